This is an optimization exercise on Yosys and OpenROAD, whose aim is small area, not a production implementation.
Where RTL was checked, it was by simulation tests only, not by an equivalence proof against the original.
Order is by start time. A run may have started before the one above it ended, and the first run may already hold edits.
Some runs may be left out. An edit can pass the tests and still lose a function that they never use.
For runs 3 to 7, only the layout was checked, not whether the RTL still works.
The flow treats the clock pin as an ideal source, which a real chip does not have.

===== design/flow/run.sh =====
#!/bin/bash
# synth_recipe.tcl (not shown) runs the flow's synth.tcl, then flattens the netlist and writes it again
# the make line also repeats each setting of config.mk as NAME=value (left out here)
make -C /OpenROAD-flow-scripts/flow DESIGN_CONFIG=/design/flow/config.mk WORK_HOME=/design/flow/orfs CLKGATE_MAP_FILE= SYNTH_SCRIPT=/design/flow/synth_recipe.tcl finish

===== design/flow/config.mk =====
export PLATFORM = sky130hd
export DESIGN_NAME = top
export DESIGN_NICKNAME = top
export VERILOG_FILES = /design/flow/design.v
export SDC_FILE = /design/flow/constraint.sdc
export NUM_CORES = 4
export LEC_CHECK = 0
export CAP_MARGIN = 20
export CORE_MARGIN = 2
export CORE_UTILIZATION = 40
export SLEW_MARGIN = 20

===== design/flow/constraint.sdc =====
create_clock -name core_clock -period 10.0 [get_ports {ck}]
set_input_delay 2.0000 -clock core_clock [delete_from_list [all_inputs] [get_ports {ck}]]
set_output_delay 2.0000 -clock core_clock [all_outputs]
set_load 0.01 [all_outputs]

===== design/flow/design.v =====
`timescale 1ns/1ps
module compare(
    input [3:0] cnt0, cnt1, cnt2, cnt3, rec0, rec1, rec2, rec3,
    output reg is_new
);
    always @(cnt0, cnt1, cnt2, cnt3, rec0, rec1, rec2, rec3) begin
        if ({cnt3, cnt2, cnt1, cnt0} < {rec3, rec2, rec1, rec0}) is_new = 1;
        else is_new = 0;
    end
endmodule
`timescale 1ns/1ps
module control(
    input ck, reset,
    input start, pul,
    input one_ms, end_wait, is_new, zero, hit_5s,
    output enable, clear_ms_enable, clear_count_ms, write_enable, load_wait, dec_wait, inc_errors, load_rand, clear_5s,
    output led, block
);
    parameter [3:0] 
        IDLE = 0,
        WAIT_RAND = 1,
        ONE_MS = 2,
        ENABLE_MS = 3,
        COMPARE = 4,
        LOAD_MEMORY = 5,
        ERROR = 6,
        LOAD_ERROR = 7,
        WAIT_ERROR = 8,
        DEC_WAIT = 9;
    reg [3:0] state, state_next;
    always @(posedge ck, posedge reset) begin
        if (reset) state <= IDLE;
        else state <= state_next;
    end
    always @(state, start, pul, end_wait, one_ms, is_new, zero, hit_5s) begin
        case (state)
            IDLE: begin
                if (start) state_next = WAIT_RAND;
                else state_next = IDLE;
            end
            WAIT_RAND: begin
                if (zero) state_next = ONE_MS;
                else if (pul) state_next = ERROR;
                else state_next = WAIT_RAND;
            end
            ONE_MS: begin
                if (pul) state_next = COMPARE;
                else if (one_ms) state_next = ENABLE_MS;
                else state_next = ONE_MS;
            end
            ENABLE_MS: begin
                if (pul) state_next = COMPARE;
                else state_next = ONE_MS;
            end
            COMPARE: begin
                if (start && is_new) state_next = LOAD_MEMORY;
                else if (start && !is_new) state_next = WAIT_RAND;
                else state_next = COMPARE;
            end
            LOAD_MEMORY: begin
                state_next = WAIT_RAND;
            end
            ERROR: begin
                state_next = LOAD_ERROR;
            end
            LOAD_ERROR: begin
                state_next = WAIT_ERROR;
            end
            WAIT_ERROR: begin
                if (end_wait) state_next = IDLE;
                else if (hit_5s) state_next = DEC_WAIT;
                else state_next = WAIT_ERROR;
            end
            DEC_WAIT: begin
                state_next = WAIT_ERROR;
            end
            default: state_next = IDLE;
        endcase
    end
    reg [10:0] outputs;
    always @(state) begin
        case (state)
            IDLE:           outputs = 11'b0x10xx01x00;
            WAIT_RAND:      outputs = 11'b0110xx00x00;
            ONE_MS:         outputs = 11'b0000xx0xx10;
            ENABLE_MS:      outputs = 11'b1000xx0xx10;
            COMPARE:        outputs = 11'b0x00xx01x00;
            LOAD_MEMORY:    outputs = 11'b0x11xx01x00;
            ERROR:          outputs = 11'b0x10xx1xx01;
            LOAD_ERROR:     outputs = 11'b0x10100x101;
            WAIT_ERROR:     outputs = 11'b0x10000x001;
            DEC_WAIT:       outputs = 11'b0x10010x001;
            default:        outputs = 11'b0;
        endcase
    end
    assign {enable, clear_ms_enable, clear_count_ms, write_enable, load_wait, dec_wait, inc_errors, load_rand, clear_5s, led, block} = outputs;
endmodule
`timescale 1ns/1ps
module count6bit(
    input ck, reset,
    output reg [5:0] count
);
    reg [5:0] count_next;
    always @(posedge ck, posedge reset) begin
        if (reset) count <= 0;
        else count <= count_next;
    end
    always @(count) begin
        count_next = count + 1;
    end
endmodule
`timescale 1ns/1ps
module count_5s(
    input ck, reset, clear,
    output reg hit
);
    reg [28:0] count, count_next;
    always @(posedge ck) begin
        if (reset) count <= 0;
        else count <= count_next;
    end
    always @(count, clear) begin
        hit = 0;
        if (clear) begin
            count_next = 0;
        end
        else if (count == 50_000) begin
            count_next = 0;
            hit = 1;
        end
        else begin
            count_next = count + 1;
        end
    end
endmodule
`timescale 1ns/1ps
module count_errors(
    input ck, reset, inc_errors,
    output reg [1:0] error_count
);
    reg [1:0] error_count_next;
    always @(posedge ck, posedge reset) begin
        if (reset) error_count <= 0;
        else error_count <= error_count_next;
    end
    always @(error_count, inc_errors) begin
        if (inc_errors) begin
            if (error_count == 3) error_count_next = error_count;
            else error_count_next = error_count + 1;
        end
        else begin
            error_count_next = error_count;
        end
    end
endmodule
`timescale 1ns/1ps
module counter(
    input ck, reset, clear, enable,
    output carry,
    output reg [3:0] count
);
    reg [3:0] count_next;
    always @(posedge ck, posedge reset) begin
        if (reset) count <= 9;
        else count <= count_next;
    end
    always @(count, enable, clear) begin
        if (clear) begin
            count_next = 0;
        end
        else if (enable) begin
            if (count == 9) begin
                count_next = 0;
            end
            else count_next = count + 1;
        end
        else begin
            count_next = count;
        end
    end
    assign carry = (count == 9 && enable) ? 1 : 0;
endmodule
module count_ms(
    input ck, reset, clear, enable,
    output [3:0] cnt0, cnt1, cnt2, cnt3
);
    wire carry0, carry1, carry2, carry3;
    counter c0(ck, reset, clear, enable, carry0, cnt0);
    counter c1(ck, reset, clear, carry0, carry1, cnt1);
    counter c2(ck, reset, clear, carry1, carry2, cnt2);
    counter c3(ck, reset, clear, carry2, carry3, cnt3);
endmodule
`timescale 1ns/1ps
module count_ds(
    input ck, reset, 
    output reg enable_ds
);
    parameter [23:0] MAX_COUNT = 1_000;
    reg [23:0] count, count_next;
    always @(posedge ck, posedge reset) begin
        if (reset) count <= 0;
        else count <= count_next;
    end
    always @(count) begin
        if (count == MAX_COUNT) begin
            count_next = 0;
            enable_ds = 1;
        end
        else begin
            count_next = count + 1;
            enable_ds = 0;
        end
    end
endmodule
module dec_count(
    input ck, reset, load,
    input [5:0] new_value,
    output zero
);
    reg [5:0] value, value_next;
    wire enable;
    count_ds u0(ck, reset, enable);
    always @(posedge ck, posedge reset) begin
        if (reset) value <= 0;
        else value <= value_next;
    end
    always @(new_value, value, load, enable) begin
        if (load) value_next = new_value;
        else if (enable && value) value_next = value - 1;
        else value_next = value;
    end
    assign zero = ~|value;
endmodule
`timescale 1ns/1ps
module cnt_8(
    input ck, reset,
    input refresh,
    output reg [2:0] sel
);
    reg [2:0] sel_next;
    always @(posedge ck, posedge reset) begin
        if (reset) sel <= 0;
        else sel <= sel_next;
    end
    always @(sel, refresh) begin
        if (refresh) sel_next = sel + 1;
        else sel_next = sel;
    end
endmodule
module dec3_8(
    input [2:0] sel,
    output reg [7:0] an
);
    always @(sel) begin
        case (sel)
            3'h0: an = 8'b1111_1110;
            3'h1: an = 8'b1111_1101;
            3'h2: an = 8'b1111_1011;
            3'h3: an = 8'b1111_0111;
            3'h4: an = 8'b1110_1111;
            3'h5: an = 8'b1101_1111;
            3'h6: an = 8'b1011_1111;
            3'h7: an = 8'b0111_1111;
            default: an = 8'b1111_1111;
        endcase
    end
endmodule
module gen_refresh(
    input ck, reset,
    output refresh
);
    reg [26:0] cnt, cnt_next;
    parameter [26:0] MAX_CNT = 27'd9;
    always @(posedge ck, posedge reset) begin
        if (reset) cnt <= 0;
        else cnt <= cnt_next;
    end
    always @(cnt) begin
        if (cnt == MAX_CNT) cnt_next = 0;
        else cnt_next = cnt + 1;
    end
    assign refresh = (cnt == MAX_CNT) ? 1 : 0;
endmodule
module mux_4(
    input [3:0] seg0, seg1, seg2, seg3, seg4, seg5, seg6, seg7,
    input [2:0] sel,
    output reg [3:0] in_seg
);
    always @(seg0, seg1, seg2, seg3, seg4, seg5, seg6, seg7, sel) begin
        case (sel)
            4'h0: in_seg = seg0;
            4'h1: in_seg = seg1;
            4'h2: in_seg = seg2;
            4'h3: in_seg = seg3;
            4'h4: in_seg = seg4;
            4'h5: in_seg = seg5;
            4'h6: in_seg = seg6;
            4'h7: in_seg = seg7;
            default: in_seg = 4'h0;
        endcase
    end
endmodule
module seven_segments(
	input [3:0] in_seg,
	output reg [6:0] c  
);
	always @(in_seg) begin
		case (in_seg)
			4'h0: c = 7'b0000001;
			4'h1: c = 7'b1001111;
			4'h2: c = 7'b0010010;
			4'h3: c = 7'b0000110;
			4'h4: c = 7'b1001100;
			4'h5: c = 7'b0100100;
			4'h6: c = 7'b0100000;
			4'h7: c = 7'b0001111;
			4'h8: c = 7'b0000000;
			4'h9: c = 7'b0000100;
			4'hA: c = 7'b0001000;
			4'hB: c = 7'b1100000;
			4'hC: c = 7'b0110001;
			4'hD: c = 7'b1000010;
			4'hE: c = 7'b0110000;
			4'hF: c = 7'b0111000;
			default: c = 7'b1111111;
		endcase
	end
endmodule
module eight_display(
    input ck, reset,
    input [3:0] seg0, seg1, seg2, seg3, seg4, seg5, seg6, seg7,
    output [7:0] an,
    output [6:0] c
);
    wire refresh;
    wire [2:0] sel;
    wire [3:0] in_seg;
    gen_refresh u0(ck, reset, refresh);
    cnt_8 u1(ck, reset, refresh, sel);
    mux_4 u2(seg0, seg1, seg2, seg3, seg4, seg5, seg6, seg7, sel, in_seg);
    dec3_8 u3(sel, an);
    seven_segments u4(in_seg, c);
endmodule
`timescale 1ns/1ps
module memory(
    input ck, reset, write_enable,
    input [3:0] cnt0, cnt1, cnt2, cnt3,
    output reg [3:0] rec0, rec1, rec2, rec3
);
    reg [3:0] new_rec0, new_rec1, new_rec2, new_rec3;
    always @(posedge ck, posedge reset) begin
        if (reset) begin
            rec0 <= 9;
            rec1 <= 9;
            rec2 <= 9;
            rec3 <= 9;
        end
        else begin
            rec0 <= new_rec0;
            rec1 <= new_rec1;
            rec2 <= new_rec2;
            rec3 <= new_rec3;
        end
    end
    always @(write_enable, cnt0, cnt1, cnt2, cnt3, rec0, rec1, rec2, rec3) begin
        if (write_enable) begin
            new_rec0 = cnt0;
            new_rec1 = cnt1;
            new_rec2 = cnt2;
            new_rec3 = cnt3;
        end
        else begin
            new_rec0 = rec0;
            new_rec1 = rec1;
            new_rec2 = rec2;
            new_rec3 = rec3;
        end
    end
endmodule
`timescale 1ns/1ps
module ms_enable(
    input ck, reset, clear,
    output reg one_ms
);
    reg [16:0] count, count_next;
    always @(posedge ck, posedge reset) begin
        if (reset) count <= 0;
        else count <= count_next;
    end
    always @(count, clear) begin
        one_ms = 0;
        if (clear) begin
            count_next = 0;
        end
        else if (count == 10) begin
            count_next = 0;
            one_ms = 1;
        end
        else begin
            count_next = count + 1;
        end
    end
endmodule
`timescale 1ns/1ps
module wait_count(
    input ck, load_wait, dec_wait,
    input [1:0] new_error_count,
    output end_wait
);
    reg [1:0] error_count, error_count_next;
    always @(posedge ck) begin
        error_count <= error_count_next;
    end
    always @(error_count, load_wait, dec_wait, new_error_count) begin
        if (load_wait) begin
            error_count_next = new_error_count;
        end
        else if (dec_wait) begin
            error_count_next = error_count - 1;
        end
        else begin
            error_count_next = error_count;
        end
    end
    assign end_wait = ~|error_count;
endmodule
`timescale 1ns / 1ps
module datapath(
    input ck, reset,
    input enable, clear_ms_enable, clear_count_ms, write_enable, load_wait, dec_wait, inc_errors, load_rand, clear_5s,
    output zero, hit_5s, end_wait, one_ms, is_new,
    output [3:0] cnt0, cnt1, cnt2, cnt3, rec0, rec1, rec2, rec3
);
    wire [5:0] new_value;
    count6bit u0(ck, reset, new_value);
    dec_count u1(ck, reset, load_rand, new_value, zero);
    ms_enable u2(ck, reset, clear_ms_enable, one_ms);
    count_ms u3(ck, reset, clear_count_ms, enable, cnt0, cnt1, cnt2, cnt3);
    memory u4(ck, reset, write_enable, cnt0, cnt1, cnt2, cnt3, rec0, rec1, rec2, rec3);
    compare u5(cnt0, cnt1, cnt2, cnt3, rec0, rec1, rec2, rec3, is_new);
    count_5s u6(ck, reset, clear_5s, hit_5s);
    wire [1:0] error_count;
    count_errors u7(ck, reset, inc_errors, error_count);
    wait_count u8(ck, load_wait, dec_wait, error_count, end_wait);
endmodule
`timescale 1ns/1ps
module top(
    input ck, reset,
    input start_button, reflex_button,
    output CA, CB, CC, CD, CE, CF, CG, DP,
    output led, block,
    output [7:0] AN
);
    wire refresh;
    wire enable, clear_ms_enable, clear_count_ms, write_enable, load_wait, dec_wait, inc_errors, load_rand, clear_5s, zero, hit_5s, end_wait, one_ms, is_new;
    wire [3:0] cnt0, cnt1, cnt2, cnt3, rec0, rec1, rec2, rec3;
    assign DP = AN[7] & AN[3];
    datapath u0(ck, reset, enable, clear_ms_enable, clear_count_ms, write_enable, load_wait, dec_wait, inc_errors, load_rand, clear_5s, zero, hit_5s, end_wait, one_ms, is_new, cnt0, cnt1, cnt2, cnt3, rec0, rec1, rec2, rec3);
    control u1(ck, reset, start_button, reflex_button, one_ms, end_wait, is_new, zero, hit_5s, enable, clear_ms_enable, clear_count_ms, write_enable, load_wait, dec_wait, inc_errors, load_rand, clear_5s, led, block);
    eight_display u2(ck, reset, cnt0, cnt1, cnt2, cnt3, rec0, rec1, rec2, rec3, AN, {CA, CB, CC, CD, CE, CF, CG});
endmodule

==> summary.txt, run 1 <==
- The run finished with no timing, DRC or antenna violations.
- Syn Area/Cell: 9.459 um2
- Unrepaired setup endpoints after global routing: false
- In the synthesized netlist the dominant register cell turns out to be dfrtp_1.
* Clock tree from TritonCTS: built
- Number of unique standard cell types used by synthesis: 65
- Reg clk slew, reported paths: 0.07 ns
* Shortest period the worst path allows: 6.017 ns
- Synthesis-to-finish area growth: 13.33%
- Element type at the critical path start: register
* Port buffer count: 21
* Critical Path AT: 4.02 ns
- Post-Place Setup Slack: 4.454 ns
* Final setup fails: 0
* CP Class: reg2out
- In this run the worst path has a maximum fanout of 16.
- Nets: 938
- The synthesized netlist devotes 7.484% of its cell area to adder and majority cells.
- The path class of the tightest hold or removal check is reg2reg.
- The number of hold buffers added after CTS was 0.
- Counting instances, the worst hold path has a depth of 1.
- The tool flagged a number of max-cap violations equal to 0.
- The clock tree synthesis step divided the H-tree into 4 levels.
- Dividing the detail-routed wire length by the instance count gives 13.76 um.
- After synthesis, the largest family of logic cells by area is simple AND/OR/NAND/NOR gates.
- Number of gates given a new drive strength after cts: 0
- XOR/XNOR share of the synthesized area: 10.48%
- In this run the deepest clock path goes through 2 buffers.
- The number of cells on the worst reg-to-reg path is 6.
* HPWL after DPL: 11100 um
* Floorplan die area: 0.02164 mm2
- After global routing the overflow that remains totals 0.
- Fraction of synthesis flops using an asynchronous set or reset pin: 79.61%
- The die is 147.1 um wide.
- Entering global routing, the biggest net connects 63 pins.
- Hold violation total from the final report: 0
- The number of antenna violations at the first check in global routing came to 0.
- Worst Tran Pin Value: 0.9890 ns
- Ports placed on the boundary: 22
- The count of nets left with antenna violations once routing finished came out at 0.
* Global-route wire length before repair: 28080 um
- The cell sitting at the root of the clock tree is a clkbuf_16.
- Highest attainable clock frequency: 166.2 MHz
- The post-route netlist has 8.241% of its cells at a drive strength greater than 1.
- Multiplexer cells account for 2.444% of the synthesized area.
- The Yosys step of the flow raised 16 warnings.
- Setup skew after layout: 0.008951 ns
* Type of destination of the critical path: output pin
- In this run the tightest slew margin relative to its limit is 34.07%.
- Number of placement rows: 52
- Via count of the first global-routing pass: 5742
- Post-DR vias/cell: 5.081
- Setup slack on the critical path of the routed design comes to 3.983 ns.
* DR vias: 5935
- Post-synthesis sequential area ratio: 45.03%
- The first TritonRoute pass finished after 4 iterations.
* Post CTS Setup Buffer Count: 0
- Share of the cycle needed by the critical path after routing: 60.17%
* Number of synthesized flops with an enable pin: 2
- Simple-gate share of the synthesized area: 22.76%
- Cts bufs inserted: 17
- The number of antenna diodes in the final layout is 0.
- Total detailed-routing wirelength: 16080 um
- Vert. Die Dim: 147.1 um
- The congestion estimate from routability-driven global placement came to 0.7701.
* Number of pins with negative max-slew slack in the final report: 0
- The synthesized netlist devotes 7.912% of its cell area to compound gates.
- The number of nets in the synthesized netlist is 919.
- Counting every instance in the synthesized netlist gives 866.
- In this run the cell area of the synthesized design comes to 0.008192 mm2.
- For this run, the total global-route usage over all layers was measured as 15.80%.
- DR iter-0 viols: 364
* Setup TNS Final: 0 ns
* Number of register bits inferred by synthesis: 152
- After detailed routing, the number of remaining DRC violations is 0.
- The clock drives 152 sinks.
- For the worst-skew pair, the clock arrives at the later sink with an insertion delay of 0.43 ns.
- Req. time, crit path: 8.00 ns
- Core Region: 0.02017 mm2
- For this configuration, the core starts out at a cell density of 40.61%.
-- placed cells by master, fill, tap and decap left out, drive strengths merged, types with 6 or more instances in the layout --
cell type / Yosys / final
a21o: 6 / 6
a21oi: 23 / 23
and2: 6 / 6
and3: 23 / 23
clkbuf: 16 / 19
clkdlybuf4s50: 0 / 21
clkinv: 0 / 6
dfrtp: 105 / 105
dfstp: 16 / 16
dfxtp: 29 / 29
ha: 49 / 49
inv: 56 / 58
mux2: 8 / 8
mux2i: 11 / 11
nand2: 70 / 70
nand2b: 8 / 8
nand3: 45 / 45
nand4: 27 / 27
nor2: 112 / 112
nor2b: 10 / 10
nor3: 19 / 19
nor4: 19 / 19
o21ai: 30 / 30
or3: 6 / 6
xnor2: 42 / 42
xor2: 56 / 56
-- layer usage --
layer  vias to the layer above  routed length, um  GRT usage (%)
met4                         0                184          4.615
met1                      2822               8228          22.50
li1                       3034                  -              -
met2                        64               7245          24.02
met3                        15                418          3.789
met5                         -                  0              0
-- registers in the layout (all words and copies together), names as in the netlist, 6 cells and up --
| register | cells |
|---|---|
| u0.u2.count | 17 |
| u2.u0.cnt | 27 |
| u0.u0.count | 6 |
| u0.u1.u0.count | 24 |
| u0.u6.count | 29 |
| u0.u1.value | 6 |
-- worst max-delay path, cell delays in order (launching register included) --
cell and delay, ns:
dfrtp_1 0.64, inv_1 0.19, ha_1 0.30, or4_4 0.45
nand2b_4 0.19, a31oi_1 0.44, inv_1 0.19, ha_1 0.36
mux2i_1 0.14, a32o_1 0.15, clkdlybuf4s50_1 0.54
-- worst paths after layout --
path	startpoint	endpoint	slack, ns
worst max-delay path	u2.u1.sel[2]	CB	3.98
worst min-delay path	u0.u1.u0.count[23]	u0.u1.u0.count[23]	0.47
max in group asynchronous	reset	u0.u4.rec1[1]	6.57
worst max register to register	u0.u3.c0.count[0]	u0.u3.c3.count[2]	7.74
worst min register to register	u0.u1.u0.count[23]	u0.u1.u0.count[23]	0.47
min in group asynchronous	reset	u0.u1.u0.count[7]	2.16
-- metrics by stage --
stage	hold slack (ns)	area, um2	cells	utilization (%)
4_1_cts	0.4698	9284	1168	46.03
3_5_place_dp	0.4581	8661	1136	42.94
6_report	0.4668	9284	1168	46.03
3_3_place_gp	0.4561	8661	1136	42.94
2_1_floorplan	0.4371	8192	866	-
5_1_grt	0.5046	9284	1168	46.03
-- cells in the mapped netlist (all sizes together) (16+ instances only) --
master  number  share of area [%]
dfxtp       29                7.1
inv         56                2.6
nor2       112                5.1
nor3        19                1.3
xor2        56                6.0
nor4        19                1.5
xnor2       42                4.5
nand4       27                2.1
nand2       70                3.2
and3        23                1.8
clkbuf      16               0.73
o21ai       30                1.8
dfrtp      105                 32
a21oi       23                1.4
ha          49                7.5
dfstp       16                5.1
nand3       45                2.7
-- layout make-up --
cell class	instances	area, um2
clock buffers	19	452.9
well taps	270	337.8
inverters	56	212.7
flip-flops and latches	152	3689
fillers	1973	10890
clock inverters	13	170.2
repair buffers	24	232.7
multi-input cells	634	4189
-- logic make-up after synthesis --
family	Yosys count
and+or+nand+nor	370
DFF	152
AOI/OAI and AO/OA	98
xor gates and xnor gates	98
buffers and inverters	80
adders and majority gates	49
muxes	19
Power of run 1 is not shown: the default activity estimate is doubtful for this run.
==> run 2, diff against run 1 <==
==> design/flow/design.v (replaced) <==
`timescale 1ns/1ps
module top(
    input ck, reset,
    input start_button, reflex_button,
    output CA, CB, CC, CD, CE, CF, CG, DP,
    output led, block,
    output [7:0] AN
);
    localparam [2:0] S_IDLE = 3'd0, S_WR = 3'd1, S_T = 3'd2, S_CMP = 3'd3, S_LM = 3'd4, S_LOCK = 3'd5;
    reg [2:0] st;
    reg [5:0] r6;        
    reg [9:0] ds;        
    reg [5:0] val;       
    reg [15:0] k;        
    reg [1:0] err;       
    reg [1:0] w;         
    reg [3:0] cnt0, cnt1, cnt2, cnt3;
    reg [3:0] rec0, rec1, rec2, rec3;
    reg [3:0] rf;        
    reg [2:0] sel;
    wire in_wr = (st == S_WR);
    wire in_t = (st == S_T);
    wire in_lock = (st == S_LOCK);
    wire en_ds = (ds == 10'd1000);
    wire zero = ~|val;
    wire wrap = in_t ? (k[3] & k[1]) : (k == 16'd50000);
    wire ms_tick = in_t & k[3] & k[1] & ~k[0];
    wire lock_end = ~|w & k[3] & k[2] & k[1];
    wire [1:0] err_inc = (err == 2'd3) ? 2'd3 : err + 2'd1;
    wire is_new = {cnt3, cnt2, cnt1, cnt0} < {rec3, rec2, rec1, rec0};
    wire clr_cnt = ~(in_t | (st == S_CMP));
    reg [2:0] st_n;
    always @(*) begin
        case (st)
            S_IDLE: st_n = start_button ? S_WR : S_IDLE;
            S_WR:   st_n = zero ? S_T : (reflex_button ? S_LOCK : S_WR);
            S_T:    st_n = reflex_button ? S_CMP : S_T;
            S_CMP:  st_n = start_button ? (is_new ? S_LM : S_WR) : S_CMP;
            S_LM:   st_n = S_WR;
            S_LOCK: st_n = lock_end ? S_IDLE : S_LOCK;
            default: st_n = S_IDLE;
        endcase
    end
    always @(posedge ck or posedge reset)
        if (reset) st <= S_IDLE;
        else st <= st_n;
    always @(posedge ck or posedge reset)
        if (reset) begin
            r6 <= 6'd0;
            ds <= 10'd0;
            err <= 2'd0;
            rf <= 4'd0;
            sel <= 3'd0;
        end else begin
            r6 <= r6 + 6'd1;
            ds <= en_ds ? 10'd0 : ds + 10'd1;
            if (in_wr & ~zero & reflex_button) err <= err_inc;
            rf <= (rf == 4'd9) ? 4'd0 : rf + 4'd1;
            if (rf == 4'd9) sel <= sel + 3'd1;
        end
    always @(posedge ck) begin
        if (in_wr) begin
            if (en_ds & ~zero) val <= val - 6'd1;
        end else
            val <= r6;
        k <= in_wr ? 16'd11 : (wrap ? 16'd0 : k + 16'd1);
        if (~in_lock) w <= err_inc;
        else if (wrap) w <= w - 2'd1;
    end
    wire c0 = ms_tick & (cnt0 == 4'd9);
    wire c1 = c0 & (cnt1 == 4'd9);
    wire c2 = c1 & (cnt2 == 4'd9);
    always @(posedge ck or posedge reset)
        if (reset) cnt0 <= 4'd9;
        else if (clr_cnt) cnt0 <= 4'd0;
        else if (ms_tick) cnt0 <= (cnt0 == 4'd9) ? 4'd0 : cnt0 + 4'd1;
    always @(posedge ck) begin
        if (clr_cnt) begin
            cnt1 <= 4'd0; cnt2 <= 4'd0; cnt3 <= 4'd0;
        end else begin
            if (c0) cnt1 <= (cnt1 == 4'd9) ? 4'd0 : cnt1 + 4'd1;
            if (c1) cnt2 <= (cnt2 == 4'd9) ? 4'd0 : cnt2 + 4'd1;
            if (c2) cnt3 <= (cnt3 == 4'd9) ? 4'd0 : cnt3 + 4'd1;
        end
    end
    always @(posedge ck or posedge reset)
        if (reset) begin
            rec0 <= 4'd9; rec1 <= 4'd9; rec2 <= 4'd9; rec3 <= 4'd9;
        end else if (st == S_LM) begin
            rec0 <= cnt0; rec1 <= cnt1; rec2 <= cnt2; rec3 <= cnt3;
        end
    reg [3:0] dig;
    always @(*) begin
        case (sel)
            3'd0: dig = cnt0;
            3'd1: dig = cnt1;
            3'd2: dig = cnt2;
            3'd3: dig = cnt3;
            3'd4: dig = rec0;
            3'd5: dig = rec1;
            3'd6: dig = rec2;
            default: dig = rec3;
        endcase
    end
    reg [6:0] seg;
    always @(*) begin
        case (dig)
            4'd0: seg = 7'b0000001;
            4'd1: seg = 7'b1001111;
            4'd2: seg = 7'b0010010;
            4'd3: seg = 7'b0000110;
            4'd4: seg = 7'b1001100;
            4'd5: seg = 7'b0100100;
            4'd6: seg = 7'b0100000;
            4'd7: seg = 7'b0001111;
            4'd8: seg = 7'b0000000;
            4'd9: seg = 7'b0000100;
            default: seg = 7'bxxxxxxx;
        endcase
    end
    assign {CA, CB, CC, CD, CE, CF, CG} = seg;
    assign AN = ~(8'd1 << sel);
    assign DP = ~(sel[1] & sel[0]);
    assign led = in_t;
    assign block = in_lock;
endmodule
==> summary.txt, run 2 <==
- The arrival time at the worst endpoint came to 3.73 ns (-0.29 ns).
- Shortest period the worst path allows: 5.725 ns (-0.2910 ns)
* Setup skew after layout: 0.009090 ns (+0.0001388 ns)
* Total detailed-routing wirelength: 9487 um (-41%)
* Final-layout fill cell count: 1089 (-45%)
* Largest net degree at the start of global routing: 49 (-22%)
* CTS hold repair buffers: 0 (unchanged)
- Max FO, Critical Path: 17 (+1)
* Number of synthesized flops with an enable pin: 8 (+6)
* Share of final-layout standard cells stronger than drive strength 1: 7.807% (-0.43 points)
- Post-DR vias/cell: 5.220 (+2.7%)
- Number of placement rows: 39 (-25%)
* Net Count, Synth: 558 (-39%)
- Number of gates given a new drive strength after cts: 0 (unchanged)
- Cell taking the most area after synthesis: dfrtp_1
* Final GP Congestion: 0.7941 (+3.1%)
- The fraction of synthesis flops using an asynchronous set or reset pin was 57.14% (-22 points).
* Critical-path cell with the highest stage delay: or4_1
- Commonest non-fill, non-tap cells in the layout: nand2_1, nor2_1, inv_1, dfrtp_1, ha_1
- Most area-consuming cells after synthesis: dfrtp_1, dfxtp_1, ha_1, dfstp_2, edfxtp_1
* Width of the chip: 112.6 um (-23%)
- Share of the synthesized area in the top cell type: 20.16% (-12 points)
* Number of unique standard cell types used by synthesis: 63 (-3.1%)
- Netlist area before placement: 0.004716 mm2 (-42%)
* Global-route wire length before repair: 16530 um (-41%)
- The number of top-level pins came to 22 (unchanged).
- The maximum level of the CTS H-tree was 3 (-1).
- The clock edge transition at the registers on the reported setup and hold paths came to 0.06 ns (about the same).
- The post-synthesis average cell area came to 9.086 um2 (-3.9%).
- The total number of yosys warnings was 1 (-15).
- The buffer depth of the longest clock path is 2 (unchanged).
- The final standard cell utilization of the core was 46.31% (+0.28 points).
* Vert. Die Dim: 112.6 um (-23%)
- The sequential element share of the synthesized area is 42.72% (-2.3 points).
* Post-placement cell count: 665 (-41%)
- Total overflow reported by the global router: 0 (unchanged)
- Stage delay of the slowest cell on the critical path: 0.69 ns (+0.05 ns)
- The via count of the first global-routing pass came to 3523 (-39%).
- Cts bufs inserted: 9 (-8)
- The setup-violating endpoint count in the final report is 0 (unchanged).
- Req. time, crit path: 8.00 ns (about the same)
- The setup fix buffers added after clock tree synthesis came to 0 (unchanged).
* DR iter-0 viols: 123 (-66%)
* Finished Layout Cells: 681 (-42%)
- The total count of max-transition violations in the final report came to 0 (unchanged).
- The share of the clock period used by the worst path was 57.25% (-2.9 points).
- The setup path with the least slack is of type reg2out.
- The relative max-transition margin is 43.83% (+9.8 points).
- The flow ran to the end and the layout has no timing, DRC or antenna violations.
* Cell chosen for the clock root: clkbuf_16
* Largest Register: k
* Worst Hold Slack: 0.4675 ns (+0.0007090 ns)
* Hold violation total from the final report: 0 (unchanged)
* Antenna violation net count after detailed routing: 0 (unchanged)
* Starting density of the core: 41.12% (+0.51 points)
- Drt wl/cell: 13.93 um (+1.2%)
* Chain of cells forming the critical path: inv_1, ha_1, or4_1, o22ai_1, inv_1, ha_1, a21oi_1, clkdlybuf4s50_1
* Storage cell area: 0.002014 mm2 (-45%)
- The count of max-cap constraint violations was 0 (unchanged).
- For this run, the leading register cell type out of synthesis is dfrtp_1.
- The number of clock sinks came to 84 (-45%).
- The number of synthesized register bits was 84 (-45%).
- Core Region: 0.01147 mm2 (-43%)
* GRT Util Overall: 16.14% (+0.34 points)
- The total via count after detailed routing is 3555 (-40%).
- The die area came to 0.01267 mm2 (-41%).
* Class of the most critical hold timing path: reg2reg
* Count of mapped cells out of synthesis: 519 (-40%)
- The number of port buffers was 21 (unchanged).
- In the final layout, the registers with the most flip-flops are k x16, ds x10.
* Nets: 572 (-39%)
- The number of flip-flops in the largest register is 16 (-45%).
- Most frequent standard cell in the layout excluding fill and tap cells: nand2_1
- The area of the multi-input gates is 0.002429 mm2 (-42%).
- Broken down by cell family, the worst path's largest delay share belongs to buffers and inverters.
- Setup repair after global routing left no endpoint under its margin.
- The worst setup path is captured at an output pin.
* HPWL after DPL: 6855 um (-38%)
- By count the netlist is led by nand2_1, inv_1, nor2_1.
* Initial antenna violation count: 0 (unchanged)
- Clock tree from TritonCTS: built
- Relative to the synthesized area, the layout overhead comes to 12.60%.
* Insertion delay of the later-clocked pin in the worst-skew pair: 0.34 ns (-0.09 ns)
* Number of search-and-repair iterations in the first detailed-routing pass: 4 (unchanged)
- Total buffers and inverters traversed by the critical path: 3 (unchanged)
- The DRC violation count after routing is 0 (unchanged).
* Element type at the critical path start: register
* Antenna Cells: 0 (unchanged)
* Highest attainable clock frequency: 174.7 MHz (+5.1%)
* Worst Tran Pin Value: 0.8416 ns (-0.1474 ns)
* Setup TNS Final: 0 ns (unchanged)
- Count leader, synth: nand2_1
## run 2: area by class of cell
class,instances,share of cell area [%]
clock buffers,15,5.419
clock inverters,1,0.09425
inverters,47,3.346
multi-input cells,369,45.74
flip-flops and latches,84,37.94
well taps,143,3.369
repair buffers,22,4.100
## run 2: cells by family (layout without fill, tap and decap cells)
kind of cell               Yosys count  count (layout)  share of synthesized area [%]
adders and majority gates           35              35                          9.286
AOI/OAI and AO/OA                   90              90                          12.31
DFF                                 84              84                          42.72
xor gates and xnor gates            37              37                          6.872
buffers and inverters               66              85                          5.890
muxes                                6               6                          1.353
and+or+nand+nor                    201             201                          21.57
## run 2: layer usage
metal  vias to the layer above  part of all wire [%]  GRT usage (%)  wire [um]
met2                        43                    46          26.03       4356
li1                       1815                     -              -          -
met5                         -                     0              0          0
met1                      1683                    50          21.58       4701
met3                        14                   2.5          3.294        237
met4                         0                   2.0          5.772        191
## run 2: worst register-to-register path: stages, from the launching register on
cell and delay (ns):
dfxtp_1 0.47, ha_1 0.31, a21oi_1 0.15, nand2_1 0.07, a211o_1 0.31, or4_1 0.57, a31o_2 0.27
## run 2: worst paths after layout
check / startpoint / end / slack (ns) / depth (start not counted)
max: sel[2] / CD / 4.27 / 8
min: r6[5] / r6[5] / 0.47 / 1
max reg2reg: cnt3[2] / st[0] / 7.73 / 6
min reg2reg: r6[5] / r6[5] / 0.47 / 1
max in group asynchronous: reset / cnt0[2] / 7.37 / 2
min in group asynchronous: reset / rf[1] / 2.13 / 2
## run 2: stage by stage
step | setup slack, ns | cell area, um2
floorplan | 5.358 | 4716
global placement | 4.783 | 5016
detailed placement | 4.659 | 5016
CTS | 4.290 | 5309
global route | 4.036 | 5310
finish | 4.275 | 5310
Power of run 2 is not shown: the default activity estimate is doubtful for this run.
==> run 3, diff against run 2 <==
--- a/design/flow/design.v
+++ b/design/flow/design.v
@@ -21,13 +21,26 @@
     wire in_wr = (st == S_WR);
     wire in_t = (st == S_T);
     wire in_lock = (st == S_LOCK);
-    wire en_ds = (ds == 10'd1000);
+    wire rf9 = rf[3] & rf[0];
+    wire en_ds = (ds[8:0] == 9'd278);
     wire zero = ~|val;
-    wire wrap = in_t ? (k[3] & k[1]) : (k == 16'd50000);
-    wire ms_tick = in_t & k[3] & k[1] & ~k[0];
-    wire lock_end = ~|w & k[3] & k[2] & k[1];
-    wire [1:0] err_inc = (err == 2'd3) ? 2'd3 : err + 2'd1;
-    wire is_new = {cnt3, cnt2, cnt1, cnt0} < {rec3, rec2, rec1, rec0};
+    wire lock_hit = (k[15:2] == 14'b11010011000000);
+    wire ms_tick = in_t & k[10];
+    wire wrap = ms_tick | lock_hit;
+    wire lock_end = ~|w & k[2];
+    wire k_fb = ~(k[15] ^ k[9] ^ k[3] ^ k[0]);
+    wire r6_fb = r6[5] ^ (r6[4] | ~|r6[3:0]);
+    wire val_top = val[0] ^ (val[5] | ~|val[4:1]);
+    wire [1:0] err_inc = {err[1] | err[0], err[1] | ~err[0]};
+    wire [15:0] ca = {cnt3, cnt2, cnt1, cnt0};
+    wire [15:0] cb = {rec3, rec2, rec1, rec0};
+    wire [16:0] bw;
+    assign bw[0] = 1'b0;
+    genvar gi;
+    generate for (gi = 0; gi < 16; gi = gi + 1) begin : g_cmp
+        assign bw[gi+1] = (~ca[gi] & cb[gi]) | (~ca[gi] & bw[gi]) | (cb[gi] & bw[gi]);
+    end endgenerate
+    wire is_new = bw[16];
     wire clr_cnt = ~(in_t | (st == S_CMP));
     reg [2:0] st_n;
     always @(*) begin
@@ -47,40 +60,43 @@
     always @(posedge ck or posedge reset)
         if (reset) begin
             r6 <= 6'd0;
-            ds <= 10'd0;
+            ds <= 10'd556;
             err <= 2'd0;
             rf <= 4'd0;
             sel <= 3'd0;
         end else begin
-            r6 <= r6 + 6'd1;
-            ds <= en_ds ? 10'd0 : ds + 10'd1;
+            r6 <= {r6[4:0], r6_fb};
+            ds <= {ds[8:0], ds[9] ^ ds[2] ^ en_ds};
             if (in_wr & ~zero & reflex_button) err <= err_inc;
-            rf <= (rf == 4'd9) ? 4'd0 : rf + 4'd1;
-            if (rf == 4'd9) sel <= sel + 3'd1;
+            rf <= rf9 ? 4'd0 : {rf[3] ^ (rf[2] & rf[1] & rf[0]), rf[2] ^ (rf[1] & rf[0]), rf[1] ^ rf[0], ~rf[0]};
+            if (rf9) sel <= {sel[2] ^ (sel[1] & sel[0]), sel[1] ^ sel[0], ~sel[0]};
         end
     always @(posedge ck) begin
         if (in_wr) begin
-            if (en_ds & ~zero) val <= val - 6'd1;
+            if (en_ds & ~zero) val <= {val_top, val[5:1]};
         end else
             val <= r6;
-        k <= in_wr ? 16'd11 : (wrap ? 16'd0 : k + 16'd1);
+        k <= in_wr ? 16'd0 : (wrap ? 16'd1 : {k[14:0], k_fb});
         if (~in_lock) w <= err_inc;
-        else if (wrap) w <= w - 2'd1;
+        else if (lock_hit) w <= {w[1] ~^ w[0], ~w[0]};
     end
-    wire c0 = ms_tick & (cnt0 == 4'd9);
-    wire c1 = c0 & (cnt1 == 4'd9);
-    wire c2 = c1 & (cnt2 == 4'd9);
+    function [3:0] inc10(input [3:0] d);
+        inc10 = {(d[3] & ~d[0]) | (d[2] & d[1] & d[0]), d[2] ^ (d[1] & d[0]), (d[1] ^ d[0]) & ~d[3], ~d[0]};
+    endfunction
+    wire c0 = ms_tick & cnt0[3] & cnt0[0];
+    wire c1 = c0 & cnt1[3] & cnt1[0];
+    wire c2 = c1 & cnt2[3] & cnt2[0];
     always @(posedge ck or posedge reset)
         if (reset) cnt0 <= 4'd9;
         else if (clr_cnt) cnt0 <= 4'd0;
-        else if (ms_tick) cnt0 <= (cnt0 == 4'd9) ? 4'd0 : cnt0 + 4'd1;
+        else if (ms_tick) cnt0 <= inc10(cnt0);
     always @(posedge ck) begin
         if (clr_cnt) begin
             cnt1 <= 4'd0; cnt2 <= 4'd0; cnt3 <= 4'd0;
         end else begin
-            if (c0) cnt1 <= (cnt1 == 4'd9) ? 4'd0 : cnt1 + 4'd1;
-            if (c1) cnt2 <= (cnt2 == 4'd9) ? 4'd0 : cnt2 + 4'd1;
-            if (c2) cnt3 <= (cnt3 == 4'd9) ? 4'd0 : cnt3 + 4'd1;
+            if (c0) cnt1 <= inc10(cnt1);
+            if (c1) cnt2 <= inc10(cnt2);
+            if (c2) cnt3 <= inc10(cnt3);
         end
     end
     always @(posedge ck or posedge reset)
--- a/design/flow/config.mk
+++ b/design/flow/config.mk
@@ -5,7 +5,9 @@
 export SDC_FILE = /design/flow/constraint.sdc
 export NUM_CORES = 4
 export LEC_CHECK = 0
+export ABC_AREA = 1
 export CAP_MARGIN = 20
 export CORE_MARGIN = 2
 export CORE_UTILIZATION = 40
+export CTS_BUF_LIST = sky130_fd_sc_hd__clkbuf_8
 export SLEW_MARGIN = 20
==> summary.txt, run 3 <==
* Type of destination of the critical path: output pin
- Max FFs per register: 16 (unchanged)
* Insertion delay of the later-clocked pin in the worst-skew pair: 0.37 ns (+0.03 ns)
- Share of the cycle needed by the critical path after routing: 52.83% (-4.4 points)
- Uppermost layer routed: met4
- The count of unique library cells instantiated by Yosys is 37 (-41%).
- Amount of wire on met3 after detailed routing: 366 um (+54%)
- The first-pass GRT wire length was 13740 um (-17%).
* GRT Util Overall: 16.06% (-0.083 points)
- The detailed-route vias per instance came to 4.714 (-9.7%).
* Clock tree from TritonCTS: built
* Worst Tran Pin Value: 0.9234 ns (+0.08186 ns)
* Stage delay of the slowest cell on the critical path: 0.48 ns (-0.21 ns)
* Cell chosen for the clock root: clkbuf_8
- The length of the first detailed-routing pass in iterations came to 4 (unchanged).
- Highest attainable clock frequency: 189.3 MHz (+8.4%)
- Biggest registers after layout: k x16, ds x10
* CP Class: reg2out
- The count of max-cap constraint violations was 0 (unchanged).
- The number of port buffers was 21 (unchanged).
* Met1 Routed Length: 3843 um (-18%)
- CTS max path bufs: 2 (unchanged)
* DR vias: 2984 (-16%)
- Netlist area before placement: 0.003971 mm2 (-16%)
- The routability-driven placement congestion ratio is 0.8509 (+7.2%).
* Number of DRC violations after detailed routing: 0 (unchanged)
- The fraction of synthesis flops using an asynchronous set or reset pin is 57.14% (unchanged).
* Top Family by Delay on Critical Path: adder cells
- The number of clock buffers inserted by TritonCTS came to 9 (unchanged).
* Post-Place Setup Slack: 5.090 ns (+0.4304 ns)
- Req. time, crit path: 8.00 ns (about the same)
- The largest fanout on the critical path was 8 (-9).
- The share of post-route cells with drive strength above 1 was 9.000% (+1.2 points).
* Post CTS Setup Buffer Count: 0 (unchanged)
* Headroom to the max-slew limit: 38.29% (-5.5 points)
* Antenna Cells: 0 (unchanged)
- The aggregate global routing overflow was 0 (unchanged).
* Total buffers and inverters traversed by the critical path: 2 (-1)
- Drt wl/cell: 12.74 um (-8.5%)
- Via count of the first global-routing pass: 2832 (-20%)
- The number of top-level pins was 22 (unchanged).
- Number of register bits inferred by synthesis: 84 (unchanged)
* Number of synthesized flops with an enable pin: 8 (unchanged)
- Post-synth top flop: dfrtp_1
- The total negative slack is 0 ns (unchanged).
- Setup skew after layout: 0.01748 ns (+0.008394 ns)
* Chain of cells forming the critical path: ha_1, ha_1, nor4_4, a211oi_1, a22oi_1, inv_1, ha_1, o21ai_0, a21oi_1, clkdlybuf4s50_1
- Met2 WL: 3743 um (-14%)
* Starting density of the core: 41.01% (-0.12 points)
- H-tree level count: 3 (unchanged)
- The number of clock sinks came to 84 (unchanged).
- The setup-violating endpoint count in the final report is 0 (unchanged).
* Reg clk slew, reported paths: 0.09 ns (+0.03 ns)
* Core Region: 0.009684 mm2 (-16%)
- Vert. Die Dim: 103.6 um (-7.9%)
- The worst setup path is launched from a register.
* Share of the synthesized area in the top cell type: 21.42% (+1.3 points)
- Post-placement cell area: 0.004333 mm2 (-14%)
* Complex-gate fraction of the synthesized area: 14.46% (+2.2 points)
- In this run the worst hold path is classified as reg2reg.
* Cell types with the highest counts after synthesis: inv_1, nand2_1, o21ai_0
- The register with the most flip-flops in the final layout is k.
* Adder-cell area share of the yosys netlist: 5.356% (-3.9 points)
* Antenna violation net count after detailed routing: 0 (unchanged)
- Total detailed-routing wirelength: 8067 um (-15%)
- Nets: 516 (-9.8%)
- Largest net degree at the start of global routing: 49 (unchanged)
- The post-CTS resize count is 0 (unchanged).
* Shortest period the worst path allows: 5.283 ns (-0.4429 ns)
- Run status: timing/DRC/antenna clean
* CTS hold repair buffers: 0 (unchanged)
- Share of synthesized area spent on multiplexers: 0% (-1.4 points)
- Floorplan die area: 0.01074 mm2 (-15%)
- Combinational family with the most area after synthesis: simple AND/OR/NAND/NOR gates
- The count of mapped cells out of synthesis was 468 (-9.8%).
- Critical Path AT: 3.28 ns (-0.45 ns)
* Net Count, Synth: 489 (-12%)
- The post-synthesis average cell area came to 8.486 um2 (-6.6%).
* DR iter-0 viols: 162 (+32%)
* Count leader, synth: inv_1
- Unrepaired setup endpoints after global routing: false
* Initial antenna violation count: 0 (unchanged)
- Number of placement rows: 36 (-7.7%)
- Finished Layout Cells: 633 (-7.0%)
- The total count of max-transition violations in the final report was 0 (unchanged).
- The fraction of the mapped netlist area in simple logic gates came to 17.17% (-4.4 points).
- Synthesis-to-finish area growth: 13.80%
* Most frequent standard cell in the layout excluding fill and tap cells: inv_1
- Post-synthesis sequential area ratio: 50.85% (+8.1 points)
* Most repeated library cell on the critical path: ha_1
- The number of cells in the design after placement was 617 (-7.2%).
- The slowest stage of the critical path is the nor4_4 cell.
- The synthesized design spends more area on one cell type than any other, namely dfrtp_1.
- Post-route design area: 0.004519 mm2 (-15%)
- Most area-consuming cells after synthesis: dfrtp_1, dfxtp_1, inv_1, dfstp_2, nand2_1
- The post-synthesis xor/xnor area fraction is 1.764% (-5.1 points).
- Crit path setup slack, layout: 4.717 ns (+0.4429 ns)
- Commonest non-fill, non-tap cells in the layout: inv_1, nand2_1, o21ai_0, nor2_1, dfrtp_1
- The number of hold violations in the final report came to 0 (unchanged).
* Width of the chip: 103.6 um (-7.9%)
- The post-detailed-placement half-perimeter wirelength is 5953 um (-13%).
- The total number of yosys warnings was 1 (unchanged).
[run 3: cell types whose count changed in the layout (fill, tap and decap cells not counted), moves of 9 or more]
cell	delta
clkbuf_16	-9
nand2_1	+22
ha_1	-18
nor2b_1	-9
nand3_1	-17
inv_1	+55
nor2_1	-9
o21ai_0	+12
and3_1	-9
xnor2_1	-15
xor2_1	-14
o22ai_1	+16
[run 3: metal layers]
| layer | track usage [%] | vias to the layer above |
|---|---|---|
| li1 | - | 1549 |
| met1 | 21.77 | 1378 |
| met2 | 25.31 | 46 |
| met3 | 3.776 | 11 |
| met4 | 5.598 | 0 |
| met5 | 0 | - |
[run 3: area by class of cell]
type / count / area (um2)
timing repair buffer: 22 / 217.7
clock buffer: 9 / 123.9
tap: 133 / 166.4
multi-input combinational: 274 / 1539
sequential: 84 / 2019
fill: 950 / 5165
clock inverter: 7 / 61.31
inverter: 104 / 391.6
[run 3: path summary, 6_finish.rpt]
check,endpoint,slack (ns),cells past startpoint,startpoint
hold reg to reg,r6[4],0.38,0,r6[3]
max in group asynchronous,rec2[2],7.39,2,reset
setup / recovery,CD,4.72,10,sel[0]
setup reg to reg,cnt3[2],7.85,14,st[2]
min in group asynchronous,rf[3],2.09,2,reset
hold / removal,r6[4],0.38,0,r6[3]
[run 3: cells by family after synthesis]
| group | after synthesis |
|---|---|
| buffers and inverters | 110 |
| AO/OA/AOI/OAI | 101 |
| XOR/XNOR | 8 |
| flip-flops | 84 |
| adder cells (fa/ha/maj) | 17 |
| AND/OR/NAND/NOR | 148 |
[run 3: worst reg2reg max path, cell delays in order, from the launching register on]
cell,delay [ns]
dfrtp_1,0.44
nor2_4,0.25
inv_2,0.17
nor2_4,0.13
inv_2,0.08
nor2_8,0.12
nand3_4,0.11
nor2_4,0.14
nand2_4,0.09
nor2_4,0.12
nand2_2,0.09
inv_2,0.08
nand2_1,0.06
o21ai_1,0.11
a21oi_1,0.05
[run 3: through the flow]
| step | hold WS (ns) | utilization, % |
|---|---|---|
| after floorplan | 0.3537 | - |
| after CTS | 0.3795 | 46.65 |
| after global placement | 0.3590 | 44.74 |
| final | 0.3788 | 46.67 |
| after global routing | 0.3887 | 46.67 |
| after detailed placement | 0.3608 | 44.74 |
Power of run 3 is not shown: the default activity estimate is doubtful for this run.
==> run 4, diff against run 3 <==
--- a/design/flow/config.mk
+++ b/design/flow/config.mk
@@ -9,5 +9,5 @@
 export CAP_MARGIN = 20
 export CORE_MARGIN = 2
 export CORE_UTILIZATION = 40
-export CTS_BUF_LIST = sky130_fd_sc_hd__clkbuf_8
+export CTS_BUF_LIST = sky130_fd_sc_hd__clkbuf_4 sky130_fd_sc_hd__clkbuf_8
 export SLEW_MARGIN = 20
==> summary.txt, run 4 <==
- The number of routed nets with antenna violations came to 0 (unchanged).
* Number of gates given a new drive strength after cts: 0 (unchanged)
- Register-to-Register Path Depth: 14 (unchanged)
* CP Class: reg2out
- Worst Tran Pin Value: 0.9160 ns (-0.007440 ns)
- Most utilized layer in the global route result: met2
- The largest net degree at the start of global routing is 49 (unchanged).
- The post-synthesis average cell area is 8.486 um2 (unchanged).
* Class of the most critical hold timing path: reg2reg
- Share of the cycle needed by the critical path after routing: 52.81% (about the same)
- CTS placed an instance of clkbuf_8 at the clock tree root.
- The library cell used most frequently in the layout, excluding fill and tap cells, is inv_1.
* Share of final-layout standard cells stronger than drive strength 1: 9.400% (+0.40 points)
* Number of search-and-repair iterations in the first detailed-routing pass: 4 (unchanged)
* Final setup fails: 0 (unchanged)
* Largest Register: k
- Total detailed-routing wirelength: 8064 um (about the same)
* Port buffer count: 21 (unchanged)
- The DRC violation count after routing is 0 (unchanged).
- Cts bufs inserted: 9 (unchanged)
- Counting instances in the post-synthesis netlist gives the leading cell types as inv_1, nand2_1, o21ai_0.
- The area of the mapped netlist was 0.003971 mm2 (unchanged).
- GRT Util Overall: 16.10% (+0.040 points)
* Met1 track utilization from global routing: 21.56% (-0.20 points)
- Unrepaired setup endpoints after global routing: false
- The arrival time at the worst endpoint came to 3.28 ns (about the same).
* DR iter-0 viols: 179 (+10%)
* Floorplan die area: 0.01074 mm2 (unchanged)
- Core Region: 0.009684 mm2 (unchanged)
- Number of cells on the worst hold path: 0 (unchanged)
* Req. time, crit path: 8.00 ns (about the same)
- The worst hold path terminates at r6[4].
- STA classifies the critical path endpoint as an output pin.
- The number of clock sinks is 84 (unchanged).
- Critical hold path startpoint: r6[3]
* Count leader, synth: inv_1
- In the synthesized netlist the dominant register cell turns out to be dfrtp_1.
* Number of synthesized flops with an enable pin: 8 (unchanged)
- Via count of the first global-routing pass: 2831 (-0.035%)
* RR Startpoint: st[2]
* Final GP Congestion: 0.8509 (unchanged)
- Ports placed on the boundary: 22 (unchanged)
* Count of yosys warnings during synthesis: 1 (unchanged)
* Fraction of synthesis flops using an asynchronous set or reset pin: 57.14% (unchanged)
* Reg clk slew, reported paths: 0.09 ns (about the same)
* Net Count, Synth: 489 (unchanged)
- Post-Place Setup Slack: 5.090 ns (unchanged)
* Run status: timing/DRC/antenna clean
- Summed over all instances, the cell type with the most area after synthesis is dfrtp_1.
- The count of max-cap constraint violations came to 0 (unchanged).
* HPWL after DPL: 5953 um (unchanged)
- By area the synthesized netlist is led by dfrtp_1, dfxtp_1, inv_1, dfstp_2, nand2_1.
- The largest fanout on the critical path came to 8 (unchanged).
- The sequential element share of the synthesized area is 50.85% (unchanged).
- The met2 usage came to 25.40% (+0.095 points).
* Share of the synthesized area in the top cell type: 21.42% (unchanged)
- Vert. Die Dim: 103.6 um (unchanged)
* Starting density of the core: 41.01% (unchanged)
- The layout net count was 516 (unchanged).
- Worst Hold Slack: 0.3788 ns (+0.00001300 ns)
- Antenna Cells: 0 (unchanged)
* Setup skew after layout: 0.01707 ns (-0.0004145 ns)
- Insertion delay of the later-clocked pin in the worst-skew pair: 0.36 ns (about the same)
- Number of register bits inferred by synthesis: 84 (unchanged)
* Commonest non-fill, non-tap cells in the layout: inv_1, nand2_1, o21ai_0, nor2_1, dfrtp_1
- Shortest period the worst path allows: 5.281 ns (-0.001140 ns)
- Number of placement rows: 36 (unchanged)
- Highest attainable clock frequency: 189.3 MHz (about the same)
- The total negative slack is 0 ns (unchanged).
* H-tree level count: 3 (unchanged)
- The total count of max-transition violations in the final report came to 0 (unchanged).
* CTS max path bufs: 2 (unchanged)
- The worst setup path is launched from a register.
* Post CTS Setup Buffer Count: 0 (unchanged)
- Headroom to the max-slew limit: 38.79% (+0.50 points)
* Initial antenna violation count: 0 (unchanged)
* Max FFs per register: 16 (unchanged)
- Clock tree from TritonCTS: built
- The wire length per cell is 12.74 um (about the same).
* Number of unique standard cell types used by synthesis: 37 (unchanged)
* Count of mapped cells out of synthesis: 468 (unchanged)
- The hold buffer count at cts is 0 (unchanged).
- The total via count after detailed routing was 2971 (-0.44%).
- Crit path setup slack, layout: 4.719 ns (+0.001140 ns)
- Post-placement cell area: 0.004333 mm2 (unchanged)
- The largest registers in the layout are k x16, ds x10.
- The aggregate global routing overflow came to 0 (unchanged).
- Width of the chip: 103.6 um (unchanged)
- The filler cell count in the final layout was 950 (unchanged).
* Post-route design area: 0.004527 mm2 (+0.17%)
- The slack of the worst reg-to-reg path came to 7.83 ns (-0.02 ns).
* Post-DR vias/cell: 4.694 (-0.44%)
- The met3 demand-to-capacity share in global routing is 4.531% (+0.76 points).
- From synthesis to final layout, the design area changed by 13.99%.
- Hold violation total from the final report: 0 (unchanged)
* Endpoint of the worst-slack reg-to-reg timing path: cnt3[2]
- The first-pass GRT wire length came to 13740 um (unchanged).
-- run 4: cell counts after synthesis --
Identical to the previous run, type by type.
-- run 4: kinds of logic (layout without fill, tap and decap cells) --
group / count (synthesis) / in the layout / share of synthesized area [%]
flip-flops: 84 / 84 / 50.85
adder cells (fa/ha/maj): 17 / 17 / 5.356
AND/OR/NAND/NOR: 148 / 148 / 17.17
XOR/XNOR: 8 / 8 / 1.764
buffers and inverters: 110 / 142 / 10.40
AO/OA/AOI/OAI: 101 / 101 / 14.46
-- run 4: layer usage --
metal  up-vias  routed length, um
met4         0                 54
met1      1377               3859
met5         -                  0
met3         5                338
li1       1550                  -
met2        39               3811
-- run 4: layout make-up --
type	instances	area, um2	share of cell area, %
clock buffers	11	138.9	3.068
clock inverters	5	53.80	1.189
inverters	104	391.6	8.651
multi-input cells	274	1539	34.00
flip-flops and latches	84	2019	44.61
well taps	133	166.4	3.676
repair buffers	22	217.7	4.809
-- run 4: through the flow --
stage               util [%]  instances
detailed placement     44.74        617
global placement       44.74        617
CTS                    46.73        633
finish                 46.74        633
floorplan                  -        468
global route           46.74        633
-- run 4: how the worst max path moves through the flow --
stage | startpoint | end | slack (ns) | cells after the start
6_report | sel[0] | CD | 4.72 | 10
5_1_grt | sel[0] | CD | 4.43 | 10
4_1_cts | sel[0] | CD | 4.67 | 10
3_5_place_dp | sel[0] | CD | 5.09 | 10
3_3_place_gp | sel[0] | CD | 5.22 | 10
2_1_floorplan | sel[0] | CD | 5.80 | 9
-- run 4: critical path, cell delays in order (launching register included) --
cell,delay [ns]
dfrtp_1,0.41
ha_1,0.25
ha_1,0.28
nor4_4,0.48
a211oi_1,0.08
a22oi_1,0.31
inv_1,0.14
ha_1,0.20
o21ai_0,0.22
a21oi_1,0.07
clkdlybuf4s50_1,0.48
Power of run 4 is not shown: the default activity estimate is doubtful for this run.
==> run 5, diff against run 4 <==
--- a/design/flow/design.v
+++ b/design/flow/design.v
@@ -32,15 +32,9 @@
     wire r6_fb = r6[5] ^ (r6[4] | ~|r6[3:0]);
     wire val_top = val[0] ^ (val[5] | ~|val[4:1]);
     wire [1:0] err_inc = {err[1] | err[0], err[1] | ~err[0]};
-    wire [15:0] ca = {cnt3, cnt2, cnt1, cnt0};
-    wire [15:0] cb = {rec3, rec2, rec1, rec0};
-    wire [16:0] bw;
-    assign bw[0] = 1'b0;
-    genvar gi;
-    generate for (gi = 0; gi < 16; gi = gi + 1) begin : g_cmp
-        assign bw[gi+1] = (~ca[gi] & cb[gi]) | (~ca[gi] & bw[gi]) | (cb[gi] & bw[gi]);
-    end endgenerate
-    wire is_new = bw[16];
+    wire eq = ({cnt3, cnt2, cnt1, cnt0} == {rec3, rec2, rec1, rec0});
+    reg ge;
+    wire is_new = ~(ge | eq);
     wire clr_cnt = ~(in_t | (st == S_CMP));
     reg [2:0] st_n;
     always @(*) begin
@@ -99,6 +93,8 @@
             if (c2) cnt3 <= inc10(cnt3);
         end
     end
+    always @(posedge ck)
+        ge <= ~clr_cnt & ~(c2 & cnt3[3] & cnt3[0]) & (ge | eq);
     always @(posedge ck or posedge reset)
         if (reset) begin
             rec0 <= 4'd9; rec1 <= 4'd9; rec2 <= 4'd9; rec3 <= 4'd9;
==> design/flow/flow/run.sh (new file) <==
#!/bin/bash
# Standard ORFS layout, with two changes:
#  - synthesis maps logic with an area-oriented ABC script (flow/abc_area.script);
#    everything else in synthesis, including register mapping, is the standard one
#  - port buffers use the smallest buffer cell
# Each step's full output goes to a log file in the work folder.
set -euo pipefail
W=$PWD
rm -rf "$W/myscripts"
cp -r "$FLOW_HOME/scripts" "$W/myscripts"
cp "$W/flow/abc_area.script" "$W/myscripts/abc_area.script"
SCRIPTS_DIR="$W/myscripts" bash "$W/standard.sh" synth > "$W/synth.log" 2>&1
BUFFER_PORTS_ARGS="-buffer_cell sky130_fd_sc_hd__buf_1" bash "$W/standard.sh" > "$W/layout.log" 2>&1
==> design/flow/flow/abc_area.script (new file) <==
strash
dc2
balance -l
resub -K 6 -l
rewrite -l
resub -K 6 -N 2 -l
refactor -l
resub -K 8 -l
balance -l
resub -K 8 -N 2 -l
rewrite -l
resub -K 10 -l
rewrite -z -l
resub -K 10 -N 2 -l
balance -l
resub -K 12 -l
refactor -z -l
resub -K 12 -N 2 -l
rewrite -z -l
balance -l
dch -f
amap
topo
==> design/flow/standard.sh (new file) <==
#!/bin/bash
# synth_recipe.tcl (not shown) runs the flow's synth.tcl, then flattens the netlist and writes it again
# the make line also repeats each setting of config.mk as NAME=value (left out here)
make -C /OpenROAD-flow-scripts/flow DESIGN_CONFIG=/design/flow/config.mk WORK_HOME=/design/flow/orfs CLKGATE_MAP_FILE= SYNTH_SCRIPT=/design/flow/synth_recipe.tcl "${@:-finish}"
--- a/design/flow/config.mk
+++ b/design/flow/config.mk
@@ -9,5 +9,5 @@
 export CAP_MARGIN = 20
 export CORE_MARGIN = 2
 export CORE_UTILIZATION = 40
-export CTS_BUF_LIST = sky130_fd_sc_hd__clkbuf_4 sky130_fd_sc_hd__clkbuf_8
+export CTS_BUF_LIST = sky130_fd_sc_hd__clkbuf_8
 export SLEW_MARGIN = 20
removed: design/flow/run.sh
==> summary.txt, run 5 <==
- Setup repair after global routing left no endpoint under its margin.
- Width of the chip: 99.96 um (-3.6%)
* Setup skew after layout: 0.01366 ns (-0.003404 ns)
* Adder-cell area share of the yosys netlist: 5.774% (+0.42 points)
- TritonCTS built the clock tree.
- Biggest registers after layout: k x16, ds x10
- In the layout the commonest cells are clkinv_1, nor2_1, o22ai_1, dfrtp_1, dfxtp_1.
- Port buffer count: 21 (unchanged)
* Number of unique standard cell types used by synthesis: 32 (-14%)
- Simple-gate share of the synthesized area: 12.87% (-4.3 points)
* DR iter-0 viols: 103 (-42%)
- Critical Path AT: 3.11 ns (-0.17 ns)
- Sink Count: 85 (+1.2%)
- Reg clk slew, reported paths: 0.08 ns (about the same)
- The setup-violating endpoint count in the final report was 0 (unchanged).
* Via count of the first global-routing pass: 2792 (-1.4%)
* Element type at the critical path start: register
* Run status: timing/DRC/antenna clean
* Crit path setup slack, layout: 4.887 ns (+0.1681 ns)
- The post-synthesis xor/xnor area fraction is 0% (-1.8 points).
- The initial core utilization is 40.63% (-0.37 points).
- The total count of max-transition violations in the final report was 0 (unchanged).
* Highest attainable clock frequency: 195.6 MHz (+3.3%)
- Total overflow reported by the global router: 0 (unchanged)
* DR vias: 2834 (-4.6%)
- Most frequent standard cell in the layout excluding fill and tap cells: clkinv_1
- HPWL after DPL: 5700 um (-4.3%)
- The die height came to 99.96 um (-3.6%).
- Complex-gate fraction of the synthesized area: 18.55% (+4.1 points)
- The first-pass GRT wire length came to 12930 um (-5.9%).
- Core Region: 0.009065 mm2 (-6.4%)
* Combinational family with the most area after synthesis: compound AO/OA/AOI/OAI gates
- The number of synthesized register bits was 85 (+1.2%).
- The largest fanout on the critical path came to 4 (-4).
- The share of the clock period used by the worst path is 51.13% (-1.7 points).
- Post-synthesis sequential area ratio: 55.37% (+4.5 points)
- Cell types with the highest counts after synthesis: clkinv_1, nor2_1, o22ai_1
- GRT Util Overall: 16.57% (+0.48 points)
- The clock period minus worst slack is 5.113 ns (-0.1681 ns).
- The count of max-cap constraint violations was 0 (unchanged).
* Final GP Congestion: 0.8670 (+1.9%)
- The buffer depth of the longest clock path is 2 (unchanged).
- CTS placed an instance of clkbuf_8 at the clock tree root.
- The cell area after layout was 0.004135 mm2 (-8.7%).
- The most common cell in the synthesized netlist is clkinv_1.
- Count of yosys warnings during synthesis: 1 (unchanged)
* Hold violation total from the final report: 0 (unchanged)
- Synthesis-to-finish area growth: 12.26%
* Netlist area before placement: 0.003684 mm2 (-7.2%)
- CP Class: reg2out
* Headroom to the max-slew limit: 33.16% (-5.6 points)
- The total negative slack came to 0 ns (unchanged).
- Post-placement cell area: 0.003914 mm2 (-9.7%)
- The largest net degree at the start of global routing was 49 (unchanged).
- The number of antenna violations at the first check in global routing came to 0 (unchanged).
- The data required time of the critical path is 8.00 ns (about the same).
- Ranked by flip-flop count, first place goes to k.
- The number of routed nets with antenna violations was 0 (unchanged).
- Count of mapped cells out of synthesis: 384 (-18%)
- Cts bufs inserted: 9 (unchanged)
- Insertion delay of the later-clocked pin in the worst-skew pair: 0.35 ns (about the same)
* Number of search-and-repair iterations in the first detailed-routing pass: 4 (unchanged)
- The count of flip-flops with a built-in enable after synthesis was 8 (unchanged).
- The share of post-route cells with drive strength above 1 is 7.820% (-1.6 points).
- Share of synthesized area spent on multiplexers: 0% (unchanged)
- The die area was 0.009992 mm2 (-7.0%).
- Type of destination of the critical path: output pin
- The detailed-route vias per instance is 5.317 (+13%).
- Drt wl/cell: 14.34 um (+13%)
* Ports placed on the boundary: 22 (unchanged)
- Number of gates given a new drive strength after cts: 0 (unchanged)
- H-tree level count: 3 (unchanged)
- The DRC violation count after routing is 0 (unchanged).
- CTS hold repair buffers: 0 (unchanged)
- Class of the most critical hold timing path: reg2reg
- After synthesis, the cell types taking the most area are dfrtp_1, dfxtp_1, dfstp_2, o22ai_1, clkinv_1.
- The fraction of synthesis flops using an asynchronous set or reset pin came to 56.47% (-0.67 points).
- Nets: 438 (-15%)
- The count of antenna diodes in the layout came to 0 (unchanged).
- Post CTS Setup Buffer Count: 0 (unchanged)
* Net Count, Synth: 405 (-17%)
- Of all cell types, the one taking the most synthesized area is dfrtp_1.
- Share of the synthesized area in the top cell type: 23.10% (+1.7 points)
- Worst Tran Pin Value: 0.9950 ns (+0.07902 ns)
* Total detailed-routing wirelength: 7642 um (-5.2%)
* Post-synth top flop: dfrtp_1
- The post-synthesis average cell area was 9.593 um2 (+13%).
- The worst slack at placement came to 5.213 ns (+0.1233 ns).
- Number of placement rows: 35 (-2.8%)
- The number of flip-flops in the largest register was 16 (unchanged).
[run 5: cell count changes in the layout (fill, tap and decap cells not counted), sizes merged, moves of 26 or more]
cell | previous run | this run
o21ai | 48 | 9
inv | 104 | 3
nand2 | 81 | 16
clkinv | 4 | 74
o22ai | 18 | 44
[run 5: per-layer routing]
layer	GRT usage, %	vias to the layer above	share of wire [%]
li1	-	1440	-
met1	20.42	1299	46
met2	26.77	78	47
met3	5.223	17	4.6
met4	7.482	0	2.3
met5	0	-	0
[run 5: cells by family (layout without fill, tap and decap cells)]
logic type                 count (synthesis)  after routing
DFF                                       85             85
adders and majority gates                 17             17
buffers and inverters                     73            111
AOI/OAI and AO/OA                        105            105
and+or+nand+nor                          104            104
[run 5: metrics by stage]
| stage | instances | hold slack [ns] | utilization (%) |
|---|---|---|---|
| 6_report | 533 | 0.3681 | 45.62 |
| 5_1_grt | 533 | 0.3813 | 45.62 |
| 4_1_cts | 533 | 0.3751 | 45.62 |
| 3_5_place_dp | 517 | 0.3563 | 43.17 |
| 3_3_place_gp | 517 | 0.3504 | 43.17 |
| 2_1_floorplan | 384 | 0.3454 | - |
[run 5: final cells by class]
type                       count  area (um2)
inverter                      73       274.0
sequential                    85        2039
clock buffer                   9       123.9
multi-input combinational    226        1375
fill                         889        4930
clock inverter                 7       97.59
tap                          111       138.9
timing repair buffer          22       86.33
[run 5: critical path, stage by stage (launching register included)]
cell and delay [ns]:
dfrtp_1 0.42, ha_1 0.25, ha_1 0.23, nor4_1 0.37
clkinv_1 0.20, o21ai_0 0.42, clkinv_1 0.22, ha_1 0.22
o21ai_0 0.22, nor2_1 0.08, buf_1 0.13
[run 5: path summary, 6_finish.rpt]
kind | start | endpoint | slack (ns) | depth (start not counted)
max | sel[0] | CA | 4.89 | 10
min | ds[0] | ds[1] | 0.37 | 0
max reg2reg | st[2] | register | 5.88 | 19
min reg2reg | ds[0] | ds[1] | 0.37 | 0
max in group asynchronous | reset | rec3[2] | 7.55 | 2
min in group asynchronous | reset | st[1] | 1.85 | 2
Power of run 5 is not shown: the default activity estimate is doubtful for this run.
==> run 6, diff against run 5 <==
==> design/flow/design.v (replaced) <==
`timescale 1ns/1ps
module top(
    input ck, reset,
    input start_button, reflex_button,
    output CA, CB, CC, CD, CE, CF, CG, DP,
    output led, block,
    output [7:0] AN
);
    localparam [3:0] S_IDLE = 4'd0, S_WR = 4'd1, S_T = 4'd2, S_CMP = 4'd3, S_LM = 4'd4;
    reg [3:0] st;
    reg [5:0] r6;        
    reg [9:0] ds;        
    reg [5:0] val;       
    reg [9:0] kl;        
    reg [1:0] err;       
    reg [3:0] cnt0, cnt1, cnt2, cnt3;
    reg [3:0] rec0, rec1, rec2, rec3;
    reg [3:0] rf;        
    reg [2:0] sel;
    reg ge;              
    wire in_idle = (st == S_IDLE);
    wire in_wr = (st == S_WR);
    wire in_t = (st == S_T);
    wire in_cmp = (st == S_CMP);
    wire in_lm = (st == S_LM);
    wire in_lock = st[3];
    wire [1:0] w = st[1:0];
    wire [15:0] k = {val, kl};
    wire k_fb = ~(k[15] ^ k[9] ^ k[3] ^ k[0]);
    wire lock_hit = (k[15:2] == 14'b11010011000000);
    wire ms_tick = in_t & k[10];
    wire wrap = ms_tick | lock_hit;
    wire lock_end = k[2];
    wire en_ds = (ds[8:0] == 9'd278);
    wire zero = ~|val;
    wire r6_top = r6[0] ^ (r6[5] | ~|r6[4:1]);
    wire val_fb = val[5] ^ (val[4] | ~|val[3:0]);
    wire [1:0] err_inc = {err[1] | err[0], err[1] | ~err[0]};
    wire eq = ({cnt3, cnt2, cnt1, cnt0} == {rec3, rec2, rec1, rec0});
    wire is_new = ~(ge | eq);
    wire clr_cnt = ~(in_t | in_cmp);
    reg [3:0] st_n;
    always @(*) begin
        if (in_lock) begin
            if (w == 2'd0) st_n = lock_end ? S_IDLE : st;
            else st_n = lock_hit ? {2'b10, w[1] & w[0], ~w[0]} : st;
        end else begin
            case (st)
                S_IDLE: st_n = start_button ? S_WR : S_IDLE;
                S_WR:   st_n = zero ? S_T : (reflex_button ? {2'b10, err_inc} : S_WR);
                S_T:    st_n = reflex_button ? S_CMP : S_T;
                S_CMP:  st_n = start_button ? (is_new ? S_LM : S_WR) : S_CMP;
                default: st_n = S_WR;
            endcase
        end
    end
    always @(posedge ck or posedge reset)
        if (reset) st <= S_IDLE;
        else st <= st_n;
    reg rf_fb;
    always @(*) begin
        case (rf)
            4'd0, 4'd2, 4'd5, 4'd11, 4'd7: rf_fb = 1'b1;
            4'd1, 4'd15, 4'd14, 4'd12, 4'd8: rf_fb = 1'b0;
            default: rf_fb = 1'bx;
        endcase
    end
    wire rf9 = rf[3] & ~rf[2] & ~rf[1];
    always @(posedge ck or posedge reset)
        if (reset) begin
            r6 <= 6'd0;
            ds <= 10'd556;
            err <= 2'd0;
            rf <= 4'd0;
            sel <= 3'd0;
        end else begin
            r6 <= {r6_top, r6[5:1]};
            ds <= {ds[8:0], ds[9] ^ ds[2] ^ en_ds};
            if (in_wr & ~zero & reflex_button) err <= err_inc;
            rf <= {rf[2:0], rf_fb};
            if (rf9) sel <= {sel[2] ^ (sel[1] & sel[0]), sel[1] ^ sel[0], ~sel[0]};
        end
    always @(posedge ck) begin
        if (in_wr) begin
            kl <= 10'd0;
            if (reflex_button) val <= 6'd0;
            else if (en_ds & ~zero) val <= {val[4:0], val_fb};
        end else if (in_t | in_lock) begin
            if (wrap) {val, kl} <= 16'd1;
            else {val, kl} <= {k[14:0], k_fb};
        end else begin
            val <= r6;
            kl <= 10'd0;
        end
    end
    function [3:0] inc10(input [3:0] d);
        inc10 = {(d[3] & ~d[0]) | (d[2] & d[1] & d[0]), d[2] ^ (d[1] & d[0]), (d[1] ^ d[0]) & ~d[3], ~d[0]};
    endfunction
    wire c0 = ms_tick & cnt0[3] & cnt0[0];
    wire c1 = c0 & cnt1[3] & cnt1[0];
    wire c2 = c1 & cnt2[3] & cnt2[0];
    wire c3 = c2 & cnt3[3] & cnt3[0];
    always @(posedge ck or posedge reset)
        if (reset) begin
            cnt0 <= 4'd9; cnt1 <= 4'd9; cnt2 <= 4'd9; cnt3 <= 4'd9;
        end else if (clr_cnt) begin
            cnt0 <= 4'd0; cnt1 <= 4'd0; cnt2 <= 4'd0; cnt3 <= 4'd0;
        end else begin
            if (ms_tick) cnt0 <= inc10(cnt0);
            if (c0) cnt1 <= inc10(cnt1);
            if (c1) cnt2 <= inc10(cnt2);
            if (c2) cnt3 <= inc10(cnt3);
        end
    always @(posedge ck)
        ge <= ~clr_cnt & ~c3 & (ge | eq);
    always @(posedge ck)
        if (in_lm | reset) begin
            rec0 <= cnt0; rec1 <= cnt1; rec2 <= cnt2; rec3 <= cnt3;
        end
    reg [3:0] dig;
    always @(*) begin
        case (sel)
            3'd0: dig = cnt0;
            3'd1: dig = cnt1;
            3'd2: dig = cnt2;
            3'd3: dig = cnt3;
            3'd4: dig = rec0;
            3'd5: dig = rec1;
            3'd6: dig = rec2;
            default: dig = rec3;
        endcase
    end
    reg [6:0] seg;
    always @(*) begin
        case (dig)
            4'd0: seg = 7'b0000001;
            4'd1: seg = 7'b1001111;
            4'd2: seg = 7'b0010010;
            4'd3: seg = 7'b0000110;
            4'd4: seg = 7'b1001100;
            4'd5: seg = 7'b0100100;
            4'd6: seg = 7'b0100000;
            4'd7: seg = 7'b0001111;
            4'd8: seg = 7'b0000000;
            4'd9: seg = 7'b0000100;
            default: seg = 7'bxxxxxxx;
        endcase
    end
    assign {CA, CB, CC, CD, CE, CF, CG} = seg;
    assign AN = ~(8'd1 << sel);
    assign DP = ~(sel[1] & sel[0]);
    assign led = in_t;
    assign block = in_lock;
endmodule
==> design/flow/flow/run.sh (replaced) <==
#!/bin/bash
# Standard ORFS layout (standard.sh), with these changes:
#  - synthesis maps logic with an area-oriented ABC script (flow/abc_area.script);
#    everything else in synthesis, including register mapping, is the standard one
#  - port buffers use the smallest buffer cell
#  - clock tree synthesis arguments from flow/cts_args.txt (no dummy loads)
# Each step's full output goes to a log file in the work folder.
set -euo pipefail
W=$PWD
rm -rf "$W/myscripts"
cp -r "$FLOW_HOME/scripts" "$W/myscripts"
cp "$W/flow/abc_area.script" "$W/myscripts/abc_area.script"
SCRIPTS_DIR="$W/myscripts" bash "$W/standard.sh" synth > "$W/synth.log" 2>&1
export BUFFER_PORTS_ARGS="-buffer_cell sky130_fd_sc_hd__buf_1"
export CTS_ARGS="$(cat "$W/flow/cts_args.txt")"
bash "$W/standard.sh" > "$W/layout.log" 2>&1
==> design/flow/flow/cts_args.txt (new file) <==
-sink_clustering_enable -repair_clock_nets -buf_list sky130_fd_sc_hd__clkbuf_8 -dont_use_dummy_load
--- a/design/flow/config.mk
+++ b/design/flow/config.mk
@@ -9,5 +9,4 @@
 export CAP_MARGIN = 20
 export CORE_MARGIN = 2
 export CORE_UTILIZATION = 40
-export CTS_BUF_LIST = sky130_fd_sc_hd__clkbuf_8
 export SLEW_MARGIN = 20
==> summary.txt, run 6 <==
- Run status: timing/DRC/antenna clean
- The total number of yosys warnings was 1 (unchanged).
* Hold violation total from the final report: 0 (unchanged)
* Netlist area before placement: 0.003537 mm2 (-4.0%)
- The top cell types in the final layout, fill and taps aside, are clkinv_1, nor2_1, dfrtp_1, nand2_1, o22ai_1.
- Req. time, crit path: 8.00 ns (about the same)
- Highest attainable clock frequency: 193.2 MHz (-1.2%)
- Max FO, Critical Path: 4 (unchanged)
- Minimum setup slack among reg-to-reg paths: 5.71 ns (-0.17 ns)
- Global-route wire length before repair: 12720 um (-1.6%)
* Insertion delay of the later-clocked pin in the worst-skew pair: 0.35 ns (about the same)
- Final GP Congestion: 0.9288 (+7.1%)
* Count of mapped cells out of synthesis: 352 (-8.3%)
* Number of placement rows: 34 (-2.9%)
- The arrival time at the worst endpoint was 3.18 ns (+0.07 ns).
- The wire length per cell was 15.16 um (+5.8%).
- Post-Place Setup Slack: 5.189 ns (-0.02361 ns)
* Antenna violation net count after detailed routing: 0 (unchanged)
- The layout net count is 405 (-7.5%).
- Number of register bits inferred by synthesis: 78 (-8.2%)
- Cell taking the most area after synthesis: dfrtp_1
- Setup repair after global routing left no endpoint under its margin.
- The hold buffer count at cts is 0 (unchanged).
- The largest registers in the layout are ds x10, kl x10.
- The total via count after detailed routing was 2696 (-4.9%).
- HPWL after DPL: 5663 um (-0.65%)
- By instance count, the leading cell after synthesis is clkinv_1.
- Post-route design area: 0.003890 mm2 (-5.9%)
- The placed instance area was 0.003766 mm2 (-3.8%).
- Following the worst setup path forward leads to its endpoint at CA.
* Core Region: 0.008636 mm2 (-4.7%)
- The relative max-transition margin came to 54.41% (+21 points).
- The worst register-to-register path begins at st[3].
- STA classifies the critical path endpoint as an output pin.
* Most frequent standard cell in the layout excluding fill and tap cells: clkinv_1
- Via count of the first global-routing pass: 2566 (-8.1%)
- The number of clock buffers inserted by TritonCTS was 9 (unchanged).
- Total overflow reported by the global router: 0 (unchanged)
- For this run, the leading register cell type out of synthesis is dfrtp_1.
- The setup fix buffers added after clock tree synthesis came to 0 (unchanged).
- The violation count after the first detailed-routing iteration was 127 (+23%).
* Element type at the critical path start: register
- Number of DRC violations after detailed routing: 0 (unchanged)
- The share of post-route cells with drive strength above 1 was 6.250% (-1.6 points).
- CTS max path bufs: 2 (unchanged)
- Share of the cycle needed by the critical path after routing: 51.75% (+0.62 points)
- Post-DR vias/cell: 5.480 (+3.1%)
- The count of antenna diodes in the layout came to 0 (unchanged).
- The die height came to 98.04 um (-1.9%).
* Setup skew after layout: 0.01831 ns (+0.004641 ns)
* Origin of the worst setup path: sel[0]
- GRT Util Overall: 16.79% (+0.22 points)
- Number of gates given a new drive strength after cts: 0 (unchanged)
* Number of pins with negative max-slew slack in the final report: 0 (unchanged)
- In this run the clock root is driven by a clkbuf_8.
- The initial core utilization came to 40.96% (+0.32 points).
* Net Count, Synth: 371 (-8.4%)
- Ports placed on the boundary: 22 (unchanged)
- The largest net degree at the start of global routing came to 47 (-4.1%).
- CP Class: reg2out
- The routed wire length was 7460 um (-2.4%).
- The count of flip-flops with a built-in enable after synthesis is 22 (+14).
* Initial antenna violation count: 0 (unchanged)
- The setup slack of the critical path after layout is 4.825 ns (-0.06214 ns).
* Setup TNS Final: 0 ns (unchanged)
- Final setup fails: 0 (unchanged)
- The fraction of synthesis flops using an asynchronous set or reset pin came to 57.69% (+1.2 points).
- The worst-margin pin slew came to 0.6822 ns (-0.3128 ns).
- The floorplan die width is 98.04 um (-1.9%).
* Endpoint of the worst-slack reg-to-reg timing path: cnt3[3]
- The clock edge transition at the registers on the reported setup and hold paths came to 0.07 ns (about the same).
* Cell types with the highest counts after synthesis: clkinv_1, nor2_1, dfrtp_1
- Floorplan die area: 0.009611 mm2 (-3.8%)
* Syn Area/Cell: 10.05 um2 (+4.8%)
- H-tree level count: 3 (unchanged)
- The length of the first detailed-routing pass in iterations came to 4 (unchanged).
- TritonCTS built the clock tree.
* Class of the most critical hold timing path: reg2reg
* Number of unique standard cell types used by synthesis: 38 (+19%)
* Most area-consuming cells after synthesis: dfrtp_1, edfxtp_1, dfstp_2, clkinv_1, dfxtp_1
- Maximum capacitance violations: 0 (unchanged)
* Sink Count: 78 (-8.2%)
- Share of the synthesized area in the top cell type: 23.35% (+0.25 points)
- Post-synthesis sequential area ratio: 57.16% (+1.8 points)
* Register-to-Register Path Depth: 17 (-2)
- Port buffer count: 21 (unchanged)
* Shortest period the worst path allows: 5.175 ns (+0.06214 ns)
* Synthesis-to-finish area growth: 9.975%
==> run 6: cell types whose count changed after synthesis, sizes merged, moves of 6 or more <==
cell    delta
edfxtp    +14
nor2       -7
a32o       +7
clkinv    -11
o22ai     -21
dfxtp     -18
a211oi     -6
nand2      +8
==> run 6: kinds of logic (layout without fill, tap and decap cells) <==
family,Yosys count,count (layout),synth area share (%)
and+or+nand+nor,107,107,13.72
buffers and inverters,62,94,6.579
AOI/OAI and AO/OA,90,90,17.23
DFF,78,78,57.16
adders and majority gates,15,15,5.306
==> run 6: layer usage <==
metal  part of all wire, %  track usage (%)  vias up
li1                      -                -     1333
met4                   2.0            5.769        0
met1                    48            23.07     1292
met2                    45            25.03       57
met3                   4.7            5.655       14
met5                     0                0        -
==> run 6: how the worst min path moves through the flow <==
stage | startpoint | slack, ns | endpoint | depth (start not counted)
global placement | ds[0] | 0.35 | ds[1] | 0
global route | ds[0] | 0.38 | ds[1] | 0
detailed placement | ds[0] | 0.36 | ds[1] | 0
floorplan | ds[0] | 0.35 | ds[1] | 0
finish | ds[0] | 0.37 | ds[1] | 0
CTS | ds[0] | 0.37 | ds[1] | 0
==> run 6: worst max-delay path, cell delays in order, from the launching register on <==
cell and delay [ns]:
dfrtp_1 0.42, ha_1 0.26, ha_1 0.23, nor4_1 0.48, clkinv_1 0.17, o21ai_0 0.41, clkinv_1 0.22, ha_1 0.23
o21ai_0 0.21, nor2_1 0.08, buf_1 0.13
==> run 6: layout make-up <==
cell class,count,area [um2]
Timing Repair Buffer,23,93.84
Inverter,62,232.7
Multi-Input combinational cell,212,1282
Tap cell,108,135.1
Sequential cell,78,2022
Fill cell,829,4746
Clock buffer,9,123.9
==> run 6: through the flow <==
step,cells,hold WS (ns),util (%)
after global routing,492,0.3789,45.04
final,492,0.3688,45.04
after detailed placement,483,0.3577,43.61
after CTS,492,0.3707,45.04
after global placement,483,0.3542,43.61
after floorplan,352,0.3454,-
Power of run 6 is not shown: the default activity estimate is doubtful for this run.
==> run 7, diff against run 6 <==
==> design/flow/flow/cts_args.txt (replaced) <==
-sink_clustering_enable -repair_clock_nets -buf_list sky130_fd_sc_hd__clkbuf_4 -sink_clustering_size 8 -dont_use_dummy_load
==> summary.txt, run 7 <==
* Run status: timing/DRC/antenna clean
- Port buffer count: 21 (unchanged)
- Drt wl/cell: 15.06 um (-0.67%)
* Via count of the first global-routing pass: 2560 (-0.23%)
- The data required time of the critical path is 8.00 ns (about the same).
- The share of post-route cells with drive strength above 1 was 6.250% (unchanged).
* Count leader, synth: clkinv_1
- Netlist area before placement: 0.003537 mm2 (unchanged)
- The violation count after the first detailed-routing iteration came to 134 (+5.5%).
- Class of the most critical hold timing path: reg2reg
- Antenna violation net count after detailed routing: 0 (unchanged)
- GRT Util Overall: 16.53% (-0.26 points)
- The number of hold violations in the final report came to 0 (unchanged).
* DR vias: 2683 (-0.48%)
* Clock tree from TritonCTS: built
* Stage delay of the slowest cell on the critical path: 0.47 ns (about the same)
- Total overflow reported by the global router: 0 (unchanged)
- CTS max path bufs: 2 (unchanged)
- Setup repair after global routing left no endpoint under its margin.
* Vert. Die Dim: 98.04 um (unchanged)
* Cts bufs inserted: 9 (unchanged)
* Number of register bits inferred by synthesis: 78 (unchanged)
- Headroom to the max-slew limit: 54.10% (-0.31 points)
* Floorplan die area: 0.009611 mm2 (unchanged)
- Synthesis-to-finish area growth: 8.384%
- The length of the first detailed-routing pass in iterations was 4 (unchanged).
- Post-synth top flop: dfrtp_1
* HPWL after DPL: 5663 um (unchanged)
- Post-DR vias/cell: 5.453 (-0.48%)
- The routed wire length is 7410 um (-0.67%).
* Cell taking the most area after synthesis: dfrtp_1
- The initial core utilization came to 40.96% (unchanged).
- The maximum frequency from static timing analysis came to 191.3 MHz (-1.0%).
- Number of unique standard cell types used by synthesis: 38 (unchanged)
- The clock edge transition at the registers on the reported setup and hold paths is 0.11 ns (+0.04 ns).
- Maximum capacitance violations: 0 (unchanged)
- Post CTS Setup Buffer Count: 0 (unchanged)
- The slowest stage of the critical path belongs to the cell nor4_1.
- The worst setup path is captured at an output pin.
* Ports placed on the boundary: 22 (unchanged)
- Final setup fails: 0 (unchanged)
* Worst Tran Pin Value: 0.6869 ns (+0.004675 ns)
- Commonest non-fill, non-tap cells in the layout: clkinv_1, nor2_1, dfrtp_1, nand2_1, o22ai_1
* Element type at the critical path start: register
* Shortest period the worst path allows: 5.228 ns (+0.05284 ns)
- Setup TNS Final: 0 ns (unchanged)
* CP Class: reg2out
- Cell chosen for the clock root: clkbuf_4
- The post-CTS resize count was 0 (unchanged).
- Global-route wire length before repair: 12650 um (-0.60%)
- Critical Path AT: 3.23 ns (+0.05 ns)
- The number of antenna violations at the first check in global routing came to 0 (unchanged).
- The share of the clock period used by the worst path is 52.28% (+0.53 points).
- Cell types with the highest counts after synthesis: clkinv_1, nor2_1, dfrtp_1
* Syn Area/Cell: 10.05 um2 (unchanged)
* Insertion delay of the later-clocked pin in the worst-skew pair: 0.41 ns (+0.06 ns)
* Nets: 405 (unchanged)
- The placeable core region was 0.008636 mm2 (unchanged).
- Final GP Congestion: 0.9288 (unchanged)
- The count of mapped cells out of synthesis came to 352 (unchanged).
* Post-synthesis sequential area ratio: 57.16% (unchanged)
- Yosys attributes the largest share of cell area to dfrtp_1, edfxtp_1, dfstp_2, clkinv_1, dfxtp_1.
- The largest fanout on the critical path came to 4 (unchanged).
- The floorplan die width came to 98.04 um (unchanged).
* Number of DRC violations after detailed routing: 0 (unchanged)
- The total number of yosys warnings was 1 (unchanged).
- Largest net degree at the start of global routing: 47 (unchanged)
* Most repeated library cell on the critical path: ha_1
- The number of clock sinks came to 78 (unchanged).
* H-tree level count: 3 (unchanged)
* Number of placement rows: 34 (unchanged)
- Most frequent standard cell in the layout excluding fill and tap cells: clkinv_1
- Net Count, Synth: 371 (unchanged)
- Fraction of synthesis flops using an asynchronous set or reset pin: 57.69% (unchanged)
- The area share of the leading cell type in the synthesized netlist was 23.35% (unchanged).
- The worst setup skew after layout is 0.02892 ns (+0.01062 ns).
* Biggest registers after layout: ds x10, kl x10
- CTS hold repair buffers: 0 (unchanged)
* Number of pins with negative max-slew slack in the final report: 0 (unchanged)
- The signal on the critical path passes through ha_1, ha_1, nor4_1, clkinv_1, o21ai_0, clkinv_1, ha_1, o21ai_0, nor2_1, buf_1.
- Antenna Cells: 0 (unchanged)
- The count of flip-flops with a built-in enable after synthesis came to 22 (unchanged).
[run 7: cell type report]
| class | count | area [um2] |
|---|---|---|
| fill | 834 | 4802 |
| sequential | 78 | 2022 |
| multi-input combinational | 212 | 1282 |
| inverter | 62 | 232.7 |
| tap | 108 | 135.1 |
| timing repair buffer | 23 | 93.84 |
| clock buffer | 9 | 67.56 |
[run 7: routing by layer]
| metal | part of all wire, % | global-route usage [%] | vias to the layer above |
|---|---|---|---|
| li1 | - | - | 1330 |
| met1 | 49 | 23.07 | 1290 |
| met2 | 45 | 24.92 | 55 |
| met3 | 4.7 | 4.581 | 8 |
| met4 | 1.6 | 5.769 | 0 |
| met5 | 0 | 0 | - |
[run 7: cell families (layout without fill, tap and decap cells)]
kind of cell / count (synthesis) / after routing / synth area share [%]
flops: 78 / 78 / 57.16
simple gates: 107 / 107 / 13.72
buf+inv: 62 / 94 / 6.579
fa+ha+maj: 15 / 15 / 5.306
compound gates: 90 / 90 / 17.23
[run 7: path summary, 6_finish.rpt]
kind                        start       to  slack [ns]  cells after the start
hold / removal              ds[0]    ds[1]        0.38                      0
setup / recovery           sel[0]       CA        4.77                     10
min in group asynchronous   reset    st[2]        1.71                      3
max in group asynchronous   reset  cnt3[3]        7.88                      3
setup reg to reg            st[3]  cnt3[3]        5.71                     17
hold reg to reg             ds[0]    ds[1]        0.38                      0
[run 7: through the flow]
step	hold WS, ns	utilization, %	setup WS [ns]	cell area (um2)	std cells
floorplan	0.3454	-	5.504	3537	352
global placement	0.3542	43.61	5.274	3766	483
detailed placement	0.3577	43.61	5.189	3766	483
CTS	0.3775	44.39	4.700	3834	492
global route	0.3862	44.39	4.300	3834	492
finish	0.3751	44.39	4.772	3834	492
[run 7: worst max-delay path: cells and delay by family (launching register included)]
family          cells  cell delay (ns)
compound gates      2             0.62
buf+inv             3             0.51
fa+ha+maj           3             0.72
simple gates        2             0.55
flops               1             0.43
Power of run 7 is not shown: the default activity estimate is doubtful for this run.
==> run 8, diff against run 7 <==
--- a/design/flow/design.v
+++ b/design/flow/design.v
@@ -13,8 +13,10 @@
     reg [5:0] val;       
     reg [9:0] kl;        
     reg [1:0] err;       
-    reg [3:0] cnt0, cnt1, cnt2, cnt3;
-    reg [3:0] rec0, rec1, rec2, rec3;
+    reg [3:0] ncnt0, ncnt1, ncnt2, ncnt3;
+    reg [3:0] nrec0, nrec1, nrec2, nrec3;
+    wire [3:0] cnt0 = ~ncnt0, cnt1 = ~ncnt1, cnt2 = ~ncnt2, cnt3 = ~ncnt3;
+    wire [3:0] rec0 = ~nrec0, rec1 = ~nrec1, rec2 = ~nrec2, rec3 = ~nrec3;
     reg [3:0] rf;        
     reg [2:0] sel;
     reg ge;              
@@ -102,20 +104,20 @@
     wire c3 = c2 & cnt3[3] & cnt3[0];
     always @(posedge ck or posedge reset)
         if (reset) begin
-            cnt0 <= 4'd9; cnt1 <= 4'd9; cnt2 <= 4'd9; cnt3 <= 4'd9;
+            ncnt0 <= ~4'd9; ncnt1 <= ~4'd9; ncnt2 <= ~4'd9; ncnt3 <= ~4'd9;
         end else if (clr_cnt) begin
-            cnt0 <= 4'd0; cnt1 <= 4'd0; cnt2 <= 4'd0; cnt3 <= 4'd0;
+            ncnt0 <= ~4'd0; ncnt1 <= ~4'd0; ncnt2 <= ~4'd0; ncnt3 <= ~4'd0;
         end else begin
-            if (ms_tick) cnt0 <= inc10(cnt0);
-            if (c0) cnt1 <= inc10(cnt1);
-            if (c1) cnt2 <= inc10(cnt2);
-            if (c2) cnt3 <= inc10(cnt3);
+            if (ms_tick) ncnt0 <= ~inc10(cnt0);
+            if (c0) ncnt1 <= ~inc10(cnt1);
+            if (c1) ncnt2 <= ~inc10(cnt2);
+            if (c2) ncnt3 <= ~inc10(cnt3);
         end
     always @(posedge ck)
         ge <= ~clr_cnt & ~c3 & (ge | eq);
     always @(posedge ck)
         if (in_lm | reset) begin
-            rec0 <= cnt0; rec1 <= cnt1; rec2 <= cnt2; rec3 <= cnt3;
+            nrec0 <= ncnt0; nrec1 <= ncnt1; nrec2 <= ncnt2; nrec3 <= ncnt3;
         end
     reg [3:0] dig;
     always @(*) begin
--- a/design/flow/flow/abc_area.script
+++ b/design/flow/flow/abc_area.script
@@ -18,6 +18,8 @@
 resub -K 12 -N 2 -l
 rewrite -z -l
 balance -l
-dch -f
-amap
+&get -n
+&dch -f
+&nf -p -R 1000
+&put
 topo
==> design/flow/flow/cts_args.txt (replaced) <==
-sink_clustering_enable -repair_clock_nets -buf_list sky130_fd_sc_hd__clkbuf_4 -sink_clustering_size 6 -dont_use_dummy_load
==> summary.txt, run 8 <==
- CTS hold repair buffers: 0 (unchanged)
- The via count of the first global-routing pass was 2430 (-5.1%).
- Post-Place Setup Slack: 4.996 ns (-0.1937 ns)
- Core Region: 0.008593 mm2 (-0.49%)
- The total negative slack came to 0 ns (unchanged).
- DR iter-0 viols: 92 (-31%)
- Number of placement rows: 34 (unchanged)
* H-tree level count: 3 (unchanged)
- Most area-consuming cells after synthesis: dfrtp_1, edfxtp_1, dfstp_2, dfxtp_1, ha_1
- HPWL after DPL: 5153 um (-9.0%)
* Critical Path AT: 3.44 ns (+0.21 ns)
- The share of post-route cells with drive strength above 1 came to 6.197% (-0.053 points).
- Most frequent standard cell in the layout excluding fill and tap cells: nand2_1
- The fraction of synthesis flops using an asynchronous set or reset pin is 57.69% (unchanged).
* Netlist area before placement: 0.003480 mm2 (-1.6%)
- The initial core utilization came to 40.49% (-0.47 points).
- Ports placed on the boundary: 22 (unchanged)
- Counting instances in the post-synthesis netlist gives the leading cell types as nand2_1, dfrtp_1, nor2_1.
* Maximum capacitance violations: 0 (unchanged)
* Req. time, crit path: 8.00 ns (about the same)
- The first-pass GRT wire length was 11850 um (-6.3%).
- Count of mapped cells out of synthesis: 324 (-8.0%)
- The buffer depth of the longest clock path came to 2 (unchanged).
* Most utilized layer in the global route result: met2
- The run finished with no timing, DRC or antenna violations.
* Largest net degree at the start of global routing: 47 (unchanged)
* Number of gates given a new drive strength after cts: 0 (unchanged)
* Cell taking the most area after synthesis: dfrtp_1
- The relative max-transition margin is 40.72% (-13 points).
- Worst Tran Pin Value: 0.8824 ns (+0.1956 ns)
* Post-DR vias/cell: 5.356 (-1.8%)
- Synthesis-to-finish area growth: 8.306% (about the same)
* Max FO, Critical Path: 6 (+2)
* Number of DRC violations after detailed routing: 0 (unchanged)
- Number of synthesized flops with an enable pin: 22 (unchanged)
- The final standard cell utilization of the core came to 43.86% (-0.54 points).
- Type of destination of the critical path: output pin
- CP Class: reg2out
- The root buffer cell chosen for the clock tree is clkbuf_4.
- Met3 demand-to-capacity share in global routing: 5.755% (+1.2 points)
- The number of clock sinks was 78 (unchanged).
* Number of pins with negative max-slew slack in the final report: 0 (unchanged)
* Floorplan die area: 0.009461 mm2 (-1.6%)
* Number of unique standard cell types used by synthesis: 39 (+2.6%)
* Syn Area/Cell: 10.74 um2 (+6.9%)
- Commonest non-fill, non-tap cells in the layout: nand2_1, dfrtp_1, nor2_1, clkinv_1, edfxtp_1
- Reg clk slew, reported paths: 0.10 ns (about the same)
- The wire length per cell was 15.17 um (+0.70%).
- Met1 track utilization from global routing: 19.70% (-3.4 points)
* Setup skew after layout: 0.03982 ns (+0.01090 ns)
- The aggregate global routing overflow was 0 (unchanged).
- The number of hold violations in the final report is 0 (unchanged).
- The met2 usage was 25.96% (+1.0 points).
* Vert. Die Dim: 97.27 um (-0.78%)
- The total number of yosys warnings came to 1 (unchanged).
- Class of the most critical hold timing path: reg2reg
* Share of the cycle needed by the critical path after routing: 54.36% (+2.1 points)
- Among all cell types in the netlist, the one instantiated most often is nand2_1.
* Net Count, Synth: 343 (-7.5%)
- Total detailed-routing wirelength: 7022 um (-5.2%)
- In the synthesized netlist the dominant register cell turns out to be dfrtp_1.
- The later-pin clock latency in the skew report is 0.41 ns (about the same).
* Cts bufs inserted: 9 (unchanged)
* Port buffer count: 21 (unchanged)
- The worst setup path is launched from a register.
- The number of routed nets with antenna violations was 0 (unchanged).
- The total via count after detailed routing was 2480 (-7.6%).
* Final GP Congestion: 0.9138 (-1.6%)
* Initial antenna violation count: 0 (unchanged)
- Shortest period the worst path allows: 5.436 ns (+0.2073 ns)
- The total track usage was 15.68% (-0.85 points).
- Share of the synthesized area in the top cell type: 23.73% (+0.39 points)
- Post-synthesis sequential area ratio: 58.11% (+0.95 points)
* Highest attainable clock frequency: 184.0 MHz (-3.8%)
- The layout net count came to 376 (-7.2%).
- The setup-violating endpoint count in the final report came to 0 (unchanged).
- Setup repair after global routing left no endpoint under its margin.
- Clock tree from TritonCTS: built
- Crit path setup slack, layout: 4.564 ns (-0.2073 ns)
* Post CTS Setup Buffer Count: 0 (unchanged)
- Number of register bits inferred by synthesis: 78 (unchanged)
* Width of the chip: 97.27 um (-0.78%)
- In the final layout, the registers with the most flip-flops are ds x10, kl x10.
* Number of search-and-repair iterations in the first detailed-routing pass: 4 (unchanged)
- The count of antenna diodes in the layout is 0 (unchanged).
## run 8: layout make-up
| class | instances | area, um2 |
|---|---|---|
| inverter | 25 | 93.84 |
| multi-input combinational | 221 | 1364 |
| tap | 108 | 135.1 |
| clock buffer | 9 | 67.56 |
| timing repair buffer | 22 | 86.33 |
| sequential | 78 | 2022 |
| fill | 840 | 4825 |
## run 8: cells by family (layout without fill, tap and decap cells)
family / Yosys count / after routing / share of synthesized area (%)
AO/OA/AOI/OAI: 74 / 74 / 13.13
AND/OR/NAND/NOR: 112 / 112 / 15.61
buffers and inverters: 25 / 56 / 2.697
XOR/XNOR: 19 / 19 / 4.782
adder cells (fa/ha/maj): 15 / 15 / 5.394
flip-flops: 78 / 78 / 58.11
multiplexers: 1 / 1 / 0.2877
## run 8: worst paths after layout
check                        from  endpoint  slack [ns]  cells past startpoint
max                        sel[0]        CA        4.56                     12
min                         ds[8]     ds[9]        0.38                      0
max reg2reg                 st[3]        ge        6.78                     12
min reg2reg                 ds[8]     ds[9]        0.38                      0
max in group asynchronous   reset  ncnt1[3]        7.88                      3
min in group asynchronous   reset     r6[0]        1.70                      3
## run 8: worst max-delay path: stages (launching register included)
cell and delay [ns]:
dfrtp_1 0.42, ha_1 0.25, ha_1 0.25, nor4_1 0.72
a21oi_1 0.08, o221ai_1 0.11, nor3_1 0.06, a21oi_1 0.30
clkinv_1 0.20, ha_1 0.22, o21ai_0 0.22, nor2_1 0.08
buf_1 0.13
## run 8: routing by layer
metal / part of all wire (%) / vias up
met3: 5.0 / 7
met5: 0 / -
li1: - / 1221
met1: 46 / 1189
met2: 48 / 63
met4: 1.0 / 0
## run 8: per-stage QoR
stage	cells	instance area (um2)	hold WS [ns]
2_1_floorplan	324	3480	0.3454
3_3_place_gp	454	3701	0.3507
3_5_place_dp	454	3701	0.3504
4_1_cts	463	3769	0.3844
5_1_grt	463	3769	0.3904
6_report	463	3769	0.3816
Power of run 8 is not shown: the default activity estimate is doubtful for this run.
==> run 9, diff against run 8 <==
==> design/flow/flow/cts_args.txt (replaced) <==
-sink_clustering_enable -repair_clock_nets -buf_list sky130_fd_sc_hd__clkbuf_8 -sink_clustering_size 20 -dont_use_dummy_load
==> summary.txt, run 9 <==
- The number of routed nets with antenna violations came to 0 (unchanged).
- Stage delay of the slowest cell on the critical path: 0.72 ns (about the same)
* Number of pins with negative max-slew slack in the final report: 0 (unchanged)
- Setup TNS Final: 0 ns (unchanged)
* Vert. Die Dim: 97.27 um (unchanged)
- The count of max-cap constraint violations is 0 (unchanged).
- The area of the mapped netlist was 0.003480 mm2 (unchanged).
- The aggregate global routing overflow came to 0 (unchanged).
- The count of antenna diodes in the layout was 0 (unchanged).
* RR Startpoint: st[3]
- Fraction of synthesis flops using an asynchronous set or reset pin: 57.69% (unchanged)
- Critical path capture point: CA
- Final setup fails: 0 (unchanged)
- The arrival time at the worst endpoint came to 3.36 ns (-0.08 ns).
- The largest fanout on the critical path is 6 (unchanged).
- CTS max path bufs: 2 (unchanged)
* DR iter-0 viols: 66 (-28%)
- HPWL after DPL: 5153 um (unchanged)
- Port buffer count: 21 (unchanged)
- Number of register bits inferred by synthesis: 78 (unchanged)
- The clock edge transition at the registers on the reported setup and hold paths is 0.07 ns (-0.03 ns).
* Count of yosys warnings during synthesis: 1 (unchanged)
- Starting density of the core: 40.49% (unchanged)
- The layout net count came to 376 (unchanged).
* Total detailed-routing wirelength: 6974 um (-0.68%)
- Number of gates on the worst path with buffers counted: 12 (unchanged)
* Ports placed on the boundary: 22 (unchanged)
- The worst setup skew after layout is 0.02780 ns (-0.01202 ns).
* Post-DR vias/cell: 5.335 (-0.40%)
* Chain of cells forming the critical path: ha_1, ha_1, nor4_1, a21oi_1, o221ai_1, nor3_1, a21oi_1, clkinv_1, ha_1, o21ai_0, nor2_1, buf_1
* Register-to-Register Path Depth: 12 (unchanged)
* Share of the cycle needed by the critical path after routing: 53.63% (-0.73 points)
* Width of the chip: 97.27 um (unchanged)
- The count of unique library cells instantiated by Yosys was 39 (unchanged).
- Hold violation total from the final report: 0 (unchanged)
- Most area-consuming cells after synthesis: dfrtp_1, edfxtp_1, dfstp_2, dfxtp_1, ha_1
- The relative max-transition margin is 42.38% (+1.7 points).
* Core Region: 0.008593 mm2 (unchanged)
- TritonCTS built the clock tree.
- The critical path starts at sel[0].
- Global-route wire length before repair: 11840 um (-0.12%)
* Most repeated library cell on the critical path: ha_1
* DR vias: 2470 (-0.40%)
- Share of the synthesized area in the top cell type: 23.73% (unchanged)
- The count of flip-flops with a built-in enable after synthesis is 22 (unchanged).
- Commonest non-fill, non-tap cells in the layout: nand2_1, dfrtp_1, nor2_1, clkinv_1, edfxtp_1
- Number of placement rows: 34 (unchanged)
- Unrepaired setup endpoints after global routing: false
- Initial antenna violation count: 0 (unchanged)
* Worst Tran Pin Value: 0.8577 ns (-0.02473 ns)
- Post-synth top flop: dfrtp_1
- The share of post-route cells with drive strength above 1 came to 6.197% (unchanged).
- Post CTS Setup Buffer Count: 0 (unchanged)
- The library cell used most frequently in the layout, excluding fill and tap cells, is nand2_1.
* Endpoint of the worst-slack reg-to-reg timing path: ge
* Biggest registers after layout: ds x10, kl x10
* Class of the most critical hold timing path: reg2reg
- Net Count, Synth: 343 (unchanged)
* Final GP Congestion: 0.9138 (unchanged)
* CP Class: reg2out
- Cell taking the most area after synthesis: dfrtp_1
- The worst setup path is launched from a register.
- Count of mapped cells out of synthesis: 324 (unchanged)
- The number of clock buffers inserted by TritonCTS came to 9 (unchanged).
- Type of destination of the critical path: output pin
- Drt wl/cell: 15.06 um (-0.68%)
* Minimum setup slack among reg-to-reg paths: 6.78 ns (about the same)
- On the critical path, the stage with the largest delay is an instance of nor4_1.
- The later-pin clock latency in the skew report came to 0.34 ns (-0.07 ns).
- The post-synthesis average cell area was 10.74 um2 (unchanged).
* GRT Util Overall: 15.64% (-0.031 points)
* Cell types with the highest counts after synthesis: nand2_1, dfrtp_1, nor2_1
- Among cell families on the critical path, the largest total delay comes from simple AND/OR/NAND/NOR gates.
* Total buffers and inverters traversed by the critical path: 2 (unchanged)
- The data required time of the critical path came to 8.00 ns (about the same).
- Run status: timing/DRC/antenna clean
- Post-synthesis sequential area ratio: 58.11% (unchanged)
- The maximum frequency from static timing analysis is 186.5 MHz (+1.4%).
* Synthesis-to-finish area growth: 9.925%
- Shortest period the worst path allows: 5.363 ns (-0.07310 ns)
- Cell chosen for the clock root: clkbuf_8
- The largest net degree at the start of global routing was 47 (unchanged).
- In the post-synthesis netlist, the cell with the most instances is nand2_1.
- Number of gates given a new drive strength after cts: 0 (unchanged)
- The die area was 0.009461 mm2 (unchanged).
* CTS hold repair buffers: 0 (unchanged)
- H-tree level count: 3 (unchanged)
- Via count of the first global-routing pass: 2450 (+0.82%)
- The length of the first detailed-routing pass in iterations came to 4 (unchanged).
- The DRC violation count after routing came to 0 (unchanged).
- Sink Count: 78 (unchanged)
## run 9: cell counts after synthesis
Identical to the previous run, type by type.
## run 9: metrics by stage
step | setup slack [ns] | instance area (um2) | hold slack, ns | std cells | utilization [%]
final | 4.638 | 3825 | 0.3721 | 463 | 44.51
after global routing | 4.283 | 3825 | 0.3851 | 463 | 44.51
after CTS | 4.634 | 3825 | 0.3741 | 463 | 44.51
after detailed placement | 4.996 | 3701 | 0.3504 | 454 | 43.07
after global placement | 5.108 | 3701 | 0.3507 | 454 | 43.07
after floorplan | 5.423 | 3480 | 0.3454 | 324 | -
## run 9: area by class of cell
type | count | area, um2
clock buffer | 9 | 123.9
sequential | 78 | 2022
multi-input combinational | 221 | 1364
fill | 834 | 4768
timing repair buffer | 22 | 86.33
tap | 108 | 135.1
inverter | 25 | 93.84
## run 9: per-layer routing
metal / wire length (um) / GRT usage (%) / vias up / part of all wire, %
li1: - / - / 1213 / -
met1: 3209 / 19.89 / 1178 / 46
met2: 3309 / 25.69 / 63 / 47
met3: 345 / 4.892 / 16 / 4.9
met4: 110 / 4.915 / 0 / 1.6
met5: 0 / 0 / - / 0
## run 9: cells by family after synthesis
logic type | after synthesis | share of synthesized area (%)
flops | 78 | 58.11
fa+ha+maj | 15 | 5.394
compound gates | 74 | 13.13
buf+inv | 25 | 2.697
simple gates | 112 | 15.61
xor+xnor | 19 | 4.782
mux | 1 | 0.2877
## run 9: worst min-delay path by stage
stage	from	endpoint	slack (ns)	cells after the start
4_1_cts	ds[0]	ds[1]	0.37	0
5_1_grt	ds[0]	ds[1]	0.39	0
2_1_floorplan	ds[0]	ds[1]	0.35	0
3_5_place_dp	ds[0]	ds[1]	0.35	0
3_3_place_gp	ds[0]	ds[1]	0.35	0
6_report	ds[0]	ds[1]	0.37	0
Power of run 9 is not shown: the default activity estimate is doubtful for this run.
==> run 10, diff against run 9 <==
==> design/flow/flow/run.sh (replaced) <==
#!/bin/bash
# Standard ORFS layout (standard.sh), with these changes:
#  - synthesis maps logic with an area-oriented ABC script (flow/abc_area.script) and
#    without the adder-cell extraction step (ADDER_MAP_FILE empty); register mapping and
#    everything else in synthesis is the standard one
#  - port buffers use the smallest buffer cell
#  - clock tree synthesis arguments from flow/cts_args.txt (no dummy loads)
# Each step's full output goes to a log file in the work folder.
set -euo pipefail
W=$PWD
rm -rf "$W/myscripts"
cp -r "$FLOW_HOME/scripts" "$W/myscripts"
cp "$W/flow/abc_area.script" "$W/myscripts/abc_area.script"
SCRIPTS_DIR="$W/myscripts" ADDER_MAP_FILE= bash "$W/standard.sh" synth > "$W/synth.log" 2>&1
export BUFFER_PORTS_ARGS="-buffer_cell sky130_fd_sc_hd__buf_1"
export CTS_ARGS="$(cat "$W/flow/cts_args.txt")"
bash "$W/standard.sh" > "$W/layout.log" 2>&1
==> summary.txt, run 10 <==
- Run status: timing/DRC/antenna clean
- Number of pins with negative max-slew slack in the final report: 0 (unchanged)
- The number of top-level pins came to 22 (unchanged).
- The area of the mapped netlist came to 0.003297 mm2 (-5.2%).
- Final setup fails: 0 (unchanged)
* Stage delay of the slowest cell on the critical path: 0.48 ns (-0.24 ns)
* Maximum capacitance violations: 0 (unchanged)
* Count of mapped cells out of synthesis: 298 (-8.0%)
* Net Count, Synth: 302 (-12%)
- Vert. Die Dim: 94.79 um (-2.6%)
* Clock tree from TritonCTS: built
* Post-placement cell count: 425 (-6.4%)
* Unrepaired setup endpoints after global routing: false
- The violation count after the first detailed-routing iteration is 144 (+120%).
- The via count of the first global-routing pass was 2247 (-8.3%).
* Sink Count: 78 (unchanged)
* Type of destination of the critical path: output pin
- Most repeated library cell on the critical path: or2_0
* Most area-consuming cells after synthesis: dfrtp_1, edfxtp_1, dfstp_2, dfxtp_1, nand2_1
- Largest net degree at the start of global routing: 47 (unchanged)
* Setup TNS Final: 0 ns (unchanged)
- The number of standard-cell rows in the floorplan was 33 (-2.9%).
* Worst Hold Slack: 0.3617 ns (-0.01034 ns)
- CTS hold repair buffers: 0 (unchanged)
- The sequential element share of the synthesized area was 61.33% (+3.2 points).
- Total detailed-routing wirelength: 6638 um (-4.8%)
- Fraction of synthesis flops using an asynchronous set or reset pin: 57.69% (unchanged)
- The area growth from synthesis to layout is 10.36%.
- Commonest non-fill, non-tap cells in the layout: nand2_1, dfrtp_1, nor2_1, edfxtp_1, buf_1
- The post-detailed-placement half-perimeter wirelength is 4860 um (-5.7%).
- The total buffers and inverters traversed by the critical path is 1 (-1).
- Highest attainable clock frequency: 206.7 MHz (+11%)
- The DRC violation count after routing was 0 (unchanged).
- The die area is 0.008984 mm2 (-5.0%).
* Worst Tran Pin Value: 0.8032 ns (-0.05451 ns)
- The later-pin clock latency in the skew report came to 0.34 ns (about the same).
- The post-CTS resize count came to 0 (unchanged).
- The initial core utilization is 40.74% (+0.25 points).
- Global-route wire length before repair: 10960 um (-7.5%)
- Max FO, Critical Path: 11 (+5)
* Post-synth top flop: dfrtp_1
- The share of the clock period used by the worst path came to 48.39% (-5.2 points).
- The aggregate global routing overflow was 0 (unchanged).
* Element type at the critical path start: register
- The worst setup skew after layout was 0.01913 ns (-0.008668 ns).
* Antenna violation net count after detailed routing: 0 (unchanged)
- The post-synthesis average cell area came to 11.06 um2 (+3.0%).
* DR vias: 2327 (-5.8%)
* Post-DR vias/cell: 5.362 (+0.51%)
- The maximum level of the CTS H-tree is 3 (unchanged).
- The biggest area contributor in the post-synthesis netlist is dfrtp_1.
- CTS max path bufs: 2 (unchanged)
- Share of final-layout standard cells stronger than drive strength 1: 6.991% (+0.79 points)
- Top Family by Delay on Critical Path: simple AND/OR/NAND/NOR gates
- The arrival time at the worst endpoint is 2.84 ns (-0.52 ns).
* Core Region: 0.008093 mm2 (-5.8%)
- The slowest stage of the critical path is the dfrtp_1 cell.
* Class of the most critical hold timing path: reg2reg
- The final standard cell utilization of the core was 44.96% (+0.45 points).
- Cell types with the highest counts after synthesis: dfrtp_1, nand2_1, nor2_1
* Width of the chip: 94.79 um (-2.6%)
- The number of clock buffers inserted by TritonCTS was 9 (unchanged).
* Shortest period the worst path allows: 4.839 ns (-0.5240 ns)
- Number of search-and-repair iterations in the first detailed-routing pass: 4 (unchanged)
- The layout net count came to 335 (-11%).
- The final cell count without fillers came to 434 (-6.3%).
- The setup fix buffers added after clock tree synthesis came to 0 (unchanged).
- The number of port buffers is 21 (unchanged).
* Initial antenna violation count: 0 (unchanged)
* CP Class: reg2out
- Final-layout fill cell count: 805 (-3.5%)
- GRT Util Overall: 16.12% (+0.48 points)
- Chain of cells forming the critical path: nand2_1, or2_0, o22ai_1, nor2_1, or3b_1, o21ai_0, a21oi_1, a211oi_1, nor2b_1, or2_0, buf_1
- The relative max-transition margin is 45.89% (+3.5 points).
- The clock edge transition at the registers on the reported setup and hold paths is 0.08 ns (about the same).
- Number of register bits inferred by synthesis: 78 (unchanged)
- Antenna Cells: 0 (unchanged)
- The count of flip-flops with a built-in enable after synthesis is 22 (unchanged).
- Req. time, crit path: 8.00 ns (about the same)
- The tree is rooted in a clkbuf_8.
* Number of unique standard cell types used by synthesis: 43 (+10%)
- The number of hold violations in the final report is 0 (unchanged).
- Drt wl/cell: 15.29 um (+1.5%)
- The routability-driven placement congestion ratio was 0.8961 (-1.9%).
- Count of yosys warnings during synthesis: 1 (unchanged)
- Share of the synthesized area in the top cell type: 25.05% (+1.3 points)
- The largest registers in the layout are ds x10, kl x10.
-- run 10: layer usage --
layer  wire length [um]  part of all wire [%]  GRT usage, %
met1               3162                    48         21.48
met3                268                   4.0         3.990
met2               3052                    46         24.94
met4                155                   2.3         7.246
met5                  0                     0             0
-- run 10: cell type report --
type                    instances  area [um2]  share of cell area [%]
clock buffers                   9       123.9                   3.404
multi-input cells             207        1226                   33.70
repair buffers                 22       86.33                   2.373
inverters                      13       48.80                   1.341
well taps                     105       131.4                   3.611
flip-flops and latches         78        2022                   55.57
-- run 10: kinds of logic (layout without fill, tap and decap cells) --
kind of cell           after synthesis  after routing  share of synthesized area, %
buffers and inverters               13             44                         1.480
AND/OR/NAND/NOR                    117            117                         18.10
XOR/XNOR                            18             18                         4.782
flip-flops                          78             78                         61.33
AO/OA/AOI/OAI                       72             72                         14.31
-- run 10: path summary, 6_finish.rpt --
path | slack (ns) | cells after the start | endpoint | start
max | 5.16 | 11 | CE | sel[0]
min | 0.36 | 0 | ds[7] | ds[6]
max reg2reg | 6.43 | 11 | ncnt3[3] | st[3]
min reg2reg | 0.36 | 0 | ds[7] | ds[6]
max in group asynchronous | 7.84 | 3 | ncnt2[2] | reset
min in group asynchronous | 1.77 | 3 | r6[2] | reset
-- run 10: stage by stage --
step / cell area (um2) / setup slack (ns)
after floorplan: 3297 / 5.447
after global placement: 3515 / 5.611
after detailed placement: 3515 / 5.494
after CTS: 3638 / 5.107
after global routing: 3638 / 4.810
final: 3638 / 5.161
Power of run 10 is not shown: the default activity estimate is doubtful for this run.
==> run 11, diff against run 10 <==
--- a/design/flow/design.v
+++ b/design/flow/design.v
@@ -19,7 +19,6 @@
     wire [3:0] rec0 = ~nrec0, rec1 = ~nrec1, rec2 = ~nrec2, rec3 = ~nrec3;
     reg [3:0] rf;        
     reg [2:0] sel;
-    reg ge;              
     wire in_idle = (st == S_IDLE);
     wire in_wr = (st == S_WR);
     wire in_t = (st == S_T);
@@ -38,8 +37,15 @@
     wire r6_top = r6[0] ^ (r6[5] | ~|r6[4:1]);
     wire val_fb = val[5] ^ (val[4] | ~|val[3:0]);
     wire [1:0] err_inc = {err[1] | err[0], err[1] | ~err[0]};
-    wire eq = ({cnt3, cnt2, cnt1, cnt0} == {rec3, rec2, rec1, rec0});
-    wire is_new = ~(ge | eq);
+    wire [15:0] ca = {cnt3, cnt2, cnt1, cnt0};
+    wire [15:0] cb = {rec3, rec2, rec1, rec0};
+    wire [16:0] bw;
+    assign bw[0] = 1'b0;
+    genvar gi;
+    generate for (gi = 0; gi < 16; gi = gi + 1) begin : g_cmp
+        assign bw[gi+1] = (~ca[gi] & cb[gi]) | (~ca[gi] & bw[gi]) | (cb[gi] & bw[gi]);
+    end endgenerate
+    wire is_new = bw[16];
     wire clr_cnt = ~(in_t | in_cmp);
     reg [3:0] st_n;
     always @(*) begin
@@ -114,8 +120,6 @@
             if (c2) ncnt3 <= ~inc10(cnt3);
         end
     always @(posedge ck)
-        ge <= ~clr_cnt & ~c3 & (ge | eq);
-    always @(posedge ck)
         if (in_lm | reset) begin
             nrec0 <= ncnt0; nrec1 <= ncnt1; nrec2 <= ncnt2; nrec3 <= ncnt3;
         end
--- a/design/flow/flow/abc_area.script
+++ b/design/flow/flow/abc_area.script
@@ -19,6 +19,7 @@
 rewrite -z -l
 balance -l
 &get -n
+&deepsyn -T 30
 &dch -f
 &nf -p -R 1000
 &put
==> design/flow/flow/cts_args.txt (replaced) <==
-sink_clustering_enable -repair_clock_nets -buf_list sky130_fd_sc_hd__clkbuf_4 -dont_use_dummy_load
==> summary.txt, run 11 <==
* Count of yosys warnings during synthesis: 1 (unchanged)
- Highest attainable clock frequency: 193.5 MHz (-6.4%)
- The data required time of the critical path is 8.00 ns (about the same).
* Drt wl/cell: 15.66 um (+2.4%)
* Cell taking the most area after synthesis: dfrtp_1
- The slack of the worst reg-to-reg path is 6.81 ns (+0.38 ns).
- Sorting the synthesized cells by area gives the leading types as dfrtp_1, edfxtp_1, dfstp_2, dfxtp_1, o22ai_1.
* Insertion delay of the later-clocked pin in the worst-skew pair: 0.42 ns (+0.08 ns)
- Most utilized layer in the global route result: met2
- The post-detailed-placement half-perimeter wirelength came to 4960 um (+2.1%).
- Largest net degree at the start of global routing: 47 (unchanged)
- Cts bufs inserted: 9 (unchanged)
* Hold violation total from the final report: 0 (unchanged)
- The die area is 0.008883 mm2 (-1.1%).
* Number of synthesized flops with an enable pin: 22 (unchanged)
- Shortest period the worst path allows: 5.168 ns (+0.3298 ns)
- The number of routed nets with antenna violations is 0 (unchanged).
- Critical Path AT: 3.17 ns (+0.33 ns)
* Maximum capacitance violations: 0 (unchanged)
* Nets: 338 (+0.90%)
- The die height was 94.25 um (-0.56%).
* Post-DR vias/cell: 5.442 (+1.5%)
- The commonest cells after synthesis are dfrtp_1, nor2_1, nand2_1.
- Port buffer count: 21 (unchanged)
- Number of unique standard cell types used by synthesis: 40 (-7.0%)
- The setup-violating endpoint count in the final report came to 0 (unchanged).
- The area share of the leading cell type in the synthesized netlist is 25.35% (+0.30 points).
- TritonCTS built the clock tree.
- The worst-margin pin slew came to 0.7586 ns (-0.04455 ns).
- The path class of the tightest hold or removal check is reg2reg.
* Share of final-layout standard cells stronger than drive strength 1: 6.928% (-0.063 points)
- The sequential element share of the synthesized area is 61.44% (+0.12 points).
- Type of destination of the critical path: output pin
- Starting density of the core: 41.73% (+0.99 points)
- Register-to-Register Path Depth: 12 (+1)
- The setup fix buffers added after clock tree synthesis was 0 (unchanged).
- Share of the cycle needed by the critical path after routing: 51.68% (+3.3 points)
- The floorplan die width is 94.25 um (-0.56%).
- Core Region: 0.007807 mm2 (-3.5%)
* Endpoint of the worst-slack reg-to-reg timing path: ncnt3[2]
* Initial antenna violation count: 0 (unchanged)
- The buffer depth of the longest clock path came to 2 (unchanged).
* CTS hold repair buffers: 0 (unchanged)
- Number of DRC violations after detailed routing: 0 (unchanged)
* Number of search-and-repair iterations in the first detailed-routing pass: 4 (unchanged)
- Number of register bits inferred by synthesis: 77 (-1.3%)
* RR Startpoint: st[3]
- The post-synthesis average cell area is 10.82 um2 (-2.2%).
- Met1 track utilization from global routing: 23.46% (+2.0 points)
* Antenna Cells: 0 (unchanged)
- The largest fanout on the critical path is 11 (unchanged).
- Relative to the synthesized area, the layout overhead comes to 8.640%.
* Net Count, Synth: 305 (+0.99%)
* Biggest registers after layout: ds x10, kl x10
- The number of top-level pins came to 22 (unchanged).
- Most frequent standard cell in the layout excluding fill and tap cells: dfrtp_1
* Count of mapped cells out of synthesis: 301 (+1.0%)
- The number of clock sinks came to 77 (-1.3%).
- Headroom to the max-slew limit: 48.89% (+3.0 points)
* Global-route wire length before repair: 11700 um (+6.8%)
* Final GP Congestion: 0.9285 (+3.6%)
* Number of gates given a new drive strength after cts: 0 (unchanged)
- Number of cells on the worst hold path: 0 (unchanged)
- The met2 usage was 26.25% (+1.3 points).
- Netlist area before placement: 0.003258 mm2 (-1.2%)
- In this run the most critical hold path is launched from ds[2].
- CP Class: reg2out
* Run status: timing/DRC/antenna clean
- Setup skew after layout: 0.03118 ns (+0.01205 ns)
- The routed wire length is 6795 um (+2.4%).
* DR vias: 2362 (+1.5%)
* Commonest non-fill, non-tap cells in the layout: dfrtp_1, nor2_1, nand2_1, o22ai_1, edfxtp_1
- Unrepaired setup endpoints after global routing: false
* DR iter-0 viols: 110 (-24%)
- Reg clk slew, reported paths: 0.11 ns (+0.03 ns)
* Final-layout fill cell count: 758 (-5.8%)
* Fraction of synthesis flops using an asynchronous set or reset pin: 58.44% (+0.75 points)
- The total count of max-transition violations in the final report came to 0 (unchanged).
* Via count of the first global-routing pass: 2373 (+5.6%)
* Cell chosen for the clock root: clkbuf_4
* Total overflow reported by the global router: 0 (unchanged)
* Post-synth top flop: dfrtp_1
- GRT Util Overall: 17.24% (+1.1 points)
- The met3 demand-to-capacity share in global routing came to 5.859% (+1.9 points).
- End-of-flow core utilization: 45.34% (+0.38 points)
- The total negative slack was 0 ns (unchanged).
- The number of standard-cell rows in the floorplan is 32 (-3.0%).
* End of the worst hold path: ds[3]
- In the post-synthesis netlist, the cell with the most instances is dfrtp_1.
- The worst setup path is launched from a register.
* H-tree level count: 3 (unchanged)
run 11: changes by cell type in the layout (fill, tap and decap cells not counted), sizes merged, moves of 6 or more:
cell    delta
nand2      -6
o22ai      +6
clkinv     +9
xor2       -9
nor2b      +8
and2       -9
run 11: per-layer routing:
layer	up-vias	share of wire, %	wire (um)
met2	53	45	3080
met4	0	1.5	100
li1	1164	-	-
met1	1134	48	3240
met3	11	5.5	373
met5	-	0	0
run 11: cell type report:
type                    instances  area [um2]  share of cell area (%)
clock buffers                   9       67.56                   1.909
inverters                      22       82.58                   2.333
multi-input cells             202        1174                   33.16
flip-flops and latches         77        2002                   56.56
well taps                     102       127.6                   3.606
repair buffers                 22       86.33                   2.439
run 11: logic make-up after synthesis:
kind of cell	count (synthesis)	synth area share (%)
adder cells (fa/ha/maj)	1	0.3072
flip-flops	77	61.44
AO/OA/AOI/OAI	84	16.71
XOR/XNOR	8	2.151
buffers and inverters	22	2.535
AND/OR/NAND/NOR	109	16.86
run 11: worst max path at each step:
| stage | start | to | slack [ns] | depth (start not counted) |
|---|---|---|---|---|
| 6_report | sel[0] | CE | 4.83 | 9 |
| 5_1_grt | sel[0] | CE | 4.59 | 9 |
| 4_1_cts | sel[0] | CE | 4.83 | 9 |
| 3_5_place_dp | sel[0] | CE | 5.29 | 9 |
| 3_3_place_gp | sel[0] | CE | 5.53 | 9 |
| 2_1_floorplan | sel[0] | CE | 5.27 | 8 |
run 11: stage by stage:
stage               area, um2  hold WS, ns  cells  setup slack (ns)
global route             3540       0.3910    434             4.588
finish                   3540       0.3827    434             4.832
CTS                      3540       0.3859    434             4.829
global placement         3472       0.3541    425             5.526
floorplan                3258       0.3454    301             5.273
detailed placement       3472       0.3605    425             5.290
run 11: critical path: stages (launching register included):
cell and delay [ns]:
dfrtp_1 0.49, nand2_1 0.16, or2_0 0.23, o22ai_1 0.12
or4_1 0.62, o21ai_0 0.35, nor2b_1 0.13, nor4_1 0.37
or2_0 0.16, buf_1 0.15
Power of run 11 is not shown: the default activity estimate is doubtful for this run.
==> run 12, diff against run 11 <==
--- a/design/flow/flow/run.sh
+++ b/design/flow/flow/run.sh
@@ -4,7 +4,8 @@
 #    without the adder-cell extraction step (ADDER_MAP_FILE empty); register mapping and
 #    everything else in synthesis is the standard one
 #  - port buffers use the smallest buffer cell
-#  - clock tree synthesis arguments from flow/cts_args.txt (no dummy loads)
+#  - clock tree synthesis arguments from flow/cts_args.txt (no dummy loads), then
+#    flow/post_cts.tcl upsizes the clock buffers whose clock pins see the most slew
 # Each step's full output goes to a log file in the work folder.
 set -euo pipefail
 W=$PWD
@@ -14,4 +15,5 @@
 SCRIPTS_DIR="$W/myscripts" ADDER_MAP_FILE= bash "$W/standard.sh" synth > "$W/synth.log" 2>&1
 export BUFFER_PORTS_ARGS="-buffer_cell sky130_fd_sc_hd__buf_1"
 export CTS_ARGS="$(cat "$W/flow/cts_args.txt")"
+export POST_CTS_TCL="$W/flow/post_cts.tcl"
 bash "$W/standard.sh" > "$W/layout.log" 2>&1
==> design/flow/flow/post_cts.tcl (new file) <==
set_propagated_clock [all_clocks]
estimate_parasitics -placement
foreach inst [get_cells clkbuf_*] {
  if { [get_property $inst ref_name] ne "sky130_fd_sc_hd__clkbuf_4" } { continue }
  set out [get_pins -of_objects $inst -filter "direction == output"]
  set worst 0
  foreach p [get_pins -of_objects [get_nets -of_objects $out] -filter "direction == input"] {
    set s [get_property $p slew_max]
    if { $s > $worst } { set worst $s }
  }
  if { $worst > 0.105 } {
    puts "post_cts: upsizing [get_full_name $inst] (clock pin slew [format %.1f [expr {$worst * 1000}]] ps)"
    replace_cell $inst sky130_fd_sc_hd__clkbuf_8
  }
}
detailed_placement
estimate_parasitics -placement
==> summary.txt, run 12 <==
- The aggregate global routing overflow was 0 (unchanged).
* Floorplan die area: 0.008883 mm2 (unchanged)
- The worst register-to-register path begins at st[3].
- The DRC violation count after routing was 0 (unchanged).
- The most common cell in the synthesized netlist is dfrtp_1.
- Global-route wire length before repair: 11700 um (unchanged)
* Fraction of synthesis flops using an asynchronous set or reset pin: 58.44% (unchanged)
- The path with the worst hold slack has its endpoint at ds[1].
* Top Family by Delay on Critical Path: simple AND/OR/NAND/NOR gates
- The clock period minus worst slack is 5.118 ns (-0.05035 ns).
- Largest net degree at the start of global routing: 47 (unchanged)
* Post-synth top flop: dfrtp_1
* Number of pins with negative max-slew slack in the final report: 0 (unchanged)
- Count of yosys warnings during synthesis: 1 (unchanged)
- The number of top-level pins was 22 (unchanged).
- The arrival time at the worst endpoint is 3.12 ns (-0.05 ns).
- The synthesized netlist net count came to 305 (unchanged).
- Number of unique standard cell types used by synthesis: 40 (unchanged)
- GRT Util Overall: 17.30% (+0.051 points)
- The number of port buffers came to 21 (unchanged).
- The later-pin clock latency in the skew report is 0.34 ns (-0.08 ns).
- Post-synthesis sequential area ratio: 61.44% (unchanged)
- Antenna violation net count after detailed routing: 0 (unchanged)
- Maximum capacitance violations: 0 (unchanged)
- The area share of the leading cell type in the synthesized netlist came to 25.35% (unchanged).
* Reg clk slew, reported paths: 0.10 ns (about the same)
- Synthesis-to-finish area growth: 9.409%
* Endpoint of the worst-slack reg-to-reg timing path: ncnt3[2]
- The setup slack of the critical path after layout is 4.882 ns (+0.05035 ns).
- Final setup fails: 0 (unchanged)
* DR iter-0 viols: 93 (-15%)
- The count of mapped cells out of synthesis was 301 (unchanged).
* Critical hold path startpoint: ds[0]
* Number of placement rows: 32 (unchanged)
- Core Region: 0.007807 mm2 (unchanged)
- The slack of the worst reg-to-reg path came to 6.74 ns (-0.07 ns).
* Final GP Congestion: 0.9285 (unchanged)
- Max FO, Critical Path: 11 (unchanged)
- The wire length per cell was 15.70 um (+0.28%).
- Register-to-Register Path Depth: 12 (unchanged)
- Initial antenna violation count: 0 (unchanged)
- The worst setup skew after layout came to 0.02539 ns (-0.005789 ns).
* Commonest non-fill, non-tap cells in the layout: dfrtp_1, nor2_1, nand2_1, o22ai_1, edfxtp_1
- The number of hold violations in the final report is 0 (unchanged).
* Post-DR vias/cell: 5.447 (about the same)
* Final-layout fill cell count: 756 (-0.26%)
* Biggest registers after layout: ds x10, kl x10
- Number of register bits inferred by synthesis: 77 (unchanged)
- The total negative slack came to 0 ns (unchanged).
* HPWL after DPL: 4960 um (unchanged)
- The placed instance area was 0.003472 mm2 (unchanged).
- Type of destination of the critical path: output pin
- The total buffers and inverters traversed by the critical path came to 1 (unchanged).
- The critical path goes through nand2_1, or2_0, o22ai_1, or4_1, o21ai_0, nor2b_1, nor4_1, or2_0, buf_1.
- The number of clock sinks is 77 (unchanged).
* Number of cells on the worst hold path: 0 (unchanged)
- The routed wire length is 6814 um (+0.28%).
* Antenna Cells: 0 (unchanged)
* Element type at the critical path start: register
- Post-route design area: 0.003565 mm2 (+0.71%)
- The area of the mapped netlist was 0.003258 mm2 (unchanged).
- Via count of the first global-routing pass: 2366 (-0.29%)
- Stage delay of the slowest cell on the critical path: 0.62 ns (about the same)
* Post-Place Setup Slack: 5.290 ns (unchanged)
- The number of cells in the design after placement was 425 (unchanged).
- The worst-margin pin slew came to 0.7536 ns (-0.005049 ns).
- Starting density of the core: 41.73% (unchanged)
- CP Class: reg2out
- Req. time, crit path: 8.00 ns (about the same)
- The relative max-transition margin came to 49.23% (+0.34 points).
- Leaving out fill and tap cells, the most frequent cell in the layout is dfrtp_1.
- By instance count, the cell type seen most on the critical path is or2_0.
* Share of final-layout standard cells stronger than drive strength 1: 6.928% (unchanged)
- Run status: timing/DRC/antenna clean
* DR vias: 2364 (+0.085%)
- Finished Layout Cells: 434 (unchanged)
- Yosys attributes the largest share of cell area to dfrtp_1, edfxtp_1, dfstp_2, dfxtp_1, o22ai_1.
- Among all stages on the critical path, the largest delay is contributed by or4_1.
- Setup repair after global routing left no endpoint under its margin.
- By count the netlist is led by dfrtp_1, nor2_1, nand2_1.
- The post-synthesis average cell area came to 10.82 um2 (unchanged).
- Number of synthesized flops with an enable pin: 22 (unchanged)
* Number of search-and-repair iterations in the first detailed-routing pass: 4 (unchanged)
- Cell taking the most area after synthesis: dfrtp_1
* Nets: 338 (unchanged)
* Vert. Die Dim: 94.25 um (unchanged)
- Width of the chip: 94.25 um (unchanged)
* Share of the cycle needed by the critical path after routing: 51.18% (-0.50 points)
- Class of the most critical hold timing path: reg2reg
- Origin of the worst setup path: sel[0]
- The maximum frequency from static timing analysis came to 195.4 MHz (+0.98%).
- TritonCTS built the clock tree.
==> run 12: changes by cell type in the layout (fill, tap and decap cells not counted) <==
cell      change
clkbuf_8      +4
clkbuf_4      -4
==> run 12: cell families after synthesis <==
| kind of cell | after synthesis | synth area share (%) |
|---|---|---|
| simple gates | 109 | 16.86 |
| fa+ha+maj | 1 | 0.3072 |
| buf+inv | 22 | 2.535 |
| flops | 77 | 61.44 |
| compound gates | 84 | 16.71 |
| xor+xnor | 8 | 2.151 |
==> run 12: area by class of cell <==
class | count | area, um2 | share of cell area (%)
inverter | 22 | 82.58 | 2.317
timing repair buffer | 22 | 86.33 | 2.422
multi-input combinational | 202 | 1174 | 32.92
clock buffer | 9 | 92.59 | 2.597
tap | 102 | 127.6 | 3.580
sequential | 77 | 2002 | 56.16
==> run 12: worst max path at each step <==
| stage | cells past startpoint | endpoint | slack, ns |
|---|---|---|---|
| 2_1_floorplan | 8 | CE | 5.27 |
| 3_3_place_gp | 9 | CE | 5.53 |
| 3_5_place_dp | 9 | CE | 5.29 |
| 5_1_grt | 9 | CE | 4.65 |
| 6_report | 9 | CE | 4.88 |
==> run 12: per-layer routing <==
| layer | track usage, % | vias up | routed length [um] |
|---|---|---|---|
| li1 | - | 1167 | - |
| met1 | 23.46 | 1130 | 3263 |
| met2 | 26.25 | 61 | 3136 |
| met3 | 6.100 | 6 | 347 |
| met4 | 4.952 | 0 | 67 |
| met5 | 0 | - | 0 |
==> run 12: stage by stage <==
stage | util (%) | hold slack (ns)
floorplan | - | 0.3454
global placement | 44.47 | 0.3541
detailed placement | 44.47 | 0.3605
global route | 45.66 | 0.3886
finish | 45.66 | 0.3674
Power of run 12 is not shown: the default activity estimate is doubtful for this run.
==> run 13, diff against run 12 <==
--- a/design/flow/flow/post_cts.tcl
+++ b/design/flow/flow/post_cts.tcl
@@ -5,6 +5,7 @@
   set out [get_pins -of_objects $inst -filter "direction == output"]
   set worst 0
   foreach p [get_pins -of_objects [get_nets -of_objects $out] -filter "direction == input"] {
+    if { [get_property $p lib_pin_name] ne "CLK" } { continue }
     set s [get_property $p slew_max]
     if { $s > $worst } { set worst $s }
   }
==> summary.txt, run 13 <==
- The detailed-route vias per instance is 5.433 (-0.25%).
- The area growth from synthesis to layout is 9.216%.
- The floorplan die width is 94.25 um (unchanged).
- Insertion delay of the later-clocked pin in the worst-skew pair: 0.42 ns (+0.08 ns)
- The post-detailed-placement half-perimeter wirelength is 4960 um (unchanged).
* Core Region: 0.007807 mm2 (unchanged)
- Setup repair after global routing left no endpoint under its margin.
- Number of placement rows: 32 (unchanged)
- The worst hold path belongs to the class reg2reg.
- The DRC violation count after routing came to 0 (unchanged).
* Floorplan die area: 0.008883 mm2 (unchanged)
- Worst Hold Slack: 0.3664 ns (-0.0009880 ns)
- Count of mapped cells out of synthesis: 301 (unchanged)
* Vert. Die Dim: 94.25 um (unchanged)
* Ports placed on the boundary: 22 (unchanged)
- The largest registers in the layout are ds x10, kl x10.
- The post-synthesis average cell area was 10.82 um2 (unchanged).
- The routed wire length came to 6830 um (+0.23%).
- Nets: 338 (unchanged)
- The sequential element share of the synthesized area was 61.44% (unchanged).
- Leaving out fill and tap cells, the most frequent cell in the layout is dfrtp_1.
- Number of synthesized flops with an enable pin: 22 (unchanged)
- The total number of yosys warnings is 1 (unchanged).
- Commonest non-fill, non-tap cells in the layout: dfrtp_1, nor2_1, nand2_1, o22ai_1, edfxtp_1
* Share of the synthesized area in the top cell type: 25.35% (unchanged)
* Worst Tran Pin Value: 0.7536 ns (unchanged)
- dfrtp_1 takes more of the synthesized area than any other cell.
* Critical Path AT: 3.20 ns (+0.08 ns)
* Most area-consuming cells after synthesis: dfrtp_1, edfxtp_1, dfstp_2, dfxtp_1, o22ai_1
* Reg clk slew, reported paths: 0.10 ns (about the same)
* Setup TNS Final: 0 ns (unchanged)
- Share of the cycle needed by the critical path after routing: 51.96% (+0.78 points)
- The commonest cells after synthesis are dfrtp_1, nor2_1, nand2_1.
- Fraction of synthesis flops using an asynchronous set or reset pin: 58.44% (unchanged)
- The synthesized netlist net count was 305 (unchanged).
- Antenna violation net count after detailed routing: 0 (unchanged)
- The relative max-transition margin is 49.23% (unchanged).
- The number of clock sinks came to 77 (unchanged).
* Largest net degree at the start of global routing: 47 (unchanged)
- The via count of the first global-routing pass is 2370 (+0.17%).
* Global-route wire length before repair: 11700 um (about the same)
- TritonCTS built the clock tree.
- The aggregate global routing overflow was 0 (unchanged).
- Req. time, crit path: 8.00 ns (about the same)
* CP Class: reg2out
- Setup skew after layout: 0.02652 ns (+0.001134 ns)
- The run finished with no timing, DRC or antenna violations.
- DR vias: 2358 (-0.25%)
- Count leader, synth: dfrtp_1
- The routability-driven placement congestion ratio came to 0.9285 (unchanged).
* Type of destination of the critical path: output pin
* Number of pins with negative max-slew slack in the final report: 0 (unchanged)
* Number of search-and-repair iterations in the first detailed-routing pass: 4 (unchanged)
- The count of unique library cells instantiated by Yosys is 40 (unchanged).
- For this run, the leading register cell type out of synthesis is dfrtp_1.
* Port buffer count: 21 (unchanged)
- The largest fanout on the critical path is 11 (unchanged).
* Share of final-layout standard cells stronger than drive strength 1: 6.928% (unchanged)
- The number of antenna violations at the first check in global routing came to 0 (unchanged).
- The number of hold violations in the final report came to 0 (unchanged).
- Number of register bits inferred by synthesis: 77 (unchanged)
* Netlist area before placement: 0.003258 mm2 (unchanged)
* DR iter-0 viols: 86 (-7.5%)
- The count of max-cap constraint violations was 0 (unchanged).
* Shortest period the worst path allows: 5.196 ns (+0.07806 ns)
- Antenna Cells: 0 (unchanged)
* GRT Util Overall: 17.24% (-0.051 points)
- The wire length per cell was 15.74 um (+0.23%).
- The worst setup path is launched from a register.
- The setup-violating endpoint count in the final report was 0 (unchanged).
- The maximum frequency from static timing analysis was 192.5 MHz (-1.5%).
- The initial core utilization came to 41.73% (unchanged).
-- run 13: stage by stage --
step / instances / utilization, % / area (um2) / worst slack, ns
floorplan: 301 / - / 3258 / 5.273
finish: 434 / 45.58 / 3558 / 4.804
detailed placement: 425 / 44.47 / 3472 / 5.290
global route: 434 / 45.58 / 3558 / 4.571
global placement: 425 / 44.47 / 3472 / 5.526
-- run 13: per-layer routing --
layer	up-vias	wire (um)	track usage, %
met1	1133	3268	23.46
met4	0	81	4.952
li1	1167	-	-
met2	50	3111	26.25
met3	8	368	5.859
met5	-	0	0
-- run 13: logic make-up (layout without fill, tap and decap cells) --
kind of cell	count (synthesis)	in the layout	share of synthesized area [%]
AOI/OAI and AO/OA	84	84	16.71
adders and majority gates	1	1	0.3072
xor gates and xnor gates	8	8	2.151
DFF	77	77	61.44
and+or+nand+nor	109	109	16.86
buffers and inverters	22	53	2.535
-- run 13: final cells by class --
type | instances | area [um2]
Timing Repair Buffer | 22 | 86.33
Fill cell | 755 | 4249
Multi-Input combinational cell | 202 | 1174
Sequential cell | 77 | 2002
Inverter | 22 | 82.58
Clock buffer | 9 | 86.33
Tap cell | 102 | 127.6
-- run 13: final timing paths --
check / start / endpoint / slack, ns / cells past startpoint
max: sel[0] / CE / 4.80 / 9
max reg2reg: st[3] / ncnt3[2] / 6.75 / 12
min: ds[0] / ds[1] / 0.37 / 0
max in group asynchronous: reset / ds[2] / 7.90 / 3
min in group asynchronous: reset / ncnt3[0] / 1.69 / 3
min reg2reg: ds[0] / ds[1] / 0.37 / 0
-- run 13: critical path, stage by stage (launching register included) --
cell,delay [ns]
dfrtp_1,0.49
nand2_1,0.16
or2_0,0.23
o22ai_1,0.12
or4_1,0.62
o21ai_0,0.35
nor2b_1,0.13
nor4_1,0.37
or2_0,0.16
buf_1,0.15
Power of run 13 is not shown: the default activity estimate is doubtful for this run.
==> run 14, diff against run 13 <==
--- a/design/flow/design.v
+++ b/design/flow/design.v
@@ -6,8 +6,8 @@
     output led, block,
     output [7:0] AN
 );
-    localparam [3:0] S_IDLE = 4'd0, S_WR = 4'd1, S_T = 4'd2, S_CMP = 4'd3, S_LM = 4'd4;
-    reg [3:0] st;
+    localparam [2:0] S_IDLE = 3'd0, S_WR = 3'd1, S_T = 3'd2, S_CMP = 3'd3, S_LM = 3'd4, S_L1 = 3'd5;
+    reg [2:0] st;
     reg [5:0] r6;        
     reg [9:0] ds;        
     reg [5:0] val;       
@@ -24,14 +24,13 @@
     wire in_t = (st == S_T);
     wire in_cmp = (st == S_CMP);
     wire in_lm = (st == S_LM);
-    wire in_lock = st[3];
+    wire in_lock = st[2] & (st[1] | st[0]);
     wire [1:0] w = st[1:0];
     wire [15:0] k = {val, kl};
     wire k_fb = ~(k[15] ^ k[9] ^ k[3] ^ k[0]);
     wire lock_hit = (k[15:2] == 14'b11010011000000);
     wire ms_tick = in_t & k[10];
     wire wrap = ms_tick | lock_hit;
-    wire lock_end = k[2];
     wire en_ds = (ds[8:0] == 9'd278);
     wire zero = ~|val;
     wire r6_top = r6[0] ^ (r6[5] | ~|r6[4:1]);
@@ -47,15 +46,15 @@
     end endgenerate
     wire is_new = bw[16];
     wire clr_cnt = ~(in_t | in_cmp);
-    reg [3:0] st_n;
+    reg [2:0] st_n;
     always @(*) begin
         if (in_lock) begin
-            if (w == 2'd0) st_n = lock_end ? S_IDLE : st;
-            else st_n = lock_hit ? {2'b10, w[1] & w[0], ~w[0]} : st;
+            if (lock_hit) st_n = (st == S_L1) ? S_IDLE : {1'b1, w[1] & w[0], ~w[0]};
+            else st_n = st;
         end else begin
             case (st)
                 S_IDLE: st_n = start_button ? S_WR : S_IDLE;
-                S_WR:   st_n = zero ? S_T : (reflex_button ? {2'b10, err_inc} : S_WR);
+                S_WR:   st_n = zero ? S_T : (reflex_button ? {1'b1, err_inc} : S_WR);
                 S_T:    st_n = reflex_button ? S_CMP : S_T;
                 S_CMP:  st_n = start_button ? (is_new ? S_LM : S_WR) : S_CMP;
                 default: st_n = S_WR;
@@ -91,8 +90,10 @@
     always @(posedge ck) begin
         if (in_wr) begin
             kl <= 10'd0;
-            if (reflex_button) val <= 6'd0;
-            else if (en_ds & ~zero) val <= {val[4:0], val_fb};
+            if (~zero) begin
+                if (reflex_button) val <= 6'b111000;
+                else if (en_ds) val <= {val[4:0], val_fb};
+            end
         end else if (in_t | in_lock) begin
             if (wrap) {val, kl} <= 16'd1;
             else {val, kl} <= {k[14:0], k_fb};
==> summary.txt, run 14 <==
- Most repeated library cell on the critical path: or2_0
- The number of hold violations in the final report was 0 (unchanged).
* Synthesis-to-finish area growth: 9.299% (about the same)
- The slack of the worst reg-to-reg path is 7.08 ns (+0.33 ns).
- Netlist area before placement: 0.003229 mm2 (-0.88%)
* Register-to-Register Path Depth: 16 (+4)
- Port buffer count: 21 (unchanged)
- Maximum capacitance violations: 0 (unchanged)
* CP Class: reg2out
- The number of routed nets with antenna violations was 0 (unchanged).
- Biggest registers after layout: ds x10, kl x10
* Number of cells on the worst hold path: 0 (unchanged)
- Post-synthesis sequential area ratio: 61.22% (-0.23 points)
* Critical Path AT: 3.06 ns (-0.14 ns)
- Post-Place Setup Slack: 5.357 ns (+0.06677 ns)
* Unrepaired setup endpoints after global routing: false
* Post-placement cell count: 420 (-1.2%)
- Antenna Cells: 0 (unchanged)
- The share of the clock period used by the worst path is 50.63% (-1.3 points).
- The die area came to 0.008808 mm2 (-0.85%).
- The number of top-level pins is 22 (unchanged).
* RR Startpoint: ncnt0[2]
- Total overflow reported by the global router: 0 (unchanged)
* Post-DR vias/cell: 5.657 (+4.1%)
- Fraction of synthesis flops using an asynchronous set or reset pin: 57.89% (-0.55 points)
- The via count of the first global-routing pass came to 2297 (-3.1%).
* Number of DRC violations after detailed routing: 0 (unchanged)
* Shortest period the worst path allows: 5.063 ns (-0.1333 ns)
- Cell types with the highest counts after synthesis: dfrtp_1, nand2_1, edfxtp_1, o22ai_1, clkinv_1
- STA classifies the critical path startpoint as a register.
* Req. time, crit path: 8.00 ns (about the same)
- DR iter-0 viols: 137 (+59%)
- The synthesized netlist net count came to 300 (-1.6%).
- Number of unique standard cell types used by synthesis: 44 (+10%)
- The fraction of the mapped netlist area in adder cells came to 0% (-0.31 points).
- The number of synthesized register bits came to 76 (-1.3%).
- The first-pass GRT wire length is 11320 um (-3.2%).
- Simple-gate share of the synthesized area: 18.02% (+1.2 points)
* Width of the chip: 93.85 um (-0.42%)
* Finished Layout Cells: 429 (-1.2%)
- The maximum frequency from static timing analysis is 197.5 MHz (+2.6%).
- Combinational family with the most area after synthesis: simple AND/OR/NAND/NOR gates
- The post-synthesis compound-gate area fraction is 16.16% (-0.55 points).
- Final setup fails: 0 (unchanged)
- The routed wire length is 6845 um (+0.22%).
* HPWL after DPL: 4887 um (-1.5%)
- The initial core utilization is 41.58% (-0.16 points).
- The sequential standard cell area came to 0.001977 mm2 (-1.2%).
* XOR/XNOR share of the synthesized area: 2.170% (+0.019 points)
* Share of the synthesized area in the top cell type: 24.80% (-0.55 points)
- Critical-path cell with the highest stage delay: or4_1
* Count of yosys warnings during synthesis: 1 (unchanged)
* Count of mapped cells out of synthesis: 296 (-1.7%)
* Number of placement rows: 32 (unchanged)
* Class of the most critical hold timing path: reg2reg
- Reg clk slew, reported paths: 0.07 ns (-0.03 ns)
- Syn Area/Cell: 10.91 um2 (+0.79%)
- The total via count after detailed routing came to 2427 (+2.9%).
- The die height came to 93.85 um (-0.42%).
- Most area-consuming cells after synthesis: dfrtp_1, edfxtp_1, dfstp_2, dfxtp_1, o22ai_1
* Number of synthesized flops with an enable pin: 22 (unchanged)
- Type of destination of the critical path: output pin
* Clock tree from TritonCTS: built
- The later-pin clock latency in the skew report was 0.41 ns (about the same).
* Initial antenna violation count: 0 (unchanged)
- The largest fanout on the critical path came to 10 (-1).
* Number of search-and-repair iterations in the first detailed-routing pass: 4 (unchanged)
- Commonest non-fill, non-tap cells in the layout: dfrtp_1, nand2_1, o22ai_1, edfxtp_1
- dfrtp_1 is the most common cell in the netlist.
- Headroom to the max-slew limit: 29.30% (-20 points)
- Sink Count: 76 (-1.3%)
* Run status: timing/DRC/antenna clean
- The total negative slack is 0 ns (unchanged).
* Chain of cells forming the critical path: nand2_1, or2_0, o22ai_1, or4_1, o21ai_0, nor2b_1, nor4_1, or2_0, buf_1
- Leaving out fill and tap cells, the most frequent cell in the layout is dfrtp_1.
- Critical hold path startpoint: ds[8]
- The maximum single-stage delay on the critical path is 0.58 ns (-0.04 ns).
- Post-route design area: 0.003530 mm2 (-0.81%)
- Nets: 333 (-1.5%)
- Final-layout fill cell count: 757 (+0.26%)
* Drt wl/cell: 15.96 um (+1.4%)
- The worst setup skew after layout was 0.02392 ns (-0.002600 ns).
- The total track usage was 16.87% (-0.37 points).
- In this run the critical register-to-register path is captured at st[0].
- Core Region: 0.007767 mm2 (-0.51%)
- End of the worst hold path: ds[9]
- Number of pins with negative max-slew slack in the final report: 0 (unchanged)
* Share of final-layout standard cells stronger than drive strength 1: 6.728% (-0.20 points)
- Share of synthesized area spent on multiplexers: 0% (unchanged)
- Post-placement cell area: 0.003443 mm2 (-0.83%)
* Cell taking the most area after synthesis: dfrtp_1
- Crit path setup slack, layout: 4.937 ns (+0.1333 ns)
* Post-synth top flop: dfrtp_1
- Final GP Congestion: 0.8452 (-9.0%)
- The worst-margin pin slew was 1.058 ns (+0.3047 ns).
- The area of the multi-input gates was 0.001174 mm2 (unchanged).
- The largest net degree at the start of global routing came to 46 (-2.1%).
==> run 14: changes by cell type in the layout (fill, tap and decap cells not counted), moves of 3 or more <==
cell | previous run | this run
nor2_1 | 29 | 18
and3_1 | 0 | 10
o21a_1 | 6 | 0
nor2b_1 | 12 | 7
nand3_1 | 5 | 9
o2bb2ai_1 | 0 | 4
or3_1 | 3 | 7
a21oi_1 | 11 | 14
a22o_1 | 5 | 2
==> run 14: per-stage QoR <==
stage	util [%]	hold slack, ns
2_1_floorplan	-	0.3454
3_3_place_gp	44.33	0.3591
3_5_place_dp	44.33	0.3562
5_1_grt	45.44	0.3886
6_report	45.44	0.3752
==> run 14: final cells by class <==
cell class | instances | area share [%]
inverters | 21 | 2.233
clock buffers | 9 | 2.446
multi-input cells | 199 | 33.25
repair buffers | 22 | 2.446
well taps | 102 | 3.616
flip-flops and latches | 76 | 56.01
==> run 14: worst max-delay path: cells and delay by family, from the launching register on <==
family | cells | cell delay [ns]
and+or+nand+nor | 6 | 1.61
buffers and inverters | 1 | 0.15
DFF | 1 | 0.48
AOI/OAI and AO/OA | 2 | 0.43
==> run 14: cell families after synthesis <==
kind of cell | after synthesis
compound gates | 81
xor+xnor | 8
buf+inv | 21
flops | 76
simple gates | 110
==> run 14: how the worst max path moves through the flow <==
| stage | from | to | depth (start not counted) |
|---|---|---|---|
| after floorplan | sel[1] | CE | 8 |
| after global placement | sel[1] | CE | 9 |
| after detailed placement | sel[1] | CE | 9 |
| after global routing | sel[1] | CE | 9 |
| final | sel[1] | CE | 9 |
==> run 14: routing by layer <==
layer | up-vias | wire length [um] | global-route usage (%)
li1 | 1172 | - | -
met1 | 1186 | 3362 | 23.36
met2 | 54 | 3025 | 24.88
met3 | 15 | 291 | 4.254
met4 | 0 | 165 | 7.850
met5 | - | 0 | 0
Power of run 14 is not shown: the default activity estimate is doubtful for this run.
==> run 15, diff against run 14 <==
--- a/design/flow/config.mk
+++ b/design/flow/config.mk
@@ -8,5 +8,5 @@
 export ABC_AREA = 1
 export CAP_MARGIN = 20
 export CORE_MARGIN = 2
-export CORE_UTILIZATION = 40
+export CORE_UTILIZATION = 60
 export SLEW_MARGIN = 20
==> summary.txt, run 15 <==
- The number of synthesized register bits was 76 (unchanged).
- Element type at the critical path start: register
- The library cell used most frequently in the layout, excluding fill and tap cells, is dfrtp_1.
- Cell types with the highest counts after synthesis: dfrtp_1, nand2_1, edfxtp_1, o22ai_1, clkinv_1
- For this run, the leading register cell type out of synthesis is dfrtp_1.
* Headroom to the max-slew limit: 51.49% (+22 points)
- Core Region: 0.005140 mm2 (-34%)
- The synthesized netlist net count is 300 (unchanged).
- Share of the cycle needed by the critical path after routing: 52.35% (+1.7 points)
- The number of hold violations in the final report was 0 (unchanged).
* Insertion delay of the later-clocked pin in the worst-skew pair: 0.44 ns (+0.03 ns)
- Number of pins with negative max-slew slack in the final report: 0 (unchanged)
- Starting density of the core: 62.83% (+21 points)
- The total number of yosys warnings was 1 (unchanged).
- The share of post-route cells with drive strength above 1 was 7.034% (+0.31 points).
* Ports placed on the boundary: 22 (unchanged)
- The post-detailed-placement half-perimeter wirelength came to 4705 um (-3.7%).
- The wire length per cell came to 16.91 um (+6.0%).
- The clock period minus worst slack is 5.235 ns (+0.1726 ns).
- TritonCTS built the clock tree.
- CP Class: reg2out
- Syn Area/Cell: 10.91 um2 (unchanged)
* Total area of multi-input combinational cells: 0.001176 mm2 (+0.21%)
- The sequential standard cell area came to 0.001977 mm2 (unchanged).
- The filler cell count in the final layout was 419 (-45%).
- Most repeated library cell on the critical path: or2_0
* Netlist area before placement: 0.003229 mm2 (unchanged)
* Initial antenna violation count: 0 (unchanged)
- Req. time, crit path: 8.00 ns (about the same)
* Total detailed-routing wirelength: 6714 um (-1.9%)
- Chain of cells forming the critical path: nand2_1, or2_0, o22ai_1, or4_1, o21ai_0, nor2b_1, nor4_1, or2_0, buf_1
- Setup TNS Final: 0 ns (unchanged)
- In this run the worst hold path is classified as reg2reg.
- The area share of the leading cell type in the synthesized netlist was 24.80% (unchanged).
* Unrepaired setup endpoints after global routing: false
* Worst Tran Pin Value: 0.7277 ns (-0.3306 ns)
- From synthesis to final layout, the design area changed by 8.330%.
- The cell area after layout came to 0.003498 mm2 (-0.89%).
- The violation count after the first detailed-routing iteration came to 180 (+31%).
* Most area-consuming cells after synthesis: dfrtp_1, edfxtp_1, dfstp_2, dfxtp_1, o22ai_1
* Number of placement rows: 26 (-19%)
- Setup skew after layout: 0.03282 ns (+0.008899 ns)
- Leaving out fill and tap cells, the most frequent cells in the layout are dfrtp_1, nand2_1, o22ai_1, edfxtp_1.
- Final GP Congestion: 0.8719 (+3.2%)
* Highest attainable clock frequency: 191.0 MHz (-3.3%)
- Maximum capacitance violations: 0 (unchanged)
- Antenna Cells: 0 (unchanged)
* Reg clk slew, reported paths: 0.10 ns (+0.03 ns)
- The die area was 0.005985 mm2 (-32%).
* RR Startpoint: ncnt0[2]
* Count of mapped cells out of synthesis: 296 (unchanged)
- Number of DRC violations after detailed routing: 0 (unchanged)
- Type of destination of the critical path: output pin
- Number of search-and-repair iterations in the first detailed-routing pass: 5 (+1)
- The worst hold path begins at ds[0].
- Origin of the worst setup path: sel[1]
- Total overflow reported by the global router: 0 (unchanged)
- Number of unique standard cell types used by synthesis: 44 (unchanged)
- The total via count after detailed routing is 2458 (+1.3%).
- The die height was 77.37 um (-18%).
- Biggest registers after layout: ds x10, kl x10
- The number of port buffers is 21 (unchanged).
- Nets: 333 (unchanged)
- The number of clock sinks is 76 (unchanged).
* Run status: timing/DRC/antenna clean
- Antenna violation net count after detailed routing: 0 (unchanged)
- Number of synthesized flops with an enable pin: 22 (unchanged)
- Max FO, Critical Path: 10 (unchanged)
- The placed instance area is 0.003403 mm2 (-1.2%).
* Via count of the first global-routing pass: 2358 (+2.7%)
- GRT Util Overall: 24.91% (+8.0 points)
- The first-pass GRT wire length is 11390 um (+0.61%).
- Largest net degree at the start of global routing: 46 (unchanged)
- The sequential element share of the synthesized area was 61.22% (unchanged).
- The fraction of synthesis flops using an asynchronous set or reset pin came to 57.89% (unchanged).
* Width of the chip: 77.37 um (-18%)
- Critical Path AT: 3.24 ns (+0.18 ns)
- Count leader, synth: dfrtp_1
- dfrtp_1 takes more of the synthesized area than any other cell.
- The detailed-route vias per instance was 6.191 (+9.4%).
- The maximum single-stage delay on the critical path was 0.58 ns (about the same).
- Critical-path cell with the highest stage delay: or4_1
- The setup-violating endpoint count in the final report came to 0 (unchanged).
==> run 15: critical path, delay by kind of cell, from the launching register on <==
kind	cells	cell delay, ns
AO/OA/AOI/OAI	2	0.44
buffers and inverters	1	0.15
flip-flops	1	0.49
AND/OR/NAND/NOR	6	1.72
==> run 15: area by class of cell <==
class | count | area share, %
clock buffers | 9 | 2.647
inverters | 21 | 2.253
multi-input cells | 199 | 33.62
flip-flops and latches | 76 | 56.51
well taps | 70 | 2.504
repair buffers | 22 | 2.468
==> run 15: path summary, 6_finish.rpt <==
kind	end	slack (ns)	depth (start not counted)
worst max-delay path	CE	4.76	9
worst min-delay path	ds[1]	0.36	0
worst max register to register	st[0]	7.09	16
worst min register to register	ds[1]	0.36	0
max in group asynchronous	ncnt3[2]	7.93	3
min in group asynchronous	ncnt2[3]	1.67	3
==> run 15: through the flow <==
stage | hold slack, ns | worst slack [ns] | utilization [%] | cells
floorplan | 0.3454 | 5.290 | - | 296
global placement | 0.3573 | 5.525 | 66.21 | 388
detailed placement | 0.3605 | 5.279 | 66.21 | 388
global route | 0.3670 | 4.542 | 68.06 | 397
finish | 0.3644 | 4.765 | 68.06 | 397
==> run 15: cells by family after synthesis <==
logic type             synth area share [%]
AO/OA/AOI/OAI                         16.16
XOR/XNOR                              2.170
flip-flops                            61.22
buffers and inverters                 2.441
AND/OR/NAND/NOR                       18.02
==> run 15: routing by layer <==
layer / track usage, % / share of wire, % / up-vias
met5: 0 / 0 / -
met4: 12.32 / 2.2 / 0
met3: 3.953 / 4.6 / 14
met2: 37.39 / 46 / 78
met1: 35.71 / 47 / 1196
li1: - / - / 1170
Power of run 15 is not shown: the default activity estimate is doubtful for this run.
==> run 16, diff against run 15 <==
--- a/design/flow/config.mk
+++ b/design/flow/config.mk
@@ -8,5 +8,5 @@
 export ABC_AREA = 1
 export CAP_MARGIN = 20
 export CORE_MARGIN = 2
-export CORE_UTILIZATION = 60
+export CORE_UTILIZATION = 85
 export SLEW_MARGIN = 20
==> summary.txt, run 16 <==
- The flow ran to the end and the layout has no timing, DRC or antenna violations.
- Total detailed-routing wirelength: 10230 um (+52%)
- The placed instance area is 0.003376 mm2 (-0.81%).
* HPWL after DPL: 5384 um (+14%)
- Net Count, Synth: 300 (unchanged)
- The number of routed nets with antenna violations was 0 (unchanged).
- Largest net degree at the start of global routing: 46 (unchanged)
* Most frequent standard cell in the layout excluding fill and tap cells: dfrtp_1
- Critical Path AT: 3.26 ns (+0.02 ns)
- Count of yosys warnings during synthesis: 1 (unchanged)
- The filler cell count in the final layout was 102 (-76%).
- Headroom to the max-slew limit: 30.52% (-21 points)
* Number of search-and-repair iterations in the first detailed-routing pass: 8 (+3)
- The wire length per cell is 27.28 um (+61%).
* Max FO, Critical Path: 10 (unchanged)
- Syn Area/Cell: 10.91 um2 (unchanged)
* Req. time, crit path: 8.00 ns (about the same)
- The biggest area contributor in the post-synthesis netlist is dfrtp_1.
* Final setup fails: 0 (unchanged)
- Maximum capacitance violations: 0 (unchanged)
* Type of destination of the critical path: output pin
- The floorplan die width was 65.64 um (-15%).
* Count of mapped cells out of synthesis: 296 (unchanged)
- Highest attainable clock frequency: 190.1 MHz (-0.45%)
- The initial core utilization is 88.21% (+25 points).
- Insertion delay of the later-clocked pin in the worst-skew pair: 0.42 ns (-0.02 ns)
* Port buffer count: 21 (unchanged)
- In this run the worst hold path is classified as reg2reg.
- Floorplan die area: 0.004308 mm2 (-28%)
* Element type at the critical path start: register
- Post-route design area: 0.003450 mm2 (-1.4%)
- The total via count after detailed routing was 3016 (+23%).
- The layout net count is 333 (unchanged).
- Netlist area before placement: 0.003229 mm2 (unchanged)
* Critical hold path startpoint: ds[2]
* Sink Count: 76 (unchanged)
- Setup repair after global routing left no endpoint under its margin.
* Cell types with the highest counts after synthesis: dfrtp_1, nand2_1, edfxtp_1, o22ai_1, clkinv_1
* Ports placed on the boundary: 22 (unchanged)
* Worst Tran Pin Value: 1.040 ns (+0.3123 ns)
* Count leader, synth: dfrtp_1
* DR iter-0 viols: 746 (+310%)
* Global-route wire length before repair: 15740 um (+38%)
- The worst setup skew after layout is 0.03104 ns (-0.001780 ns).
* Initial antenna violation count: 0 (unchanged)
- The worst register-to-register path begins at ncnt0[2].
* Post-DR vias/cell: 8.043 (+30%)
- CP Class: reg2out
* Core Region: 0.003661 mm2 (-29%)
- In the layout the commonest cells are dfrtp_1, nand2_1, o22ai_1, edfxtp_1.
- Number of synthesized flops with an enable pin: 22 (unchanged)
- Via count of the first global-routing pass: 2934 (+24%)
- Compared with the post-synthesis result, the final layout area differs by 6.819%.
* Reg clk slew, reported paths: 0.12 ns (+0.02 ns)
* Number of DRC violations after detailed routing: 0 (unchanged)
- The count of unique library cells instantiated by Yosys came to 44 (unchanged).
* Post-synthesis sequential area ratio: 61.22% (unchanged)
- Shortest period the worst path allows: 5.259 ns (+0.02368 ns)
* Fraction of synthesis flops using an asynchronous set or reset pin: 57.89% (unchanged)
* Worst Hold Slack: 0.3817 ns (+0.01725 ns)
- The total negative slack came to 0 ns (unchanged).
* Total overflow reported by the global router: 0 (unchanged)
* Origin of the worst setup path: sel[0]
- The area share of the leading cell type in the synthesized netlist was 24.80% (unchanged).
- GRT Util Overall: 52.79% (+28 points)
- Hold violation total from the final report: 0 (unchanged)
* Biggest registers after layout: ds x10, kl x10
* Number of placement rows: 22 (-15%)
- Number of register bits inferred by synthesis: 76 (unchanged)
- Clock tree from TritonCTS: built
* Post-synth top flop: dfrtp_1
- The routability-driven placement congestion ratio was 0.9581 (+9.9%).
- Vert. Die Dim: 65.64 um (-15%)
* Antenna Cells: 0 (unchanged)
- The share of the clock period used by the worst path came to 52.59% (+0.24 points).
- Share of final-layout standard cells stronger than drive strength 1: 6.728% (-0.31 points)
- After synthesis, the cell types taking the most area are dfrtp_1, edfxtp_1, dfstp_2, dfxtp_1, o22ai_1.
* Number of pins with negative max-slew slack in the final report: 0 (unchanged)
[run 16: cell counts after synthesis]
Identical to the previous run, type by type.
[run 16: cell type report]
class                           count  area [um2]  share of cell area (%)
Clock buffer                        9       73.82                   2.140
Inverter                           21       78.83                   2.285
Multi-Input combinational cell    199        1174                   34.02
Sequential cell                    76        1977                   57.31
Tap cell                           48       60.06                   1.741
Timing Repair Buffer               22       86.33                   2.503
[run 16: cell families after synthesis]
kind of cell,synth area share (%)
xor+xnor,2.170
simple gates,18.02
flops,61.22
buf+inv,2.441
compound gates,16.16
[run 16: critical path, stage by stage, from the launching register on]
cell and delay (ns):
dfrtp_1 0.49, nand2_1 0.12, or2_0 0.25, o22ai_1 0.12
or4_1 0.60, o21ai_0 0.36, nor2b_1 0.16, nor4_1 0.43
or2_0 0.17, buf_1 0.15
[run 16: final timing paths]
check                      endpoint  slack, ns  depth (start not counted)
min in group asynchronous  ncnt1[3]       1.71                          3
max                              CE       4.74                          9
min                           ds[3]       0.38                          0
min reg2reg                   ds[3]       0.38                          0
max reg2reg                   st[0]       6.64                         16
max in group asynchronous  ncnt3[2]       7.87                          3
[run 16: layer usage]
layer | part of all wire [%] | vias to the layer above | GRT usage [%] | routed length [um]
met3 | 14 | 126 | 19.18 | 1428
met4 | 11 | 0 | 40.89 | 1146
met5 | 0 | - | 1.389 | 0
met2 | 44 | 382 | 82.70 | 4539
li1 | - | 1163 | - | -
met1 | 30 | 1345 | 58.05 | 3116
[run 16: through the flow]
| stage | worst slack, ns | util, % | cells |
|---|---|---|---|
| 2_1_floorplan | 5.290 | - | 296 |
| 3_3_place_gp | 5.562 | 92.21 | 366 |
| 3_5_place_dp | 5.372 | 92.21 | 366 |
| 5_1_grt | 4.592 | 94.22 | 375 |
| 6_report | 4.741 | 94.22 | 375 |
Power of run 16 is not shown: the default activity estimate is doubtful for this run.
==> run 17, diff against run 16 <==
--- a/design/flow/config.mk
+++ b/design/flow/config.mk
@@ -8,5 +8,5 @@
 export ABC_AREA = 1
 export CAP_MARGIN = 20
 export CORE_MARGIN = 2
-export CORE_UTILIZATION = 85
+export CORE_UTILIZATION = 75
 export SLEW_MARGIN = 20
==> summary.txt, run 17 <==
- Number of pins with negative max-slew slack in the final report: 0 (unchanged)
- The total track usage is 30.89% (-22 points).
- The largest registers in the layout are ds x10, kl x10.
- CP Class: reg2out
- Post-synthesis sequential area ratio: 61.22% (unchanged)
- Port buffer count: 21 (unchanged)
- Setup TNS Final: 0 ns (unchanged)
- Unrepaired setup endpoints after global routing: false
- Element type at the critical path start: register
- Antenna Cells: 0 (unchanged)
* Core Region: 0.004086 mm2 (+12%)
* Most frequent standard cell in the layout excluding fill and tap cells: dfrtp_1
* Reg clk slew, reported paths: 0.11 ns (about the same)
- Post-DR vias/cell: 6.862 (-15%)
- The routability-driven placement congestion ratio came to 0.9361 (-2.3%).
- Antenna violation net count after detailed routing: 0 (unchanged)
- Number of register bits inferred by synthesis: 76 (unchanged)
- The first-pass GRT wire length was 11630 um (-26%).
- Max FO, Critical Path: 10 (unchanged)
- Commonest non-fill, non-tap cells in the layout: dfrtp_1, nand2_1, o22ai_1, edfxtp_1
- Syn Area/Cell: 10.91 um2 (unchanged)
* Count of yosys warnings during synthesis: 1 (unchanged)
- The largest net degree at the start of global routing came to 46 (unchanged).
- The count of unique library cells instantiated by Yosys is 44 (unchanged).
* Most repeated library cell on the critical path: or2_0
- Critical Path AT: 3.11 ns (-0.15 ns)
* Total buffers and inverters traversed by the critical path: 1 (unchanged)
- The slowest stage of the critical path belongs to the cell or4_1.
- Final-layout fill cell count: 240 (+140%)
- Shortest period the worst path allows: 5.114 ns (-0.1450 ns)
- The initial core utilization is 79.03% (-9.2 points).
* Number of search-and-repair iterations in the first detailed-routing pass: 5 (-3)
* Top Family by Delay on Critical Path: simple AND/OR/NAND/NOR gates
- Highest attainable clock frequency: 195.5 MHz (+2.8%)
- Synthesis-to-finish area growth: 6.897% (about the same)
* Via count of the first global-routing pass: 2450 (-16%)
- Number of DRC violations after detailed routing: 0 (unchanged)
- Ranked by total cell area, the synthesized netlist is headed by dfrtp_1, edfxtp_1, dfstp_2, dfxtp_1, o22ai_1.
- The worst setup skew after layout is 0.03198 ns (+0.0009359 ns).
* Headroom to the max-slew limit: 31.48% (+0.96 points)
* Total detailed-routing wirelength: 6849 um (-33%)
* Sink Count: 76 (unchanged)
- Vert. Die Dim: 69.62 um (+6.1%)
- Floorplan die area: 0.004847 mm2 (+13%)
* Cell types with the highest counts after synthesis: dfrtp_1, nand2_1, edfxtp_1, o22ai_1, clkinv_1
- DR vias: 2587 (-14%)
* Register-to-Register Path Depth: 16 (unchanged)
- The share of post-route cells with drive strength above 1 came to 6.728% (unchanged).
* Number of cells on the worst hold path: 0 (unchanged)
* Chain of cells forming the critical path: nand2_1, or2_0, o22ai_1, or4_1, o21ai_0, nor2b_1, nor4_1, or2_0, buf_1
- The aggregate global routing overflow was 0 (unchanged).
* Number of synthesized flops with an enable pin: 22 (unchanged)
* Type of destination of the critical path: output pin
- Final setup fails: 0 (unchanged)
- In this run the critical register-to-register path is launched from ncnt0[2].
- The wire length per cell was 18.17 um (-33%).
- The violation count after the first detailed-routing iteration is 298 (-60%).
- Class of the most critical hold timing path: reg2reg
- The synthesized netlist net count was 300 (unchanged).
- Run status: timing/DRC/antenna clean
* Width of the chip: 69.62 um (+6.1%)
- The most used flip-flop cell after synthesis is dfrtp_1.
- The logic depth of the worst path, buffers included is 9 (unchanged).
- Ports placed on the boundary: 22 (unchanged)
- Count of mapped cells out of synthesis: 296 (unchanged)
* Maximum capacitance violations: 0 (unchanged)
* Number of placement rows: 23 (+4.5%)
- The fraction of synthesis flops using an asynchronous set or reset pin is 57.89% (unchanged).
- The worst-margin pin slew is 1.026 ns (-0.01440 ns).
* Cell taking the most area after synthesis: dfrtp_1
- The later-pin clock latency in the skew report is 0.42 ns (about the same).
- Count leader, synth: dfrtp_1
- The layout net count was 333 (unchanged).
- HPWL after DPL: 4780 um (-11%)
- Stage delay of the slowest cell on the critical path: 0.58 ns (-0.02 ns)
* Clock tree from TritonCTS: built
- The number of antenna violations at the first check in global routing came to 0 (unchanged).
* Critical hold path startpoint: ds[2]
- Hold violation total from the final report: 0 (unchanged)
- Netlist area before placement: 0.003229 mm2 (unchanged)
* End of the worst hold path: ds[3]
- Share of the synthesized area in the top cell type: 24.80% (unchanged)
- The share of the clock period used by the worst path came to 51.14% (-1.5 points).
* Endpoint of the worst-slack reg-to-reg timing path: st[0]
- The slack of the worst reg-to-reg path came to 6.94 ns (+0.30 ns).
* Req. time, crit path: 8.00 ns (about the same)
[run 17: cell counts after synthesis]
No cell type changed its count.
[run 17: worst max-delay path by stage]
| stage | startpoint | to | slack [ns] |
|---|---|---|---|
| after floorplan | sel[1] | CE | 5.29 |
| after global placement | sel[1] | CE | 5.56 |
| after detailed placement | sel[1] | CE | 5.39 |
| after global routing | sel[1] | CE | 4.62 |
| final | sel[1] | CE | 4.89 |
[run 17: layout make-up]
class                   count  area, um2  share of cell area [%]
clock buffers               9      73.82                   2.138
inverters                  21      78.83                   2.283
multi-input cells         199       1174                   34.00
flip-flops and latches     76       1977                   57.27
well taps                  50      62.56                   1.812
repair buffers             22      86.33                   2.501
[run 17: worst register-to-register path, cell delays in order (launching register included)]
cell,delay [ns]
dfstp_2,0.60
clkinv_1,0.10
a22oi_1,0.19
a2bb2oi_1,0.09
a21oi_1,0.12
o2bb2ai_1,0.11
a21oi_1,0.15
a21oi_1,0.06
a21oi_1,0.14
o2bb2ai_1,0.11
o21ai_0,0.10
a21o_1,0.14
a21oi_1,0.07
a221oi_1,0.25
o21ai_0,0.18
nor2b_1,0.18
or3_1,0.36
[run 17: stage by stage]
step / hold slack [ns] / utilization, % / worst slack [ns] / instance area [um2] / std cells
floorplan: 0.3454 / - / 5.290 / 3229 / 296
global placement: 0.3572 / 82.67 / 5.557 / 3378 / 368
detailed placement: 0.3623 / 82.67 / 5.393 / 3378 / 368
global route: 0.3571 / 84.48 / 4.625 / 3452 / 377
finish: 0.3629 / 84.48 / 4.886 / 3452 / 377
[run 17: metal layers]
layer | wire [um] | track usage (%) | vias up
li1 | - | - | 1177
met1 | 2784 | 41.88 | 1209
met2 | 3265 | 48.50 | 162
met3 | 540 | 6.395 | 39
met4 | 259 | 14.32 | 0
met5 | 0 | 0 | -
[run 17: cells by family after synthesis]
group | count (synthesis) | share of synthesized area, %
AOI/OAI and AO/OA | 81 | 16.16
xor gates and xnor gates | 8 | 2.170
buffers and inverters | 21 | 2.441
DFF | 76 | 61.22
and+or+nand+nor | 110 | 18.02
Power of run 17 is not shown: the default activity estimate is doubtful for this run.

==> separate check: timing with driven ports <==
The results above use ideal ports. As a check the final layouts listed here were re-extracted and re-timed, cells and wires unchanged. Step 1 sets driving cells, clkbuf_16 on the clock port and buf_2 on the other inputs (assumed; they add their load-dependent delay and slew). Step 2 moves the port delays by t, midway between the first and last clock arrival at a register: inputs arrive t later, outputs are due t later. That takes back most of the time a late clock gives input paths. Slacks: ideal ports / drivers / drivers and shift; pairs: ideal ports / drivers.
run | t (ns) | setup slack, ns | hold slack, ns | worst setup path at the end | worst register clock-pin slew, ns
run 1 | 0.469 | 3.983 / 3.937 / 4.405 | 0.467 / 0.467 / 0.467 | register to output | 0.07 / 0.07
run 2 | 0.372 | 4.275 / 4.235 / 4.608 | 0.468 / 0.468 / 0.468 | register to output | 0.06 / 0.06
run 3 | 0.387 | 4.717 / 4.688 / 5.075 | 0.379 / 0.379 / 0.379 | register to output | 0.09 / 0.09
run 4 | 0.386 | 4.719 / 4.689 / 5.075 | 0.379 / 0.379 / 0.379 | register to output | 0.09 / 0.09
run 5 | 0.379 | 4.887 / 4.857 / 5.235 | 0.368 / 0.368 / 0.368 | register to output | 0.09 / 0.09
run 6 | 0.372 | 4.825 / 4.794 / 5.167 | 0.369 / 0.369 / 0.369 | register to output | 0.08 / 0.08
run 7 | 0.427 | 4.772 / 4.743 / 5.171 | 0.375 / 0.375 / 0.375 | register to output | 0.12 / 0.12
run 8 | 0.415 | 4.564 / 4.537 / 4.952 | 0.382 / 0.382 / 0.382 | register to output | 0.12 / 0.12
run 9 | 0.355 | 4.638 / 4.608 / 4.963 | 0.372 / 0.372 / 0.372 | register to output | 0.08 / 0.08
run 10 | 0.356 | 5.161 / 5.135 / 5.491 | 0.362 / 0.362 / 0.362 | register to output | 0.08 / 0.08
run 11 | 0.428 | 4.832 / 4.803 / 5.232 | 0.383 / 0.383 / 0.383 | register to output | 0.12 / 0.12
run 12 | 0.356 | 4.882 / 4.851 / 5.207 | 0.367 / 0.367 / 0.367 | register to output | 0.10 / 0.10
run 13 | 0.430 | 4.804 / 4.775 / 5.206 | 0.366 / 0.366 / 0.366 | register to output | 0.10 / 0.10
run 14 | 0.428 | 4.937 / 4.908 / 5.336 | 0.375 / 0.375 / 0.375 | register to output | 0.10 / 0.10
run 15 | 0.451 | 4.765 / 4.736 / 5.186 | 0.364 / 0.364 / 0.364 | register to output | 0.10 / 0.10
run 16 | 0.429 | 4.741 / 4.713 / 5.142 | 0.382 / 0.382 / 0.382 | register to output | 0.12 / 0.12
run 17 | 0.427 | 4.886 / 4.860 / 5.287 | 0.363 / 0.363 / 0.363 | register to output | 0.11 / 0.11
After both steps every run listed still meets setup and hold.
